Source: an optimization exercise on an open RTL-to-GDS flow (aim: small area). Production flows keep margins and buffers that such runs may drop.
RTL that was checked went through simulation tests only; none was proved equivalent to the original.
Order is by start time. A run may have started before the one above it ended, and the first run may already hold edits.
Not every run is shown, and edits may drop behaviour that the tests do not exercise.
Only the layout flow was run in runs 4 to 6; the RTL was not checked for function there.
The clock cells of runs 10 to 13 come from the design's own scripts or RTL, not from TritonCTS.
The clock port is modelled as an ideal driver, which makes a skipped or thinned clock tree look cheaper than it is; a real chip needs a root buffer or a tree.
No activity file was given, so power comes from the tool's default toggle rates.

$ cat design/flow/run.sh
#!/bin/bash
# synth_recipe.tcl (not shown) runs the flow's synth.tcl, then flattens the netlist and writes it again
# the make line also repeats each setting of config.mk as NAME=value (left out here)
make -C /OpenROAD-flow-scripts/flow DESIGN_CONFIG=/design/flow/config.mk WORK_HOME=/design/flow/orfs CLKGATE_MAP_FILE= SYNTH_SCRIPT=/design/flow/synth_recipe.tcl finish
$ cat design/flow/constraint.sdc
create_clock -name core_clock -period 10.0 [get_ports {clk}]
set_input_delay 2.0000 -clock core_clock [delete_from_list [all_inputs] [get_ports {clk}]]
set_output_delay 2.0000 -clock core_clock [all_outputs]
set_load 0.01 [all_outputs]
$ cat design/flow/design.v
module SEDE (input clk,
	     input rst,
	     input [7:0] pix_data,
	     output reg valid,
	     output reg [7:0] edge_out,
	     output reg busy);
	reg [8*67-1:0] sr;
	always @(posedge clk)
		sr <= {sr[8*66-1:0], pix_data};
	wire [7:0] pa = sr[8*66 +: 8];   
	wire [7:0] pb = sr[8*65 +: 8];   
	wire [7:0] pc = sr[8*34 +: 8];   
	wire [7:0] pd = sr[8*32 +: 8];   
	wire [7:0] pe = sr[8*1  +: 8];   
	wire [7:0] pf = sr[8*0  +: 8];   
	reg [10:0] cnt;
	always @(posedge clk or posedge rst)
		if (rst)
			cnt <= 11'h7ff;
		else if (!(cnt[10] & !cnt[9] & cnt[0]))
			cnt <= cnt + 1'b1;
	wire [10:0] s = {3'b000, pa} + {3'b000, pb} + {3'b000, pc}
	              - {3'b000, pd} - {3'b000, pe} - {3'b000, pf};
	wire border = (cnt < 11'd66) || (cnt[4:0] == 5'd1) || (cnt[4:0] == 5'd2) || (cnt[10] & !cnt[9] & cnt[0]);
	always @(*) begin
		busy = cnt[10];
		valid = (cnt >= 11'd34);
		if (border || s[10])
			edge_out = 8'd0;
		else if (s[9:8] != 2'b00)
			edge_out = 8'hff;
		else
			edge_out = s[7:0];
	end
endmodule
$ cat design/flow/config.mk
export PLATFORM = sky130hd
export DESIGN_NAME = SEDE
export DESIGN_NICKNAME = SEDE
export VERILOG_FILES = /design/flow/design.v
export SDC_FILE = /design/flow/constraint.sdc
export NUM_CORES = 4
export LEC_CHECK = 0
export CAP_MARGIN = 20
export CORE_MARGIN = 2
export CORE_UTILIZATION = 40
export SLEW_MARGIN = 20
==> tab_implementation.tex, run 1 <==
\begin{tabular}{lr}
\hline
Metric & Value \\
\hline
\multicolumn{2}{l}{\textbf{Synthesis}} \\
Async S/R FF share, synth & slightly above 2\% \\
Cell types occupying the most area after synthesis & sky130\_fd\_sc\_hd\_\_dfxtp\_1, sky130\_fd\_sc\_hd\_\_fa\_1, sky130\_fd\_sc\_hd\_\_dfstp\_2, sky130\_fd\_sc\_hd\_\_inv\_1, sky130\_fd\_sc\_hd\_\_ha\_1 \\
Area fraction of the dominant cell type after synthesis & 84.6\% \\
Number of synthesized flops with an enable pin & 0 \\
Total of warnings raised by yosys & 1 \\
Largest area contributor in the synthesized netlist & sky130\_fd\_sc\_hd\_\_dfxtp\_1 \\
Summed instance area of the synthesized netlist & 12,700 sq um \\
Synth Net Count & 812 \\
Post-synthesis register bit count & about 550 \\
Sequential element share of the synthesized area & 86.9\% \\
Synthesized area divided by synthesized cell count & 16.8 sq um \\
Mapped Cells & about 760 \\
Top FF cell, synth & sky130\_fd\_sc\_hd\_\_dfxtp\_1 \\
Synth cell types & 38 \\
\multicolumn{2}{l}{\textbf{Drt}} \\
Total detailed-routing wirelength & 14,200 um \\
Total via count in the routed design & roughly 4,800 \\
Drt via density & 3.80 \\
Pre-Repair DR Iteration Count & 4 \\
Avg WL per Cell & 11.3 um \\
First DRT Iteration DRCs & between 150 and 200 \\
DRC violation count after routing & 0 \\
Final ANT Viol Nets & 0 \\
\multicolumn{2}{l}{\textbf{Timing}} \\
Setup clock skew after layout & 0.0157 ns \\
Slew at the pin with the worst max-slew slack & 0.734 ns \\
Slew Viols, Final & 0 \\
Final critical-path share of the clock period & between 70\% and 80\% \\
Setup\_tns & 0 ns \\
Post-layout minimum cycle time & 7.21 ns \\
Top achievable clock speed & roughly 140 MHz \\
Hold slack & 0.317 ns \\
Unrepaired setup endpoints after global routing & false \\
Worst slew margin relative to its limit & 51.1\% \\
Number of hold violations in the final report & 0 \\
Final setup violation count & 0 \\
\multicolumn{2}{l}{\textbf{Global routing}} \\
Layer with the highest usage after global routing & met1 \\
Global Route met3 Usage & 2.97\% \\
Met1 Resource Use GR & 13.8\% \\
Wire length of the first global-routing pass & 24,600 um \\
GR Overflow Total & 0 \\
Antenna violations before repair & 0 \\
Aggregate global-route resource usage & 9.26\% \\
Vias in the first global route & roughly 5,000 \\
GR met2 Demand/Resource & 12.1\% \\
Pin count of the biggest net entering global routing & 17 \\
\multicolumn{2}{l}{\textbf{Floorplan}} \\
Die height & around 180 um \\
I/O pin cnt & 20 \\
Core Area & between 30,000 and 40,000 sq um \\
Core Rows & 65 \\
Starting utilization of the core area & roughly 40\% \\
Overall die area & 33,100 sq um \\
Die width & 182 um \\
\multicolumn{2}{l}{\textbf{Run}} \\
\# Max-Cap Violations & 0 \\
\multicolumn{2}{l}{\textbf{Placed design}} \\
Detailed Place HPWL & 7760 um \\
Number of port buffers & 19 \\
Gp weighted congestion & a little over 0.7 \\
\multicolumn{2}{l}{\textbf{Setup path}} \\
Top cell by count, worst path & sky130\_fd\_sc\_hd\_\_inv\_1 \\
Worst setup EP type & output port \\
Worst path max stage delay & 0.60 ns \\
Data arrival time of the critical path & 5.21 ns \\
Classification of the worst setup path & flip-flop to output port \\
CP required & 8.00 ns \\
Cell type of the slowest stage on the worst timing path & sky130\_fd\_sc\_hd\_\_a2111oi\_4 \\
Cell chain of the critical path & inv\_1 > fa\_1 > inv\_1 > fa\_1 > inv\_1 > fa\_1 > inv\_1 > ha\_1 > inv\_1 > fa\_1 > nand2b\_1 > a211oi\_2 > mux2i\_1 > a2111oi\_4 > a31oi\_1 > clkdlybuf4s50\_1 \\
Maximum fanout along the worst path & 8 \\
Element type at the critical path start & flip-flop \\
\multicolumn{2}{l}{\textbf{Final layout}} \\
Commonest non-fill, non-tap cell in the layout & sky130\_fd\_sc\_hd\_\_dfxtp\_1 \\
Layout fillers & 2,685 \\
Antenna cells & 0 \\
Commonest non-fill, non-tap cells in the layout & sky130\_fd\_sc\_hd\_\_dfxtp\_1, sky130\_fd\_sc\_hd\_\_inv\_1, sky130\_fd\_sc\_hd\_\_clkbuf\_16 \\
Net count, final & 878 \\
Fraction of layout instances using a drive strength above 1 & a little over a tenth \\
Synthesis-to-finish area growth & 17.0\% \\
\multicolumn{2}{l}{\textbf{Min path}} \\
Path type of the worst min-delay path & flip-flop to flip-flop \\
\multicolumn{2}{l}{\textbf{Clock tree}} \\
CTS resizes & 0 \\
Cell at the root of the clock tree & sky130\_fd\_sc\_hd\_\_clkbuf\_16 \\
Sinks on the clock net & 547 \\
Count of hold buffers inserted by post-cts repair & 0 \\
Clock transition at the registers of the reported paths & 0.06 ns \\
Number of setup buffers added after CTS & 0 \\
Number of buffers between clock root and the deepest sink & 3 \\
TritonCTS clock tree & built \\
CTS buffer count & 46 \\
Number of H-tree levels & 2 \\
Clk\_lat worst skew & between 0.5 and 0.6 ns \\
\multicolumn{2}{l}{\textbf{Pwr}} \\
Pwr/cell area & roughly 280 nW/um\^{}2 \\
Worst vdd ir & 0.195 mV \\
Leakage component of the power & between 6 and 7 nW \\
\multicolumn{2}{l}{\textbf{Run status}} \\
Result of the run & timing/DRC/antenna clean \\
\hline
\end{tabular}
## sequential cells by signal (all words and copies together), names as in the netlist
signal and count:
cnt 11, sr 536
## synth_stat cells (all sizes together), types with 2 or more instances
master and count:
nor2 10, xnor2 8, nor3 3, a211oi 2, nor2b 2, o21ai 6, xor2 4, nand2b 2
inv 73, a21oi 8, dfxtp 536, ha 14, nand3 3, dfstp 11, fa 32, nand2 13
nand4 5, a31oi 8
## routing by layer
metal  vias to the layer above  wire length (um)
li1                       2470                 -
met1                      2205              7970
met2                        72              5090
met3                        39               687
met4                         0               427
met5                         -                 0
## final timing paths
kind | endpoint | start | slack (ns) | depth (start not counted)
max reg2reg | cnt[9] | cnt[3] | 8.44 | 5
min reg2reg | sr[233] | sr[225] | 0.32 | 0
min | sr[233] | sr[225] | 0.32 | 0
max in group asynchronous | cnt[6] | rst | 7.92 | 2
min in group asynchronous | cnt[3] | rst | 2.05 | 2
max | edge_out[5] | sr[521] | 2.79 | 16
## report_power, final
group / switching, mW / internal, mW
Sequential: 0.0214 / 2.27
Clock: 0.739 / 0.967
Combinational: 0.132 / 0.0890
Total: 0.893 / 3.32
## per-stage QoR
step | total power, mW | worst slack, ns | area (sq um) | utilization [%] | std cells
6_report | 4.21 | 2.79 | 14800 | 47.3 | 1258
5_1_grt | 4.40 | 2.51 | 14800 | 47.3 | 1258
4_1_cts | 4.27 | 2.72 | 14800 | 47.3 | 1258
3_5_place_dp | 2.56 | 3.33 | 13400 | 42.6 | 1176
3_3_place_gp | 2.56 | 3.34 | 13400 | 42.6 | 1176
2_1_floorplan | 2.50 | 4.28 | 12700 | - | 756
## cell type report
class | instances | area (sq um) | area share (%)
repair buffers | 19 | 190 | 1.28
multi-input cells | 135 | 1380 | 9.32
clock inverters | 23 | 221 | 1.49
inverters | 73 | 274 | 1.85
well taps | 402 | 503 | 3.39
clock buffers | 59 | 1250 | 8.42
flip-flops and latches | 547 | 11000 | 74.3
## logic make-up after synthesis
group	synth area share (%)
xor+xnor	0.829
mux	0.168
fa+ha+maj	6.43
flops	86.9
compound gates	1.75
simple gates	1.73
buf+inv	2.19
## worst max-delay path, delay by kind of cell, from the launching register on
kind / cells / cell delay [ns]
buf+inv: 6 / 0.87
fa+ha+maj: 5 / 2.03
mux: 1 / 0.13
simple gates: 1 / 0.20
compound gates: 3 / 1.11
flops: 1 / 0.33
==> inputs of run 2 (changes only) <==
==> design/flow/flow/run.sh (new file) <==
#!/bin/bash
# Standard layout, with CTS told not to add dummy balancing loads and the
# port buffers made with the smallest buffer cell.
set -euo pipefail
bash standard.sh finish \
  "CTS_ARGS=-sink_clustering_enable -repair_clock_nets -dont_use_dummy_load -sink_clustering_size 20 -sink_clustering_max_diameter 40 -buf_list {sky130_fd_sc_hd__clkbuf_8}" \
  "BUFFER_PORTS_ARGS=-buffer_cell sky130_fd_sc_hd__buf_1" > standard.log 2>&1
==> design/flow/standard.sh (new file) <==
#!/bin/bash
# synth_recipe.tcl (not shown) runs the flow's synth.tcl, then flattens the netlist and writes it again
# the make line also repeats each setting of config.mk as NAME=value (left out here)
make -C /OpenROAD-flow-scripts/flow DESIGN_CONFIG=/design/flow/config.mk WORK_HOME=/design/flow/orfs CLKGATE_MAP_FILE= SYNTH_SCRIPT=/design/flow/synth_recipe.tcl "${@:-finish}"
--- a/design/flow/config.mk
+++ b/design/flow/config.mk
@@ -8,4 +8,7 @@
 export CAP_MARGIN = 20
 export CORE_MARGIN = 2
-export CORE_UTILIZATION = 40
+export CORE_UTILIZATION = 60
+export CTS_BUF_LIST = sky130_fd_sc_hd__clkbuf_4 sky130_fd_sc_hd__clkbuf_8
+export CTS_CLUSTER_DIAMETER = 60
+export CTS_CLUSTER_SIZE = 30
 export SLEW_MARGIN = 20
removed: design/flow/run.sh
==> run 2 against run 1 <==
Clock skew is 0.025 ns higher. Design area is 7.9% lower. Clock power is 44% lower. Core utilization is 18 points higher. Largest power group unchanged. Clock-buffer cell count is 17 lower. Still clean on timing, DRC and antenna. Synthesized cell count stayed put. Critical path depth stayed put. Die area is 33% lower. Maximum frequency is 5.4% higher. Sequential power hardly changed. Via count is 1.2% higher. Wire length is 0.35% higher. Highest routed layer unchanged. Critical endpoint is now edge_out[2].
==> tab_implementation.tex, run 2 <==
\begin{tabular}{lr}
\hline
Metric & Value \\
\hline
\multicolumn{2}{l}{\textbf{Timing}} \\
Setup clock skew after layout & between 0.04 and 0.05 ns \\
Unrepaired setup endpoints after global routing & false \\
Slew Viols, Final & 0 \\
Worst slew margin relative to its limit & 38.9\% \\
Slew at the pin with the worst max-slew slack & 0.917 ns \\
Number of hold violations in the final report & 0 \\
Setup\_tns & 0 ns \\
Final critical-path share of the clock period & 68.4\% \\
Post-layout minimum cycle time & a little under 7 ns \\
Top achievable clock speed & about 150 MHz \\
Final setup violation count & 0 \\
\multicolumn{2}{l}{\textbf{Placed design}} \\
Number of port buffers & 19 \\
Detailed Place HPWL & 8300 um \\
Gp weighted congestion & 0.791 \\
\multicolumn{2}{l}{\textbf{Synthesis}} \\
Post-synthesis register bit count & around 550 \\
Synth cell types & 38 \\
Sequential element share of the synthesized area & a little under 90\% \\
Cell types occupying the most area after synthesis & sky130\_fd\_sc\_hd\_\_dfxtp\_1, sky130\_fd\_sc\_hd\_\_fa\_1, sky130\_fd\_sc\_hd\_\_dfstp\_2, sky130\_fd\_sc\_hd\_\_inv\_1, sky130\_fd\_sc\_hd\_\_ha\_1 \\
Summed instance area of the synthesized netlist & 12,700 sq um \\
Synthesized area divided by synthesized cell count & 16.8 sq um \\
Area fraction of the dominant cell type after synthesis & 84.6\% \\
Number of synthesized flops with an enable pin & 0 \\
Synth Net Count & 812 \\
Largest area contributor in the synthesized netlist & sky130\_fd\_sc\_hd\_\_dfxtp\_1 \\
Total of warnings raised by yosys & 1 \\
Cell with the most instances after synthesis & sky130\_fd\_sc\_hd\_\_dfxtp\_1 \\
Async S/R FF share, synth & between 2 and 2.5\% \\
Ranking of synthesized cells by instance count & sky130\_fd\_sc\_hd\_\_dfxtp\_1, sky130\_fd\_sc\_hd\_\_inv\_1, sky130\_fd\_sc\_hd\_\_fa\_1, sky130\_fd\_sc\_hd\_\_ha\_1, sky130\_fd\_sc\_hd\_\_nand2\_1 \\
Mapped Cells & 756 \\
Top FF cell, synth & sky130\_fd\_sc\_hd\_\_dfxtp\_1 \\
\multicolumn{2}{l}{\textbf{Setup path}} \\
Worst setup EP type & output port \\
Element type at the critical path start & flip-flop \\
CP required & 8.00 ns \\
Classification of the worst setup path & flip-flop to output port \\
Data arrival time of the critical path & 4.84 ns \\
Maximum fanout along the worst path & 8 \\
\multicolumn{2}{l}{\textbf{Pwr}} \\
Pwr/cell area & 256 nW/um\^{}2 \\
Worst vdd ir & 0.161 mV \\
Total power consumption of the routed design & between 3 and 4 mW \\
Leakage component of the power & 5.77 nW \\
\multicolumn{2}{l}{\textbf{Floorplan}} \\
Die width & 149 um \\
Die height & 149 um \\
Core Area & between 20,000 and 25,000 sq um \\
Core Rows & 53 \\
I/O pin cnt & 20 \\
Overall die area & 22,300 sq um \\
Starting utilization of the core area & approximately three fifths \\
\multicolumn{2}{l}{\textbf{Drt}} \\
DRC violation count after routing & 0 \\
Avg WL per Cell & 13.0 um \\
Total via count in the routed design & 4,843 \\
Total detailed-routing wirelength & about 14,000 um \\
Final ANT Viol Nets & 0 \\
Drt via density & 4.44 \\
First DRT Iteration DRCs & 153 \\
Pre-Repair DR Iteration Count & 4 \\
\multicolumn{2}{l}{\textbf{Clock tree}} \\
CTS buffer count & 42 \\
TritonCTS clock tree & built \\
Sinks on the clock net & 547 \\
Number of setup buffers added after CTS & 0 \\
CTS resizes & 0 \\
Clk\_lat worst skew & 0.56 ns \\
Cell at the root of the clock tree & sky130\_fd\_sc\_hd\_\_clkbuf\_8 \\
Number of buffers between clock root and the deepest sink & 3 \\
Count of hold buffers inserted by post-cts repair & 0 \\
Clock transition at the registers of the reported paths & 0.11 ns \\
Number of H-tree levels & 2 \\
\multicolumn{2}{l}{\textbf{Global routing}} \\
Met1 Resource Use GR & 20.3\% \\
GR Overflow Total & 0 \\
GR met2 Demand/Resource & 20.0\% \\
Aggregate global-route resource usage & between 10\% and 20\% \\
Vias in the first global route & 5,142 \\
Pin count of the biggest net entering global routing & 21 \\
Global Route met3 Usage & between 3 and 4\% \\
Wire length of the first global-routing pass & 24,700 um \\
Antenna violations before repair & 0 \\
Layer with the highest usage after global routing & met1 \\
\multicolumn{2}{l}{\textbf{Final layout}} \\
Fraction of layout instances using a drive strength above 1 & roughly 7.4\% \\
Net count, final & 874 \\
Commonest non-fill, non-tap cell in the layout & sky130\_fd\_sc\_hd\_\_dfxtp\_1 \\
Max FFs per register & 536 \\
Register with the highest flop count & sr \\
Antenna cells & 0 \\
Synthesis-to-finish area growth & 7.81\% \\
Commonest non-fill, non-tap cells in the layout & sky130\_fd\_sc\_hd\_\_dfxtp\_1, sky130\_fd\_sc\_hd\_\_inv\_1, sky130\_fd\_sc\_hd\_\_clkbuf\_8 \\
Top Registers & sr: 536 flops, cnt: 11 flops \\
\multicolumn{2}{l}{\textbf{Min path}} \\
Path type of the worst min-delay path & flip-flop to flip-flop \\
\multicolumn{2}{l}{\textbf{Run}} \\
\# Max-Cap Violations & 0 \\
\multicolumn{2}{l}{\textbf{Run status}} \\
Result of the run & timing/DRC/antenna clean \\
\hline
\end{tabular}
[run 2: logic make-up after synthesis]
logic type	count (synthesis)	share of synthesized area [%]
mux	2	0.168
flops	547	86.9
xor+xnor	12	0.829
buf+inv	74	2.19
compound gates	31	1.75
fa+ha+maj	46	6.43
simple gates	44	1.73
[run 2: stage by stage]
step	utilization, %	instance area (sq um)	cells	hold slack [ns]	worst slack, ns
after detailed placement	62.7	13100	1049	0.312	3.72
after global routing	65.4	13700	1091	0.291	2.85
after global placement	62.7	13100	1049	0.312	3.87
after floorplan	-	12700	756	0.310	4.28
after CTS	65.4	13700	1091	0.286	3.10
final	65.4	13700	1091	0.288	3.16
[run 2: final cells by class]
cell class	instances	area (sq um)
inverter	73	274
timing repair buffer	19	71.3
multi-input combinational	135	1380
sequential	547	11000
clock buffer	42	578
tap	275	344
fill	1536	7220
[run 2: final timing paths]
path / start / end / slack (ns) / depth (start not counted)
max: sr[529] / edge_out[2] / 3.16 / 16
min: sr[112] / sr[120] / 0.29 / 0
max reg2reg: cnt[2] / cnt[9] / 8.36 / 5
min reg2reg: sr[112] / sr[120] / 0.29 / 0
max in group asynchronous: rst / cnt[9] / 8.21 / 2
min in group asynchronous: rst / cnt[0] / 1.72 / 2
[run 2: power breakdown]
part | total (mW) | switching [mW] | internal (mW) | leakage (nW)
sequential | 2.29 | 0.0225 | 2.26 | 4.59
combinational | 0.245 | 0.157 | 0.0885 | 0.883
clock | 0.962 | 0.584 | 0.378 | 0.302
total | 3.49 | 0.764 | 2.73 | 5.77
[run 2: critical path: stages, from the launching register on]
cell and delay [ns]:
sky130_fd_sc_hd__dfxtp_1 0.33, sky130_fd_sc_hd__inv_1 0.06, sky130_fd_sc_hd__fa_1 0.55, sky130_fd_sc_hd__inv_1 0.05
sky130_fd_sc_hd__fa_1 0.47, sky130_fd_sc_hd__inv_1 0.06, sky130_fd_sc_hd__fa_1 0.46, sky130_fd_sc_hd__inv_1 0.07
sky130_fd_sc_hd__ha_1 0.18, sky130_fd_sc_hd__inv_1 0.07, sky130_fd_sc_hd__fa_1 0.40, sky130_fd_sc_hd__nand2b_1 0.20
sky130_fd_sc_hd__a211oi_2 0.21, sky130_fd_sc_hd__mux2i_1 0.14, sky130_fd_sc_hd__a2111oi_4 0.70, sky130_fd_sc_hd__a31oi_1 0.21
sky130_fd_sc_hd__buf_1 0.17
[run 2: metal layers]
layer  share of wire (%)  wire, um
met5                   0         0
met4                 3.1       446
met3                 4.1       588
met2                  41      5800
met1                  52      7390
==> inputs of run 3 (changes only) <==
==> design/flow/flow/run.sh (replaced) <==
#!/bin/bash
# Standard layout, with CTS told not to add dummy balancing loads and the
# port buffers made with the smallest buffer cell.
set -euo pipefail
bash standard.sh finish \
  "CTS_ARGS=-sink_clustering_enable -repair_clock_nets -dont_use_dummy_load -sink_clustering_size 14 -sink_clustering_max_diameter 40 -buf_list {sky130_fd_sc_hd__clkbuf_4 sky130_fd_sc_hd__clkbuf_8}" \
  "BUFFER_PORTS_ARGS=-buffer_cell sky130_fd_sc_hd__buf_1" > standard.log 2>&1
==> run 3 against run 2 <==
Design area is 0.60% higher. Hold slack worse by 0.0034 ns. Sequential cell count stayed put. Global-route usage is 0.15 points higher.
==> tab_implementation.tex, run 3 <==
\begin{tabular}{lr}
\hline
Metric & Value \\
\hline
\multicolumn{2}{l}{\textbf{Run status}} \\
Result of the run & timing/DRC/antenna clean \\
\multicolumn{2}{l}{\textbf{Setup path}} \\
Top cell by count, worst path & sky130\_fd\_sc\_hd\_\_inv\_1 \\
CP required & 8.00 ns \\
Sum of buffers and inverters on the critical path & 6 \\
Worst setup EP type & output port \\
Maximum fanout along the worst path & 8 \\
Cell type of the slowest stage on the worst timing path & sky130\_fd\_sc\_hd\_\_a2111oi\_4 \\
Largest delay share family, worst path & adder cells \\
Data arrival time of the critical path & 4.84 ns \\
Classification of the worst setup path & flip-flop to output port \\
Worst reg2reg endpoint & cnt[9] \\
Cell chain of the critical path & inv\_1 > fa\_1 > inv\_1 > fa\_1 > inv\_1 > fa\_1 > inv\_1 > ha\_1 > inv\_1 > fa\_1 > nand2b\_1 > a211oi\_2 > mux2i\_1 > a2111oi\_4 > a31oi\_1 > buf\_1 \\
R2R setup slack & around 8.4 ns \\
Element type at the critical path start & flip-flop \\
Worst path max stage delay & 0.69 ns \\
Launching point of the worst reg2reg path & cnt[2] \\
Path depth of the worst reg2reg path & 5 \\
\multicolumn{2}{l}{\textbf{Synthesis}} \\
Area fraction of the dominant cell type after synthesis & 84.6\% \\
Summed instance area of the synthesized netlist & around 13,000 sq um \\
Post-synthesis register bit count & 547 \\
Largest area contributor in the synthesized netlist & sky130\_fd\_sc\_hd\_\_dfxtp\_1 \\
Synth cell types & 38 \\
Synth Net Count & 812 \\
Mapped Cells & 756 \\
Cell with the most instances after synthesis & sky130\_fd\_sc\_hd\_\_dfxtp\_1 \\
Number of synthesized flops with an enable pin & 0 \\
Cell types occupying the most area after synthesis & sky130\_fd\_sc\_hd\_\_dfxtp\_1, sky130\_fd\_sc\_hd\_\_fa\_1, sky130\_fd\_sc\_hd\_\_dfstp\_2, sky130\_fd\_sc\_hd\_\_inv\_1, sky130\_fd\_sc\_hd\_\_ha\_1 \\
Async S/R FF share, synth & 2.01\% \\
Sequential element share of the synthesized area & slightly below 90\% \\
Synthesized area divided by synthesized cell count & 16.8 sq um \\
Total of warnings raised by yosys & 1 \\
Ranking of synthesized cells by instance count & sky130\_fd\_sc\_hd\_\_dfxtp\_1, sky130\_fd\_sc\_hd\_\_inv\_1, sky130\_fd\_sc\_hd\_\_fa\_1, sky130\_fd\_sc\_hd\_\_ha\_1, sky130\_fd\_sc\_hd\_\_nand2\_1 \\
Top FF cell, synth & sky130\_fd\_sc\_hd\_\_dfxtp\_1 \\
\multicolumn{2}{l}{\textbf{Floorplan}} \\
Core Rows & between 50 and 60 \\
Die height & 149 um \\
I/O pin cnt & 20 \\
Core Area & between 20,000 and 25,000 sq um \\
Overall die area & $\sim$22,000 sq um \\
Die width & between 100 and 150 um \\
Starting utilization of the core area & 60.7\% \\
\multicolumn{2}{l}{\textbf{Clock tree}} \\
CTS resizes & 0 \\
Number of setup buffers added after CTS & 0 \\
Number of H-tree levels & 2 \\
TritonCTS clock tree & built \\
Clk\_lat worst skew & 0.55 ns \\
Sinks on the clock net & between 500 and 600 \\
Count of hold buffers inserted by post-cts repair & 0 \\
CTS buffer count & 48 \\
Number of buffers between clock root and the deepest sink & 3 \\
Cell at the root of the clock tree & sky130\_fd\_sc\_hd\_\_clkbuf\_8 \\
Clock transition at the registers of the reported paths & $\sim$0.080 ns \\
\multicolumn{2}{l}{\textbf{Timing}} \\
Final setup violation count & 0 \\
Final critical-path share of the clock period & 68.4\% \\
Setup\_tns & 0 ns \\
Top achievable clock speed & $\sim$150 MHz \\
Slew at the pin with the worst max-slew slack & 0.913 ns \\
Setup clock skew after layout & 0.0354 ns \\
Unrepaired setup endpoints after global routing & false \\
Slew Viols, Final & 0 \\
Number of hold violations in the final report & 0 \\
Worst slew margin relative to its limit & 39.1\% \\
Post-layout minimum cycle time & about 6.8 ns \\
\multicolumn{2}{l}{\textbf{Pwr}} \\
Switching power share of the total & 21.8\% \\
Net switching power figure & 775 uW \\
Worst vdd ir & 0.151 mV \\
Internal Power & 2.78 mW \\
Leakage component of the power & between 5 and 6 nW \\
Combinational group share of total power & 6.9\% \\
Power share of the sequential group & about 64\% \\
Pwr/cell area & between 200 and 300 nW/um\^{}2 \\
Fraction of power consumed by the clock network & between 20\% and 30\% \\
\multicolumn{2}{l}{\textbf{Final layout}} \\
Max FFs per register & about 540 \\
Register with the highest flop count & sr \\
Layout fillers & 1,534 \\
Commonest non-fill, non-tap cells in the layout & sky130\_fd\_sc\_hd\_\_dfxtp\_1, sky130\_fd\_sc\_hd\_\_inv\_1, sky130\_fd\_sc\_hd\_\_clkbuf\_8 \\
Fraction of layout instances using a drive strength above 1 & 8.03\% \\
Top Registers & sr: 536 flops, cnt: 11 flops \\
Antenna cells & 0 \\
Commonest non-fill, non-tap cell in the layout & sky130\_fd\_sc\_hd\_\_dfxtp\_1 \\
Non-Filler Cell Area, Final & around 14,000 sq um \\
Synthesis-to-finish area growth & 8.46\% \\
Net count, final & 880 \\
\multicolumn{2}{l}{\textbf{Drt}} \\
Drt via density & 4.44 \\
Total via count in the routed design & 4,868 \\
Avg WL per Cell & 13.0 um \\
Total detailed-routing wirelength & 14,300 um \\
First DRT Iteration DRCs & roughly 160 \\
DRC violation count after routing & 0 \\
Final ANT Viol Nets & 0 \\
Pre-Repair DR Iteration Count & 4 \\
\multicolumn{2}{l}{\textbf{Global routing}} \\
GR Overflow Total & 0 \\
Vias in the first global route & between 5,000 and 6,000 \\
Wire length of the first global-routing pass & 24,900 um \\
Pin count of the biggest net entering global routing & 15 \\
Antenna violations before repair & 0 \\
Aggregate global-route resource usage & around 14\% \\
\multicolumn{2}{l}{\textbf{Min path}} \\
Path type of the worst min-delay path & flip-flop to flip-flop \\
Critical hold path startpoint & sr[79] \\
Hold worst-path end & sr[87] \\
Hold depth & 0 \\
\multicolumn{2}{l}{\textbf{Placed design}} \\
Post-place instance area & 13,100 sq um \\
Gp weighted congestion & 0.791 \\
Detailed Place HPWL & 8300 um \\
Number of port buffers & 19 \\
\multicolumn{2}{l}{\textbf{Run}} \\
\# Max-Cap Violations & 0 \\
\hline
\end{tabular}
## run 3: changes by cell type in the layout (fill, tap and decap cells not counted), sizes merged
cell,change
clkbuf,+6
## run 3: kinds of logic after synthesis
| kind of cell | Yosys count | synth area share [%] |
|---|---|---|
| XOR/XNOR | 12 | 0.829 |
| AND/OR/NAND/NOR | 44 | 1.73 |
| flip-flops | 547 | 86.9 |
| adder cells (fa/ha/maj) | 46 | 6.43 |
| multiplexers | 2 | 0.168 |
| AO/OA/AOI/OAI | 31 | 1.75 |
| buffers and inverters | 74 | 2.19 |
## run 3: power by group through the flow
| stage | Clock [mW] | Combinational [mW] | Sequential, mW |
|---|---|---|---|
| final | 1.03 | 0.244 | 2.29 |
| after detailed placement | 0 | 0.243 | 2.34 |
| after global routing | 1.15 | 0.274 | 2.30 |
| after global placement | 0 | 0.231 | 2.34 |
| after floorplan | 0 | 0.173 | 2.33 |
| after CTS | 1.06 | 0.244 | 2.29 |
## run 3: metal layers
layer	global-route usage [%]	part of all wire, %
met1	20.5	52
met5	0	0
met4	5.71	2.9
met2	20.2	41
met3	3.91	4.4
## run 3: cell type report
cell class                      count  area [sq um]  share of cell area, %
Tap cell                          275           344                   2.50
Inverter                           73           274                   1.99
Timing Repair Buffer               19          71.3                  0.519
Multi-Input combinational cell    135          1380                   10.1
Clock buffer                       48           661                   4.80
Sequential cell                   547         11000                   80.1
## run 3: metrics by stage
step / total power, mW / hold WS, ns / util [%] / instances / worst slack [ns]
finish: 3.56 / 0.285 / 65.8 / 1097 / 3.16
global placement: 2.57 / 0.312 / 62.7 / 1049 / 3.87
CTS: 3.60 / 0.289 / 65.8 / 1097 / 3.11
global route: 3.72 / 0.291 / 65.8 / 1097 / 2.85
floorplan: 2.50 / 0.310 / - / 756 / 4.28
detailed placement: 2.58 / 0.312 / 62.7 / 1049 / 3.72
## run 3: worst max path at each step
| stage | startpoint | slack (ns) | cells past startpoint | to |
|---|---|---|---|---|
| finish | sr[521] | 3.16 | 16 | edge_out[5] |
| global placement | sr[529] | 3.87 | 16 | edge_out[6] |
| CTS | sr[521] | 3.11 | 16 | edge_out[2] |
| global route | sr[529] | 2.85 | 16 | edge_out[2] |
| detailed placement | sr[529] | 3.72 | 16 | edge_out[2] |
| floorplan | sr[529] | 4.28 | 15 | edge_out[0] |
==> inputs of run 4 (changes only) <==
==> design/flow/design.v (replaced) <==
module SEDE (input clk,
	     input rst,
	     input [7:0] pix_data,
	     output reg valid,
	     output reg [7:0] edge_out,
	     output reg busy);
	reg [8*33-1:0] sp;    
	reg [8*34-1:0] sn;    
	always @(posedge clk) begin
		sp <= {sp[8*32-1:0], pix_data};
		sn <= {sn[8*33-1:0], ~sp[8*32 +: 8]};
	end
	wire [7:0] na = sn[8*33 +: 8];   
	wire [7:0] nb = sn[8*32 +: 8];   
	wire [7:0] nc = sn[8*1  +: 8];   
	wire [7:0] pd = sp[8*32 +: 8];   
	wire [7:0] pe = sp[8*1  +: 8];   
	wire [7:0] pf = sp[8*0  +: 8];   
	reg [10:0] cnt;
	always @(posedge clk or posedge rst)
		if (rst)
			cnt <= 11'h7ff;
		else if (!(cnt[10] & !cnt[9] & cnt[0]))
			cnt <= cnt + 1'b1;
	wire [10:0] t;
	wire w1, w2;
	sede_fa u_w1 (.a(na[0]), .b(nb[0]), .c(nc[0]), .s(w1), .co(w2));
	wire w3, w4;
	sede_fa u_w3 (.a(pd[0]), .b(pe[0]), .c(pf[0]), .s(w3), .co(w4));
	wire w5, w6;
	sede_ha u_w5 (.a(w1), .b(w3), .s(w5), .co(w6));
	wire w7, w8;
	sede_fa u_w7 (.a(na[1]), .b(nb[1]), .c(nc[1]), .s(w7), .co(w8));
	wire w9, w10;
	sede_fa u_w9 (.a(pd[1]), .b(pe[1]), .c(pf[1]), .s(w9), .co(w10));
	wire w11, w12;
	sede_fa u_w11 (.a(w2), .b(w4), .c(w6), .s(w11), .co(w12));
	wire w13, w14;
	sede_fa u_w13 (.a(w7), .b(w9), .c(w11), .s(w13), .co(w14));
	wire w15 = ~w13;
	wire w16 = w13;
	wire w17, w18;
	sede_fa u_w17 (.a(na[2]), .b(nb[2]), .c(nc[2]), .s(w17), .co(w18));
	wire w19, w20;
	sede_fa u_w19 (.a(pd[2]), .b(pe[2]), .c(pf[2]), .s(w19), .co(w20));
	wire w21, w22;
	sede_fa u_w21 (.a(w8), .b(w10), .c(w12), .s(w21), .co(w22));
	wire w23, w24;
	sede_fa u_w23 (.a(w14), .b(w16), .c(w17), .s(w23), .co(w24));
	wire w25, w26;
	sede_fa u_w25 (.a(w19), .b(w21), .c(w23), .s(w25), .co(w26));
	wire w27, w28;
	sede_fa u_w27 (.a(na[3]), .b(nb[3]), .c(nc[3]), .s(w27), .co(w28));
	wire w29, w30;
	sede_fa u_w29 (.a(pd[3]), .b(pe[3]), .c(pf[3]), .s(w29), .co(w30));
	wire w31, w32;
	sede_fa u_w31 (.a(w18), .b(w20), .c(w22), .s(w31), .co(w32));
	wire w33, w34;
	sede_fa u_w33 (.a(w24), .b(w26), .c(w27), .s(w33), .co(w34));
	wire w35, w36;
	sede_fa u_w35 (.a(w29), .b(w31), .c(w33), .s(w35), .co(w36));
	wire w37, w38;
	sede_fa u_w37 (.a(na[4]), .b(nb[4]), .c(nc[4]), .s(w37), .co(w38));
	wire w39, w40;
	sede_fa u_w39 (.a(pd[4]), .b(pe[4]), .c(pf[4]), .s(w39), .co(w40));
	wire w41, w42;
	sede_fa u_w41 (.a(w28), .b(w30), .c(w32), .s(w41), .co(w42));
	wire w43, w44;
	sede_fa u_w43 (.a(w34), .b(w36), .c(w37), .s(w43), .co(w44));
	wire w45, w46;
	sede_fa u_w45 (.a(w39), .b(w41), .c(w43), .s(w45), .co(w46));
	wire w47, w48;
	sede_fa u_w47 (.a(na[5]), .b(nb[5]), .c(nc[5]), .s(w47), .co(w48));
	wire w49, w50;
	sede_fa u_w49 (.a(pd[5]), .b(pe[5]), .c(pf[5]), .s(w49), .co(w50));
	wire w51, w52;
	sede_fa u_w51 (.a(w38), .b(w40), .c(w42), .s(w51), .co(w52));
	wire w53, w54;
	sede_fa u_w53 (.a(w44), .b(w46), .c(w47), .s(w53), .co(w54));
	wire w55, w56;
	sede_fa u_w55 (.a(w49), .b(w51), .c(w53), .s(w55), .co(w56));
	wire w57, w58;
	sede_fa u_w57 (.a(na[6]), .b(nb[6]), .c(nc[6]), .s(w57), .co(w58));
	wire w59, w60;
	sede_fa u_w59 (.a(pd[6]), .b(pe[6]), .c(pf[6]), .s(w59), .co(w60));
	wire w61, w62;
	sede_fa u_w61 (.a(w48), .b(w50), .c(w52), .s(w61), .co(w62));
	wire w63, w64;
	sede_fa u_w63 (.a(w54), .b(w56), .c(w57), .s(w63), .co(w64));
	wire w65, w66;
	sede_fa u_w65 (.a(w59), .b(w61), .c(w63), .s(w65), .co(w66));
	wire w67, w68;
	sede_fa u_w67 (.a(na[7]), .b(nb[7]), .c(nc[7]), .s(w67), .co(w68));
	wire w69, w70;
	sede_fa u_w69 (.a(pd[7]), .b(pe[7]), .c(pf[7]), .s(w69), .co(w70));
	wire w71, w72;
	sede_fa u_w71 (.a(w58), .b(w60), .c(w62), .s(w71), .co(w72));
	wire w73, w74;
	sede_fa u_w73 (.a(w64), .b(w66), .c(w67), .s(w73), .co(w74));
	wire w75, w76;
	sede_fa u_w75 (.a(w69), .b(w71), .c(w73), .s(w75), .co(w76));
	wire w77, w78;
	sede_fa u_w77 (.a(w68), .b(w70), .c(w72), .s(w77), .co(w78));
	wire w79, w80;
	sede_fa u_w79 (.a(w74), .b(w76), .c(w77), .s(w79), .co(w80));
	wire w81, w82;
	sede_ha u_w81 (.a(w78), .b(w80), .s(w81), .co(w82));
	assign t = {w82, w81, w79, w75, w65, w55, w45, w35, w25, w15, w5};
	wire border = (cnt < 11'd66) || (cnt[4:0] == 5'd1) || (cnt[4:0] == 5'd2) ||
	              (cnt[10] & !cnt[9] & cnt[0]);
	always @(*) begin
		busy = cnt[10];
		valid = (cnt >= 11'd34);
		if (border || t[10] || (t[9] & t[8]))   
			edge_out = 8'd0;
		else if (!t[9])                         
			edge_out = 8'hff;
		else
			edge_out = ~t[7:0];
	end
endmodule
module sede_fa (input a, input b, input c, output s, output co);
	assign s = a ^ b ^ c;
	assign co = (a & b) | (a & c) | (b & c);
endmodule
module sede_ha (input a, input b, output s, output co);
	assign s = a ^ b;
	assign co = a & b;
endmodule
==> design/flow/flow/run.sh (replaced) <==
#!/bin/bash
# Standard layout, with CTS told not to add dummy balancing loads and the
# port buffers made with the smallest buffer cell.
set -euo pipefail
bash standard.sh finish \
  "CTS_ARGS=-sink_clustering_enable -repair_clock_nets -dont_use_dummy_load -sink_clustering_size 30 -sink_clustering_max_diameter 60 -buf_list {sky130_fd_sc_hd__clkbuf_16}" \
  "BUFFER_PORTS_ARGS=-buffer_cell sky130_fd_sc_hd__buf_1" > standard.log 2>&1
--- a/design/flow/config.mk
+++ b/design/flow/config.mk
@@ -9,6 +9,5 @@
 export CORE_MARGIN = 2
 export CORE_UTILIZATION = 60
-export CTS_BUF_LIST = sky130_fd_sc_hd__clkbuf_4 sky130_fd_sc_hd__clkbuf_8
-export CTS_CLUSTER_DIAMETER = 60
-export CTS_CLUSTER_SIZE = 30
 export SLEW_MARGIN = 20
+export SYNTH_HIERARCHICAL = 1
+export SYNTH_MINIMUM_KEEP_SIZE = 0
==> run 4 against run 3 <==
The layout now fails its checks (negative setup slack). Clock power shrank 4%. Clock skew grew 0.0034 ns. Sequential power is essentially flat. Setup slack lost 3.9 ns. Hold slack gained 0.012 ns. Critical path type unchanged. Critical endpoint is now edge_out[3]. Largest power group unchanged.
==> tab_implementation.tex, run 4 <==
\begin{tabular}{lr}
\hline
Metric & Value \\
\hline
\multicolumn{2}{l}{\textbf{Timing}} \\
Unrepaired setup endpoints after global routing & true \\
Slew at the pin with the worst max-slew slack & 0.573 ns \\
Slew Viols, Final & 0 \\
Setup\_tns & -5.85 ns \\
Post-layout minimum cycle time & 10.76 ns \\
Number of hold violations in the final report & 0 \\
Setup clock skew after layout & roughly 0.039 ns \\
Least setup slack across all paths after layout & -0.755 ns \\
Final setup violation count & 8 \\
Final critical-path share of the clock period & 108\% \\
Worst slew margin relative to its limit & 61.8\% \\
Top achievable clock speed & 93.0 MHz \\
\multicolumn{2}{l}{\textbf{Drt}} \\
DRC violation count after routing & 0 \\
Final ANT Viol Nets & 0 \\
Drt via density & 4.32 \\
Avg WL per Cell & 13.3 um \\
Total via count in the routed design & 4,167 \\
Total detailed-routing wirelength & 12,900 um \\
Pre-Repair DR Iteration Count & 4 \\
First DRT Iteration DRCs & 137 \\
\multicolumn{2}{l}{\textbf{Min path}} \\
Path type of the worst min-delay path & flip-flop to flip-flop \\
\multicolumn{2}{l}{\textbf{Pwr}} \\
Combinational group share of total power & 5.6\% \\
Leakage component of the power & 5.51 nW \\
Power share of the sequential group & 65.9\% \\
Pwr/cell area & 260 nW/um\^{}2 \\
Worst vdd ir & about 0.16 mV \\
Internal Power & 2.77 mW \\
Switching power share of the total & 20.1\% \\
Net switching power figure & 699 uW \\
Fraction of power consumed by the clock network & 28.5\% \\
\multicolumn{2}{l}{\textbf{Placed design}} \\
Gp weighted congestion & 0.733 \\
Pre-CTS setup slack & -0.315 ns \\
Number of port buffers & 19 \\
Detailed Place HPWL & roughly 7500 um \\
\multicolumn{2}{l}{\textbf{Floorplan}} \\
Core Area & 20,100 sq um \\
Die height & 147 um \\
Overall die area & 21,500 sq um \\
I/O pin cnt & 20 \\
Die width & 147 um \\
Starting utilization of the core area & between 60\% and 70\% \\
Core Rows & 52 \\
\multicolumn{2}{l}{\textbf{Synthesis}} \\
Ranking of synthesized cells by instance count & sky130\_fd\_sc\_hd\_\_dfxtp\_1, sky130\_fd\_sc\_hd\_\_fa\_1, sky130\_fd\_sc\_hd\_\_inv\_1, sky130\_fd\_sc\_hd\_\_dfstp\_2 \\
Synth Net Count & 702 \\
Cell types occupying the most area after synthesis & sky130\_fd\_sc\_hd\_\_dfxtp\_1, sky130\_fd\_sc\_hd\_\_fa\_1, sky130\_fd\_sc\_hd\_\_dfstp\_2, sky130\_fd\_sc\_hd\_\_a221oi\_1, sky130\_fd\_sc\_hd\_\_xnor2\_1 \\
Sequential element share of the synthesized area & 90.1\% \\
Total of warnings raised by yosys & 7 \\
Async S/R FF share, synth & 2.01\% \\
Summed instance area of the synthesized netlist & 12,200 sq um \\
Synthesized area divided by synthesized cell count & 18.8 sq um \\
Cell with the most instances after synthesis & sky130\_fd\_sc\_hd\_\_dfxtp\_1 \\
Top FF cell, synth & sky130\_fd\_sc\_hd\_\_dfxtp\_1 \\
Largest area contributor in the synthesized netlist & sky130\_fd\_sc\_hd\_\_dfxtp\_1 \\
Synth cell types & 23 \\
Post-synthesis register bit count & roughly 550 \\
Mapped Cells & $\sim$650 \\
Area fraction of the dominant cell type after synthesis & 87.7\% \\
Number of synthesized flops with an enable pin & 0 \\
\multicolumn{2}{l}{\textbf{Clock tree}} \\
CTS buffer count & 23 \\
Clk\_lat worst skew & 0.53 ns \\
TritonCTS clock tree & built \\
Sinks on the clock net & 547 \\
Count of hold buffers inserted by post-cts repair & 0 \\
Clock transition at the registers of the reported paths & 0.09 ns \\
Number of H-tree levels & 1 \\
Cell at the root of the clock tree & sky130\_fd\_sc\_hd\_\_clkbuf\_16 \\
Number of buffers between clock root and the deepest sink & 3 \\
Number of setup buffers added after CTS & 0 \\
\multicolumn{2}{l}{\textbf{Final layout}} \\
Synthesis-to-finish area growth & 9.35\% \\
Top Registers & sn: 272 flops, sp: 264 flops, cnt: 11 flops \\
Register with the highest flop count & sn \\
Commonest non-fill, non-tap cell in the layout & sky130\_fd\_sc\_hd\_\_dfxtp\_1 \\
Fraction of layout instances using a drive strength above 1 & 10.1\% \\
Antenna cells & 0 \\
Layout fillers & roughly 1,300 \\
Net count, final & between 700 and 800 \\
Area of the multi-input gates & 1270 sq um \\
Commonest non-fill, non-tap cells in the layout & sky130\_fd\_sc\_hd\_\_dfxtp\_1, sky130\_fd\_sc\_hd\_\_fa\_1, sky130\_fd\_sc\_hd\_\_clkbuf\_16 \\
Register Area & 11,000 sq um \\
Max FFs per register & 272 \\
\multicolumn{2}{l}{\textbf{Setup path}} \\
Element type at the critical path start & flip-flop \\
Worst setup EP type & output port \\
Maximum fanout along the worst path & 2 \\
Cell type of the slowest stage on the worst timing path & sky130\_fd\_sc\_hd\_\_fa\_1 \\
CP required & 8.00 ns \\
Launching point of the worst reg2reg path & cnt[1] \\
Path depth of the worst reg2reg path & 4 \\
Data arrival time of the critical path & approximately 8.8 ns \\
Cell chain of the critical path & fa\_1 > ha\_2 > fa\_1 > fa\_1 > fa\_1 > fa\_2 > fa\_1 > fa\_2 > fa\_1 > fa\_2 > fa\_1 > fa\_2 > fa\_1 > fa\_2 > fa\_1 > fa\_2 > fa\_2 > ha\_4 > a21oi\_4 > o211ai\_4 > a221oi\_2 > buf\_4 > buf\_6 \\
R2R setup slack & 8.61 ns \\
Critical Path End & edge\_out[3] \\
Classification of the worst setup path & flip-flop to output port \\
Top cell by count, worst path & sky130\_fd\_sc\_hd\_\_fa\_1 \\
Worst path max stage delay & 0.55 ns \\
Critical path launch point & sn[264] \\
Worst reg2reg endpoint & cnt[6] \\
\multicolumn{2}{l}{\textbf{Global routing}} \\
Antenna violations before repair & 0 \\
GR Overflow Total & 0 \\
Vias in the first global route & 4,374 \\
Wire length of the first global-routing pass & between 20,000 and 25,000 um \\
Pin count of the biggest net entering global routing & 31 \\
Aggregate global-route resource usage & 12.8\% \\
\multicolumn{2}{l}{\textbf{Run status}} \\
Fail Reasons & negative setup slack \\
Result of the run & finished with violations \\
\multicolumn{2}{l}{\textbf{Run}} \\
\# Max-Cap Violations & 0 \\
\hline
\end{tabular}
==> run 4: layer usage <==
metal	track usage [%]	up-vias	routed length, um
li1	-	2094	-
met1	19.3	2012	6810
met2	19.0	35	5330
met3	2.58	26	383
met4	3.59	0	340
met5	0	-	0
==> run 4: how the worst min path moves through the flow <==
| stage | startpoint | endpoint | cells past startpoint |
|---|---|---|---|
| CTS | sn[255] | sn[263] | 0 |
| global route | sn[255] | sn[263] | 0 |
| floorplan | sn[92] | sn[100] | 0 |
| detailed placement | sp[240] | sp[248] | 0 |
| finish | sn[255] | sn[263] | 0 |
| global placement | sn[182] | sn[190] | 0 |
==> run 4: stage by stage <==
step	power (mW)	std cells	util, %	instance area [sq um]	hold WS [ns]
4_1_cts	3.51	965	66.5	13400	0.306
2_1_floorplan	2.48	649	-	12300	0.310
6_report	3.47	965	66.5	13400	0.297
5_1_grt	3.62	965	66.5	13400	0.304
3_5_place_dp	2.54	942	63.6	12800	0.312
3_3_place_gp	2.54	942	63.6	12800	0.310
==> run 4: timing repair <==
item,in CTS,in global routing
setup endpoints to repair,8,8
gates resized for setup,10,3
pin swaps,1,0
==> run 4: critical path, delay by kind of cell, from the launching register on <==
family / cells / cell delay [ns]
compound gates: 3 / 0.50
fa+ha+maj: 18 / 7.13
buf+inv: 2 / 0.28
flops: 1 / 0.33
==> run 4: cells by family (layout without fill, tap and decap cells) <==
group | count (synthesis) | after routing | synth area share [%]
DFF | 547 | 547 | 90.1
and+or+nand+nor | 24 | 24 | 1.11
AOI/OAI and AO/OA | 13 | 13 | 1.00
buffers and inverters | 13 | 59 | 0.399
xor gates and xnor gates | 8 | 8 | 0.573
adders and majority gates | 43 | 43 | 6.73
muxes | 1 | 1 | 0.0921
==> run 4: cell type report <==
type                            count  share of cell area, %
Sequential cell                   547                   82.4
Multi-Input combinational cell     89                   9.47
Clock buffer                       23                   4.30
Tap cell                          270                   2.53
Timing Repair Buffer               24                  0.964
Inverter                           12                  0.337
==> run 4: Yosys stat by module, one instance, submodules excluded <==
module   cells inside  copies in the design
SEDE              609                     1
sede_fa             1                    38
sede_ha             1                     2
==> run 4: power by group through the flow <==
| stage | registers [mW] | logic [mW] | clock network, mW |
|---|---|---|---|
| final | 2.29 | 0.196 | 0.988 |
| after global routing | 2.30 | 0.219 | 1.10 |
| after CTS | 2.29 | 0.207 | 1.01 |
| after detailed placement | 2.34 | 0.206 | 0 |
| after global placement | 2.34 | 0.203 | 0 |
| after floorplan | 2.33 | 0.149 | 0 |
==> inputs of run 5 (changes only) <==
==> design/flow/design.v (replaced) <==
module SEDE (input clk,
	     input rst,
	     input [7:0] pix_data,
	     output reg valid,
	     output reg [7:0] edge_out,
	     output reg busy);
	reg [8*32-1:0] sp;    
	reg [8*34-1:0] sn;    
	always @(posedge clk) begin
		sp <= {sp[8*31-1:0], pix_data};
		sn <= {sn[8*33-1:0], ~sp[8*31 +: 8]};
	end
	wire [7:0] na = sn[8*33 +: 8];   
	wire [7:0] nb = sn[8*32 +: 8];   
	wire [7:0] nc = sn[8*1  +: 8];   
	wire [7:0] pd = sp[8*31 +: 8];   
	wire [7:0] pe = sp[8*0  +: 8];   
	wire [7:0] pf = pix_data;        
	reg [10:0] cnt;
	always @(posedge clk or posedge rst)
		if (rst)
			cnt <= 11'h7ff;
		else if (!(cnt[10] & !cnt[9]))
			cnt <= cnt + 1'b1;
	wire [10:0] t;
	wire w1, w2;
	sede_fa u_w1 (.a(na[0]), .b(nb[0]), .c(nc[0]), .s(w1), .co(w2));
	wire w3, w4;
	sede_fa u_w3 (.a(pd[0]), .b(pe[0]), .c(w1), .s(w3), .co(w4));
	wire w5, w6;
	sede_ha u_w5 (.a(w3), .b(pf[0]), .s(w5), .co(w6));
	wire w7, w8;
	sede_fa u_w7 (.a(na[1]), .b(nb[1]), .c(nc[1]), .s(w7), .co(w8));
	wire w9, w10;
	sede_fa u_w9 (.a(pd[1]), .b(pe[1]), .c(w2), .s(w9), .co(w10));
	wire w11, w12;
	sede_fa u_w11 (.a(w7), .b(w4), .c(w9), .s(w11), .co(w12));
	wire w13, w14;
	sede_fa u_w13 (.a(w11), .b(pf[1]), .c(w6), .s(w13), .co(w14));
	wire w15 = ~w13;
	wire w16, w17;
	sede_fa u_w16 (.a(na[2]), .b(nb[2]), .c(nc[2]), .s(w16), .co(w17));
	wire w18, w19;
	sede_fa u_w18 (.a(pd[2]), .b(pe[2]), .c(w8), .s(w18), .co(w19));
	wire w20, w21;
	sede_fa u_w20 (.a(w16), .b(w10), .c(w18), .s(w20), .co(w21));
	wire w22, w23;
	sede_fa u_w22 (.a(w12), .b(w20), .c(pf[2]), .s(w22), .co(w23));
	wire w24, w25;
	sede_fa u_w24 (.a(w22), .b(w14), .c(w13), .s(w24), .co(w25));
	wire w26, w27;
	sede_fa u_w26 (.a(na[3]), .b(nb[3]), .c(nc[3]), .s(w26), .co(w27));
	wire w28, w29;
	sede_fa u_w28 (.a(pd[3]), .b(pe[3]), .c(w17), .s(w28), .co(w29));
	wire w30, w31;
	sede_fa u_w30 (.a(w26), .b(w19), .c(w28), .s(w30), .co(w31));
	wire w32, w33;
	sede_fa u_w32 (.a(w21), .b(w30), .c(pf[3]), .s(w32), .co(w33));
	wire w34, w35;
	sede_fa u_w34 (.a(w23), .b(w32), .c(w25), .s(w34), .co(w35));
	wire w36, w37;
	sede_fa u_w36 (.a(na[4]), .b(nb[4]), .c(nc[4]), .s(w36), .co(w37));
	wire w38, w39;
	sede_fa u_w38 (.a(pd[4]), .b(pe[4]), .c(w27), .s(w38), .co(w39));
	wire w40, w41;
	sede_fa u_w40 (.a(w36), .b(w29), .c(w38), .s(w40), .co(w41));
	wire w42, w43;
	sede_fa u_w42 (.a(w31), .b(w40), .c(pf[4]), .s(w42), .co(w43));
	wire w44, w45;
	sede_fa u_w44 (.a(w33), .b(w42), .c(w35), .s(w44), .co(w45));
	wire w46, w47;
	sede_fa u_w46 (.a(na[5]), .b(nb[5]), .c(nc[5]), .s(w46), .co(w47));
	wire w48, w49;
	sede_fa u_w48 (.a(pd[5]), .b(pe[5]), .c(w37), .s(w48), .co(w49));
	wire w50, w51;
	sede_fa u_w50 (.a(w46), .b(w39), .c(w48), .s(w50), .co(w51));
	wire w52, w53;
	sede_fa u_w52 (.a(w41), .b(w50), .c(pf[5]), .s(w52), .co(w53));
	wire w54, w55;
	sede_fa u_w54 (.a(w43), .b(w52), .c(w45), .s(w54), .co(w55));
	wire w56, w57;
	sede_fa u_w56 (.a(na[6]), .b(nb[6]), .c(nc[6]), .s(w56), .co(w57));
	wire w58, w59;
	sede_fa u_w58 (.a(pd[6]), .b(pe[6]), .c(w47), .s(w58), .co(w59));
	wire w60, w61;
	sede_fa u_w60 (.a(w56), .b(w49), .c(w58), .s(w60), .co(w61));
	wire w62, w63;
	sede_fa u_w62 (.a(w51), .b(w60), .c(pf[6]), .s(w62), .co(w63));
	wire w64, w65;
	sede_fa u_w64 (.a(w53), .b(w62), .c(w55), .s(w64), .co(w65));
	wire w66, w67;
	sede_fa u_w66 (.a(na[7]), .b(nb[7]), .c(nc[7]), .s(w66), .co(w67));
	wire w68, w69;
	sede_fa u_w68 (.a(pd[7]), .b(pe[7]), .c(w57), .s(w68), .co(w69));
	wire w70, w71;
	sede_fa u_w70 (.a(w66), .b(w59), .c(w68), .s(w70), .co(w71));
	wire w72, w73;
	sede_fa u_w72 (.a(w61), .b(w70), .c(pf[7]), .s(w72), .co(w73));
	wire w74, w75;
	sede_fa u_w74 (.a(w63), .b(w72), .c(w65), .s(w74), .co(w75));
	wire w76, w77;
	sede_fa u_w76 (.a(w67), .b(w69), .c(w71), .s(w76), .co(w77));
	wire w78, w79;
	sede_fa u_w78 (.a(w76), .b(w73), .c(w75), .s(w78), .co(w79));
	wire w80, w81;
	sede_ha u_w80 (.a(w77), .b(w79), .s(w80), .co(w81));
	assign t = {w81, w80, w78, w74, w64, w54, w44, w34, w24, w15, w5};
	wire border = (cnt[10:6] == 5'd0) || (cnt[4:1] == 4'd0) || cnt[10];
	reg [7:0] res;
	always @(*) begin
		if (border || t[10] || (t[9] & t[8]))   
			res = 8'd0;
		else if (!t[9])                         
			res = 8'hff;
		else
			res = ~t[7:0];
	end
	always @(posedge clk)
		edge_out <= res;
	always @(*) begin
		busy = cnt[10];
		valid = (cnt >= 11'd34);
	end
endmodule
module sede_fa (input a, input b, input c, output s, output co);
	assign s = a ^ b ^ c;
	assign co = (a & b) | (a & c) | (b & c);
endmodule
module sede_ha (input a, input b, output s, output co);
	assign s = a ^ b;
	assign co = a & b;
endmodule
==> run 5 against run 4 <==
Now clean on timing, DRC and antenna. Critical path depth down 8. Die area rose by 0.17%. Clock skew up 0.0016 ns. Critical endpoint is now edge_out[5].
==> tab_implementation.tex, run 5 <==
\begin{tabular}{lr}
\hline
Metric & Value \\
\hline
\multicolumn{2}{l}{\textbf{Run status}} \\
Result of the run & timing/DRC/antenna clean \\
\multicolumn{2}{l}{\textbf{Final layout}} \\
Commonest non-fill, non-tap cells in the layout & sky130\_fd\_sc\_hd\_\_dfxtp\_1, sky130\_fd\_sc\_hd\_\_fa\_1, sky130\_fd\_sc\_hd\_\_clkbuf\_16 \\
Top Registers & sn: 272 flops, sp: 256 flops, cnt: 11 flops \\
Antenna cells & 0 \\
Non-Filler Cell Area, Final & between 10,000 and 15,000 sq um \\
Commonest non-fill, non-tap cell in the layout & sky130\_fd\_sc\_hd\_\_dfxtp\_1 \\
Net count, final & 742 \\
Layout fillers & roughly 1,400 \\
Fraction of layout instances using a drive strength above 1 & 6.54\% \\
Register with the highest flop count & sn \\
Utilization after layout & 65.8\% \\
Synthesis-to-finish area growth & 8.26\% \\
Max FFs per register & 272 \\
\multicolumn{2}{l}{\textbf{Drt}} \\
Routed length on met1 & 6980 um \\
Drt via density & 4.32 \\
Final ANT Viol Nets & 0 \\
Highest metal layer with signal wires & met4 \\
Total length of routed met2 wires & 5060 um \\
Total detailed-routing wirelength & 12,800 um \\
Metal3 WL & 502 um \\
Pre-Repair DR Iteration Count & 4 \\
DRC violation count after routing & 0 \\
First DRT Iteration DRCs & 157 \\
Total via count in the routed design & 4,134 \\
Avg WL per Cell & 13.4 um \\
\multicolumn{2}{l}{\textbf{Setup path}} \\
Cell type of the slowest stage on the worst timing path & sky130\_fd\_sc\_hd\_\_fa\_1 \\
Sum of buffers and inverters on the critical path & 0 \\
CP required & 10.44 ns \\
Cell chain of the critical path & fa\_1 > fa\_1 > fa\_1 > fa\_1 > fa\_1 > fa\_1 > fa\_1 > fa\_1 > fa\_1 > fa\_1 > fa\_1 > ha\_1 > a211oi\_1 > nand2\_2 > a211oi\_1 \\
Classification of the worst setup path & flip-flop to flip-flop \\
Worst path max stage delay & roughly 0.54 ns \\
Worst setup EP type & flip-flop \\
Launching point of the worst reg2reg path & sn[264] \\
Maximum fanout along the worst path & 9 \\
Critical path launch point & sn[264] \\
Top cell by count, worst path & sky130\_fd\_sc\_hd\_\_fa\_1 \\
Largest delay share family, worst path & adder cells \\
Element type at the critical path start & flip-flop \\
Data arrival time of the critical path & 6.59 ns \\
\multicolumn{2}{l}{\textbf{Synthesis}} \\
Ranking of synthesized cells by instance count & sky130\_fd\_sc\_hd\_\_dfxtp\_1, sky130\_fd\_sc\_hd\_\_fa\_1, sky130\_fd\_sc\_hd\_\_dfstp\_2, sky130\_fd\_sc\_hd\_\_inv\_1, sky130\_fd\_sc\_hd\_\_a211oi\_1 \\
Total of warnings raised by yosys & 7 \\
Synth cell types & 24 \\
Mapped Cells & 646 \\
Cell types occupying the most area after synthesis & sky130\_fd\_sc\_hd\_\_dfxtp\_1, sky130\_fd\_sc\_hd\_\_fa\_1, sky130\_fd\_sc\_hd\_\_dfstp\_2, sky130\_fd\_sc\_hd\_\_nor4b\_4, sky130\_fd\_sc\_hd\_\_a211oi\_1 \\
Number of synthesized flops with an enable pin & 0 \\
Largest area contributor in the synthesized netlist & sky130\_fd\_sc\_hd\_\_dfxtp\_1 \\
Cell with the most instances after synthesis & sky130\_fd\_sc\_hd\_\_dfxtp\_1 \\
Synth Net Count & 698 \\
Async S/R FF share, synth & 2.01\% \\
Summed instance area of the synthesized netlist & 12,300 sq um \\
Area fraction of the dominant cell type after synthesis & between 80 and 90\% \\
Sequential element share of the synthesized area & about nine tenths \\
Post-synthesis register bit count & approximately 550 \\
Top FF cell, synth & sky130\_fd\_sc\_hd\_\_dfxtp\_1 \\
Synthesized area divided by synthesized cell count & 19.0 sq um \\
\multicolumn{2}{l}{\textbf{Pwr}} \\
Worst vdd ir & 0.192 mV \\
Pwr/cell area & 256 nW/um\^{}2 \\
Leakage component of the power & roughly 5.5 nW \\
\multicolumn{2}{l}{\textbf{Placed design}} \\
Pre-CTS setup slack & 3.31 ns \\
Gp weighted congestion & 0.766 \\
Number of port buffers & 19 \\
Post-place instance area & 12,600 sq um \\
Detailed Place HPWL & 7420 um \\
\multicolumn{2}{l}{\textbf{Min path}} \\
Critical hold path startpoint & sn[136] \\
Path type of the worst min-delay path & flip-flop to flip-flop \\
\multicolumn{2}{l}{\textbf{Run}} \\
\# Max-Cap Violations & 0 \\
\multicolumn{2}{l}{\textbf{Timing}} \\
Setup\_tns & 0 ns \\
Top achievable clock speed & around 160 MHz \\
Final setup violation count & 0 \\
Final critical-path share of the clock period & 61.5\% \\
Slew at the pin with the worst max-slew slack & 0.731 ns \\
Number of hold violations in the final report & 0 \\
Worst slew margin relative to its limit & 51.1\% \\
Least setup slack across all paths after layout & 3.85 ns \\
Hold slack & between 0.2 and 0.3 ns \\
Setup clock skew after layout & 0.0403 ns \\
Unrepaired setup endpoints after global routing & false \\
Slew Viols, Final & 0 \\
Post-layout minimum cycle time & 6.15 ns \\
\multicolumn{2}{l}{\textbf{Clock tree}} \\
Number of buffers between clock root and the deepest sink & 3 \\
Number of H-tree levels & 1 \\
Sinks on the clock net & 547 \\
TritonCTS clock tree & built \\
Number of setup buffers added after CTS & 0 \\
Cell at the root of the clock tree & sky130\_fd\_sc\_hd\_\_clkbuf\_16 \\
Clock transition at the registers of the reported paths & 0.10 ns \\
CTS buffer count & 25 \\
Clk\_lat worst skew & approximately 0.53 ns \\
CTS resizes & 0 \\
Count of hold buffers inserted by post-cts repair & 0 \\
\multicolumn{2}{l}{\textbf{Global routing}} \\
Pin count of the biggest net entering global routing & 31 \\
Aggregate global-route resource usage & 12.7\% \\
Antenna violations before repair & 0 \\
Wire length of the first global-routing pass & 22,000 um \\
GR Overflow Total & 0 \\
Vias in the first global route & between 4,000 and 5,000 \\
\multicolumn{2}{l}{\textbf{Floorplan}} \\
Starting utilization of the core area & 60.8\% \\
Overall die area & 21,600 sq um \\
Core Rows & 52 \\
Die width & 147 um \\
Core Area & 20,200 sq um \\
I/O pin cnt & 20 \\
Die height & 147 um \\
\hline
\end{tabular}
==> run 5: metal layers <==
| metal | up-vias | track usage, % |
|---|---|---|
| li1 | 2065 | - |
| met2 | 57 | 17.8 |
| met1 | 1988 | 20.2 |
| met4 | 0 | 3.37 |
| met5 | - | 0 |
| met3 | 24 | 3.01 |
==> run 5: kinds of logic (layout without fill, tap and decap cells) <==
group / count (synthesis) / count (layout) / synth area share [%]
fa+ha+maj: 42 / 42 / 6.62
mux: 1 / 1 / 0.0919
compound gates: 10 / 10 / 0.572
simple gates: 25 / 25 / 1.65
flops: 547 / 547 / 89.9
xor+xnor: 9 / 9 / 0.643
buf+inv: 12 / 54 / 0.490
==> run 5: final timing paths <==
path	end	slack, ns	cells after the start
max in group asynchronous	cnt[9]	8.21	2
worst max-delay path	edge_out[5]	3.85	15
worst max register to register	edge_out[5]	3.85	15
min in group asynchronous	cnt[0]	1.73	2
worst min-delay path	sn[144]	0.28	0
worst min register to register	sn[144]	0.28	0
==> run 5: layout make-up <==
cell class,instances,area [sq um],area share (%)
repair buffers,19,71.3,0.538
inverters,10,37.5,0.283
flip-flops and latches,547,11000,83.1
well taps,270,338,2.55
multi-input cells,87,1170,8.85
clock buffers,25,626,4.72
==> run 5: per-stage QoR <==
stage / cells / power (mW)
3_5_place_dp: 933 / 2.43
2_1_floorplan: 646 / 2.40
5_1_grt: 958 / 3.54
6_report: 958 / 3.40
3_3_place_gp: 933 / 2.43
4_1_cts: 958 / 3.44
==> run 5: Yosys stat by module, one instance, submodules excluded <==
module	area [sq um]	cells inside	flops+latches
SEDE	11500	606	547
sede_fa	20.0	1	0
sede_ha	12.5	1	0
==> run 5: where the power goes <==
part           switching, mW  internal, mW
sequential            0.0242          2.26
combinational         0.0502        0.0412
clock                  0.573         0.447
==> inputs of run 6 (changes only) <==
==> design/flow/flow/run.sh (replaced) <==
#!/bin/bash
# Standard layout, with CTS told not to add dummy balancing loads and the
# port buffers made with the smallest buffer cell.
set -euo pipefail
bash standard.sh finish \
  "CTS_ARGS=-sink_clustering_enable -repair_clock_nets -dont_use_dummy_load -sink_clustering_size 25 -sink_clustering_max_diameter 50 -buf_list {sky130_fd_sc_hd__clkbuf_8 sky130_fd_sc_hd__clkbuf_16}" \
  "BUFFER_PORTS_ARGS=-buffer_cell sky130_fd_sc_hd__buf_1" > standard.log 2>&1
==> run 6 against run 5 <==
Sequential share of layout area is 1.4 points lower. Critical endpoint unchanged. Still clean. Maximum frequency is 0.31% lower. Critical path type is now primary input to flip-flop. Sequential power hardly changed. Wire length is 0.10% lower.
==> tab_implementation.tex, run 6 <==
\begin{tabular}{lr}
\hline
Metric & Value \\
\hline
\multicolumn{2}{l}{\textbf{Final layout}} \\
Top Registers & sn: 272 flops, sp: 256 flops, cnt: 11 flops \\
Non-Filler Cell Area, Final & roughly 13,000 sq um \\
Synthesis-to-finish area growth & 10.1\% \\
Commonest non-fill, non-tap cells in the layout & sky130\_fd\_sc\_hd\_\_dfxtp\_1, sky130\_fd\_sc\_hd\_\_fa\_1, sky130\_fd\_sc\_hd\_\_clkbuf\_16 \\
Max FFs per register & between 200 and 300 \\
Area of the multi-input gates & 1170 sq um \\
Layout fillers & 1,389 \\
Layout Cells excl Fill & 967 \\
Register with the highest flop count & sn \\
Commonest non-fill, non-tap cell in the layout & sky130\_fd\_sc\_hd\_\_dfxtp\_1 \\
Register Area & 11,000 sq um \\
Antenna cells & 0 \\
Fraction of layout instances using a drive strength above 1 & 7.75\% \\
Net count, final & $\sim$750 \\
\multicolumn{2}{l}{\textbf{Clock tree}} \\
Count of hold buffers inserted by post-cts repair & 0 \\
Number of setup buffers added after CTS & 0 \\
Sinks on the clock net & 547 \\
CTS buffer count & 34 \\
TritonCTS clock tree & built \\
Number of H-tree levels & 2 \\
Clk\_lat worst skew & 0.51 ns \\
CTS resizes & 0 \\
Cell at the root of the clock tree & sky130\_fd\_sc\_hd\_\_clkbuf\_16 \\
Clock transition at the registers of the reported paths & 0.07 ns \\
Number of buffers between clock root and the deepest sink & 3 \\
\multicolumn{2}{l}{\textbf{Placed design}} \\
Pre-CTS setup slack & 3.31 ns \\
Number of port buffers & 19 \\
Cell count after placement & 933 \\
Detailed Place HPWL & 7420 um \\
Gp weighted congestion & between 0.7 and 0.8 \\
Post-place instance area & roughly 13,000 sq um \\
\multicolumn{2}{l}{\textbf{Pwr}} \\
Net switching power figure & 676 uW \\
Worst vdd ir & about 0.19 mV \\
Power share of the sequential group & 63.8\% \\
Combinational group share of total power & under 10\% \\
Fraction of power consumed by the clock network & approximately 34\% \\
Internal Power & 2.91 mW \\
Switching power share of the total & 18.8\% \\
Leakage component of the power & $\sim$5.6 nW \\
Pwr/cell area & 266 nW/um\^{}2 \\
\multicolumn{2}{l}{\textbf{Synthesis}} \\
Total of warnings raised by yosys & 7 \\
Sequential element share of the synthesized area & 89.9\% \\
Synth cell types & 24 \\
Parity-gate share of the synthesized area counting xor and xnor cells & 0.643\% \\
Simple-gate share of the synthesized area & 1.65\% \\
Cell types occupying the most area after synthesis & sky130\_fd\_sc\_hd\_\_dfxtp\_1, sky130\_fd\_sc\_hd\_\_fa\_1, sky130\_fd\_sc\_hd\_\_dfstp\_2, sky130\_fd\_sc\_hd\_\_nor4b\_4, sky130\_fd\_sc\_hd\_\_a211oi\_1 \\
Main combinational cell family by area after synthesis & adder cells \\
Ranking of synthesized cells by instance count & sky130\_fd\_sc\_hd\_\_dfxtp\_1, sky130\_fd\_sc\_hd\_\_fa\_1, sky130\_fd\_sc\_hd\_\_dfstp\_2, sky130\_fd\_sc\_hd\_\_inv\_1, sky130\_fd\_sc\_hd\_\_a211oi\_1 \\
Number of synthesized flops with an enable pin & 0 \\
Synthesized area divided by synthesized cell count & 19.0 sq um \\
Arithmetic-cell share of the synthesized area counting full adders, half adders and majority gates & 6.62\% \\
Fraction of the mapped netlist area in compound gates & 0.572\% \\
Synth Net Count & 698 \\
Area fraction of the dominant cell type after synthesis & 87.6\% \\
Async S/R FF share, synth & roughly 2.0\% \\
Fraction of synthesized area in multiplexers & 0.0919\% \\
Top FF cell, synth & sky130\_fd\_sc\_hd\_\_dfxtp\_1 \\
Largest area contributor in the synthesized netlist & sky130\_fd\_sc\_hd\_\_dfxtp\_1 \\
Summed instance area of the synthesized netlist & $\sim$12,000 sq um \\
Mapped Cells & 646 \\
Cell with the most instances after synthesis & sky130\_fd\_sc\_hd\_\_dfxtp\_1 \\
Post-synthesis register bit count & 547 \\
\multicolumn{2}{l}{\textbf{Timing}} \\
Post-layout minimum cycle time & 6.17 ns \\
Least setup slack across all paths after layout & 3.83 ns \\
Setup\_tns & 0 ns \\
Setup clock skew after layout & between 0.04 and 0.05 ns \\
Worst slew margin relative to its limit & around half \\
Number of hold violations in the final report & 0 \\
Unrepaired setup endpoints after global routing & false \\
Hold slack & 0.300 ns \\
Final critical-path share of the clock period & 61.7\% \\
Top achievable clock speed & 162 MHz \\
Slew Viols, Final & 0 \\
Slew at the pin with the worst max-slew slack & between 0.7 and 0.8 ns \\
Final setup violation count & 0 \\
\multicolumn{2}{l}{\textbf{Floorplan}} \\
Die width & around 150 um \\
Die height & 147 um \\
Core Area & 20,200 sq um \\
I/O pin cnt & 20 \\
Core Rows & 52 \\
Overall die area & 21,600 sq um \\
Starting utilization of the core area & 60.8\% \\
\multicolumn{2}{l}{\textbf{Drt}} \\
DRC violation count after routing & 0 \\
First DRT Iteration DRCs & 131 \\
Avg WL per Cell & approximately 13 um \\
Total via count in the routed design & 4,194 \\
Total detailed-routing wirelength & 12,800 um \\
Pre-Repair DR Iteration Count & 4 \\
Drt via density & 4.34 \\
Final ANT Viol Nets & 0 \\
\multicolumn{2}{l}{\textbf{Run}} \\
\# Max-Cap Violations & 0 \\
\multicolumn{2}{l}{\textbf{Setup path}} \\
Data arrival time of the critical path & 6.56 ns \\
Worst reg2reg endpoint & edge\_out[5] \\
Launching point of the worst reg2reg path & sn[265] \\
Path depth of the worst reg2reg path & 15 \\
Maximum fanout along the worst path & 9 \\
Element type at the critical path start & primary input \\
Critical path launch point & pix\_data[0] \\
Worst setup EP type & flip-flop \\
R2R setup slack & 3.85 ns \\
Classification of the worst setup path & primary input to flip-flop \\
CP required & 10.39 ns \\
\multicolumn{2}{l}{\textbf{Global routing}} \\
Pin count of the biggest net entering global routing & 26 \\
Vias in the first global route & 4,537 \\
Wire length of the first global-routing pass & 22,200 um \\
Aggregate global-route resource usage & 13.0\% \\
Antenna violations before repair & 0 \\
GR Overflow Total & 0 \\
\multicolumn{2}{l}{\textbf{Min path}} \\
Critical hold path startpoint & sn[1] \\
Path type of the worst min-delay path & flip-flop to flip-flop \\
Hold worst-path end & sn[9] \\
Hold depth & 0 \\
\multicolumn{2}{l}{\textbf{Run status}} \\
Result of the run & timing/DRC/antenna clean \\
\hline
\end{tabular}
-- run 6: cell families after synthesis --
family | after synthesis
adder cells (fa/ha/maj) | 42
flip-flops | 547
AO/OA/AOI/OAI | 10
XOR/XNOR | 9
buffers and inverters | 12
multiplexers | 1
AND/OR/NAND/NOR | 25
-- run 6: per-stage QoR --
stage	power (mW)	util, %
floorplan	2.40	-
global placement	2.43	62.7
detailed placement	2.43	62.7
CTS	3.63	66.9
global route	3.73	66.9
finish	3.59	66.9
-- run 6: area by class of cell --
cell class                 count  area share (%)
sequential                   547            81.7
multi-input combinational     87            8.70
clock buffer                  34            6.31
tap                          270            2.50
timing repair buffer          19           0.529
inverter                      10           0.278
-- run 6: metal layers --
layer | vias up | GRT usage [%] | part of all wire, %
li1 | 2090 | - | -
met2 | 61 | 18.0 | 39
met4 | 0 | 5.05 | 2.2
met3 | 23 | 3.35 | 4.1
met5 | - | 0 | 0
met1 | 2020 | 20.0 | 54
-- run 6: worst max-delay path, stage by stage --
cell and delay, ns:
sky130_fd_sc_hd__buf_1 0.09, sky130_fd_sc_hd__ha_1 0.19, sky130_fd_sc_hd__fa_1 0.49, sky130_fd_sc_hd__fa_1 0.41
sky130_fd_sc_hd__fa_1 0.39, sky130_fd_sc_hd__fa_1 0.38, sky130_fd_sc_hd__fa_1 0.39, sky130_fd_sc_hd__fa_1 0.38
sky130_fd_sc_hd__fa_1 0.39, sky130_fd_sc_hd__fa_1 0.38, sky130_fd_sc_hd__ha_1 0.40, sky130_fd_sc_hd__a211oi_1 0.28
sky130_fd_sc_hd__nand2_2 0.16, sky130_fd_sc_hd__a211oi_1 0.22
-- run 6: worst max path at each step --
stage / endpoint / slack [ns]
floorplan: edge_out[0] / 3.69
finish: edge_out[5] / 3.83
CTS: edge_out[5] / 3.81
detailed placement: edge_out[5] / 3.31
global placement: edge_out[0] / 3.43
global route: edge_out[5] / 3.50
-- run 6: per-module statistics from Yosys, one instance, submodules excluded --
module / flops+latches / cell area (sq um) / cells / times used
SEDE: 547 / 11500 / 606 / 1
sede_ha: 0 / 12.5 / 1 / 2
sede_fa: 0 / 20.0 / 1 / 38
-- run 6: power groups by stage --
stage | logic (mW) | clock network [mW] | registers (mW)
global placement | 0.0919 | 0 | 2.34
CTS | 0.0935 | 1.25 | 2.29
finish | 0.0914 | 1.21 | 2.29
floorplan | 0.0738 | 0 | 2.33
global route | 0.109 | 1.33 | 2.30
detailed placement | 0.0921 | 0 | 2.34
==> inputs of run 7 (changes only) <==
--- a/design/flow/design.v
+++ b/design/flow/design.v
@@ -18,9 +18,21 @@
 	wire [7:0] pf = pix_data;        
 	reg [10:0] cnt;
+	wire en = ~cnt[10] | cnt[9];
+	wire [10:0] inc;
+	wire [10:0] cy;
+	sede_ha u_inc0 (.a(cnt[0]), .b(en), .s(inc[0]), .co(cy[0]));
+	genvar gi;
+	generate
+		for (gi = 1; gi < 10; gi = gi + 1) begin : g_inc
+			sede_ha u_inc (.a(cnt[gi]), .b(cy[gi-1]), .s(inc[gi]), .co(cy[gi]));
+		end
+	endgenerate
+	assign inc[10] = cnt[10] ^ cy[9];
+	assign cy[10] = 1'b0;
 	always @(posedge clk or posedge rst)
 		if (rst)
 			cnt <= 11'h7ff;
-		else if (!(cnt[10] & !cnt[9]))
-			cnt <= cnt + 1'b1;
+		else
+			cnt <= inc;
 	wire [10:0] t;
 	wire w1, w2;
@@ -107,13 +119,6 @@
 	assign t = {w81, w80, w78, w74, w64, w54, w44, w34, w24, w15, w5};
 	wire border = (cnt[10:6] == 5'd0) || (cnt[4:1] == 4'd0) || cnt[10];
-	reg [7:0] res;
-	always @(*) begin
-		if (border || t[10] || (t[9] & t[8]))   
-			res = 8'd0;
-		else if (!t[9])                         
-			res = 8'hff;
-		else
-			res = ~t[7:0];
-	end
+	wire zero = border | t[10] | (t[9] & t[8]);
+	wire [7:0] res = ~({8{zero}} | ({8{t[9]}} & t[7:0]));
 	always @(posedge clk)
 		edge_out <= res;
==> design/flow/flow/run.sh (replaced) <==
#!/bin/bash
# Standard layout, with CTS told not to add dummy balancing loads and the
# port buffers made with the smallest buffer cell.
set -euo pipefail
bash standard.sh finish \
  "CTS_ARGS=-sink_clustering_enable -repair_clock_nets -dont_use_dummy_load -sink_clustering_size 30 -sink_clustering_max_diameter 60 -buf_list {sky130_fd_sc_hd__clkbuf_16}" \
  "BUFFER_PORTS_ARGS=-buffer_cell sky130_fd_sc_hd__buf_1" > standard.log 2>&1
--- a/design/flow/config.mk
+++ b/design/flow/config.mk
@@ -6,4 +6,5 @@
 export NUM_CORES = 4
 export LEC_CHECK = 0
+export ABC_AREA = 1
 export CAP_MARGIN = 20
 export CORE_MARGIN = 2
==> run 7 against run 6 <==
Global-route usage about the same. Hold slack got worse by 0.023 ns. Setup slack improved by 0.16 ns. Sequential share of layout area increased by 1.8 points. Die area decreased by 0.83%. Sequential power about the same. Total power decreased by 4.2%. Area after synthesis decreased by 0.85%. Core utilization decreased by 1.0 points. Design area decreased by 2.2%. Clock power decreased by 13%. Combinational power increased by 7.8%.
==> tab_implementation.tex, run 7 <==
\begin{tabular}{lr}
\hline
Metric & Value \\
\hline
\multicolumn{2}{l}{\textbf{Synthesis}} \\
Synthesized area divided by synthesized cell count & 18.8 sq um \\
Fraction of synthesized area in multiplexers & 0\% \\
Parity-gate share of the synthesized area counting xor and xnor cells & 0.0721\% \\
Number of synthesized flops with an enable pin & 0 \\
Sequential element share of the synthesized area & between 90\% and 100\% \\
Synth cell types & 13 \\
Area fraction of the dominant cell type after synthesis & 88.3\% \\
Synth Net Count & 707 \\
Total of warnings raised by yosys & 7 \\
Cell with the most instances after synthesis & sky130\_fd\_sc\_hd\_\_dfxtp\_1 \\
Async S/R FF share, synth & 2.01\% \\
Ranking of synthesized cells by instance count & sky130\_fd\_sc\_hd\_\_dfxtp\_1, sky130\_fd\_sc\_hd\_\_fa\_1, sky130\_fd\_sc\_hd\_\_inv\_1, sky130\_fd\_sc\_hd\_\_nor2\_1, sky130\_fd\_sc\_hd\_\_ha\_1 \\
Fraction of the mapped netlist area in compound gates & 0.0618\% \\
Simple-gate share of the synthesized area & 0.958\% \\
Main combinational cell family by area after synthesis & adder cells \\
Largest area contributor in the synthesized netlist & sky130\_fd\_sc\_hd\_\_dfxtp\_1 \\
Arithmetic-cell share of the synthesized area counting full adders, half adders and majority gates & 7.50\% \\
Summed instance area of the synthesized netlist & $\sim$12,000 sq um \\
Mapped Cells & between 600 and 700 \\
Post-synthesis register bit count & 547 \\
Cell types occupying the most area after synthesis & sky130\_fd\_sc\_hd\_\_dfxtp\_1, sky130\_fd\_sc\_hd\_\_fa\_1, sky130\_fd\_sc\_hd\_\_dfstp\_2, sky130\_fd\_sc\_hd\_\_ha\_1, sky130\_fd\_sc\_hd\_\_inv\_1 \\
Top FF cell, synth & sky130\_fd\_sc\_hd\_\_dfxtp\_1 \\
\multicolumn{2}{l}{\textbf{Final layout}} \\
Layout Cells excl Fill & 961 \\
Top Registers & sn: 272 flops, sp: 256 flops, cnt: 11 flops \\
Commonest non-fill, non-tap cells in the layout & sky130\_fd\_sc\_hd\_\_dfxtp\_1, sky130\_fd\_sc\_hd\_\_fa\_1, sky130\_fd\_sc\_hd\_\_clkbuf\_16 \\
Synthesis-to-finish area growth & 8.63\% \\
Area of the multi-input gates & 1040 sq um \\
Register with the highest flop count & sn \\
Max FFs per register & $\sim$270 \\
Net count, final & between 700 and 800 \\
Utilization after layout & 65.9\% \\
Fraction of layout instances using a drive strength above 1 & 5.64\% \\
Layout fillers & 1,436 \\
Register Area & 11,000 sq um \\
Antenna cells & 0 \\
Commonest non-fill, non-tap cell in the layout & sky130\_fd\_sc\_hd\_\_dfxtp\_1 \\
\multicolumn{2}{l}{\textbf{Run status}} \\
Result of the run & timing/DRC/antenna clean \\
\multicolumn{2}{l}{\textbf{Placed design}} \\
Gp weighted congestion & 0.806 \\
Number of port buffers & 19 \\
Cell count after placement & 935 \\
Detailed Place HPWL & 7420 um \\
\multicolumn{2}{l}{\textbf{Timing}} \\
Number of hold violations in the final report & 0 \\
Slew Viols, Final & 0 \\
Post-layout minimum cycle time & 6.01 ns \\
Final critical-path share of the clock period & 60.1\% \\
Final setup violation count & 0 \\
Setup clock skew after layout & 0.0535 ns \\
Unrepaired setup endpoints after global routing & false \\
Setup\_tns & 0 ns \\
Worst slew margin relative to its limit & 73.9\% \\
Slew at the pin with the worst max-slew slack & 0.392 ns \\
Top achievable clock speed & 167 MHz \\
\multicolumn{2}{l}{\textbf{Drt}} \\
First DRT Iteration DRCs & 138 \\
Final ANT Viol Nets & 0 \\
Pre-Repair DR Iteration Count & 3 \\
Avg WL per Cell & between 10 and 15 um \\
Drt via density & 4.23 \\
Total via count in the routed design & just over 4,000 \\
DRC violation count after routing & 0 \\
Total detailed-routing wirelength & 12,900 um \\
\multicolumn{2}{l}{\textbf{Global routing}} \\
Wire length of the first global-routing pass & 22,200 um \\
Aggregate global-route resource usage & 13.0\% \\
Vias in the first global route & 4,334 \\
Pin count of the biggest net entering global routing & 31 \\
GR Overflow Total & 0 \\
Antenna violations before repair & 0 \\
\multicolumn{2}{l}{\textbf{Floorplan}} \\
Core Rows & 52 \\
I/O pin cnt & 20 \\
Core Area & 20,000 sq um \\
Overall die area & 21,400 sq um \\
Starting utilization of the core area & 60.6\% \\
Die width & 146 um \\
Die height & 146 um \\
\multicolumn{2}{l}{\textbf{Clock tree}} \\
Number of setup buffers added after CTS & 0 \\
TritonCTS clock tree & built \\
Clk\_lat worst skew & 0.56 ns \\
CTS resizes & 0 \\
Number of buffers between clock root and the deepest sink & 3 \\
Cell at the root of the clock tree & sky130\_fd\_sc\_hd\_\_clkbuf\_16 \\
Count of hold buffers inserted by post-cts repair & 0 \\
Clock transition at the registers of the reported paths & 0.10 ns \\
CTS buffer count & 26 \\
Number of H-tree levels & 1 \\
Sinks on the clock net & 547 \\
\multicolumn{2}{l}{\textbf{Setup path}} \\
Launching point of the worst reg2reg path & sn[265] \\
Maximum fanout along the worst path & 9 \\
Data arrival time of the critical path & 6.44 ns \\
Classification of the worst setup path & flip-flop to flip-flop \\
Element type at the critical path start & flip-flop \\
Critical path launch point & sn[265] \\
Worst setup EP type & flip-flop \\
CP required & 10.44 ns \\
\multicolumn{2}{l}{\textbf{Pwr}} \\
Leakage component of the power & 5.55 nW \\
Worst vdd ir & about 0.16 mV \\
Pwr/cell area & 260 nW/um\^{}2 \\
\multicolumn{2}{l}{\textbf{Run}} \\
\# Max-Cap Violations & 0 \\
\multicolumn{2}{l}{\textbf{Min path}} \\
Critical hold path startpoint & sn[231] \\
Path type of the worst min-delay path & flip-flop to flip-flop \\
\hline
\end{tabular}
==> run 7: critical path: stages (launching register included) <==
cell and delay (ns):
sky130_fd_sc_hd__dfxtp_1 0.33, sky130_fd_sc_hd__fa_1 0.44, sky130_fd_sc_hd__fa_1 0.51, sky130_fd_sc_hd__fa_1 0.43
sky130_fd_sc_hd__fa_1 0.50, sky130_fd_sc_hd__fa_1 0.45, sky130_fd_sc_hd__fa_1 0.39, sky130_fd_sc_hd__fa_1 0.39
sky130_fd_sc_hd__fa_1 0.41, sky130_fd_sc_hd__fa_1 0.40, sky130_fd_sc_hd__fa_1 0.39, sky130_fd_sc_hd__fa_1 0.37
sky130_fd_sc_hd__ha_1 0.41, sky130_fd_sc_hd__nand2_1 0.11, sky130_fd_sc_hd__nand2_1 0.06, sky130_fd_sc_hd__inv_2 0.06
sky130_fd_sc_hd__nand3_4 0.12, sky130_fd_sc_hd__nor2_1 0.15
==> run 7: logic make-up (layout without fill, tap and decap cells) <==
family | count (synthesis) | after routing
XOR/XNOR | 1 | 1
buffers and inverters | 21 | 65
adder cells (fa/ha/maj) | 50 | 50
flip-flops | 547 | 547
AND/OR/NAND/NOR | 27 | 27
AO/OA/AOI/OAI | 1 | 1
==> run 7: worst paths after layout <==
kind | cells past startpoint | slack [ns] | to
hold / removal | 0 | 0.28 | sn[239]
max in group asynchronous | 2 | 8.25 | cnt[4]
setup reg to reg | 17 | 3.99 | edge_out[3]
hold reg to reg | 0 | 0.28 | sn[239]
setup / recovery | 17 | 3.99 | edge_out[3]
min in group asynchronous | 2 | 1.67 | cnt[1]
==> run 7: per-module statistics from Yosys, one instance, submodules excluded <==
module,copies in the design,flip-flops and latches
SEDE,1,547
sede_ha,12,0
sede_fa,38,0
==> run 7: power by group <==
part | total, mW | internal [mW] | switching (mW) | leakage, nW
clock network | 1.05 | 0.464 | 0.583 | 0.320
logic | 0.0985 | 0.0436 | 0.0549 | 0.642
registers | 2.29 | 2.26 | 0.0241 | 4.59
==> run 7: area by class of cell <==
class,instances,share of cell area [%]
Clock buffer,26,4.93
Inverter,20,0.569
Timing Repair Buffer,19,0.540
Tap cell,270,2.56
Multi-Input combinational cell,79,7.91
Sequential cell,547,83.5
==> run 7: per-layer routing <==
metal | share of wire (%) | vias up | track usage (%)
met5 | 0 | - | 0
met4 | 2.6 | 0 | 4.17
met3 | 3.9 | 23 | 2.94
met2 | 39 | 50 | 18.0
met1 | 55 | 1957 | 20.5
li1 | - | 2032 | -
==> run 7: stage by stage <==
step | instance area, sq um | hold WS [ns] | setup WS [ns] | power, mW
global placement | 12500 | 0.312 | 3.58 | 2.43
global route | 13200 | 0.274 | 3.77 | 3.57
detailed placement | 12500 | 0.312 | 3.45 | 2.44
finish | 13200 | 0.277 | 3.99 | 3.43
floorplan | 12100 | 0.310 | 3.90 | 2.41
CTS | 13200 | 0.281 | 3.94 | 3.47
==> inputs of run 8 (changes only) <==
==> design/flow/flow/run.sh (replaced) <==
#!/bin/bash
# Standard layout, with CTS told not to add dummy balancing loads and the
# port buffers made with the smallest buffer cell.
set -euo pipefail
bash standard.sh finish \
  "CTS_ARGS=-sink_clustering_enable -repair_clock_nets -dont_use_dummy_load -sink_clustering_size 40 -sink_clustering_max_diameter 50 -buf_list {sky130_fd_sc_hd__clkbuf_16}" \
  "BUFFER_PORTS_ARGS=-buffer_cell sky130_fd_sc_hd__buf_1" > standard.log 2>&1
--- a/design/flow/config.mk
+++ b/design/flow/config.mk
@@ -9,5 +9,6 @@
 export CAP_MARGIN = 20
 export CORE_MARGIN = 2
-export CORE_UTILIZATION = 60
+export CORE_UTILIZATION = 75
+export PLACE_DENSITY = 0.85
 export SLEW_MARGIN = 20
 export SYNTH_HIERARCHICAL = 1
==> run 8 against run 7 <==
The flow now stops in clock tree synthesis. Synthesized cell count unchanged. Area after synthesis unchanged.
==> tab_implementation.tex, run 8 <==
\begin{tabular}{lr}
\hline
Metric & Value \\
\hline
\multicolumn{2}{l}{\textbf{Run status}} \\
Result of the run & did not finish \\
Stage where the run ended & clock tree synthesis \\
First error in the log & [ERROR DPL-0033] detailed placement checks failed during check placement. \\
\multicolumn{2}{l}{\textbf{Clock tree}} \\
Number of setup buffers added after CTS & 0 \\
CTS buffer count & 28 \\
Sinks on the clock net & 547 \\
Number of buffers between clock root and the deepest sink & 3 \\
CTS resizes & 0 \\
Count of hold buffers inserted by post-cts repair & 0 \\
Cell at the root of the clock tree & sky130\_fd\_sc\_hd\_\_clkbuf\_16 \\
Number of H-tree levels & 1 \\
\multicolumn{2}{l}{\textbf{Synthesis}} \\
Top FF cell, synth & sky130\_fd\_sc\_hd\_\_dfxtp\_1 \\
Area fraction of the dominant cell type after synthesis & 88.3\% \\
Largest area contributor in the synthesized netlist & sky130\_fd\_sc\_hd\_\_dfxtp\_1 \\
Async S/R FF share, synth & 2.01\% \\
Cell types occupying the most area after synthesis & sky130\_fd\_sc\_hd\_\_dfxtp\_1, sky130\_fd\_sc\_hd\_\_fa\_1, sky130\_fd\_sc\_hd\_\_dfstp\_2, sky130\_fd\_sc\_hd\_\_ha\_1, sky130\_fd\_sc\_hd\_\_inv\_1 \\
Number of synthesized flops with an enable pin & 0 \\
Summed instance area of the synthesized netlist & 12,100 sq um \\
Ranking of synthesized cells by instance count & sky130\_fd\_sc\_hd\_\_dfxtp\_1, sky130\_fd\_sc\_hd\_\_fa\_1, sky130\_fd\_sc\_hd\_\_inv\_1, sky130\_fd\_sc\_hd\_\_nor2\_1, sky130\_fd\_sc\_hd\_\_ha\_1 \\
Sequential element share of the synthesized area & 90.7\% \\
Synth Net Count & 707 \\
Synth cell types & 13 \\
Cell with the most instances after synthesis & sky130\_fd\_sc\_hd\_\_dfxtp\_1 \\
Mapped Cells & 647 \\
Total of warnings raised by yosys & 7 \\
Synthesized area divided by synthesized cell count & around 19 sq um \\
Post-synthesis register bit count & 547 \\
\multicolumn{2}{l}{\textbf{Floorplan}} \\
Core Rows & 46 \\
Die width & between 100 and 150 um \\
Die height & approximately 130 um \\
I/O pin cnt & 20 \\
Starting utilization of the core area & 76.5\% \\
\multicolumn{2}{l}{\textbf{Placed design}} \\
Gp weighted congestion & between 0.7 and 0.8 \\
Post-place instance area & 12,500 sq um \\
Cell count after placement & roughly 900 \\
Pre-CTS setup slack & 3.37 ns \\
Number of port buffers & 19 \\
Detailed Place HPWL & 9080 um \\
\hline
\end{tabular}
run 8: power by group through the flow:
stage                     clock network (mW)  logic (mW)  registers [mW]
after floorplan                            0      0.0824            2.33
after global placement                     0      0.0952            2.34
after detailed placement                   0       0.109            2.34
run 8: cell families after synthesis:
logic type,share of synthesized area (%)
flip-flops,90.7
adder cells (fa/ha/maj),7.50
AND/OR/NAND/NOR,0.958
buffers and inverters,0.711
AO/OA/AOI/OAI,0.0618
XOR/XNOR,0.0721
run 8: worst min path at each step:
stage	from	to	slack (ns)
global placement	sp[246]	sp[254]	0.31
detailed placement	sn[215]	sn[223]	0.31
floorplan	sn[92]	sn[100]	0.31
run 8: metrics by stage:
step / hold WS, ns / total power [mW]
floorplan: 0.310 / 2.41
global placement: 0.312 / 2.43
detailed placement: 0.312 / 2.45
run 8: Yosys stat by module, one instance, submodules excluded:
module / copies in the design / cells / area, sq um / flip-flops and latches
SEDE: 1 / 597 / 11200 / 547
sede_fa: 38 / 1 / 20.0 / 0
sede_ha: 12 / 1 / 12.5 / 0
==> inputs of run 9 (changes only) <==
==> design/flow/flow/run.sh (replaced) <==
#!/bin/bash
# Standard layout, with CTS told not to add dummy balancing loads and the
# port buffers made with the smallest buffer cell.
set -euo pipefail
bash standard.sh finish \
  "CTS_ARGS=-sink_clustering_enable -repair_clock_nets -dont_use_dummy_load -sink_clustering_size 36 -sink_clustering_max_diameter 60 -buf_list {sky130_fd_sc_hd__clkbuf_16}" \
  "BUFFER_PORTS_ARGS=-buffer_cell sky130_fd_sc_hd__buf_1" > standard.log 2>&1
==> run 9 against run 8 <==
The run now finishes clean. Area after synthesis stayed put. Synthesized cell count stayed put.
==> tab_implementation.tex, run 9 <==
\begin{tabular}{lr}
\hline
Metric & Value \\
\hline
\multicolumn{2}{l}{\textbf{Run status}} \\
Result of the run & timing/DRC/antenna clean \\
\multicolumn{2}{l}{\textbf{Run}} \\
\# Max-Cap Violations & 0 \\
\multicolumn{2}{l}{\textbf{Drt}} \\
DRC violation count after routing & 0 \\
Drt via density & 4.70 \\
First DRT Iteration DRCs & $\sim$200 \\
Pre-Repair DR Iteration Count & 4 \\
Final ANT Viol Nets & 0 \\
Total detailed-routing wirelength & 18,300 um \\
Avg WL per Cell & $\sim$20 um \\
Total via count in the routed design & 4,229 \\
\multicolumn{2}{l}{\textbf{Setup path}} \\
Classification of the worst setup path & flip-flop to flip-flop \\
CP required & 10.42 ns \\
Worst setup EP type & flip-flop \\
Data arrival time of the critical path & 6.82 ns \\
Element type at the critical path start & flip-flop \\
Maximum fanout along the worst path & 9 \\
\multicolumn{2}{l}{\textbf{Synthesis}} \\
Mapped Cells & 647 \\
Top FF cell, synth & sky130\_fd\_sc\_hd\_\_dfxtp\_1 \\
Area fraction of the dominant cell type after synthesis & about 88\% \\
Synth Net Count & 707 \\
Cell types occupying the most area after synthesis & sky130\_fd\_sc\_hd\_\_dfxtp\_1, sky130\_fd\_sc\_hd\_\_fa\_1, sky130\_fd\_sc\_hd\_\_dfstp\_2, sky130\_fd\_sc\_hd\_\_ha\_1, sky130\_fd\_sc\_hd\_\_inv\_1 \\
Largest area contributor in the synthesized netlist & sky130\_fd\_sc\_hd\_\_dfxtp\_1 \\
Ranking of synthesized cells by instance count & sky130\_fd\_sc\_hd\_\_dfxtp\_1, sky130\_fd\_sc\_hd\_\_fa\_1, sky130\_fd\_sc\_hd\_\_inv\_1, sky130\_fd\_sc\_hd\_\_nor2\_1, sky130\_fd\_sc\_hd\_\_ha\_1 \\
Summed instance area of the synthesized netlist & about 12,000 sq um \\
Number of synthesized flops with an enable pin & 0 \\
Total of warnings raised by yosys & 7 \\
Cell with the most instances after synthesis & sky130\_fd\_sc\_hd\_\_dfxtp\_1 \\
Sequential element share of the synthesized area & 90.7\% \\
Synth cell types & 13 \\
Async S/R FF share, synth & 2.01\% \\
Synthesized area divided by synthesized cell count & 18.8 sq um \\
Post-synthesis register bit count & between 500 and 600 \\
\multicolumn{2}{l}{\textbf{Placed design}} \\
Number of port buffers & 19 \\
Detailed Place HPWL & 9080 um \\
Gp weighted congestion & 0.773 \\
Pre-CTS setup slack & around 3.4 ns \\
\multicolumn{2}{l}{\textbf{Floorplan}} \\
Starting utilization of the core area & 76.5\% \\
I/O pin cnt & 20 \\
Core Rows & 46 \\
Overall die area & approximately 17,000 sq um \\
Core Area & 15,900 sq um \\
Die height & 131 um \\
Die width & 131 um \\
\multicolumn{2}{l}{\textbf{Timing}} \\
Hold slack & 0.310 ns \\
Setup clock skew after layout & between 0.02 and 0.03 ns \\
Slew Viols, Final & 0 \\
Least setup slack across all paths after layout & roughly 3.6 ns \\
Unrepaired setup endpoints after global routing & false \\
Slew at the pin with the worst max-slew slack & 0.455 ns \\
Worst slew margin relative to its limit & 69.6\% \\
Final critical-path share of the clock period & between 60\% and 70\% \\
Number of hold violations in the final report & 0 \\
Post-layout minimum cycle time & 6.40 ns \\
Setup\_tns & 0 ns \\
Top achievable clock speed & $\sim$160 MHz \\
Final setup violation count & 0 \\
\multicolumn{2}{l}{\textbf{Global routing}} \\
GR Overflow Total & 0 \\
Wire length of the first global-routing pass & 29,000 um \\
Aggregate global-route resource usage & between 20\% and 30\% \\
Vias in the first global route & 4,949 \\
Antenna violations before repair & 0 \\
Pin count of the biggest net entering global routing & 37 \\
\multicolumn{2}{l}{\textbf{Pwr}} \\
Internal Power & 2.66 mW \\
Fraction of power consumed by the clock network & 27.7\% \\
Combinational group share of total power & 3.6\% \\
Power share of the sequential group & 68.7\% \\
Pwr/cell area & 258 nW/um\^{}2 \\
Leakage component of the power & roughly 5.5 nW \\
Switching power share of the total & 20.4\% \\
Net switching power figure & a little under 700 uW \\
Worst vdd ir & 0.202 mV \\
\multicolumn{2}{l}{\textbf{Final layout}} \\
Synthesis-to-finish area growth & 6.63\% \\
Utilization after layout & 81.6\% \\
Commonest non-fill, non-tap cells in the layout & sky130\_fd\_sc\_hd\_\_dfxtp\_1, sky130\_fd\_sc\_hd\_\_fa\_1, sky130\_fd\_sc\_hd\_\_inv\_1, sky130\_fd\_sc\_hd\_\_clkbuf\_16, sky130\_fd\_sc\_hd\_\_buf\_1 \\
Register with the highest flop count & sn \\
Max FFs per register & 272 \\
Layout fillers & 713 \\
Fraction of layout instances using a drive strength above 1 & 4.68\% \\
Antenna cells & 0 \\
Net count, final & 746 \\
Top Registers & sn: 272 flops, sp: 256 flops, cnt: 11 flops \\
Commonest non-fill, non-tap cell in the layout & sky130\_fd\_sc\_hd\_\_dfxtp\_1 \\
\multicolumn{2}{l}{\textbf{Clock tree}} \\
Clk\_lat worst skew & 0.52 ns \\
Clock transition at the registers of the reported paths & 0.12 ns \\
Number of buffers between clock root and the deepest sink & 3 \\
CTS buffer count & 19 \\
Count of hold buffers inserted by post-cts repair & 0 \\
Number of setup buffers added after CTS & 0 \\
Number of H-tree levels & 1 \\
TritonCTS clock tree & built \\
Cell at the root of the clock tree & sky130\_fd\_sc\_hd\_\_clkbuf\_16 \\
Sinks on the clock net & 547 \\
CTS resizes & 0 \\
\multicolumn{2}{l}{\textbf{Min path}} \\
Path type of the worst min-delay path & flip-flop to flip-flop \\
\hline
\end{tabular}
## run 9: final cells by class
| class | instances | area [sq um] | area share [%] |
|---|---|---|---|
| clock buffers | 19 | 475 | 3.67 |
| inverters | 20 | 75.1 | 0.579 |
| flip-flops and latches | 547 | 11000 | 85.1 |
| multi-input cells | 79 | 1040 | 8.05 |
| well taps | 216 | 270 | 2.09 |
| repair buffers | 19 | 71.3 | 0.551 |
## run 9: routing by layer
| metal | share of wire (%) | global-route usage [%] |
|---|---|---|
| met5 | 0 | 0 |
| met4 | 2.8 | 6.40 |
| met3 | 2.8 | 3.51 |
| met2 | 52 | 41.1 |
| met1 | 42 | 28.4 |
## run 9: power groups by stage
stage | Combinational (mW) | Sequential [mW] | Clock, mW
2_1_floorplan | 0.0824 | 2.33 | 0
3_3_place_gp | 0.0952 | 2.34 | 0
3_5_place_dp | 0.109 | 2.34 | 0
4_1_cts | 0.124 | 2.30 | 0.939
5_1_grt | 0.135 | 2.30 | 1.01
6_report | 0.121 | 2.30 | 0.926
## run 9: through the flow
stage | std cells | area (sq um) | power, mW
3_5_place_dp | 881 | 12500 | 2.45
2_1_floorplan | 647 | 12100 | 2.41
4_1_cts | 900 | 13000 | 3.36
5_1_grt | 900 | 13000 | 3.45
6_report | 900 | 13000 | 3.34
3_3_place_gp | 881 | 12500 | 2.43
## run 9: final timing paths
check	startpoint	slack (ns)	cells past startpoint	endpoint
worst max register to register	sn[8]	3.60	17	edge_out[7]
max in group asynchronous	rst	8.18	2	cnt[3]
worst max-delay path	sn[8]	3.60	17	edge_out[7]
worst min register to register	sp[146]	0.31	0	sp[154]
worst min-delay path	sp[146]	0.31	0	sp[154]
min in group asynchronous	rst	1.77	2	cnt[9]
## run 9: logic make-up after synthesis
kind of cell,count (synthesis),synth area share [%]
AOI/OAI and AO/OA,1,0.0618
xor gates and xnor gates,1,0.0721
adders and majority gates,50,7.50
buffers and inverters,21,0.711
DFF,547,90.7
and+or+nand+nor,27,0.958
## run 9: worst max-delay path: stages, from the launching register on
cell and delay (ns):
sky130_fd_sc_hd__dfxtp_1 0.42, sky130_fd_sc_hd__fa_1 0.45, sky130_fd_sc_hd__fa_1 0.42, sky130_fd_sc_hd__fa_1 0.51, sky130_fd_sc_hd__fa_1 0.57, sky130_fd_sc_hd__fa_1 0.43
sky130_fd_sc_hd__fa_1 0.41, sky130_fd_sc_hd__fa_1 0.43, sky130_fd_sc_hd__fa_1 0.44, sky130_fd_sc_hd__fa_1 0.41, sky130_fd_sc_hd__fa_1 0.39, sky130_fd_sc_hd__fa_1 0.39
sky130_fd_sc_hd__ha_1 0.43, sky130_fd_sc_hd__nand2_1 0.14, sky130_fd_sc_hd__nand2_1 0.08, sky130_fd_sc_hd__inv_2 0.07, sky130_fd_sc_hd__nand3_4 0.13, sky130_fd_sc_hd__nor2_1 0.18
## run 9: per-module statistics from Yosys (local to each module, per instance)
module / flip-flops and latches / area, sq um / times used
SEDE: 547 / 11200 / 1
sede_ha: 0 / 12.5 / 12
sede_fa: 0 / 20.0 / 38
==> inputs of run 10 (changes only) <==
==> design/flow/flow/run.sh (replaced) <==
#!/bin/bash
# Standard layout, except that the clock tree is built by flow/mycts.tcl
# (root buffer -> 4 inverters -> 20 inverters -> flip-flops) and the port
# buffers use the smallest buffer cell. Output of the make run goes to
# standard.log; ORFS keeps each step's log under orfs/logs.
set -euo pipefail
export MYCTS_NLEAF=20
export MYCTS_NMID=4
export MYCTS_LEAF=sky130_fd_sc_hd__inv_8
export MYCTS_MID=sky130_fd_sc_hd__inv_8
export MYCTS_ROOT=sky130_fd_sc_hd__clkbuf_8
bash standard.sh finish \
  "PRE_CTS_TCL=$PWD/flow/mycts.tcl" \
  "BUFFER_PORTS_ARGS=-buffer_cell sky130_fd_sc_hd__buf_1" > standard.log 2>&1
==> design/flow/flow/mycts.tcl (new file) <==
# Clock tree built by hand, in place of TritonCTS. cts.tcl sources this file
# (PRE_CTS_TCL) and then calls clock_tree_synthesis, which this file redefines.
#
# Tree: clk port -> one root buffer -> MID inverters -> LEAF inverters -> flops.
# Two inversions, so every flop still sees the rising edge of clk. The flops
# are split into LEAF groups of (near) equal size by recursive bisection of
# their placement, and each group gets one inverter at its centre; the leaf
# inverters are grouped the same way under the MID inverters.

proc mycts_env { name default } {
  if { [info exists ::env($name)] && $::env($name) ne "" } { return $::env($name) }
  return $default
}

# items: list of {x y payload}; returns a list of n groups (lists of items)
proc mycts_split { items n } {
  if { $n <= 1 || [llength $items] <= 1 } { return [list $items] }
  set xs {}; set ys {}
  foreach it $items { lappend xs [lindex $it 0]; lappend ys [lindex $it 1] }
  set xs [lsort -integer $xs]; set ys [lsort -integer $ys]
  set w [expr {[lindex $xs end] - [lindex $xs 0]}]
  set h [expr {[lindex $ys end] - [lindex $ys 0]}]
  set key [expr {$w >= $h ? 0 : 1}]
  set sorted [lsort -integer -index $key $items]
  set n1 [expr {$n / 2}]
  set n2 [expr {$n - $n1}]
  set k [expr {int(round([llength $sorted] * double($n1) / $n))}]
  set a [lrange $sorted 0 [expr {$k - 1}]]
  set b [lrange $sorted $k end]
  return [concat [mycts_split $a $n1] [mycts_split $b $n2]]
}

proc mycts_centre { group } {
  set sx 0; set sy 0
  foreach it $group { set sx [expr {$sx + [lindex $it 0]}]; set sy [expr {$sy + [lindex $it 1]}] }
  set n [llength $group]
  return [list [expr {$sx / $n}] [expr {$sy / $n}]]
}

proc mycts_place { block inst x y } {
  # snap to the row grid; detailed_placement legalises afterwards
  set rows [$block getRows]
  set row [lindex $rows 0]
  set site [$row getSite]
  set sw [$site getWidth]
  set sh [$site getHeight]
  set core [$block getCoreArea]
  set x0 [$core xMin]; set y0 [$core yMin]
  set mw [[$inst getMaster] getWidth]
  set x [expr {$x - $mw / 2}]
  set x [expr {$x0 + (($x - $x0) / $sw) * $sw}]
  set y [expr {$y0 + (($y - $y0) / $sh) * $sh}]
  if { $x < $x0 } { set x $x0 }
  if { $y < $y0 } { set y $y0 }
  $inst setLocation $x $y
  $inst setPlacementStatus PLACED
}

proc mycts_driver { block master name x y innet } {
  set inst [odb::dbInst_create $block $master $name]
  mycts_place $block $inst $x $y
  set net [odb::dbNet_create $block "${name}_net"]
  $net setSigType CLOCK
  foreach it [$inst getITerms] {
    set mt [$it getMTerm]
    set sig [$mt getSigType]
    if { $sig eq "POWER" || $sig eq "GROUND" } { continue }
    if { [$mt getIoType] eq "OUTPUT" } {
      $it connect $net
    } else {
      $it connect $innet
    }
  }
  return [list $inst $net]
}

rename clock_tree_synthesis mycts_orig_clock_tree_synthesis
proc clock_tree_synthesis { args } {
  set nleaf [mycts_env MYCTS_NLEAF 14]
  set nmid [mycts_env MYCTS_NMID 3]
  set leafcell [mycts_env MYCTS_LEAF sky130_fd_sc_hd__clkinv_8]
  set midcell [mycts_env MYCTS_MID sky130_fd_sc_hd__clkinv_8]
  set rootcell [mycts_env MYCTS_ROOT sky130_fd_sc_hd__clkbuf_8]
  puts "mycts: $nleaf x $leafcell under $nmid x $midcell under $rootcell"

  set db [ord::get_db]
  set block [ord::get_db_block]
  set clknet [$block findNet clk]
  set leafm [$db findMaster $leafcell]
  set midm [$db findMaster $midcell]
  set rootm [$db findMaster $rootcell]

  set sinks {}
  foreach it [$clknet getITerms] {
    set inst [$it getInst]
    set bb [$inst getBBox]
    set x [expr {([$bb xMin] + [$bb xMax]) / 2}]
    set y [expr {([$bb yMin] + [$bb yMax]) / 2}]
    lappend sinks [list $x $y $it]
  }
  puts "mycts: [llength $sinks] sinks"
  foreach s $sinks { [lindex $s 2] disconnect }

  # root buffer at the centre of all sinks, fed by the clk port
  lassign [mycts_centre $sinks] cx cy
  lassign [mycts_driver $block $rootm "mycts_root" $cx $cy $clknet] rinst rnet

  set groups [mycts_split $sinks $nleaf]
  set leaves {}
  set i 0
  foreach g $groups {
    lassign [mycts_centre $g] x y
    lappend leaves [list $x $y $g $i]
    incr i
  }
  if { $nmid > 0 } {
    set mids [mycts_split $leaves $nmid]
  } else {
    set mids [list $leaves]
  }
  set j 0
  foreach mg $mids {
    if { $nmid > 0 } {
      lassign [mycts_centre $mg] x y
      lassign [mycts_driver $block $midm "mycts_mid_$j" $x $y $rnet] minst mnet
    } else {
      set mnet $rnet
    }
    foreach lf $mg {
      lassign $lf x y g i
      lassign [mycts_driver $block $leafm "mycts_leaf_$i" $x $y $mnet] linst lnet
      foreach s $g { [lindex $s 2] connect $lnet }
      puts "mycts: leaf $i under mid $j drives [llength $g] flops"
    }
    incr j
  }
  set_propagated_clock [all_clocks]
}
==> run 10 against run 9 <==
Maximum frequency is 4.3% higher. Combinational power is 12% lower. Critical endpoint is now edge_out[2]. Die area did not move. Setup slack improved by 0.26 ns. Register-to-register slack improved by 0.27 ns. Clock skew fell by 0.014 ns.
==> tab_implementation.tex, run 10 <==
\begin{tabular}{lr}
\hline
Metric & Value \\
\hline
\multicolumn{2}{l}{\textbf{Global routing}} \\
Pin count of the biggest net entering global routing & 29 \\
Vias in the first global route & 4,534 \\
Antenna violations before repair & 0 \\
Aggregate global-route resource usage & 16.9\% \\
GR Overflow Total & 0 \\
Wire length of the first global-routing pass & 23,400 um \\
\multicolumn{2}{l}{\textbf{Synthesis}} \\
Async S/R FF share, synth & between 2 and 2.5\% \\
Sequential element share of the synthesized area & roughly nine tenths \\
Main combinational cell family by area after synthesis & adder cells \\
Synth Net Count & 707 \\
Cell with the most instances after synthesis & sky130\_fd\_sc\_hd\_\_dfxtp\_1 \\
Synthesized area divided by synthesized cell count & 18.8 sq um \\
Total of warnings raised by yosys & 7 \\
Synth cell types & 13 \\
Summed instance area of the synthesized netlist & $\sim$12,000 sq um \\
Arithmetic-cell share of the synthesized area counting full adders, half adders and majority gates & 7.50\% \\
Fraction of the mapped netlist area in compound gates & 0.0618\% \\
Cell types occupying the most area after synthesis & sky130\_fd\_sc\_hd\_\_dfxtp\_1, sky130\_fd\_sc\_hd\_\_fa\_1, sky130\_fd\_sc\_hd\_\_dfstp\_2, sky130\_fd\_sc\_hd\_\_ha\_1, sky130\_fd\_sc\_hd\_\_inv\_1 \\
Top FF cell, synth & sky130\_fd\_sc\_hd\_\_dfxtp\_1 \\
Post-synthesis register bit count & about 550 \\
Parity-gate share of the synthesized area counting xor and xnor cells & 0.0721\% \\
Largest area contributor in the synthesized netlist & sky130\_fd\_sc\_hd\_\_dfxtp\_1 \\
Number of synthesized flops with an enable pin & 0 \\
Mapped Cells & 647 \\
Simple-gate share of the synthesized area & 0.958\% \\
Area fraction of the dominant cell type after synthesis & 88.3\% \\
Fraction of synthesized area in multiplexers & 0\% \\
Ranking of synthesized cells by instance count & sky130\_fd\_sc\_hd\_\_dfxtp\_1, sky130\_fd\_sc\_hd\_\_fa\_1, sky130\_fd\_sc\_hd\_\_inv\_1, sky130\_fd\_sc\_hd\_\_nor2\_1, sky130\_fd\_sc\_hd\_\_ha\_1 \\
\multicolumn{2}{l}{\textbf{Floorplan}} \\
Starting utilization of the core area & between 70\% and 80\% \\
Die height & between 100 and 150 um \\
Core Area & 15,900 sq um \\
Die width & approximately 130 um \\
Overall die area & 17,200 sq um \\
Core Rows & 46 \\
I/O pin cnt & 20 \\
\multicolumn{2}{l}{\textbf{Final layout}} \\
Layout fillers & 823 \\
Synthesis-to-finish area growth & 5.06\% \\
Layout Cells excl Fill & 906 \\
Fraction of layout instances using a drive strength above 1 & under 10\% \\
Max FFs per register & $\sim$270 \\
Utilization after layout & approximately 80\% \\
Top Registers & sn: 272 flops, sp: 256 flops, cnt: 11 flops \\
Antenna cells & 0 \\
Register with the highest flop count & sn \\
Commonest non-fill, non-tap cells in the layout & sky130\_fd\_sc\_hd\_\_dfxtp\_1, sky130\_fd\_sc\_hd\_\_fa\_1, sky130\_fd\_sc\_hd\_\_inv\_8 \\
Commonest non-fill, non-tap cell in the layout & sky130\_fd\_sc\_hd\_\_dfxtp\_1 \\
Net count, final & 752 \\
\multicolumn{2}{l}{\textbf{Min path}} \\
Path type of the worst min-delay path & flip-flop to flip-flop \\
\multicolumn{2}{l}{\textbf{Setup path}} \\
Top cell by count, worst path & sky130\_fd\_sc\_hd\_\_fa\_1 \\
Data arrival time of the critical path & 6.55 ns \\
Worst setup EP type & flip-flop \\
Cell type of the slowest stage on the worst timing path & sky130\_fd\_sc\_hd\_\_fa\_1 \\
Largest delay share family, worst path & adder cells \\
Element type at the critical path start & primary input \\
Sum of buffers and inverters on the critical path & 2 \\
Maximum fanout along the worst path & 9 \\
Classification of the worst setup path & primary input to flip-flop \\
Cell chain of the critical path & buf\_1 > ha\_1 > fa\_1 > fa\_1 > fa\_1 > fa\_1 > fa\_1 > fa\_1 > fa\_1 > fa\_1 > ha\_1 > nand2\_1 > nand2\_1 > inv\_2 > nand3\_4 > nor2\_1 \\
Worst path max stage delay & about 0.49 ns \\
CP required & 10.41 ns \\
\multicolumn{2}{l}{\textbf{Timing}} \\
Setup clock skew after layout & 0.0151 ns \\
Setup\_tns & 0 ns \\
Number of hold violations in the final report & 0 \\
Final setup violation count & 0 \\
Post-layout minimum cycle time & 6.14 ns \\
Final critical-path share of the clock period & about three fifths \\
Worst slew margin relative to its limit & 73.1\% \\
Unrepaired setup endpoints after global routing & false \\
Slew at the pin with the worst max-slew slack & 0.403 ns \\
Top achievable clock speed & 163 MHz \\
Least setup slack across all paths after layout & 3.86 ns \\
Slew Viols, Final & 0 \\
\multicolumn{2}{l}{\textbf{Drt}} \\
Total via count in the routed design & between 4,000 and 5,000 \\
Total detailed-routing wirelength & roughly 14,000 um \\
Final ANT Viol Nets & 0 \\
First DRT Iteration DRCs & 183 \\
Drt via density & between 4 and 5 \\
Pre-Repair DR Iteration Count & 4 \\
DRC violation count after routing & 0 \\
Avg WL per Cell & 15.8 um \\
\multicolumn{2}{l}{\textbf{Clock tree}} \\
CTS resizes & 0 \\
Clock transition at the registers of the reported paths & around 0.12 ns \\
Clk\_lat worst skew & 0.47 ns \\
Number of setup buffers added after CTS & 0 \\
Count of hold buffers inserted by post-cts repair & 0 \\
\multicolumn{2}{l}{\textbf{Pwr}} \\
Worst vdd ir & 0.216 mV \\
Pwr/cell area & 247 nW/um\^{}2 \\
Leakage component of the power & 5.38 nW \\
\multicolumn{2}{l}{\textbf{Run status}} \\
Result of the run & timing/DRC/antenna clean \\
\multicolumn{2}{l}{\textbf{Placed design}} \\
Cell count after placement & 881 \\
Detailed Place HPWL & 9080 um \\
Gp weighted congestion & 0.773 \\
Pre-CTS setup slack & between 3 and 4 ns \\
Number of port buffers & 19 \\
\multicolumn{2}{l}{\textbf{Run}} \\
\# Max-Cap Violations & 0 \\
\hline
\end{tabular}
-- run 10: per-module statistics from Yosys, one instance, submodules excluded --
module   cells inside  copies in the design
sede_fa             1                    38
sede_ha             1                    12
SEDE              597                     1
-- run 10: cell type report --
type | count | area, sq um | area share [%]
Tap cell | 216 | 270 | 2.12
Buffer | 1 | 13.8 | 0.108
Timing Repair Buffer | 19 | 71.3 | 0.559
Multi-Input combinational cell | 79 | 1040 | 8.18
Sequential cell | 547 | 11000 | 86.3
Inverter | 44 | 345 | 2.71
-- run 10: per-layer routing --
layer  routed length [um]  GRT usage, %  up-vias  part of all wire (%)
li1                     -             -     2050                     -
met1                 7020          24.9     1941                    49
met2                 6480          27.7       50                    45
met3                  393          1.93       34                   2.8
met4                  400          4.23        0                   2.8
met5                    0             0        -                     0
-- run 10: logic make-up (layout without fill, tap and decap cells) --
kind of cell,count (synthesis),count (layout)
AO/OA/AOI/OAI,1,1
XOR/XNOR,1,1
buffers and inverters,21,64
AND/OR/NAND/NOR,27,27
adder cells (fa/ha/maj),50,50
flip-flops,547,547
-- run 10: stage by stage --
step | total power [mW] | hold slack, ns | area, sq um
after CTS | 3.17 | 0.331 | 12800
after detailed placement | 2.45 | 0.312 | 12500
final | 3.16 | 0.329 | 12800
after global placement | 2.43 | 0.312 | 12500
after floorplan | 2.41 | 0.310 | 12100
after global routing | 3.26 | 0.336 | 12800
-- run 10: path summary, 6_finish.rpt --
check / startpoint / endpoint / slack [ns] / cells past startpoint
worst max-delay path: pix_data[0] / edge_out[2] / 3.86 / 16
worst min-delay path: sp[167] / sp[175] / 0.33 / 0
worst max register to register: sn[264] / edge_out[2] / 3.87 / 17
worst min register to register: sp[167] / sp[175] / 0.33 / 0
max in group asynchronous: rst / cnt[9] / 8.20 / 2
min in group asynchronous: rst / cnt[1] / 1.77 / 2
-- run 10: power by group --
part | switching, mW | total [mW] | internal [mW]
clock network | 0.659 | 0.756 | 0.0974
logic | 0.0616 | 0.107 | 0.0457
registers | 0.0267 | 2.29 | 2.26
total | 0.747 | 3.16 | 2.41
==> inputs of run 11 (changes only) <==
--- a/design/flow/flow/run.sh
+++ b/design/flow/flow/run.sh
@@ -1,9 +1,9 @@
 #!/bin/bash
 # Standard layout, except that the clock tree is built by flow/mycts.tcl
-# (root buffer -> 4 inverters -> 20 inverters -> flip-flops) and the port
+# (root buffer -> 4 inverters -> 21 inverters -> flip-flops) and the port
 # buffers use the smallest buffer cell. Output of the make run goes to
 # standard.log; ORFS keeps each step's log under orfs/logs.
 set -euo pipefail
-export MYCTS_NLEAF=20
+export MYCTS_NLEAF=21
 export MYCTS_NMID=4
 export MYCTS_LEAF=sky130_fd_sc_hd__inv_8
==> run 11 against run 10 <==
Still clean. First-iteration DRC count up 14%. Sequential cell count unchanged. Clock power grew 2%. Critical endpoint unchanged.
==> tab_implementation.tex, run 11 <==
\begin{tabular}{lr}
\hline
Metric & Value \\
\hline
\multicolumn{2}{l}{\textbf{Floorplan}} \\
Overall die area & 17,200 sq um \\
Starting utilization of the core area & roughly three quarters \\
I/O pin cnt & 20 \\
Die height & 131 um \\
Die width & approximately 130 um \\
Core Area & 15,900 sq um \\
Core Rows & 46 \\
\multicolumn{2}{l}{\textbf{Timing}} \\
Slew at the pin with the worst max-slew slack & approximately 0.4 ns \\
Worst slew margin relative to its limit & 73.5\% \\
Setup\_tns & 0 ns \\
Slew Viols, Final & 0 \\
Least setup slack across all paths after layout & about 3.9 ns \\
Top achievable clock speed & 163 MHz \\
Unrepaired setup endpoints after global routing & false \\
Final setup violation count & 0 \\
Hold slack & around 0.33 ns \\
Post-layout minimum cycle time & 6.15 ns \\
Final critical-path share of the clock period & 61.5\% \\
Setup clock skew after layout & 0.0239 ns \\
Number of hold violations in the final report & 0 \\
\multicolumn{2}{l}{\textbf{Final layout}} \\
Utilization after layout & about 80\% \\
Max FFs per register & 272 \\
Layout Cells excl Fill & 907 \\
Fraction of layout instances using a drive strength above 1 & 5.64\% \\
Non-Filler Cell Area, Final & between 10,000 and 15,000 sq um \\
Commonest non-fill, non-tap cells in the layout & sky130\_fd\_sc\_hd\_\_dfxtp\_1, sky130\_fd\_sc\_hd\_\_fa\_1, sky130\_fd\_sc\_hd\_\_inv\_8 \\
Net count, final & about 750 \\
Register with the highest flop count & sn \\
Commonest non-fill, non-tap cell in the layout & sky130\_fd\_sc\_hd\_\_dfxtp\_1 \\
Antenna cells & 0 \\
Top Registers & sn: 272 flops, sp: 256 flops, cnt: 11 flops \\
Synthesis-to-finish area growth & 5.15\% \\
\multicolumn{2}{l}{\textbf{Synthesis}} \\
Summed instance area of the synthesized netlist & around 12,000 sq um \\
Fraction of synthesized area in multiplexers & 0\% \\
Sequential element share of the synthesized area & 90.7\% \\
Total of warnings raised by yosys & 7 \\
Ranking of synthesized cells by instance count & sky130\_fd\_sc\_hd\_\_dfxtp\_1, sky130\_fd\_sc\_hd\_\_fa\_1, sky130\_fd\_sc\_hd\_\_inv\_1, sky130\_fd\_sc\_hd\_\_nor2\_1, sky130\_fd\_sc\_hd\_\_ha\_1 \\
Cell with the most instances after synthesis & sky130\_fd\_sc\_hd\_\_dfxtp\_1 \\
Synth Net Count & around 700 \\
Synth cell types & 13 \\
Area fraction of the dominant cell type after synthesis & 88.3\% \\
Async S/R FF share, synth & 2.01\% \\
Number of synthesized flops with an enable pin & 0 \\
Mapped Cells & 647 \\
Arithmetic-cell share of the synthesized area counting full adders, half adders and majority gates & 7.50\% \\
Largest area contributor in the synthesized netlist & sky130\_fd\_sc\_hd\_\_dfxtp\_1 \\
Post-synthesis register bit count & roughly 550 \\
Top FF cell, synth & sky130\_fd\_sc\_hd\_\_dfxtp\_1 \\
Parity-gate share of the synthesized area counting xor and xnor cells & 0.0721\% \\
Simple-gate share of the synthesized area & 0.958\% \\
Main combinational cell family by area after synthesis & adder cells \\
Fraction of the mapped netlist area in compound gates & 0.0618\% \\
Synthesized area divided by synthesized cell count & 18.8 sq um \\
Cell types occupying the most area after synthesis & sky130\_fd\_sc\_hd\_\_dfxtp\_1, sky130\_fd\_sc\_hd\_\_fa\_1, sky130\_fd\_sc\_hd\_\_dfstp\_2, sky130\_fd\_sc\_hd\_\_ha\_1, sky130\_fd\_sc\_hd\_\_inv\_1 \\
\multicolumn{2}{l}{\textbf{Drt}} \\
Final ANT Viol Nets & 0 \\
Total via count in the routed design & approximately 4,100 \\
DRC violation count after routing & 0 \\
Pre-Repair DR Iteration Count & 4 \\
Avg WL per Cell & 16.0 um \\
Drt via density & 4.50 \\
First DRT Iteration DRCs & 209 \\
Total detailed-routing wirelength & 14,500 um \\
\multicolumn{2}{l}{\textbf{Global routing}} \\
GR Overflow Total & 0 \\
Aggregate global-route resource usage & 17.2\% \\
Antenna violations before repair & 0 \\
Vias in the first global route & 4,512 \\
Wire length of the first global-routing pass & 23,600 um \\
Pin count of the biggest net entering global routing & 28 \\
\multicolumn{2}{l}{\textbf{Placed design}} \\
Number of port buffers & 19 \\
Cell count after placement & 881 \\
Pre-CTS setup slack & 3.37 ns \\
Detailed Place HPWL & $\sim$9100 um \\
Post-place instance area & about 12,000 sq um \\
Gp weighted congestion & 0.773 \\
\multicolumn{2}{l}{\textbf{Setup path}} \\
Worst setup EP type & flip-flop \\
Element type at the critical path start & primary input \\
Critical path launch point & pix\_data[0] \\
Sum of buffers and inverters on the critical path & 2 \\
Total stage count of the critical path & 16 \\
Cell type of the slowest stage on the worst timing path & sky130\_fd\_sc\_hd\_\_fa\_1 \\
Critical Path End & edge\_out[2] \\
Worst reg2reg endpoint & edge\_out[2] \\
R2R setup slack & 3.87 ns \\
Maximum fanout along the worst path & 9 \\
Worst path max stage delay & 0.49 ns \\
Data arrival time of the critical path & 6.55 ns \\
Classification of the worst setup path & primary input to flip-flop \\
CP required & 10.40 ns \\
Largest delay share family, worst path & adder cells \\
Path depth of the worst reg2reg path & 17 \\
Cell chain of the critical path & buf\_1 > ha\_1 > fa\_1 > fa\_1 > fa\_1 > fa\_1 > fa\_1 > fa\_1 > fa\_1 > fa\_1 > ha\_1 > nand2\_1 > nand2\_1 > inv\_2 > nand3\_4 > nor2\_1 \\
Launching point of the worst reg2reg path & sn[264] \\
Top cell by count, worst path & sky130\_fd\_sc\_hd\_\_fa\_1 \\
\multicolumn{2}{l}{\textbf{Pwr}} \\
Total power consumption of the routed design & approximately 3.2 mW \\
Worst vdd ir & 0.167 mV \\
Leakage component of the power & 5.39 nW \\
Pwr/cell area & around 250 nW/um\^{}2 \\
\multicolumn{2}{l}{\textbf{Run status}} \\
Result of the run & timing/DRC/antenna clean \\
\multicolumn{2}{l}{\textbf{Clock tree}} \\
Clock transition at the registers of the reported paths & 0.12 ns \\
Count of hold buffers inserted by post-cts repair & 0 \\
Clk\_lat worst skew & 0.49 ns \\
CTS resizes & 0 \\
Number of setup buffers added after CTS & 0 \\
\multicolumn{2}{l}{\textbf{Run}} \\
\# Max-Cap Violations & 0 \\
\multicolumn{2}{l}{\textbf{Min path}} \\
Path type of the worst min-delay path & flip-flop to flip-flop \\
\hline
\end{tabular}
## run 11: cell counts after synthesis
Identical to the previous run, type by type.
## run 11: kinds of logic after synthesis
family                     after synthesis
AOI/OAI and AO/OA                        1
xor gates and xnor gates                 1
adders and majority gates               50
buffers and inverters                   21
DFF                                    547
and+or+nand+nor                         27
## run 11: worst reg2reg max path, stage by stage, from the launching register on
cell and delay, ns:
sky130_fd_sc_hd__dfxtp_1 0.34, sky130_fd_sc_hd__fa_1 0.50, sky130_fd_sc_hd__fa_1 0.41, sky130_fd_sc_hd__fa_1 0.50
sky130_fd_sc_hd__fa_1 0.55, sky130_fd_sc_hd__fa_1 0.41, sky130_fd_sc_hd__fa_1 0.39, sky130_fd_sc_hd__fa_1 0.40
sky130_fd_sc_hd__fa_1 0.41, sky130_fd_sc_hd__fa_1 0.40, sky130_fd_sc_hd__fa_1 0.39, sky130_fd_sc_hd__fa_1 0.38
sky130_fd_sc_hd__ha_1 0.43, sky130_fd_sc_hd__nand2_1 0.13, sky130_fd_sc_hd__nand2_1 0.07, sky130_fd_sc_hd__inv_2 0.07
sky130_fd_sc_hd__nand3_4 0.13, sky130_fd_sc_hd__nor2_1 0.17
## run 11: Yosys stat by module, one instance, submodules excluded
module	area (sq um)	copies in the design	flip-flops and latches
SEDE	11200	1	547
sede_fa	20.0	38	0
sede_ha	12.5	12	0
## run 11: how the worst min path moves through the flow
stage / start / endpoint / cells past startpoint
CTS: sp[222] / sp[230] / 0
detailed placement: sn[215] / sn[223] / 0
global route: sp[222] / sp[230] / 0
finish: sp[222] / sp[230] / 0
global placement: sp[246] / sp[254] / 0
floorplan: sn[92] / sn[100] / 0
## run 11: power breakdown
part           leakage, nW  internal (mW)  switching, mW
Combinational        0.642         0.0458         0.0625
Clock                0.158          0.100          0.671
Sequential            4.59           2.26         0.0266
Total                 5.39           2.41          0.760
## run 11: cell type report
class                      count  area, sq um
buffer                         1         13.8
fill                         817         3110
inverter                      45          357
multi-input combinational     79         1040
sequential                   547        11000
tap                          216          270
timing repair buffer          19         71.3
## run 11: metal layers
layer / routed length, um / up-vias / global-route usage (%) / part of all wire [%]
met3: 510 / 32 / 2.55 / 3.5
met2: 6550 / 55 / 28.1 / 45
li1: - / 2047 / - / -
met5: 0 / - / 0 / 0
met4: 377 / 0 / 3.86 / 2.6
met1: 7040 / 1948 / 25.1 / 49
==> inputs of run 12 (changes only) <==
--- a/design/flow/design.v
+++ b/design/flow/design.v
@@ -118,12 +118,21 @@
 	sede_ha u_w80 (.a(w77), .b(w79), .s(w80), .co(w81));
 	assign t = {w81, w80, w78, w74, w64, w54, w44, w34, w24, w15, w5};
-	wire border = (cnt[10:6] == 5'd0) || (cnt[4:1] == 4'd0) || cnt[10];
-	wire zero = border | t[10] | (t[9] & t[8]);
-	wire [7:0] res = ~({8{zero}} | ({8{t[9]}} & t[7:0]));
+	wire hi_nz, lo_nz, not_edge, zero;
+	sede_or4 u_hi (.a(cnt[9]), .b(cnt[8]), .c(cnt[7]), .d(cnt[6]), .y(hi_nz));
+	sede_or4 u_lo (.a(cnt[4]), .b(cnt[3]), .c(cnt[2]), .d(cnt[1]), .y(lo_nz));
+	sede_nand2 u_ne (.a(hi_nz), .b(lo_nz), .y(not_edge));
+	sede_a2111o u_zero (.a1(t[9]), .a2(t[8]), .b1(t[10]), .c1(cnt[10]), .d1(not_edge), .x(zero));
+	wire [7:0] res;
+	genvar gr;
+	generate
+		for (gr = 0; gr < 8; gr = gr + 1) begin : g_res
+			sede_a21oi u_res (.a1(t[9]), .a2(t[gr]), .b1(zero), .y(res[gr]));
+		end
+	endgenerate
 	always @(posedge clk)
 		edge_out <= res;
 	always @(*) begin
 		busy = cnt[10];
-		valid = (cnt >= 11'd34);
+		valid = cnt[10] | hi_nz | (cnt[5] & lo_nz);   
 	end
 endmodule
@@ -136,2 +145,14 @@
 	assign co = a & b;
 endmodule
+module sede_or4 (input a, input b, input c, input d, output y);
+	assign y = a | b | c | d;
+endmodule
+module sede_nand2 (input a, input b, output y);
+	assign y = ~(a & b);
+endmodule
+module sede_a2111o (input a1, input a2, input b1, input c1, input d1, output x);
+	assign x = (a1 & a2) | b1 | c1 | d1;
+endmodule
+module sede_a21oi (input a1, input a2, input b1, output y);
+	assign y = ~((a1 & a2) | b1);
+endmodule
--- a/design/flow/flow/run.sh
+++ b/design/flow/flow/run.sh
@@ -12,3 +12,4 @@
 bash standard.sh finish \
   "PRE_CTS_TCL=$PWD/flow/mycts.tcl" \
-  "BUFFER_PORTS_ARGS=-buffer_cell sky130_fd_sc_hd__buf_1" > standard.log 2>&1
+  "BUFFER_PORTS_ARGS=-buffer_cell sky130_fd_sc_hd__buf_1" \
+  RECOVER_POWER=100 > standard.log 2>&1
--- a/design/flow/config.mk
+++ b/design/flow/config.mk
@@ -6,5 +6,4 @@
 export NUM_CORES = 4
 export LEC_CHECK = 0
-export ABC_AREA = 1
 export CAP_MARGIN = 20
 export CORE_MARGIN = 2
==> run 12 against run 11 <==
Sequential share of layout area rose by 0.49 points. Design area fell by 0.57%. First-iteration DRC count fell by 16%. Core utilization fell by 0.17 points. Via count fell by 3.4%. Clock power barely moved. Critical path type unchanged.
==> tab_implementation.tex, run 12 <==
\begin{tabular}{lr}
\hline
Metric & Value \\
\hline
\multicolumn{2}{l}{\textbf{Drt}} \\
DRC violation count after routing & 0 \\
First DRT Iteration DRCs & 175 \\
Pre-Repair DR Iteration Count & 4 \\
Avg WL per Cell & 15.4 um \\
Total via count in the routed design & 3,943 \\
Total detailed-routing wirelength & 13,600 um \\
Final ANT Viol Nets & 0 \\
Drt via density & 4.47 \\
\multicolumn{2}{l}{\textbf{Floorplan}} \\
Starting utilization of the core area & 76.4\% \\
Die height & 131 um \\
Core Area & 15,800 sq um \\
Die width & 131 um \\
Overall die area & approximately 17,000 sq um \\
Core Rows & 46 \\
I/O pin cnt & 20 \\
\multicolumn{2}{l}{\textbf{Final layout}} \\
Layout fillers & 773 \\
Fraction of layout instances using a drive strength above 1 & 5.40\% \\
Max FFs per register & 272 \\
Register with the highest flop count & sn \\
Synthesis-to-finish area growth & 5.05\% \\
Net count, final & 729 \\
Commonest non-fill, non-tap cells in the layout & sky130\_fd\_sc\_hd\_\_dfxtp\_1, sky130\_fd\_sc\_hd\_\_fa\_1, sky130\_fd\_sc\_hd\_\_inv\_8 \\
Antenna cells & 0 \\
Non-Filler Cell Area, Final & 12,700 sq um \\
Commonest non-fill, non-tap cell in the layout & sky130\_fd\_sc\_hd\_\_dfxtp\_1 \\
Top Registers & sn: 272 flops, sp: 256 flops, cnt: 11 flops \\
\multicolumn{2}{l}{\textbf{Timing}} \\
Worst slew margin relative to its limit & approximately 74\% \\
Final critical-path share of the clock period & a little under two thirds \\
Top achievable clock speed & between 150 and 200 MHz \\
Slew Viols, Final & 0 \\
Number of hold violations in the final report & 0 \\
Unrepaired setup endpoints after global routing & false \\
Final setup violation count & 0 \\
Hold slack & about 0.32 ns \\
Setup\_tns & 0 ns \\
Setup clock skew after layout & 0.0191 ns \\
Post-layout minimum cycle time & 6.40 ns \\
Slew at the pin with the worst max-slew slack & 0.392 ns \\
\multicolumn{2}{l}{\textbf{Setup path}} \\
Sum of buffers and inverters on the critical path & 1 \\
Data arrival time of the critical path & 6.77 ns \\
Classification of the worst setup path & primary input to flip-flop \\
R2R setup slack & 3.63 ns \\
Top cell by count, worst path & sky130\_fd\_sc\_hd\_\_fa\_1 \\
Worst setup EP type & flip-flop \\
Launching point of the worst reg2reg path & sn[264] \\
Worst path max stage delay & $\sim$0.58 ns \\
Element type at the critical path start & primary input \\
CP required & a little over 10 ns \\
Largest delay share family, worst path & adder cells \\
Maximum fanout along the worst path & 9 \\
Worst reg2reg endpoint & edge\_out[7] \\
Path depth of the worst reg2reg path & 14 \\
Cell type of the slowest stage on the worst timing path & sky130\_fd\_sc\_hd\_\_a2111o\_1 \\
Cell chain of the critical path & buf\_1 > ha\_1 > fa\_1 > fa\_1 > fa\_1 > fa\_1 > fa\_1 > fa\_1 > fa\_1 > fa\_1 > ha\_1 > a2111o\_1 > a21oi\_1 \\
\multicolumn{2}{l}{\textbf{Clock tree}} \\
CTS resizes & 0 \\
Number of setup buffers added after CTS & 0 \\
Clock transition at the registers of the reported paths & 0.11 ns \\
Count of hold buffers inserted by post-cts repair & 0 \\
Clk\_lat worst skew & 0.47 ns \\
\multicolumn{2}{l}{\textbf{Run}} \\
\# Max-Cap Violations & 0 \\
\multicolumn{2}{l}{\textbf{Synthesis}} \\
Area fraction of the dominant cell type after synthesis & 88.7\% \\
Arithmetic-cell share of the synthesized area counting full adders, half adders and majority gates & 7.53\% \\
Async S/R FF share, synth & 2.01\% \\
Top FF cell, synth & sky130\_fd\_sc\_hd\_\_dfxtp\_1 \\
Cell with the most instances after synthesis & sky130\_fd\_sc\_hd\_\_dfxtp\_1 \\
Summed instance area of the synthesized netlist & 12,100 sq um \\
Mapped Cells & 622 \\
Parity-gate share of the synthesized area counting xor and xnor cells & less than 1\% \\
Fraction of the mapped netlist area in compound gates & 0.745\% \\
Largest area contributor in the synthesized netlist & sky130\_fd\_sc\_hd\_\_dfxtp\_1 \\
Synth Net Count & 682 \\
Synthesized area divided by synthesized cell count & between 15 and 20 sq um \\
Synth cell types & 12 \\
Number of synthesized flops with an enable pin & 0 \\
Total of warnings raised by yosys & 7 \\
Sequential element share of the synthesized area & roughly nine tenths \\
Ranking of synthesized cells by instance count & sky130\_fd\_sc\_hd\_\_dfxtp\_1, sky130\_fd\_sc\_hd\_\_fa\_1, sky130\_fd\_sc\_hd\_\_ha\_1, sky130\_fd\_sc\_hd\_\_dfstp\_2, sky130\_fd\_sc\_hd\_\_inv\_1 \\
Simple-gate share of the synthesized area & 0.207\% \\
Cell types occupying the most area after synthesis & sky130\_fd\_sc\_hd\_\_dfxtp\_1, sky130\_fd\_sc\_hd\_\_fa\_1, sky130\_fd\_sc\_hd\_\_dfstp\_2, sky130\_fd\_sc\_hd\_\_ha\_1, sky130\_fd\_sc\_hd\_\_a21oi\_2 \\
Fraction of synthesized area in multiplexers & 0\% \\
Post-synthesis register bit count & $\sim$550 \\
Main combinational cell family by area after synthesis & adder cells \\
\multicolumn{2}{l}{\textbf{Global routing}} \\
Pin count of the biggest net entering global routing & 28 \\
GR Overflow Total & 0 \\
Antenna violations before repair & 0 \\
Aggregate global-route resource usage & between 15 and 20\% \\
Vias in the first global route & 4,160 \\
Wire length of the first global-routing pass & 21,300 um \\
\multicolumn{2}{l}{\textbf{Placed design}} \\
Number of port buffers & 19 \\
Post-place instance area & 12,400 sq um \\
Detailed Place HPWL & 8400 um \\
Gp weighted congestion & just over 0.8 \\
\multicolumn{2}{l}{\textbf{Run status}} \\
Result of the run & timing/DRC/antenna clean \\
\multicolumn{2}{l}{\textbf{Pwr}} \\
Leakage component of the power & 5.29 nW \\
Total power consumption of the routed design & 3.15 mW \\
Worst vdd ir & 0.176 mV \\
Pwr/cell area & $\sim$250 nW/um\^{}2 \\
\multicolumn{2}{l}{\textbf{Min path}} \\
Hold worst-path end & sp[206] \\
Hold depth & 0 \\
Critical hold path startpoint & sp[198] \\
Path type of the worst min-delay path & flip-flop to flip-flop \\
\hline
\end{tabular}
## run 12: report_power, final
part           leakage [nW]  internal [mW]  switching [mW]
logic                 0.545         0.0403          0.0473
clock network         0.158          0.100           0.668
registers              4.59           2.26          0.0256
total                  5.29           2.41           0.741
## run 12: worst max-delay path by stage
stage | startpoint | end | cells after the start
floorplan | pix_data[0] | edge_out[0] | 12
global placement | pix_data[0] | edge_out[0] | 13
global route | sn[264] | edge_out[3] | 14
detailed placement | pix_data[0] | edge_out[7] | 13
CTS | sn[264] | edge_out[7] | 14
finish | pix_data[0] | edge_out[7] | 13
## run 12: per-module statistics from Yosys (local to each module, per instance)
module / copies in the design / cells inside / cell area, sq um
SEDE: 1 / 560 / 11100
sede_fa: 38 / 1 / 20.0
sede_ha: 12 / 1 / 12.5
sede_a2111o: 1 / 1 / 11.3
sede_a21oi: 8 / 1 / 8.76
sede_or4: 2 / 1 / 7.51
sede_nand2: 1 / 1 / 3.75
## run 12: logic make-up after synthesis
family | Yosys count
adders and majority gates | 50
buffers and inverters | 10
DFF | 547
AOI/OAI and AO/OA | 10
xor gates and xnor gates | 1
and+or+nand+nor | 4
## run 12: through the flow
| step | instances | worst slack (ns) | utilization [%] |
|---|---|---|---|
| detailed placement | 857 | 3.05 | 78.6 |
| global placement | 857 | 3.26 | 78.6 |
| floorplan | 622 | 3.47 | - |
| CTS | 883 | 3.52 | 80.4 |
| finish | 883 | 3.60 | 80.3 |
| global route | 883 | 3.48 | 80.3 |
## run 12: final cells by class
type                       count  area [sq um]  area share [%]
buffer                         1          13.8           0.108
sequential                   547         11000            86.8
tap                          216           270            2.13
timing repair buffer          19          71.3           0.561
multi-input combinational     65          1010            7.94
inverter                      35           319            2.51
## run 12: routing by layer
metal / part of all wire, % / GRT usage [%]
met2: 41 / 24.2
met5: 0 / 0
met1: 53 / 24.6
met3: 4.2 / 3.05
met4: 2.6 / 4.13
==> inputs of run 13 (changes only) <==
--- a/design/flow/flow/run.sh
+++ b/design/flow/flow/run.sh
@@ -9,5 +9,5 @@
 export MYCTS_LEAF=sky130_fd_sc_hd__inv_8
 export MYCTS_MID=sky130_fd_sc_hd__inv_8
-export MYCTS_ROOT=sky130_fd_sc_hd__clkbuf_8
+export MYCTS_ROOT=sky130_fd_sc_hd__clkbuf_4
 bash standard.sh finish \
   "PRE_CTS_TCL=$PWD/flow/mycts.tcl" \
==> run 13 against run 12 <==
First-iteration DRC count decreased by 8.6%. Combinational power about the same. Hold slack got worse by 0.0017 ns. Highest routed layer is now met5. Setup slack improved by 0.022 ns. Global-route usage unchanged. Die area unchanged. Largest cell class unchanged. Sequential power about the same. Largest power group unchanged. Critical endpoint unchanged.
==> tab_implementation.tex, run 13 <==
\begin{tabular}{lr}
\hline
Metric & Value \\
\hline
\multicolumn{2}{l}{\textbf{Run status}} \\
Result of the run & timing/DRC/antenna clean \\
\multicolumn{2}{l}{\textbf{Synthesis}} \\
Total of warnings raised by yosys & 7 \\
Summed instance area of the synthesized netlist & 12,100 sq um \\
Area fraction of the dominant cell type after synthesis & 88.7\% \\
Synthesized area divided by synthesized cell count & 19.4 sq um \\
Cell with the most instances after synthesis & sky130\_fd\_sc\_hd\_\_dfxtp\_1 \\
Mapped Cells & between 600 and 700 \\
Top FF cell, synth & sky130\_fd\_sc\_hd\_\_dfxtp\_1 \\
Sequential element share of the synthesized area & between 90\% and 100\% \\
Largest area contributor in the synthesized netlist & sky130\_fd\_sc\_hd\_\_dfxtp\_1 \\
Cell types occupying the most area after synthesis & sky130\_fd\_sc\_hd\_\_dfxtp\_1, sky130\_fd\_sc\_hd\_\_fa\_1, sky130\_fd\_sc\_hd\_\_dfstp\_2, sky130\_fd\_sc\_hd\_\_ha\_1, sky130\_fd\_sc\_hd\_\_a21oi\_2 \\
Number of synthesized flops with an enable pin & 0 \\
Async S/R FF share, synth & 2.01\% \\
Post-synthesis register bit count & 547 \\
Ranking of synthesized cells by instance count & sky130\_fd\_sc\_hd\_\_dfxtp\_1, sky130\_fd\_sc\_hd\_\_fa\_1, sky130\_fd\_sc\_hd\_\_ha\_1, sky130\_fd\_sc\_hd\_\_dfstp\_2, sky130\_fd\_sc\_hd\_\_inv\_1 \\
Synth Net Count & 682 \\
Synth cell types & 12 \\
\multicolumn{2}{l}{\textbf{Timing}} \\
Final critical-path share of the clock period & a little under two thirds \\
Setup clock skew after layout & 0.0206 ns \\
Post-layout minimum cycle time & 6.37 ns \\
Worst slew margin relative to its limit & 73.7\% \\
Hold slack & 0.318 ns \\
Number of hold violations in the final report & 0 \\
Slew at the pin with the worst max-slew slack & 0.394 ns \\
Unrepaired setup endpoints after global routing & false \\
Least setup slack across all paths after layout & 3.63 ns \\
Top achievable clock speed & 157 MHz \\
Final setup violation count & 0 \\
Setup\_tns & 0 ns \\
Slew Viols, Final & 0 \\
\multicolumn{2}{l}{\textbf{Global routing}} \\
Wire length of the first global-routing pass & 21,200 um \\
GR Overflow Total & 0 \\
Vias in the first global route & 4,145 \\
Antenna violations before repair & 1 \\
Aggregate global-route resource usage & 16.1\% \\
Pin count of the biggest net entering global routing & 28 \\
\multicolumn{2}{l}{\textbf{Setup path}} \\
Worst setup EP type & flip-flop \\
Classification of the worst setup path & flip-flop to flip-flop \\
Element type at the critical path start & flip-flop \\
Data arrival time of the critical path & slightly below 7 ns \\
CP required & 10.50 ns \\
Maximum fanout along the worst path & 9 \\
\multicolumn{2}{l}{\textbf{Floorplan}} \\
Die height & $\sim$130 um \\
Starting utilization of the core area & 76.4\% \\
Core Area & 15,800 sq um \\
Die width & 131 um \\
I/O pin cnt & 20 \\
Overall die area & 17,200 sq um \\
Core Rows & 46 \\
\multicolumn{2}{l}{\textbf{Pwr}} \\
Net switching power figure & around 740 uW \\
Switching power share of the total & about a quarter \\
Worst vdd ir & 0.172 mV \\
Internal Power & 2.40 mW \\
Leakage component of the power & 5.29 nW \\
Pwr/cell area & 247 nW/um\^{}2 \\
Combinational group share of total power & 2.8\% \\
Fraction of power consumed by the clock network & around a quarter \\
Power share of the sequential group & 73.0\% \\
\multicolumn{2}{l}{\textbf{Clock tree}} \\
Clk\_lat worst skew & approximately 0.6 ns \\
Clock transition at the registers of the reported paths & around 0.12 ns \\
Count of hold buffers inserted by post-cts repair & 0 \\
Number of setup buffers added after CTS & 0 \\
CTS resizes & 0 \\
\multicolumn{2}{l}{\textbf{Final layout}} \\
Fraction of layout instances using a drive strength above 1 & about 5.4\% \\
Commonest non-fill, non-tap cell in the layout & sky130\_fd\_sc\_hd\_\_dfxtp\_1 \\
Top Registers & sn: 272 flops, sp: 256 flops, cnt: 11 flops \\
Register with the highest flop count & sn \\
Max FFs per register & 272 \\
Utilization after layout & between 80\% and 90\% \\
Antenna cells & 0 \\
Commonest non-fill, non-tap cells in the layout & sky130\_fd\_sc\_hd\_\_dfxtp\_1, sky130\_fd\_sc\_hd\_\_fa\_1, sky130\_fd\_sc\_hd\_\_inv\_8 \\
Net count, final & 729 \\
Area of the multi-input gates & 1010 sq um \\
Layout fillers & 775 \\
Synthesis-to-finish area growth & 5.00\% \\
Register Area & 11,000 sq um \\
\multicolumn{2}{l}{\textbf{Drt}} \\
Pre-Repair DR Iteration Count & 5 \\
Avg WL per Cell & 15.4 um \\
DRC violation count after routing & 0 \\
First DRT Iteration DRCs & 160 \\
Total via count in the routed design & roughly 4,000 \\
Drt via density & 4.48 \\
Total detailed-routing wirelength & 13,600 um \\
Final ANT Viol Nets & 0 \\
\multicolumn{2}{l}{\textbf{Placed design}} \\
Pre-CTS setup slack & 3.05 ns \\
Gp weighted congestion & $\sim$0.83 \\
Number of port buffers & 19 \\
Detailed Place HPWL & 8400 um \\
\multicolumn{2}{l}{\textbf{Min path}} \\
Path type of the worst min-delay path & flip-flop to flip-flop \\
\multicolumn{2}{l}{\textbf{Run}} \\
\# Max-Cap Violations & 0 \\
\hline
\end{tabular}
==> run 13: cell counts after synthesis <==
No cell type changed its count.
==> run 13: worst paths after layout <==
check | startpoint | to | slack, ns | cells after the start
worst max register to register | sn[264] | edge_out[7] | 3.63 | 14
worst min-delay path | sp[198] | sp[206] | 0.32 | 0
worst min register to register | sp[198] | sp[206] | 0.32 | 0
max in group asynchronous | rst | cnt[7] | 8.33 | 2
min in group asynchronous | rst | cnt[6] | 1.63 | 2
worst max-delay path | sn[264] | edge_out[7] | 3.63 | 14
==> run 13: routing by layer <==
metal  wire length (um)  vias up  track usage, %
met2               5450       65            24.2
li1                   -     1997               -
met1               7180     1856            24.6
met5                 12        -               0
met3                619       33            3.38
met4                329        2            3.75
==> run 13: logic make-up (layout without fill, tap and decap cells) <==
family                     after synthesis  in the layout  synth area share [%]
AOI/OAI and AO/OA                       10             10                 0.745
xor gates and xnor gates                 1              1                0.0724
adders and majority gates               50             50                  7.53
buffers and inverters                   10             55                 0.310
DFF                                    547            547                  91.1
and+or+nand+nor                          4              4                 0.207
==> run 13: worst max-delay path, stage by stage (launching register included) <==
cell                       delay, ns
sky130_fd_sc_hd__dfxtp_1        0.34
sky130_fd_sc_hd__fa_1           0.48
sky130_fd_sc_hd__fa_1           0.42
sky130_fd_sc_hd__fa_1           0.51
sky130_fd_sc_hd__fa_1           0.54
sky130_fd_sc_hd__fa_1           0.43
sky130_fd_sc_hd__fa_1           0.39
sky130_fd_sc_hd__fa_1           0.41
sky130_fd_sc_hd__fa_1           0.40
sky130_fd_sc_hd__fa_1           0.40
sky130_fd_sc_hd__fa_1           0.39
sky130_fd_sc_hd__fa_1           0.37
sky130_fd_sc_hd__ha_1           0.41
sky130_fd_sc_hd__a2111o_1       0.58
sky130_fd_sc_hd__a21oi_1        0.22
==> run 13: layout make-up <==
cell class,count,area share [%]
repair buffers,19,0.562
multi-input cells,65,7.94
plain buffers,1,0.0591
well taps,216,2.13
inverters,35,2.51
flip-flops and latches,547,86.8
==> run 13: power by group through the flow <==
stage	sequential, mW	combinational [mW]	clock, mW
CTS	2.29	0.0989	0.775
floorplan	2.33	0.0738	0
finish	2.29	0.0874	0.762
detailed placement	2.34	0.0984	0
global route	2.30	0.0984	0.850
global placement	2.34	0.0914	0
==> run 13: Yosys stat by module (local to each module, per instance), excerpt <==
module	flip-flops and latches	copies in the design	cells inside
SEDE	547	1	560
sede_a2111o	0	1	1
sede_a21oi	0	8	1
sede_fa	0	38	1
sede_ha	0	12	1
sede_or4	0	2	1
==> run 13: stage by stage <==
stage,instances,area [sq um],total power [mW]
after floorplan,622,12100,2.40
after global placement,857,12400,2.43
after detailed placement,857,12400,2.44
after CTS,883,12700,3.17
after global routing,883,12700,3.25
final,883,12700,3.14

[port drivers added, routing unchanged]
Ports are ideal in the flow. The routed layouts listed here were re-timed in OpenROAD.
Step 1 (the two cells are an assumption about what drives the block):
set clk [get_ports {clk}]
set_driving_cell -lib_cell sky130_fd_sc_hd__clkbuf_16 $clk
set_driving_cell -lib_cell sky130_fd_sc_hd__buf_2 [delete_from_list [all_inputs] $clk]
Step 2, shift: input delay + t, output delay - t, t = (earliest + latest rising clock arrival at the registers) / 2. This alone moves slack from input paths to output paths.
Slacks: no drivers / after step 1 / after step 2; pairs: no drivers / after step 1.
| run | shift t [ns] | setup WS [ns] | hold WS [ns] |
|---|---|---|---|
| run 1 | 0.581 | 2.793 / 2.748 / 3.329 | 0.317 / 0.317 / 0.317 |
| run 2 | 0.569 | 3.159 / 3.118 / 3.687 | 0.288 / 0.288 / 0.288 |
| run 3 | 0.579 | 3.164 / 3.123 / 3.702 | 0.285 / 0.285 / 0.285 |
| run 4 | 0.555 | -0.755 / -0.800 / -0.245 | 0.297 / 0.297 / 0.297 |
| run 5 | 0.557 | 3.851 / 3.851 / 3.340 | 0.278 / 0.278 / 0.278 |
| run 6 | 0.538 | 3.832 / 3.852 / 3.316 | 0.300 / 0.300 / 0.300 |
| run 7 | 0.575 | 3.995 / 3.995 / 3.460 | 0.277 / 0.277 / 0.277 |
| run 9 | 0.548 | 3.598 / 3.598 / 3.116 | 0.310 / 0.310 / 0.310 |
| run 10 | 0.499 | 3.860 / 3.867 / 3.374 | 0.329 / 0.329 / 0.329 |
| run 11 | 0.506 | 3.853 / 3.864 / 3.358 | 0.326 / 0.326 / 0.326 |
| run 12 | 0.498 | 3.605 / 3.620 / 3.122 | 0.320 / 0.320 / 0.320 |
| run 13 | 0.626 | 3.627 / 3.627 / 3.121 | 0.318 / 0.318 / 0.318 |
For run 7, which loses most, drivers alone change the setup slack by 0.000 ns; drivers and shift together by -0.535 ns.
